This design comes from an exercise in tuning for small area, a short achievable clock period and few clock cycles on the open sky130 flow, not from production work. At most, simulation tests tie the RTL to the original design; equivalence was not proved. The runs stand in the order in which they began. Some may have run side by side, so a run need not build on the results above it, and the first need not be the original design. Some runs may be left out. An edit can pass the tests and still lose a function that they never use. Only the layout flow was run in runs 2 and 3; the RTL was not checked for function there. Power figures rest on the tool's default switching activity, not on a simulated workload.

===== design/flow/design.v =====
module chipmunk
	#(parameter addrSize = 12)
	(input clk,
	 input reset,
	 input [addrSize-1:0] startPC,
	 input [7:0] dataBus,
	 output [7:0] dataBusWrite,
	 output reg [addrSize-1:0] addrBus,
	 output weMem,
	 output done);
	reg [7:0] aReg;               
	reg [7:0] xReg;               
	reg [7:0] yReg;               
	reg [5:0] spReg;              
	reg [addrSize-1:0] pcReg;     
	reg [addrSize-1:0] pcRegAlt;  
	reg [addrSize-1:0] eaReg;     
	reg [7:0] dataReg;            
	wire [7:0] dataRegPlus = dataReg+1;  
	reg cFlagReg, zFlagReg, nFlagReg;
	reg [5:0] opcode;             
	reg [1:0] parameter_size;     
	reg [3:0] state;              
	reg finished;                 
	reg [7:0] dataBusOutput;        
	reg [3:0] nextState;            
	wire [7:0] addSubResult;        
	wire addSubCarryOut;
	wire [7:0] shifterResult;       
	wire shifterCarry;
	wire [7:0] bitOperationResult;  
	wire OpLoadA         = opcode[5:1] == 5'b00000;
	wire OpLoadX         = opcode[5:1] == 5'b00001;
	wire OpLoadY         = opcode[5:1] == 5'b00010;
	wire OpIncDecMem     = opcode[5:2] == 4'b0111 && opcode[0];
	wire OpRolRorMem     = (opcode == 6'b011001 || opcode == 6'b011011);
	wire OpIncDec        = opcode[5:1] == 5'b10101;
	wire OpInxDex        = opcode[5:1] == 5'b10110;
	wire OpInyDey        = opcode[5:1] == 5'b10111;
	wire OpSta           = opcode == 6'b100001;
	wire OpStx           = opcode == 6'b100011;
	wire OpSty           = opcode == 6'b100101;
	wire OpLdaY          = opcode == 6'b101000;
	wire OpStaY          = opcode == 6'b101001;
	wire OpIndexY        = opcode[5:1] == 5'b10100;  
	wire OpSetCarryFlag  = opcode[5:1] == 5'b00011;
	wire OpUseAdder      = opcode[5:3] == 3'b001;
	wire OpUseBitOp      = opcode[5:2] == 4'b0100;
	wire OpUseShifter    = opcode[5:2] == 4'b0110;
	wire OpAdderUseCarry = opcode[5:2] == 4'b0011;
	wire OpCpx           = opcode[5:1] == 5'b01011;
	wire OpCpy           = opcode == 6'b011100;
	wire OpDoCompare     = opcode[5:2] == 4'b0101 || OpCpy;
	wire OpSubtractInstead = OpDoCompare ||                           
	                         (opcode[5:3] == 3'b001 && opcode[1]) ||  
	                         (opcode[5:3] == 3'b101 && opcode[0]);    
	wire aluUseX         = OpCpx || OpInxDex;
	wire aluUseY         = OpCpy || OpInyDey;
	reg OpReadMemory;  
	wire OpReadMemory2   = dataBus[2] && !dataBus[7] && dataBus[7:2] != 6'b000111;  
	wire OpBranch        = opcode[5:3] == 3'b111;  
	wire flagsMatch      = (!opcode[2] && (!opcode[1] || (opcode[0] == nFlagReg)))     
                        || (opcode[2]  && ((!opcode[1] && (opcode[0] == zFlagReg))     
                                         || (opcode[1] && (opcode[0] == cFlagReg))));  
	wire BranchTaken     = OpBranch && flagsMatch;
	always @(posedge clk) begin
		if (!reset)
			finished <= 0;
		else if(state == 4'b0000 && dataBus == 8'h83)  
			finished <= 1;
	end
	always @(posedge clk) begin
		if (!reset)
			state <= 4'b0000;
		else 
			state <= nextState; 
	end
	always @(posedge clk) begin
		if (state == 4'b0000) begin
			opcode <= dataBus[7:2];
			parameter_size <= dataBus[1:0];
			eaReg <= 0;    
			OpReadMemory <= OpReadMemory2;
			dataReg <= (dataBus[7:3] == 5'b10101 || dataBus[7:3] == 5'b10110 || dataBus[7:3] == 5'b10111);
		end else if(state == 4'b0001) begin  
			dataReg <= dataBus;
			eaReg[7:0] <= dataBus;
		end else if(state == 4'b0010 || state == 4'b1111)  
			eaReg[addrSize-1:8] <= dataBus;
		else if(state == 4'b0101)  
			dataReg <= dataBus + (OpIncDecMem ? (opcode[1] ? 8'hff : 8'h01): 0);
		else if (state == 4'b0011 || state == 4'b0100)  
			eaReg <= eaReg + ((state == 4'b0100) ? yReg : xReg);
		else if (state == 4'b0111)  
			eaReg <= {{8{dataReg[7]}}, dataReg[7:0]} + pcReg;
		else if (state == 4'b1110)  
			eaReg[7:0] <= dataBus;
	end
	always @(posedge clk) begin
		if (!reset)
			spReg <= 6'b111111;
		else if (state == 4'b1100 ||
		        (state == 4'b0000 &&
					((dataBus[7:5] == 3'b110 && dataBus[2])  
					|| (dataBus[7:2] == 6'b100111))  
				))
			spReg <= spReg + 1'b1;  
		else if (state == 4'b1000 || state == 4'b1010 || state == 4'b1011)
			spReg <= spReg - 1'b1;  
	end
	wire [7:0] aluLeft = aluUseX ? xReg : (aluUseY ? yReg : aReg);
	assign { addSubCarryOut, addSubResult } = 
		OpAdderUseCarry ? (OpSubtractInstead ?  
			aluLeft + {1'b0, ~dataReg[7:0]} + cFlagReg
			: aluLeft + dataReg + cFlagReg)
		: (OpSubtractInstead ?  
			aluLeft + {1'b0, ~dataReg[7:0]} + 1'b1  
			: aluLeft + dataReg);
	assign bitOperationResult = opcode[1] ? (aReg ^ dataReg) : ~(aReg | dataReg);
	wire [7:0] shifterLeft = opcode[0] ? dataReg : aReg;
	assign shifterResult = opcode[1] ?  
			(shifterLeft >> 1) | ((opcode[0] && cFlagReg) ? 8'b10000000 : 8'b00000000)  
			:(shifterLeft << 1) | ((opcode[0] && cFlagReg) ? 8'b00000001 : 8'b00000000);
	assign shifterCarry = opcode[1] ? shifterLeft[0] : shifterLeft[7];
	always @(posedge clk) begin
		if (state == 4'b0110) begin
			if (OpLoadA || OpLdaY)  
				aReg <= dataReg;
			else if (OpUseAdder || OpIncDec)  
				aReg <= addSubResult;
			else if (OpUseBitOp)  
				aReg <= bitOperationResult;
			else if (OpUseShifter && !opcode[0])  
				aReg <= shifterResult;
			else if (opcode == 6'b100100 || opcode == 6'b100110)  
				aReg <= xReg;
		end else if(state == 4'b1001 && opcode[2:1] == 2'b01)  
			aReg <= dataBus;
	end
	always @(posedge clk) begin
		if (state == 4'b0110) begin
			if (OpLoadX)  
				xReg <= dataReg;
			else if(OpInxDex)  
				xReg <= addSubResult;
			else if (opcode == 6'b100010 || opcode == 6'b100110)  
				xReg <= aReg;
		end else if(state == 4'b1001 && opcode[2:1] == 2'b10)  
			xReg <= dataBus;
	end
	always @(posedge clk) begin
		if (state == 4'b0110) begin
			if (OpLoadY)  
				yReg <= dataReg;
			else if(OpInyDey)  
				yReg <= addSubResult;
		end else if(state == 4'b1001 && opcode[2:1] == 2'b11)  
			yReg <= dataBus;
	end
	always @(posedge clk) begin
		if (state == 4'b0110) begin
			if (OpSetCarryFlag)  
				cFlagReg <= opcode[0];
			else if (OpUseAdder || OpDoCompare || OpIncDec || OpInxDex || OpInyDey) begin  
				nFlagReg <= addSubResult[7];
				zFlagReg <= (addSubResult == 8'b00000000) ? 1 : 0;
				if (OpUseAdder || OpDoCompare)  
					cFlagReg <= addSubCarryOut;
			end else if(OpUseBitOp) begin
				nFlagReg <= bitOperationResult[7];
				zFlagReg <= (bitOperationResult == 8'b00000000) ? 1 : 0;
			end else if(OpUseShifter) begin
				nFlagReg <= shifterResult[7];
				zFlagReg <= (shifterResult == 8'b00000000) ? 1 : 0;
				cFlagReg <= shifterCarry;
			end else if(OpLoadA || OpLoadX || OpLoadY || OpIncDecMem) begin
				nFlagReg <= dataReg[7];
				zFlagReg <= (dataReg == 8'b00000000) ? 1 : 0;
			end
		end else if(state == 4'b1001 && opcode[2:1] == 2'b00)
			{nFlagReg, zFlagReg, cFlagReg} <= dataBus[2:0];
	end
	always @(posedge clk) begin
		if (!reset)
			pcReg <= startPC; 
		else if(state == 4'b0000 || state == 4'b0001 || state == 4'b0010)
			pcReg <= pcReg + 1'b1;
		else if(state == 4'b0110 && BranchTaken) begin
			pcRegAlt <= pcReg;                  
			pcReg <= eaReg;
		end else if(state == 4'b1100) begin
			pcRegAlt[7:0] <= dataBus;           
		end else if(state == 4'b1101) begin
			pcReg <= {pcRegAlt[7:0], dataBus};  
		end
	end
	always @* begin
		case (state)
			4'b0101, 4'b0110:  
				addrBus <= eaReg;
			4'b1000, 4'b1001, 4'b1010, 4'b1011, 4'b1100, 4'b1101: 
				addrBus <= { {(addrSize-9){1'b0}}, 1'b1, 1'b1, 1'b1, spReg };  
			4'b0000, 4'b0001, 4'b0010:  
				addrBus <= pcReg;
			4'b1110:
				addrBus <= {{(addrSize-8){1'b0}}, dataReg};
			4'b1111:
				addrBus <= {{(addrSize-8){1'b0}}, dataRegPlus};
			default:
				addrBus <= {addrSize{1'b0}};
		endcase
	end
	always @* begin
		if (state == 4'b0110 && (OpSta || OpStaY))
			dataBusOutput <= aReg;
		else if (state == 4'b0110 && OpStx)
			dataBusOutput <= xReg;
		else if (state == 4'b0110 && OpSty)
			dataBusOutput <= yReg;
		else if (state == 4'b0110 && OpRolRorMem)  
			dataBusOutput <= shifterResult;
		else if (state == 4'b0110 && OpIncDecMem)  
			dataBusOutput <= dataReg;
		else if (state == 4'b1000)  
			dataBusOutput <= (opcode[2:1] == 2'b00) ? {1'b0, 1'b0, 1'b0, 1'b0, 1'b0, nFlagReg, zFlagReg, cFlagReg} :
			                 (opcode[2:1] == 2'b01) ? aReg :
			                 (opcode[2:1] == 2'b10) ? xReg :
			                 yReg;
		else if (state == 4'b1010)
			dataBusOutput <= pcRegAlt[7:0];
		else if (state == 4'b1011)
			dataBusOutput <= { {(16-addrSize){1'b0}}, pcRegAlt[addrSize-1:8] };
		else
			dataBusOutput <= 8'b00000000;
	end
	wire writeCycle =  ((state == 4'b0110 && (OpSta || OpStx || OpSty || OpStaY || OpIncDecMem || OpRolRorMem)) || state == 4'b1000 || state == 4'b1010 || state == 4'b1011);
	assign weMem = !writeCycle;  
	assign dataBusWrite = dataBusOutput;  
	assign done = finished;
	always @* begin		
		case (state)
			4'b0000:
				nextState = (dataBus[7:2] == 6'b100111) ? 4'b1100 :
					((dataBus[7:5] == 3'b110 && !dataBus[2]) ? 4'b1000 : 
					((dataBus[7:5] == 3'b110 && dataBus[2]) ? 4'b1001 :
					(dataBus[0] || dataBus[1]) ? 4'b0001 :
					(OpReadMemory2 ? 4'b0101 : 4'b0110)));
			4'b0001:
				nextState = parameter_size[1] ? 4'b0010 :   
				           (OpReadMemory ? 4'b0101 :     
				           (OpBranch ? 4'b0111 :          
				           (OpIndexY ? 4'b1110 :                 
				           4'b0110)));                         
			4'b0010:
				nextState = parameter_size[0] ? 4'b0011 :         
				(OpReadMemory ? 4'b0101 :                
				(OpIndexY ? 4'b0100 :                             
				4'b0110));
			4'b0011:
				nextState = OpReadMemory ? 4'b0101 : 4'b0110;
			4'b0101, 4'b0111:               
				nextState = 4'b0110;
			4'b0110:
				nextState = (BranchTaken && opcode[2:0] == 3'b001) ? 4'b1010 : 4'b0000;  
			4'b1011, 4'b1101, 4'b1001, 4'b1000:
				nextState = 4'b0000;
			4'b0100:
				nextState = OpLdaY ? 4'b0101 : 4'b0110;
			4'b1100:
				nextState = 4'b1101;
			4'b1010:
				nextState = 4'b1011;
			4'b1110:  
				nextState = 4'b1111;
			4'b1111:  
				nextState = 4'b0100;
		endcase
	end
endmodule

===== design/flow/config.mk =====
export PLATFORM = sky130hd
export DESIGN_NAME = chipmunk
export DESIGN_NICKNAME = chipmunk
export VERILOG_FILES = /design/flow/design.v
export SDC_FILE = /design/flow/constraint.sdc
export NUM_CORES = 4
export LEC_CHECK = 0
export CAP_MARGIN = 20
export CORE_MARGIN = 2
export CORE_UTILIZATION = 40
export SLEW_MARGIN = 20

===== design/flow/run.sh =====
#!/bin/bash
# synth_recipe.tcl (not shown) runs the flow's synth.tcl, then flattens the netlist and writes it again
# the make line also repeats each setting of config.mk as NAME=value (left out here)
make -C /OpenROAD-flow-scripts/flow DESIGN_CONFIG=/design/flow/config.mk WORK_HOME=/design/flow/orfs CLKGATE_MAP_FILE= SYNTH_SCRIPT=/design/flow/synth_recipe.tcl finish

===== design/flow/constraint.sdc =====
create_clock -name core_clock -period 5.0 [get_ports {clk}]
set_input_delay 1.0000 -clock core_clock [delete_from_list [all_inputs] [get_ports {clk}]]
set_output_delay 1.0000 -clock core_clock [all_outputs]
set_load 0.01 [all_outputs]

==> results.json, run 1 <==
{
  "final_hold_viol_count": 0,
  "num-fill-cells": 2522,
  "drt-total-wl_mm": 39.5,
  "setup_violations": 0,
  "path_class": "flip-flop to flip-flop",
  "grt_use_met3": 0.0457,
  "arrival_ns": 4.87,
  "ys_seq_area_frac": 0.244,
  "first_global_vias": 10216,
  "cts_sinks": 91,
  "port_buffers": 43,
  "fmaxAchievable_mhz": 211,
  "synthCells": 1295,
  "finalPower_w": 0.00857,
  "skew_ns": 0.00828,
  "use_met2": 0.488,
  "end_kind": "flip-flop",
  "vias": 10707,
  "die_w_um": 164,
  "synth_edf_count": 68,
  "async_flop_share": 0,
  "drtPass1Iterations": 6,
  "r2r_end": "nFlagReg",
  "r2r_slack_ns": 0.25,
  "final_cell_mix": "160 x nand2_1, 118 x a21oi_1, 105 x o21ai_0",
  "yosysWarnings": 1,
  "post-route-period-util": 0.950,
  "pwr_density_cell_mw_per_mm2": 732,
  "layout_commonest_cell": "nand2_1",
  "synth_ff_type": "edfxtp_1",
  "r2r_start": "opcode[5]",
  "status": "no timing/DRC/antenna violations",
  "tightest_slew_ns": 1.12,
  "drv_slew": 0,
  "antenna_cells": 0,
  "startpoint_type": "flip-flop",
  "grt_usage": 0.297,
  "cts-root-buf": "clkbuf_16",
  "multi_input_area_mm2": 0.00728,
  "place_congestion": 1.00,
  "tritoncts": "yes",
  "rows": 58,
  "hold_class": "flip-flop to flip-flop",
  "antenna_found_initial": 0,
  "die_area_mm2": 0.0269,
  "routedWlPerCell_um": 23.6,
  "avgViaCountPerCell": 6.38,
  "hold_end": "spReg[5]",
  "syn_avg_cell_area_um2": 7.92,
  "drc": 0,
  "start_util": 0.407,
  "numCtsBuffers": 9,
  "clk_pin_slew_ns": 0.07,
  "ioPinCount": 44,
  "r2r_cells": 18,
  "drive_above_1_share": 0.126,
  "busiest_layer": "met2",
  "synth_cell_types": 84,
  "critical_path_required_ns": 5.12,
  "critPathMaxFanout": 12,
  "drt-initial-drc-count": 1307,
  "syn2layout_area_growth_pct": 14.1,
  "grt_util_met1": 0.370,
  "dieHeight_um": 164,
  "min_from": "spReg[5]",
  "seq_area_mm2": 0.00250,
  "ys_ff_latch": 91,
  "min_path_cells": 2,
  "max-vdd-ir-drop_uv": 428,
  "setup_ws_ns": 0.251,
  "grt_pass1_wl_mm": 60.4,
  "cts.htree.levels": 3,
  "clock_latency_ns": 0.37,
  "leakage_nw": 4.59,
  "ctsHoldBuffers": 0,
  "grt_max_degree": 41,
  "ant_nets": 0,
  "maxSlewHeadroom": 0.251,
  "synth_area_mm2": 0.0103,
  "dp_slack_ns": 0.204,
  "core_area_mm2": 0.0252,
  "nets": 1433,
  "hpwl_mm": 29.9,
  "cts_max_path_buffers": 2,
  "grt_overflow_total": 0,
  "post-route-min-period_ns": 4.75,
  "max_cap_viol_count": 0,
  "synth.net_count": 1384
}
==> worst max-delay path, cell delays in order (launching register included) <==
cell      delay [ns]
edfxtp_1        0.46
nand2_1         0.18
nor2_2          0.07
inv_1           0.08
o22ai_1         0.07
and2_2          0.24
buf_4           0.18
o21ai_0         0.26
ha_1            0.33
buf_4           0.19
a211oi_1        0.39
o21ai_0         0.20
a22o_1          0.25
nand2_1         0.20
nor2_1          0.13
a311o_1         0.32
or4_4           0.53
and2_4          0.19
o31a_1          0.23
==> area by class of cell <==
class / instances / area share
tap: 330 / 0.0353
timing repair buffer: 119 / 0.0856
clock buffer: 12 / 0.0211
sequential: 91 / 0.214
multi-input combinational: 1061 / 0.622
clock inverter: 4 / 0.00225
inverter: 62 / 0.0199
==> per-layer routing <==
metal,vias to the layer above,part of all wire
met5,-,0
met4,0,0.064
met3,143,0.088
met2,613,0.46
met1,5011,0.39
li1,4940,-
==> sequential cells by signal, summed over array words and instances, names as in the netlist, 2 cells and up <==
name            cells
pcRegAlt           12
opcode              6
state               4
spReg               6
aReg                8
eaReg              12
dataReg             8
xReg                8
yReg                8
parameter_size      2
pcReg              12
==> synth_stat cells, drive strengths merged (9+ instances only) <==
library cell  instances  area (um^2)
inv                  58          218
mux2i                48          480
edfxtp               68         2040
o21ai               107          536
and3                 10         62.6
o211ai               18          135
nand2               161          607
o22ai                 9         56.3
a21o                 11         82.6
a22oi                 9         67.6
a21oi               119          596
or3                  10         62.6
mux4                 10          225
a222oi                9         90.1
dfxtp                23          460
a211oi               18          135
a31oi                14         87.6
xor2                 16          140
ha                   61          763
xnor2                45          394
buf                  13         58.8
nand3                22          110
nor2b                12         75.1
a221oi               12          123
o21bai               12         90.1
clkbuf               68          255
nor2                101          379
and2                  9         58.8
mux2                 32          360
nor4                 14         87.6
nor3                 34          170
==> through the flow <==
step	instance area (um^2)	utilization	setup TNS, ns	hold WS (ns)	cells
2_1_floorplan	10300	-	-0.0818	0.460	1295
3_3_place_gp	11400	0.452	0	0.506	1662
3_5_place_dp	11400	0.453	0	0.511	1662
4_1_cts	11700	0.463	0	0.533	1678
5_1_grt	11700	0.465	-0.0322	0.553	1679
6_report	11700	0.465	0	0.534	1679
==> kinds of logic (layout without fill, tap and decap cells) <==
family / Yosys count / in the layout / synth area share
AO/OA/AOI/OAI: 428 / 428 / 0.273
AND/OR/NAND/NOR: 415 / 415 / 0.188
buffers and inverters: 143 / 197 / 0.0533
flip-flops: 91 / 91 / 0.244
multiplexers: 90 / 90 / 0.104
adder cells (fa/ha/maj): 67 / 67 / 0.0862
XOR/XNOR: 61 / 61 / 0.0521
==> worst max path at each step <==
stage          startpoint        to  slack (ns)  depth (start not counted)
4_1_cts         opcode[5]  nFlagReg        0.17                         17
2_1_floorplan   opcode[1]  nFlagReg       -0.05                         19
6_report        opcode[5]  nFlagReg        0.25                         18
5_1_grt         opcode[5]  nFlagReg       -0.02                         17
3_3_place_gp    opcode[4]  nFlagReg        0.23                         16
3_5_place_dp    opcode[5]  nFlagReg        0.20                         17
==> report_power, final <==
group / switching, W / internal (W) / leakage [nW]
clock: 0.000334 / 0.000353 / 0.137
sequential: 0.000342 / 0.00112 / 0.833
combinational: 0.00386 / 0.00255 / 3.62
total: 0.00453 / 0.00403 / 4.59
==> repair_timing <==
action,4_1_cts,5_1_grt
setup buffers,0,1
gates resized for setup,0,9
endpoints found under the setup margin,0,6
Testbench counts, summed over its fixed seeds: cycles 449,900.
==> run 2, diff against run 1 <==
==> design/flow/design.v (replaced) <==
module chipmunk
	#(parameter addrSize = 12)
	(input clk,
	 input reset,
	 input [addrSize-1:0] startPC,
	 input [7:0] dataBus,
	 output [7:0] dataBusWrite,
	 output [addrSize-1:0] addrBus,
	 output weMem,
	 output done);
	localparam [3:0] F  = 4'd0,  O1 = 4'd1,  O2 = 4'd2,  IX = 4'd3,
	                 P1 = 4'd4,  P2 = 4'd5,  M  = 4'd6,  W  = 4'd7,
	                 PL = 4'd8,  R1 = 4'd9,  R2 = 4'd10, BD = 4'd11,
	                 C1 = 4'd12, C2 = 4'd13, T  = 4'd14;
	reg [7:0] aReg, xReg, yReg;
	reg [5:0] spReg;
	reg nFlag, cFlag;
	reg [7:0] zVal;               
	wire zFlag = (zVal == 8'd0);
	reg [3:0] st;
	reg [11:0] ar;                
	reg [11:0] pc;                
	reg [7:0] ir;                 
	reg irValid;
	reg [7:0] dr;                 
	reg [3:0] hr;                 
	reg wr;                       
	reg finished;
	assign addrBus = ar;
	assign weMem = !wr;
	assign done = finished;
	wire [5:0] f = ir[7:2];
	wire [1:0] ss = ir[1:0];
	wire iStack = f[5:3] == 3'b110;
	wire iPush  = iStack && !f[0];
	wire iBr    = f[5:3] == 3'b111;
	wire iBsr   = f == 6'h39;
	wire iRmw   = f[5:3] == 3'b011 && f[0];
	wire iMem   = !f[5] && f[0] && f != 6'h07;       
	wire iSt    = f == 6'h21 || f == 6'h23 || f == 6'h25;
	wire iLdy   = f == 6'h28;
	wire iSty   = f == 6'h29;
	wire useY   = (iLdy || iSty) && ss != 2'b11;
	wire taken = !f[2] ? (!f[1] || (f[0] == nFlag)) :
	             (!f[1] ? (f[0] == zFlag) : (f[0] == cFlag));
	wire [5:0] bf = dataBus[7:2];
	wire [1:0] bs = dataBus[1:0];
	wire bStack = bf[5:3] == 3'b110;
	wire bRts   = bf == 6'h27;
	wire bMem   = !bf[5] && bf[0] && bf != 6'h07;
	wire bSt    = bf == 6'h21 || bf == 6'h23 || bf == 6'h25 || bf == 6'h29;
	wire bBr    = bf[5:3] == 3'b111;
	wire [11:0] arInc = ar + 1'b1;
	wire [11:0] spA   = {6'b000111, spReg};
	wire [5:0]  spInc = spReg + 1'b1;
	wire [5:0]  spDec = spReg - 1'b1;
	wire [11:0] spAInc = {6'b000111, spInc};
	wire [11:0] spADec = {6'b000111, spDec};
	wire [7:0] idx = useY ? yReg : xReg;
	wire [11:0] ixSum = {hr, dr} + {4'b0, idx};
	wire [11:0] relT = pc + {{4{dr[7]}}, dr};
	wire [7:0] drInc = dr + 1'b1;
	reg [3:0] stN;
	reg [11:0] arN;
	always @* begin
		stN = F;
		arN = arInc;
		case (st)
			F: begin
				if (bRts) begin stN = R1; arN = spAInc; end
				else if (bStack && !bf[0]) begin stN = W; arN = spA; end
				else if (bStack) begin stN = PL; arN = spAInc; end
				else if (bs != 2'b00) stN = O1;
				else if (bMem) begin stN = M; arN = 12'd0; end
				else if (bSt) begin stN = W; arN = 12'd0; end
				else if (bBr) stN = BD;
			end
			O1: begin
				if (ss[1]) stN = O2;
				else if (iMem) begin stN = M; arN = {4'b0, dataBus}; end
				else if (iSt) begin stN = W; arN = {4'b0, dataBus}; end
				else if (iLdy || iSty) begin stN = P1; arN = {4'b0, dataBus}; end
				else if (iBr && taken) begin
					if (iBsr) begin stN = C1; arN = spA; end
					else stN = T;
				end
			end
			O2: begin
				if (ss[0]) begin
					if (iMem || iSt || iSty || (iBr && taken)) stN = IX;
				end else begin
					if (iMem) begin stN = M; arN = {dataBus[3:0], dr}; end
					else if (iSt) begin stN = W; arN = {dataBus[3:0], dr}; end
					else if (iLdy || iSty) stN = IX;
					else if (iBr && taken) begin
						if (iBsr) begin stN = C1; arN = spA; end
						else arN = {dataBus[3:0], dr};
					end
				end
			end
			IX: begin
				arN = ixSum;
				if (iMem || iLdy) stN = M;
				else if (iSt || iSty) stN = W;
				else if (iBsr) begin stN = C1; arN = spA; end
			end
			P1: begin stN = P2; arN = {4'b0, drInc}; end
			P2: stN = IX;
			M: begin
				if (iRmw) begin stN = W; arN = ar; end
				else arN = pc;
			end
			W, PL: arN = pc;
			R1: begin stN = R2; arN = spAInc; end
			R2: arN = {hr, dataBus};
			BD: begin
				if (!taken) arN = pc;
				else if (iBsr) begin stN = C1; arN = spA; end
				else arN = {hr, dr};
			end
			C1: begin stN = C2; arN = spADec; end
			C2: begin
				if (ss == 2'b01) stN = T;
				else arN = {hr, dr};
			end
			T: arN = relT;
			default: ;
		endcase
	end
	always @(posedge clk) begin
		if (!reset) begin
			st <= F;
			ar <= startPC;
			wr <= 1'b0;
		end else begin
			st <= stN;
			ar <= arN;
			wr <= stN == W || stN == C1 || stN == C2;
		end
	end
	always @(posedge clk) begin
		if (!reset)
			finished <= 1'b0;
		else if (st == F && dataBus == 8'h83)
			finished <= 1'b1;
	end
	always @(posedge clk) begin
		if (!reset)
			irValid <= 1'b0;
		else if (st == F)
			irValid <= 1'b1;
	end
	always @(posedge clk)
		if (st == F || st == O1 || st == O2)
			pc <= arInc;
	always @(posedge clk) begin
		if (!reset)
			spReg <= 6'd63;
		else if ((st == F && (bRts || (bStack && bf[0]))) || st == R1)
			spReg <= spInc;
		else if ((st == W && iPush) || st == C1 || st == C2)
			spReg <= spDec;
	end
	always @(posedge clk) begin
		case (st)
			F: begin
				ir <= dataBus;
				dr <= {7'b0, bf[5:3] == 3'b101 && bf[2:1] != 2'b00};
				hr <= 4'b0;
			end
			O1: dr <= dataBus;
			O2: hr <= dataBus[3:0];
			IX: {hr, dr} <= ixSum;
			P1: dr <= dataBus;
			P2: hr <= dataBus[3:0];
			M:  dr <= dataBus + ((f == 6'h1D) ? 8'h01 : (f == 6'h1F) ? 8'hff : 8'h00);
			PL: dr <= dataBus;
			R1: hr <= dataBus[3:0];
			default: ;
		endcase
	end
	wire aluUseX = f == 6'h16 || f == 6'h17 || f == 6'h2C || f == 6'h2D;
	wire aluUseY = f == 6'h1C || f == 6'h2E || f == 6'h2F;
	wire doCmp   = f[5:2] == 4'b0101 || f == 6'h1C;
	wire useAdd  = f[5:3] == 3'b001;
	wire useInc  = f[5:3] == 3'b101 && f[2:1] != 2'b00;
	wire sub     = doCmp || (useAdd && f[1]) || (f[5:3] == 3'b101 && f[0]);
	wire useC    = f[5:2] == 4'b0011;
	wire [7:0] aluL = aluUseX ? xReg : (aluUseY ? yReg : aReg);
	wire [7:0] aluR = sub ? ~dr : dr;
	wire aluCin = useC ? cFlag : sub;
	wire [8:0] sum = {1'b0, aluL} + {1'b0, aluR} + {8'b0, aluCin};
	wire [7:0] bitRes = f[1] ? (aReg ^ dr) : ~(aReg | dr);
	wire [7:0] shL = f[0] ? dr : aReg;
	wire shIn = f[0] && cFlag;
	wire [7:0] shRes = f[1] ? {shIn, shL[7:1]} : {shL[6:0], shIn};
	wire shC = f[1] ? shL[0] : shL[7];
	wire ex = st == F && irValid;
	always @(posedge clk) begin
		if (ex) begin
			if (f[5:1] == 5'b00000 || f == 6'h28 || f == 6'h33)
				aReg <= dr;
			else if (useAdd || f[5:1] == 5'b10101)
				aReg <= sum[7:0];
			else if (f[5:2] == 4'b0100)
				aReg <= bitRes;
			else if (f == 6'h18 || f == 6'h1A)
				aReg <= shRes;
			else if (f == 6'h24 || f == 6'h26)
				aReg <= xReg;
		end
	end
	always @(posedge clk) begin
		if (ex) begin
			if (f[5:1] == 5'b00001 || f == 6'h35)
				xReg <= dr;
			else if (f[5:1] == 5'b10110)
				xReg <= sum[7:0];
			else if (f == 6'h22 || f == 6'h26)
				xReg <= aReg;
		end
	end
	always @(posedge clk) begin
		if (ex) begin
			if (f[5:1] == 5'b00010 || f == 6'h37)
				yReg <= dr;
			else if (f[5:1] == 5'b10111)
				yReg <= sum[7:0];
		end
	end
	always @(posedge clk) begin
		if (ex) begin
			if (f[5:1] == 5'b00011)
				cFlag <= f[0];
			else if (useAdd || doCmp || useInc) begin
				nFlag <= sum[7];
				zVal <= sum[7:0];
				if (useAdd || doCmp)
					cFlag <= sum[8];
			end else if (f[5:2] == 4'b0100) begin
				nFlag <= bitRes[7];
				zVal <= bitRes;
			end else if (f[5:2] == 4'b0110) begin
				nFlag <= shRes[7];
				zVal <= shRes;
				cFlag <= shC;
			end else if (f[5:1] == 5'b00000 || f[5:1] == 5'b00001 || f[5:1] == 5'b00010 ||
			             f == 6'h1D || f == 6'h1F) begin
				nFlag <= dr[7];
				zVal <= dr;
			end else if (f == 6'h31) begin
				nFlag <= dr[2];
				zVal <= {7'b0, !dr[1]};
				cFlag <= dr[0];
			end
		end
	end
	reg [7:0] wd;
	always @* begin
		if (st == C1)
			wd = pc[7:0];
		else if (st == C2)
			wd = {4'b0, pc[11:8]};
		else if (iStack)
			case (f[2:1])
				2'b00: wd = {5'b0, nFlag, zFlag, cFlag};
				2'b01: wd = aReg;
				2'b10: wd = xReg;
				default: wd = yReg;
			endcase
		else if (f == 6'h19 || f == 6'h1B)
			wd = shRes;
		else if (f == 6'h1D || f == 6'h1F)
			wd = dr;
		else if (f == 6'h23)
			wd = xReg;
		else if (f == 6'h25)
			wd = yReg;
		else
			wd = aReg;
	end
	assign dataBusWrite = wd;
endmodule
--- a/design/flow/config.mk
+++ b/design/flow/config.mk
@@ -7,2 +7,3 @@
 export LEC_CHECK = 0
+export ABC_CLOCK_PERIOD_IN_PS = 2000
 export CAP_MARGIN = 20
@@ -10,2 +11,3 @@
 export CORE_UTILIZATION = 40
+export SETUP_SLACK_MARGIN = 2.7
 export SLEW_MARGIN = 20
==> results.json, run 2 <==
{
  "status": "no timing/DRC/antenna violations",
  "grt_usage": 0.336,
  "yosysMostFrequentCell": "nor2_1",
  "hold_class": "flip-flop to flip-flop",
  "post-route-min-period_ns": 3.55,
  "max_cap_viol_count": 0,
  "routedWlPerCell_um": 26.4,
  "power.switching_w": 0.00588,
  "async_flop_share": 0,
  "syn2layout_area_growth_pct": 39.6,
  "startpoint_type": "flip-flop",
  "start_util": 0.409,
  "r2r_slack_ns": 1.45,
  "post-route-period-util": 0.710,
  "largestRegisters": "ar x12, pc x12",
  "r2r_cells": 15,
  "drc": 0,
  "pwr_density_cell_mw_per_mm2": 807,
  "worstSetupEndpoint": "ar[3]",
  "grt_overflow_total": 0,
  "port_buffers": 43,
  "critical_path_required_ns": 5.11,
  "crit_chain": "buf_6 > buf_12 > buf_12 > nor4_4 > nand2_2 > buf_6 > mux2_4 > ha_4 > a21o_1 > a21oi_2 > xnor2_2 > a31oi_2 > nand4_1 > a2111oi_4 > a21oi_1",
  "place_congestion": 1.02,
  "syn_avg_cell_area_um2": 7.81,
  "fmaxAchievable_mhz": 282,
  "synth_ff_type": "edfxtp_1",
  "path_depth": 15,
  "arrival_ns": 3.66,
  "core_area_mm2": 0.0253,
  "leakage_nw": 5.42,
  "cts_sinks": 91,
  "die_area_mm2": 0.0271,
  "fin_tns_setup_ns": 0,
  "drt-initial-drc-count": 2036,
  "synth.top_cell.area_share": 0.227,
  "drtPass1Iterations": 7,
  "fin_util": 0.571,
  "synth_common_cells": "136 x nor2_1, 125 x nand2_1, 119 x a21oi_1, 92 x o21ai_0, 78 x edfxtp_1",
  "setup_violations": 0,
  "path_class": "flip-flop to flip-flop",
  "yosysWarnings": 1,
  "final_hold_viol_count": 0,
  "layout_commonest_cell": "buf_4",
  "ioPinCount": 44,
  "max-vdd-ir-drop_uv": 351,
  "antenna_cells": 0,
  "synth_area_mm2": 0.0103,
  "cts_max_path_buffers": 2,
  "dieHeight_um": 165,
  "end_kind": "flip-flop",
  "r2r_start": "ir[6]",
  "final_cell_mix": "134 x buf_4, 117 x nand2_1, 115 x nor2_1",
  "yosys.area.top_type": "edfxtp_1",
  "synth.net_count": 1395,
  "ant_nets": 0,
  "crit_path_top_delay_cell": "edfxtp_1",
  "sw_frac_of_total": 0.505,
  "drt-total-wl_mm": 48.0,
  "vias": 12524,
  "p_clk_frac": 0.060,
  "grt_pass1_wl_mm": 69.3,
  "skew_ns": 0.0123,
  "max_stage_delay_ns": 0.47,
  "path_buf_inv": 4,
  "rows": 58,
  "synthCells": 1323,
  "cts.htree.levels": 3,
  "crit_family": "compound AO/OA/AOI/OAI gates",
  "p_comb_frac": 0.780,
  "numCtsBuffers": 9,
  "cts-root-buf": "clkbuf_16",
  "maxSlewHeadroom": 0.277,
  "synthTopCellsByArea": "edfxtp_1 23%, a21oi_1 5.8%, ha_1 5.4%",
  "drive_above_1_share": 0.321,
  "clock_latency_ns": 0.37,
  "crit_start": "ir[6]",
  "drv_slew": 0,
  "p_int_w": 0.00576,
  "ys_ff_latch": 91,
  "tightest_slew_ns": 1.08,
  "seq_power_share": 0.160,
  "antenna_found_initial": 0,
  "rsz0062_at_grt": "yes",
  "die_w_um": 165,
  "synth_edf_count": 78,
  "hpwl_mm": 31.8,
  "critPathMaxFanout": 5,
  "synth_cell_types": 85,
  "grt_max_degree": 38,
  "first_global_vias": 11407,
  "tritoncts": "yes",
  "ys_seq_area_frac": 0.252,
  "nets": 1553,
  "r2r_end": "ar[3]",
  "avgViaCountPerCell": 6.90,
  "clk_pin_slew_ns": 0.08
}
run 2: changes by cell type after synthesis, moves of 11 or more:
| cell | change |
|---|---|
| nor2_1 | +35 |
| buf_2 | +21 |
| nand3_1 | +16 |
| o21ai_0 | -15 |
| nand2_1 | -35 |
| o221ai_1 | +11 |
| xnor2_1 | -11 |
| ha_1 | -16 |
| mux2_2 | -20 |
| a31oi_1 | +12 |
run 2: logic make-up after synthesis:
family	synth area share
adders and majority gates	0.0651
and+or+nand+nor	0.218
DFF	0.252
xor gates and xnor gates	0.0441
muxes	0.0637
buffers and inverters	0.0591
AOI/OAI and AO/OA	0.299
run 2: worst reg2reg max path: cells and delay by family, from the launching register on:
| family | cells | cell delay, ns |
|---|---|---|
| AO/OA/AOI/OAI | 5 | 1.07 |
| XOR/XNOR | 1 | 0.12 |
| adder cells (fa/ha/maj) | 1 | 0.28 |
| buffers and inverters | 4 | 0.56 |
| flip-flops | 1 | 0.47 |
| multiplexers | 1 | 0.33 |
| AND/OR/NAND/NOR | 3 | 0.47 |
run 2: layout make-up:
cell class / count / area [um^2]
repair buffers: 244 / 2400
fillers: 2149 / 10800
multi-input cells: 1079 / 8510
clock inverters: 5 / 38.8
well taps: 330 / 413
inverters: 56 / 223
clock buffers: 11 / 233
flip-flops and latches: 91 / 2610
run 2: what timing repair did:
item / 4_1_cts / 5_1_grt
gates cloned: 3 / 2
pin swaps: 102 / 84
hold buffers: 0 / 0
setup buffers: 107 / 42
endpoints found under the setup margin: 133 / 123
resized for setup: 281 / 119
run 2: per-stage QoR:
step / std cells / cell area (um^2) / worst slack, ns / hold WS (ns) / total power [W]
5_1_grt: 1816 / 14400 / 1.34 / 0.550 / 0.0121
2_1_floorplan: 1323 / 10600 / 1.65 / 0.440 / 0.00598
6_report: 1816 / 14400 / 1.45 / 0.488 / 0.0116
3_5_place_dp: 1646 / 11300 / 0.845 / 0.460 / 0.00787
4_1_cts: 1772 / 13500 / 1.52 / 0.494 / 0.0104
3_3_place_gp: 1646 / 11300 / 0.978 / 0.457 / 0.00783
run 2: metal layers:
| metal | vias up | global-route usage | part of all wire |
|---|---|---|---|
| li1 | 5355 | - | - |
| met1 | 5905 | 0.467 | 0.39 |
| met2 | 1043 | 0.506 | 0.42 |
| met3 | 221 | 0.0781 | 0.13 |
| met4 | 0 | 0.133 | 0.051 |
| met5 | - | 0 | 0 |
run 2: how the worst min path moves through the flow:
stage / start / to / slack, ns / depth (start not counted)
floorplan: irValid / irValid / 0.44 / 2
global placement: irValid / irValid / 0.46 / 2
detailed placement: finished / finished / 0.46 / 2
CTS: finished / finished / 0.49 / 2
global route: finished / finished / 0.55 / 2
finish: finished / finished / 0.49 / 2
run 2: power by group through the flow:
stage                     Clock (W)  Combinational (W)  Sequential, W
after floorplan                   0            0.00437        0.00161
after global placement            0            0.00590        0.00193
after detailed placement          0            0.00594        0.00192
after CTS                  0.000691            0.00787        0.00182
after global routing       0.000717            0.00950        0.00187
final                      0.000701            0.00909        0.00186
==> run 3, diff against run 2 <==
--- a/design/flow/config.mk
+++ b/design/flow/config.mk
@@ -7,3 +7,2 @@
 export LEC_CHECK = 0
-export ABC_CLOCK_PERIOD_IN_PS = 2000
 export CAP_MARGIN = 20
@@ -11,3 +10,2 @@
 export CORE_UTILIZATION = 40
-export SETUP_SLACK_MARGIN = 2.7
 export SLEW_MARGIN = 20
==> results.json, run 3 <==
{
  "status": "no timing/DRC/antenna violations",
  "placed_area_mm2": 0.0112,
  "hold_class": "flip-flop to flip-flop",
  "synthCells": 1323,
  "cts-root-buf": "clkbuf_16",
  "final_hold_viol_count": 0,
  "synth_cell_types": 85,
  "path_class": "flip-flop to output pin",
  "ctsHoldBuffers": 0,
  "drc": 0,
  "finalPower_w": 0.00865,
  "routedWlPerCell_um": 25.4,
  "die_w_um": 165,
  "final_cell_mix": "136 x nor2_1, 125 x nand2_1, 118 x a21oi_1",
  "drtPass1Iterations": 6,
  "post_cts_buffers": 0,
  "synth_ff_type": "edfxtp_1",
  "ys_seq_area_frac": 0.252,
  "ant_nets": 0,
  "critPathMaxFanout": 29,
  "critical_path_required_ns": 4.00,
  "syn_avg_cell_area_um2": 7.81,
  "tritoncts": "yes",
  "avgViaCountPerCell": 6.71,
  "synth.top_cell.area_share": 0.227,
  "end_kind": "output pin",
  "clock_latency_ns": 0.37,
  "largestRegisters": "ar x12, pc x12",
  "synth_common_cells": "136 x nor2_1, 125 x nand2_1, 119 x a21oi_1, 92 x o21ai_0, 78 x edfxtp_1",
  "leakage_nw": 4.22,
  "setup_violations": 0,
  "nets": 1401,
  "start_util": 0.409,
  "yosysMostFrequentCell": "nor2_1",
  "hpwl_mm": 31.8,
  "post-route-period-util": 0.953,
  "tightest_slew_ns": 1.14,
  "ys_ff_latch": 91,
  "rows": 58,
  "max_cap_viol_count": 0,
  "post-route-min-period_ns": 4.76,
  "cts.htree.levels": 3,
  "syn2layout_area_growth_pct": 10.9,
  "drt-total-wl_mm": 42.2,
  "final_area_mm2": 0.0115,
  "grt_pass1_wl_mm": 63.8,
  "synth_area_mm2": 0.0103,
  "cts_max_path_buffers": 2,
  "die_area_mm2": 0.0271,
  "pwr_density_cell_mw_per_mm2": 755,
  "grt_overflow_total": 0,
  "fmaxAchievable_mhz": 210,
  "antenna_found_initial": 1,
  "grt_max_degree": 37,
  "yosys.area.top_type": "edfxtp_1",
  "async_flop_share": 0,
  "drive_above_1_share": 0.0855,
  "crit_chain": "buf_4 > nand3_1 > a211o_1 > nand4_1 > a22oi_1 > o21ai_0 > clkdlybuf4s50_1",
  "synth.net_count": 1395,
  "place_congestion": 0.979,
  "cts_sinks": 91,
  "startpoint_type": "flip-flop",
  "core_area_mm2": 0.0253,
  "synthTopCellsByArea": "edfxtp_1 23%, a21oi_1 5.8%, ha_1 5.4%",
  "skew_ns": 0.0132,
  "layout_commonest_cell": "nor2_1",
  "cts_resized": 0,
  "yosysWarnings": 1,
  "crit_path_top_delay_cell": "edfxtp_1",
  "first_global_vias": 10220,
  "dieHeight_um": 165,
  "max-vdd-ir-drop_uv": 300,
  "num-fill-cells": 2539,
  "ioPinCount": 44,
  "rsz0062_at_grt": "no",
  "numCtsBuffers": 9,
  "clk_pin_slew_ns": 0.07,
  "vias": 11162,
  "drv_slew": 0,
  "arrival_ns": 3.76,
  "fin_tns_setup_ns": 0,
  "port_buffers": 43,
  "maxSlewHeadroom": 0.235,
  "drt-initial-drc-count": 1707,
  "grt_usage": 0.312,
  "antenna_cells": 0,
  "synth_edf_count": 78,
  "max_stage_delay_ns": 0.82
}
run 3: cell counts after synthesis:
Identical to the previous run, type by type.
run 3: cell type report:
type	count	area [um^2]	area share
inverters	56	210	0.0183
clock inverters	7	52.6	0.00459
clock buffers	9	225	0.0197
multi-input cells	1079	7160	0.625
flip-flops and latches	91	2600	0.227
repair buffers	92	798	0.0697
well taps	330	413	0.0360
run 3: path summary, 6_finish.rpt:
path | cells after the start | slack (ns) | endpoint | start
hold / removal | 2 | 0.48 | irValid | irValid
setup reg to reg | 15 | 0.45 | hr[2] | ir[7]
setup / recovery | 7 | 0.24 | dataBusWrite[1] | ir[3]
hold reg to reg | 2 | 0.48 | irValid | irValid
run 3: power breakdown:
group	switching (W)	total [W]	internal [W]
combinational	0.00372	0.00600	0.00227
sequential	0.000584	0.00195	0.00137
clock	0.000357	0.000699	0.000342
run 3: cell families after synthesis:
kind of cell             after synthesis  share of synthesized area
AO/OA/AOI/OAI                        461                      0.299
XOR/XNOR                              52                     0.0441
adder cells (fa/ha/maj)               51                     0.0651
buffers and inverters                153                     0.0591
flip-flops                            91                      0.252
multiplexers                          58                     0.0637
AND/OR/NAND/NOR                      457                      0.218
run 3: per-stage QoR:
stage,hold WS [ns],cells,worst slack (ns),util
3_3_place_gp,0.464,1648,0.623,0.443
3_5_place_dp,0.466,1648,0.544,0.443
6_report,0.475,1664,0.236,0.454
4_1_cts,0.482,1664,0.291,0.454
5_1_grt,0.542,1664,0.0924,0.454
2_1_floorplan,0.440,1323,0.962,-
run 3: worst max-delay path, delay by kind of cell (launching register included):
kind / cells / cell delay, ns
buf+inv: 2 / 1.09
compound gates: 3 / 0.86
flops: 1 / 0.82
simple gates: 2 / 0.63
run 3: per-layer routing:
layer | GRT usage | vias up | routed length [um]
li1 | - | 5037 | -
met1 | 0.457 | 5305 | 18600
met2 | 0.456 | 708 | 17600
met3 | 0.0618 | 112 | 4480
met4 | 0.102 | 0 | 1520
met5 | 0 | - | 0
==> run 4, diff against run 3 <==
==> design/flow/design.v (replaced) <==
module chipmunk
	#(parameter addrSize = 12)
	(input clk,
	 input reset,
	 input [addrSize-1:0] startPC,
	 input [7:0] dataBus,
	 output [7:0] dataBusWrite,
	 output [addrSize-1:0] addrBus,
	 output weMem,
	 output done);
	function [8:0] add8(input [7:0] a, input [7:0] b, input ci);
		reg [7:0] g, p, gg, pp, g2, p2;
		reg [8:0] c;
		integer i, d;
		begin
			g = a & b;
			p = a ^ b;
			gg = g;
			pp = p;
			for (d = 1; d < 8; d = d * 2) begin
				g2 = gg; p2 = pp;
				for (i = d; i < 8; i = i + 1) begin
					g2[i] = gg[i] | (pp[i] & gg[i-d]);
					p2[i] = pp[i] & pp[i-d];
				end
				gg = g2; pp = p2;
			end
			c[0] = ci;
			c[8:1] = gg | (pp & {8{ci}});
			add8 = {c[8], p ^ c[7:0]};
		end
	endfunction
	function [3:0] inc4(input [3:0] a);
		inc4 = {a[3] ^ (&a[2:0]), a[2] ^ (&a[1:0]), a[1] ^ a[0], !a[0]};
	endfunction
	function [3:0] dec4(input [3:0] a);
		dec4 = {a[3] ^ !(|a[2:0]), a[2] ^ !(|a[1:0]), a[1] ^ !a[0], !a[0]};
	endfunction
	function [11:0] inc12(input [11:0] a);
		integer i;
		begin
			for (i = 0; i < 12; i = i + 1)
				inc12[i] = a[i] ^ (&(a | ~((12'd1 << i) - 12'd1)));
		end
	endfunction
	function [7:0] inc8(input [7:0] a);
		integer i;
		begin
			for (i = 0; i < 8; i = i + 1)
				inc8[i] = a[i] ^ (&(a | ~((8'd1 << i) - 8'd1)) | (i == 0));
		end
	endfunction
	function [7:0] dec8(input [7:0] a);
		integer i;
		begin
			for (i = 0; i < 8; i = i + 1)
				dec8[i] = a[i] ^ (!(|(a & ((8'd1 << i) - 8'd1))));
		end
	endfunction
	reg [7:0] aReg, xReg, yReg;
	reg [5:0] spReg;
	reg nFlag, cFlag;
	reg [7:0] zVal;               
	wire zFlag = (zVal == 8'd0);
	reg sF, sO1, sO2, sIX, sP1, sP2, sM, sW, sPL, sR1, sR2, sBD, sC1, sC2, sT, sPW;
	reg [11:0] ar;                
	reg [11:0] pc;                
	reg [7:0] ir;                 
	reg irValid;
	reg [7:0] dr;                 
	reg [3:0] hr;                 
	reg rc;                       
	reg wr;                       
	reg finished;
	reg xSelD, xSelS, xSelB, xSelH, xSelX;    
	reg xWA, xWX, xWY, xXA, xNZ, xPLP;        
	reg xCF, xCS, xCH, xCR;                   
	reg xAluX, xAluY, xSub, xUseC;
	reg wsA, wsX, wsY, wsD;
	reg pX, pY;
	assign addrBus = ar;
	assign weMem = !wr;
	assign done = finished;
	wire [5:0] f = ir[7:2];
	wire [1:0] ss = ir[1:0];
	wire iBr    = f[5:3] == 3'b111;
	wire iBsr   = f == 6'h39;
	wire iRmw   = f[5:3] == 3'b011 && f[0];
	wire iMem   = !f[5] && f[0] && f != 6'h07;       
	wire iSt    = f == 6'h21 || f == 6'h23 || f == 6'h25;
	wire iLdy   = f == 6'h28;
	wire iSty   = f == 6'h29;
	wire taken = !f[2] ? (!f[1] || (f[0] == nFlag)) :
	             (!f[1] ? (f[0] == zFlag) : (f[0] == cFlag));
	wire [5:0] bf = dataBus[7:2];
	wire [1:0] bs = dataBus[1:0];
	wire bStack = bf[5:3] == 3'b110;
	wire bRts   = bf == 6'h27;
	wire bMem   = !bf[5] && bf[0] && bf != 6'h07;
	wire bSt    = bf == 6'h21 || bf == 6'h23 || bf == 6'h25 || bf == 6'h29;
	wire bBr    = bf[5:3] == 3'b111;
	wire bPhp   = bf == 6'h30;
	wire [11:0] arInc = inc12(ar);
	wire [7:0]  spInc8 = inc8({2'b0, spReg});
	wire [7:0]  spDec8 = dec8({2'b0, spReg});
	wire [5:0]  spInc = spInc8[5:0];
	wire [5:0]  spDec = spDec8[5:0];
	wire [7:0] idx = ({8{pX}} & xReg) | ({8{pY}} & yReg);
	wire [8:0] idxLo = add8(dr, idx, 1'b0);
	wire [3:0] busHi = dataBus[3:0];
	wire [3:0] busHiInc = inc4(busHi);
	wire [11:0] idxA = {idxLo[8] ? busHiInc : busHi, idxLo[7:0]};    
	wire [8:0] ixLo = add8(dr, xReg, 1'b0);
	wire [11:0] ixSum = {ixLo[8] ? inc4(hr) : hr, ixLo[7:0]};
	wire [8:0] relLo = add8(pc[7:0], dr, 1'b0);
	wire [3:0] pcHiInc = inc4(pc[11:8]);
	wire [3:0] pcHiDec = dec4(pc[11:8]);
	wire [11:0] relT = {(relLo[8] == dr[7]) ? pc[11:8] : (relLo[8] ? pcHiInc : pcHiDec), relLo[7:0]};
	reg nF, nO1, nO2, nIX, nP1, nP2, nM, nW, nPL, nR1, nR2, nBD, nC1, nC2, nT, nPW;
	reg aInc, aPC, aSP, aSPI, aSPD, aHB, aIdx, aPtr, aHD, aRel, aHold;
	always @* begin
		{nF, nO1, nO2, nIX, nP1, nP2, nM, nW, nPL, nR1, nR2, nBD, nC1, nC2, nT, nPW} = 16'b0;
		{aInc, aPC, aSP, aSPI, aSPD, aHB, aIdx, aPtr, aHD, aRel, aHold} = 11'b0;
		if (sF) begin
			if (bRts) begin nR1 = 1'b1; aSPI = 1'b1; end
			else if (bPhp) begin nPW = 1'b1; aSP = 1'b1; end
			else if (bStack && !bf[0]) begin nW = 1'b1; aSP = 1'b1; end
			else if (bStack) begin nPL = 1'b1; aSPI = 1'b1; end
			else if (bs != 2'b00) begin nO1 = 1'b1; aInc = 1'b1; end
			else if (bMem) nM = 1'b1;                  
			else if (bSt) nW = 1'b1;                   
			else if (bBr) begin nBD = 1'b1; aInc = 1'b1; end
			else begin nF = 1'b1; aInc = 1'b1; end
		end
		if (sO1) begin
			if (ss[1]) begin nO2 = 1'b1; aInc = 1'b1; end
			else if (iMem) begin nM = 1'b1; aHB = 1'b1; end
			else if (iSt) begin nW = 1'b1; aHB = 1'b1; end
			else if (iLdy || iSty) begin nP1 = 1'b1; aHB = 1'b1; end
			else if (iBr && taken) begin
				if (iBsr) begin nC1 = 1'b1; aSP = 1'b1; end
				else begin nT = 1'b1; aHold = 1'b1; end
			end
			else begin nF = 1'b1; aInc = 1'b1; end
		end
		if (sO2) begin
			if (iMem || iSt || (iSty && ss[0])) begin
				if (iMem) nM = 1'b1; else nW = 1'b1;
				aIdx = 1'b1;
			end
			else if (!ss[0] && (iLdy || iSty)) begin
				if (iLdy) nM = 1'b1; else nW = 1'b1;
				aIdx = 1'b1;
			end
			else if (iBr && taken) begin
				if (iBsr && ss[0]) begin nIX = 1'b1; aHold = 1'b1; end
				else if (iBsr) begin nC1 = 1'b1; aSP = 1'b1; end
				else begin nF = 1'b1; aIdx = 1'b1; end
			end
			else begin nF = 1'b1; aInc = 1'b1; end
		end
		if (sIX) begin nC1 = 1'b1; aSP = 1'b1; end
		if (sP1) begin nP2 = 1'b1; aPtr = 1'b1; end
		if (sP2) begin
			if (iLdy) nM = 1'b1; else nW = 1'b1;
			aIdx = 1'b1;
		end
		if (sM) begin
			if (iRmw) begin nW = 1'b1; aHold = 1'b1; end
			else begin nF = 1'b1; aPC = 1'b1; end
		end
		if (sW || sPL) begin nF = 1'b1; aPC = 1'b1; end
		if (sPW) begin nW = 1'b1; aHold = 1'b1; end
		if (sR1) begin nR2 = 1'b1; aSPI = 1'b1; end
		if (sR2) begin nF = 1'b1; aHB = 1'b1; end
		if (sBD) begin
			if (!taken) begin nF = 1'b1; aPC = 1'b1; end
			else if (iBsr) begin nC1 = 1'b1; aSP = 1'b1; end
			else nF = 1'b1;                            
		end
		if (sC1) begin nC2 = 1'b1; aSPD = 1'b1; end
		if (sC2) begin
			if (ss == 2'b01) begin nT = 1'b1; aHold = 1'b1; end
			else begin nF = 1'b1; aHD = 1'b1; end
		end
		if (sT) begin nF = 1'b1; aRel = 1'b1; end
	end
	wire [11:0] arN = ({12{aInc}} & arInc) |
	                  ({12{aPC}}  & pc) |
	                  ({12{aSP}}  & {6'b000111, spReg}) |
	                  ({12{aSPI}} & {6'b000111, spInc}) |
	                  ({12{aSPD}} & {6'b000111, spDec}) |
	                  ({12{aHB}}  & {hr, dataBus}) |
	                  ({12{aIdx}} & idxA) |
	                  ({12{aPtr}} & {4'b0, inc8(dr)}) |
	                  ({12{aHD}}  & {hr, dr}) |
	                  ({12{aRel}} & relT);
	always @(posedge clk) begin
		if (!reset) begin
			{sF, sO1, sO2, sIX, sP1, sP2, sM, sW, sPL, sR1, sR2, sBD, sC1, sC2, sT, sPW} <= 16'h8000;
			ar <= startPC;
			wr <= 1'b0;
		end else begin
			{sF, sO1, sO2, sIX, sP1, sP2, sM, sW, sPL, sR1, sR2, sBD, sC1, sC2, sT, sPW} <=
				{nF, nO1, nO2, nIX, nP1, nP2, nM, nW, nPL, nR1, nR2, nBD, nC1, nC2, nT, nPW};
			if (!aHold)
				ar <= arN;
			wr <= nW || nC1 || nC2;
		end
	end
	always @(posedge clk) begin
		if (!reset)
			finished <= 1'b0;
		else if (sF && dataBus == 8'h83)
			finished <= 1'b1;
	end
	always @(posedge clk) begin
		if (!reset)
			irValid <= 1'b0;
		else if (sF)
			irValid <= 1'b1;
	end
	always @(posedge clk)
		if (sF || sO1 || sO2)
			pc <= arInc;
	always @(posedge clk) begin
		if (!reset)
			spReg <= 6'd63;
		else if ((sF && (bRts || (bStack && bf[0]))) || sR1)
			spReg <= spInc;
		else if (sW && (f[5:3] == 3'b110) || sC1 || sC2)
			spReg <= spDec;
	end
	always @(posedge clk) begin
		if (sF) begin
			ir <= dataBus;
			dr <= {7'b0, bf[5:3] == 3'b101 && bf[2:1] != 2'b00};
			hr <= 4'b0;
		end
		if (sO1 || sP1 || sPL)
			dr <= dataBus;
		if (sO2 || sR1)
			hr <= dataBus[3:0];
		if (sIX)
			{hr, dr} <= ixSum;
		if (sM) begin
			case (f[2:1])
				2'b00: dr <= {dataBus[6:0], cFlag};         
				2'b01: dr <= {cFlag, dataBus[7:1]};         
				2'b10: dr <= inc8(dataBus);                 
				default: dr <= dec8(dataBus);               
			endcase
			if (!iRmw)
				dr <= dataBus;
			rc <= f[1] ? dataBus[0] : dataBus[7];
		end
		if (sPW)
			dr <= {5'b0, nFlag, zFlag, cFlag};
	end
	always @(posedge clk) begin
		if (sF) begin
			xSelD <= bf[5:1] == 5'b00000 || bf[5:1] == 5'b00001 || bf[5:1] == 5'b00010 ||
			         bf == 6'h19 || bf == 6'h1B || bf == 6'h1D || bf == 6'h1F ||
			         bf == 6'h28 || bf == 6'h33 || bf == 6'h35 || bf == 6'h37;
			xSelS <= bf[5:3] == 3'b001 || bf[5:2] == 4'b0101 || bf == 6'h1C ||
			         (bf[5:3] == 3'b101 && bf[2:1] != 2'b00);
			xSelB <= bf[5:2] == 4'b0100;
			xSelH <= bf == 6'h18 || bf == 6'h1A;
			xSelX <= bf == 6'h24 || bf == 6'h26;
			xWA   <= bf[5:1] == 5'b00000 || bf[5:3] == 3'b001 || bf[5:2] == 4'b0100 ||
			         bf == 6'h18 || bf == 6'h1A || bf == 6'h24 || bf == 6'h26 ||
			         bf == 6'h28 || bf[5:1] == 5'b10101 || bf == 6'h33;
			xWX   <= bf[5:1] == 5'b00001 || bf[5:1] == 5'b10110 || bf == 6'h35;
			xWY   <= bf[5:1] == 5'b00010 || bf[5:1] == 5'b10111 || bf == 6'h37;
			xXA   <= bf == 6'h22 || bf == 6'h26;
			xNZ   <= bf[5:3] == 3'b000 && bf[2:1] != 2'b11 ||
			         bf[5:3] == 3'b001 || bf[5:2] == 4'b0100 || bf[5:2] == 4'b0101 ||
			         bf[5:2] == 4'b0110 || bf == 6'h1C || bf == 6'h1D || bf == 6'h1F ||
			         (bf[5:3] == 3'b101 && bf[2:1] != 2'b00);
			xPLP  <= bf == 6'h31;
			xCF   <= bf[5:1] == 5'b00011;
			xCS   <= bf[5:3] == 3'b001 || bf[5:2] == 4'b0101 || bf == 6'h1C;
			xCH   <= bf == 6'h18 || bf == 6'h1A;
			xCR   <= bf == 6'h19 || bf == 6'h1B;
			xAluX <= bf == 6'h16 || bf == 6'h17 || bf == 6'h2C || bf == 6'h2D;
			xAluY <= bf == 6'h1C || bf == 6'h2E || bf == 6'h2F;
			xSub  <= bf[5:2] == 4'b0101 || bf == 6'h1C || (bf[5:3] == 3'b001 && bf[1]) ||
			         (bf[5:3] == 3'b101 && bf[0]);
			xUseC <= bf[5:2] == 4'b0011;
			wsA   <= bf == 6'h21 || bf == 6'h29 || bf == 6'h32;
			wsX   <= bf == 6'h23 || bf == 6'h34;
			wsY   <= bf == 6'h25 || bf == 6'h36;
			wsD   <= bf[5:3] == 3'b011 && bf[0] || bf == 6'h30;
			pX    <= bs == 2'b11;
			pY    <= (bf == 6'h28 || bf == 6'h29) && bs != 2'b11;
		end
	end
	wire [7:0] aluL = xAluX ? xReg : (xAluY ? yReg : aReg);
	wire [8:0] sum = add8(aluL, xSub ? ~dr : dr, xUseC ? cFlag : xSub);
	wire [7:0] bitRes = ir[3] ? (aReg ^ dr) : ~(aReg | dr);
	wire [7:0] shRes = ir[3] ? {1'b0, aReg[7:1]} : {aReg[6:0], 1'b0};
	wire shC = ir[3] ? aReg[0] : aReg[7];
	wire [7:0] res = ({8{xSelD}} & dr) | ({8{xSelS}} & sum[7:0]) | ({8{xSelB}} & bitRes) |
	                 ({8{xSelH}} & shRes) | ({8{xSelX}} & xReg);
	wire ex = sF && irValid;
	always @(posedge clk) begin
		if (ex && xWA)
			aReg <= res;
		if (ex && (xWX || xXA))
			xReg <= xXA ? aReg : res;
		if (ex && xWY)
			yReg <= res;
		if (ex && xNZ) begin
			nFlag <= res[7];
			zVal <= res;
		end
		if (ex && xPLP) begin
			nFlag <= dr[2];
			zVal <= {7'b0, !dr[1]};
		end
		if (ex && (xCF || xCS || xCH || xCR || xPLP))
			cFlag <= (xCF & ir[2]) | (xCS & sum[8]) | (xCH & shC) | (xCR & rc) | (xPLP & dr[0]);
	end
	assign dataBusWrite = ({8{wsA}} & aReg) | ({8{wsX}} & xReg) | ({8{wsY}} & yReg) |
	                      ({8{wsD}} & dr) | ({8{sC1}} & pc[7:0]) | ({8{sC2}} & {4'b0, pc[11:8]});
endmodule
--- a/design/flow/config.mk
+++ b/design/flow/config.mk
@@ -9,3 +9,3 @@
 export CORE_MARGIN = 2
-export CORE_UTILIZATION = 40
+export CORE_UTILIZATION = 55
 export SLEW_MARGIN = 20
==> results.json, run 4 <==
{
  "synthAdderAreaFrac": 0.0878,
  "multi_input_area_mm2": 0.00543,
  "port_buffers": 43,
  "synth-simple-area-share": 0.173,
  "cts-root-buf": "clkbuf_16",
  "synth.net_count": 1134,
  "hold_end": "zVal[6]",
  "rows": 47,
  "start_util": 0.565,
  "ys_ff_latch": 128,
  "cts_resized": 0,
  "path_class": "flip-flop to flip-flop",
  "p_comb_frac": 0.312,
  "vias": 8696,
  "synth_compound_area_frac": 0.225,
  "synthTopCellsByArea": "edfxtp_1 29%, dfxtp_1 7.9%, ha_1 7.8%",
  "crit_path_top_delay_cell": "edfxtp_1",
  "num-fill-cells": 1486,
  "r2r_end": "xReg[7]",
  "antenna_found_initial": 0,
  "nets": 1136,
  "startpoint_type": "flip-flop",
  "tightest_slew_ns": 1.13,
  "setup_violations": 0,
  "tritoncts": "yes",
  "clk_pin_slew_ns": 0.06,
  "synthCells": 1049,
  "synth_cell_types": 73,
  "grt_pass1_wl_mm": 47.8,
  "leakage_nw": 4.12,
  "cts_sinks": 128,
  "min_path_cells": 1,
  "grt_usage": 0.347,
  "synth.top_cell.area_share": 0.290,
  "synth_top_family_by_area": "compound AO/OA/AOI/OAI gates",
  "yosysMostFrequentCell": "nand2_1",
  "drc": 0,
  "grt_overflow_total": 0,
  "cp_common_cell": "o21ai_0",
  "critPathMaxFanout": 8,
  "yosys.area_share.xor_xnor": 0.0483,
  "synth_ff_type": "edfxtp_1",
  "largestRegisters": "ar x12, pc x12",
  "p_int_w": 0.00258,
  "seq_area_mm2": 0.00347,
  "synth_common_cells": "104 x nand2_1, 91 x edfxtp_1, 79 x nor2_1, 69 x o21ai_0, 59 x ha_1",
  "cts_max_path_buffers": 2,
  "hold_ws_ns": 0.484,
  "place_congestion": 0.925,
  "routedWlPerCell_um": 24.1,
  "layout_commonest_cell": "nand2_1",
  "pwr_density_cell_mw_per_mm2": 387,
  "drtPass1Iterations": 8,
  "drt-total-wl_mm": 31.0,
  "r2r_start": "xAluY",
  "ys_seq_area_frac": 0.368,
  "rsz0062_at_grt": "no",
  "min_from": "zVal[6]",
  "synth_edf_count": 91,
  "core_area_mm2": 0.0167,
  "status": "no timing/DRC/antenna violations",
  "grt_max_degree": 41,
  "numCtsBuffers": 17,
  "drv_slew": 0,
  "skew_ns": 0.00908,
  "max-vdd-ir-drop_uv": 237,
  "end_kind": "flip-flop",
  "ioPinCount": 44,
  "synthMuxAreaShare": 0.0405,
  "critical_path_required_ns": 5.29,
  "synth_area_mm2": 0.00943,
  "p_clk_frac": 0.297,
  "arrival_ns": 3.77,
  "syn2layout_area_growth_pct": 11.2,
  "ant_nets": 0,
  "drt-initial-drc-count": 1160,
  "antenna_cells": 0,
  "seq_power_share": 0.392,
  "post_cts_buffers": 0,
  "dieHeight_um": 135,
  "final_hold_viol_count": 0,
  "syn_avg_cell_area_um2": 8.99,
  "die_area_mm2": 0.0182,
  "crit_chain": "mux2i_1 > o21ai_0 > ha_1 > nand3_1 > o2111ai_1 > a31oi_1 > o21bai_1 > xnor2_1 > o21ai_0 > mux2_2",
  "post-route-min-period_ns": 3.48,
  "max_cap_viol_count": 0,
  "r2r_cells": 10,
  "post-route-period-util": 0.696,
  "avgViaCountPerCell": 6.77,
  "cts.htree.levels": 4,
  "power.switching_w": 0.00148,
  "max_stage_delay_ns": 0.68,
  "maxSlewHeadroom": 0.239,
  "clock_latency_ns": 0.42,
  "yosys.area.top_type": "edfxtp_1",
  "dp_slack_ns": 1.16,
  "drive_above_1_share": 0.0733,
  "yosysWarnings": 1,
  "final_cell_mix": "104 x nand2_1, 91 x edfxtp_1, 79 x nor2_1",
  "hpwl_mm": 22.6,
  "fin_tns_setup_ns": 0,
  "first_global_vias": 8026,
  "sw_frac_of_total": 0.365,
  "setup_ws_ns": 1.52,
  "async_flop_share": 0,
  "fmaxAchievable_mhz": 287,
  "die_w_um": 135,
  "ctsHoldBuffers": 0,
  "hold_class": "flip-flop to flip-flop",
  "r2r_slack_ns": 1.52
}
-- run 4: changes by cell type in the layout (fill, tap and decap cells not counted), sizes merged, moves of 13 or more --
cell / before / now
a21oi: 119 / 52
o21ai: 95 / 70
nand2: 125 / 104
edfxtp: 78 / 91
ha: 45 / 59
nor2: 137 / 79
o221ai: 16 / 2
buf: 49 / 13
mux2i: 41 / 19
dfxtp: 13 / 37
a211oi: 29 / 12
a22o: 4 / 17
a222oi: 0 / 14
-- run 4: per-stage QoR --
step           cells  instance area (um^2)   util  total power [W]
6_report        1284                 10500  0.628          0.00406
4_1_cts         1284                 10500  0.628          0.00403
3_3_place_gp    1252                  9930  0.595          0.00282
5_1_grt         1284                 10500  0.628          0.00424
3_5_place_dp    1252                  9930  0.595          0.00283
2_1_floorplan   1049                  9430      -          0.00239
-- run 4: layout make-up --
class | instances | share of cell area
repair buffers | 56 | 0.0503
multi-input cells | 789 | 0.518
flip-flops and latches | 128 | 0.331
well taps | 220 | 0.0262
inverters | 59 | 0.0211
clock buffers | 18 | 0.0409
clock inverters | 14 | 0.0125
-- run 4: metal layers --
metal | GRT usage | vias up | wire length (um)
li1 | - | 3952 | -
met1 | 0.504 | 4129 | 13500
met2 | 0.524 | 538 | 13600
met3 | 0.0559 | 77 | 2920
met4 | 0.126 | 0 | 967
met5 | 0 | - | 0
-- run 4: critical path: cells and delay by family (launching register included) --
family	cells	cell delay (ns)
xor+xnor	1	0.09
compound gates	5	1.56
fa+ha+maj	1	0.38
simple gates	1	0.11
flops	1	0.68
mux	2	0.51
-- run 4: worst max path at each step --
| stage | from | to | slack [ns] |
|---|---|---|---|
| finish | xAluY | xReg[7] | 1.52 |
| global route | xAluY | nFlag | 1.22 |
| CTS | xAluY | nFlag | 1.57 |
| detailed placement | dataBus[0] | dr[2] | 1.16 |
| global placement | dataBus[0] | dr[2] | 1.24 |
| floorplan | dataBus[0] | ar[8] | 1.98 |
-- run 4: logic make-up after synthesis --
kind of cell,count (synthesis)
xor gates and xnor gates,52
adders and majority gates,64
muxes,35
and+or+nand+nor,335
AOI/OAI and AO/OA,303
DFF,128
buffers and inverters,132
-- run 4: power groups by stage --
stage	Sequential, W	Clock [W]	Combinational [W]
floorplan	0.00146	0	0.000931
global placement	0.00160	0	0.00122
detailed placement	0.00160	0	0.00123
CTS	0.00158	0.00121	0.00124
global route	0.00160	0.00125	0.00139
finish	0.00159	0.00120	0.00126
Testbench counts for the RTL of run 4, summed over its fixed seeds: cycles 330,214.
==> run 5, diff against run 4 <==
--- a/design/flow/config.mk
+++ b/design/flow/config.mk
@@ -10,2 +10,3 @@
 export CORE_UTILIZATION = 55
+export SETUP_SLACK_MARGIN = 2.4
 export SLEW_MARGIN = 20
==> results.json, run 5 <==
{
  "finish.cell_count_without_fillers": 1386,
  "arrival_ns": 3.07,
  "post-route-period-util": 0.578,
  "avgViaCountPerCell": 6.82,
  "grt_pass1_wl_mm": 50.5,
  "final_hold_viol_count": 0,
  "ioPinCount": 44,
  "antenna_cells": 0,
  "fin_util": 0.728,
  "fin_tns_setup_ns": 0,
  "min_path_cells": 2,
  "grt_usage": 0.369,
  "hold_ws_ns": 0.545,
  "start_util": 0.565,
  "synth_cell_types": 73,
  "cts-root-buf": "clkbuf_16",
  "yosysWarnings": 1,
  "syn2layout_area_growth_pct": 28.8,
  "r2r_slack_ns": 2.11,
  "grt_max_degree": 39,
  "ctsHoldBuffers": 0,
  "die_w_um": 135,
  "first_global_vias": 8453,
  "drive_above_1_share": 0.251,
  "routedWlPerCell_um": 25.4,
  "synth_ff_type": "edfxtp_1",
  "max-vdd-ir-drop_uv": 287,
  "drc": 0,
  "die_area_mm2": 0.0182,
  "layout_commonest_cell": "nand2_1",
  "pwr_density_cell_mw_per_mm2": 379,
  "clk_pin_slew_ns": 0.07,
  "startpoint_type": "flip-flop",
  "async_flop_share": 0,
  "drv_slew": 0,
  "path_class": "flip-flop to flip-flop",
  "syn_avg_cell_area_um2": 8.99,
  "grt_overflow_total": 0,
  "ys_seq_area_frac": 0.368,
  "clock_latency_ns": 0.44,
  "cts.htree.levels": 4,
  "vias": 9450,
  "drt-initial-drc-count": 1254,
  "core_area_mm2": 0.0167,
  "final_cell_mix": "101 x nand2_1, 91 x edfxtp_1, 86 x buf_4",
  "fmaxAchievable_mhz": 346,
  "tightest_slew_ns": 0.993,
  "synthTopCellsByArea": "edfxtp_1 29%, dfxtp_1 7.9%, ha_1 7.8%",
  "numCtsBuffers": 17,
  "synth_area_mm2": 0.00943,
  "max_cap_viol_count": 0,
  "antenna_found_initial": 0,
  "placed_area_mm2": 0.00997,
  "leakage_nw": 4.93,
  "yosys.area.top_type": "edfxtp_1",
  "setup_violations": 0,
  "synthCells": 1049,
  "rsz0062_at_grt": "yes",
  "critical_path_required_ns": 5.18,
  "r2r_cells": 11,
  "hpwl_mm": 22.6,
  "cts_max_path_buffers": 2,
  "critPathMaxFanout": 4,
  "place_congestion": 0.959,
  "synth.top_cell.area_share": 0.290,
  "status": "no timing/DRC/antenna violations",
  "final_area_mm2": 0.0122,
  "synth_common_cells": "104 x nand2_1, 91 x edfxtp_1, 79 x nor2_1, 69 x o21ai_0, 59 x ha_1",
  "maxSlewHeadroom": 0.336,
  "post-route-min-period_ns": 2.89,
  "place_inst": 1251,
  "synth.net_count": 1134,
  "ys_ff_latch": 128,
  "ant_nets": 0,
  "skew_ns": 0.00916,
  "port_buffers": 43,
  "nets": 1238,
  "yosysMostFrequentCell": "nand2_1",
  "hold_class": "flip-flop to flip-flop",
  "dieHeight_um": 135,
  "rows": 47,
  "largestRegisters": "ar x12, pc x12",
  "tritoncts": "yes",
  "drtPass1Iterations": 6,
  "cts_sinks": 128,
  "drt-total-wl_mm": 35.2,
  "synth_edf_count": 91,
  "end_kind": "flip-flop"
}
-- run 5: cell counts after synthesis --
No cell type changed its count.
-- run 5: final timing paths --
path / endpoint / from
hold reg to reg: irValid / irValid
setup / recovery: ar[9] / pX
setup reg to reg: ar[9] / pX
hold / removal: irValid / irValid
-- run 5: metal layers --
layer | GRT usage | part of all wire | up-vias
li1 | - | - | 4168
met1 | 0.518 | 0.39 | 4478
met2 | 0.552 | 0.44 | 674
met3 | 0.0856 | 0.12 | 130
met4 | 0.149 | 0.046 | 0
met5 | 0 | 0 | -
-- run 5: cell families (layout without fill, tap and decap cells) --
| logic type | count (synthesis) | after routing | synth area share |
|---|---|---|---|
| AOI/OAI and AO/OA | 303 | 304 | 0.225 |
| xor gates and xnor gates | 52 | 52 | 0.0483 |
| adders and majority gates | 64 | 64 | 0.0878 |
| buffers and inverters | 132 | 248 | 0.0568 |
| DFF | 128 | 128 | 0.368 |
| muxes | 35 | 35 | 0.0405 |
| and+or+nand+nor | 335 | 335 | 0.173 |
-- run 5: layout make-up --
| cell class | count | area, um^2 |
|---|---|---|
| Clock buffer | 17 | 425 |
| Clock inverter | 15 | 166 |
| Fill cell | 1268 | 4550 |
| Inverter | 59 | 234 |
| Multi-Input combinational cell | 790 | 6050 |
| Sequential cell | 128 | 3480 |
| Tap cell | 220 | 275 |
| Timing Repair Buffer | 157 | 1520 |
-- run 5: power breakdown --
group	switching, W	leakage, nW	internal, W
Combinational	0.000943	3.42	0.000849
Clock	0.000572	0.292	0.000672
Sequential	0.000238	1.22	0.00133
Total	0.00175	4.93	0.00285
-- run 5: worst max-delay path, cell delays in order, from the launching register on --
cell and delay, ns:
edfxtp_1 0.50, a22o_1 0.29, ha_2 0.18, inv_2 0.05, fa_2 0.21, nor2b_2 0.06
o2111ai_2 0.17, nand3_2 0.14, o21ai_4 0.29, mux2_4 0.37, a221oi_2 0.29, a21oi_1 0.09
-- run 5: per-stage QoR --
stage	worst slack (ns)	total power (W)
final	2.11	0.00461
after global routing	2.04	0.00478
after CTS	2.16	0.00428
after detailed placement	1.19	0.00283
after global placement	1.27	0.00282
after floorplan	2.16	0.00240
-- run 5: timing repair --
action                                  in CTS  in global routing
endpoints found under the setup margin      85                 56
pin swaps                                   37                 49
cloned                                       4                  3
buffers inserted                            64                 32
gates resized for setup                    144                 92
==> run 6, diff against run 5 <==
--- a/design/flow/design.v
+++ b/design/flow/design.v
@@ -80,2 +80,3 @@
 	reg pX, pY;
+	reg cx;                       
 	assign addrBus = ar;
@@ -108,6 +109,6 @@
 	wire [7:0] idx = ({8{pX}} & xReg) | ({8{pY}} & yReg);
-	wire [8:0] idxLo = add8(dr, idx, 1'b0);
+	wire [8:0] idxIn = add8(dataBus, idx, 1'b0);
 	wire [3:0] busHi = dataBus[3:0];
 	wire [3:0] busHiInc = inc4(busHi);
-	wire [11:0] idxA = {idxLo[8] ? busHiInc : busHi, idxLo[7:0]};    
+	wire [11:0] idxA = {cx ? busHiInc : busHi, dr};
 	wire [8:0] ixLo = add8(dr, xReg, 1'b0);
@@ -239,4 +240,8 @@
 		end
-		if (sO1 || sP1 || sPL)
+		if (sO1 || sPL)
 			dr <= dataBus;
+		if ((sO1 && ss[1]) || sP1) begin
+			dr <= idxIn[7:0];
+			cx <= idxIn[8];
+		end
 		if (sO2 || sR1)
@@ -293,3 +298,3 @@
 			wsD   <= bf[5:3] == 3'b011 && bf[0] || bf == 6'h30;
-			pX    <= bs == 2'b11;
+			pX    <= bs == 2'b11 && (bMem || bSt || (bBr && bf != 6'h39));
 			pY    <= (bf == 6'h28 || bf == 6'h29) && bs != 2'b11;
==> results.json, run 6 <==
{
  "rsz0062_at_grt": "yes",
  "p_clk_frac": 0.261,
  "drv_slew": 0,
  "synth_common_cells": "102 x nand2_1, 92 x edfxtp_1, 78 x nor2_1, 71 x a21oi_1, 59 x ha_1",
  "port_buffers": 43,
  "synth_area_mm2": 0.00968,
  "end_kind": "flip-flop",
  "layout_commonest_cell": "buf_4",
  "core_area_mm2": 0.0172,
  "final_cell_mix": "111 x buf_4, 99 x nand2_1, 92 x edfxtp_1",
  "clk_pin_slew_ns": 0.07,
  "die_w_um": 137,
  "place_congestion": 0.920,
  "maxSlewHeadroom": 0.305,
  "hold_ws_ns": 0.510,
  "ant_nets": 0,
  "syn_avg_cell_area_um2": 9.10,
  "antenna_found_initial": 0,
  "routedWlPerCell_um": 24.4,
  "drive_above_1_share": 0.275,
  "largestRegisters": "ar x12, pc x12",
  "sw_frac_of_total": 0.388,
  "ctsHoldBuffers": 0,
  "grt_max_degree": 37,
  "startpoint_type": "flip-flop",
  "ioPinCount": 44,
  "synthTopCellsByArea": "edfxtp_1 29%, dfxtp_1 7.7%, ha_1 7.6%",
  "skew_ns": 0.0123,
  "leakage_nw": 5.04,
  "finalPower_w": 0.00485,
  "grt_usage": 0.363,
  "avgViaCountPerCell": 6.76,
  "synthCells": 1064,
  "clock_latency_ns": 0.43,
  "ys_seq_area_frac": 0.362,
  "status": "no timing/DRC/antenna violations",
  "cts_sinks": 129,
  "yosys.area.top_type": "edfxtp_1",
  "critPathMaxFanout": 3,
  "synth_edf_count": 92,
  "tightest_slew_ns": 1.03,
  "synth_ff_type": "edfxtp_1",
  "hold_class": "flip-flop to flip-flop",
  "path_class": "flip-flop to flip-flop",
  "fin_util": 0.724,
  "setup_violations": 0,
  "max-vdd-ir-drop_uv": 243,
  "pwr_density_cell_mw_per_mm2": 389,
  "die_area_mm2": 0.0187,
  "first_global_vias": 8548,
  "grt_overflow_total": 0,
  "drtPass1Iterations": 6,
  "vias": 9608,
  "start_util": 0.562,
  "max_cap_viol_count": 0,
  "numCtsBuffers": 17,
  "syn2layout_area_growth_pct": 29.0,
  "fin_tns_setup_ns": 0,
  "post-route-min-period_ns": 2.78,
  "ys_ff_latch": 129,
  "setup_ws_ns": 2.22,
  "p_int_w": 0.00297,
  "hpwl_mm": 22.8,
  "p_comb_frac": 0.404,
  "final_hold_viol_count": 0,
  "dieHeight_um": 137,
  "power.switching_w": 0.00188,
  "arrival_ns": 2.97,
  "yosysMostFrequentCell": "nand2_1",
  "tritoncts": "yes",
  "num-fill-cells": 1293,
  "async_flop_share": 0,
  "cts.htree.levels": 4,
  "cts-root-buf": "clkbuf_16",
  "cts_max_path_buffers": 2,
  "drt-initial-drc-count": 1273,
  "drt-total-wl_mm": 34.7,
  "nets": 1268,
  "synth.top_cell.area_share": 0.285,
  "drc": 0,
  "seq_power_share": 0.335,
  "rows": 48,
  "grt_pass1_wl_mm": 50.6,
  "yosysWarnings": 1,
  "post-route-period-util": 0.557,
  "fmaxAchievable_mhz": 359,
  "dp_slack_ns": 1.09,
  "antenna_cells": 0,
  "synth_cell_types": 81,
  "critical_path_required_ns": 5.18,
  "synth.net_count": 1149
}
[run 6: cell count changes after synthesis, sizes merged, moves of 6 or more]
cell    before  now
a21oi       52   71
buf         28   35
inv         57   47
mux2i       19   26
nand2b       6   20
nand3       35   24
nor3        26   19
nor4        16    5
o221ai       2    8
[run 6: final cells by class]
class | instances | area, um^2 | share of cell area
inverter | 50 | 214 | 0.0171
multi-input combinational | 810 | 6330 | 0.507
timing repair buffer | 175 | 1540 | 0.123
clock inverter | 15 | 174 | 0.0139
sequential | 129 | 3510 | 0.282
clock buffer | 17 | 425 | 0.0341
tap | 225 | 282 | 0.0225
[run 6: logic make-up (layout without fill, tap and decap cells)]
logic type / Yosys count / in the layout / synth area share
simple gates: 328 / 328 / 0.171
compound gates: 327 / 328 / 0.237
flops: 129 / 129 / 0.362
buf+inv: 126 / 257 / 0.0548
fa+ha+maj: 63 / 63 / 0.0845
xor+xnor: 53 / 53 / 0.0480
mux: 38 / 38 / 0.0420
[run 6: power groups by stage]
stage / registers [W] / logic [W] / clock network, W
after floorplan: 0.00150 / 0.00106 / 0
after global placement: 0.00166 / 0.00136 / 0
after detailed placement: 0.00166 / 0.00138 / 0
after CTS: 0.00160 / 0.00168 / 0.00127
after global routing: 0.00163 / 0.00209 / 0.00132
final: 0.00163 / 0.00196 / 0.00126
[run 6: per-layer routing]
metal  share of wire  GRT usage
met5               0          0
met3            0.12     0.0781
met4           0.030      0.124
met1            0.40      0.512
met2            0.45      0.553
[run 6: critical path, cell delays in order, from the launching register on]
cell and delay, ns:
edfxtp_1 0.44, buf_4 0.18, mux2i_1 0.11, o21ai_0 0.23, ha_1 0.31, a21o_1 0.18
nand2_1 0.09, nand3b_1 0.15, a21oi_2 0.18, xor2_1 0.21, o221ai_2 0.14, mux2_2 0.30
[run 6: worst paths after layout]
| kind | slack [ns] | end | from | cells after the start |
|---|---|---|---|---|
| worst min-delay path | 0.51 | sR2 | sR1 | 1 |
| worst max register to register | 2.22 | xReg[4] | xAluY | 11 |
| worst max-delay path | 2.22 | xReg[4] | xAluY | 11 |
| worst min register to register | 0.51 | sR2 | sR1 | 1 |
[run 6: stage by stage]
stage	area (um^2)	cells
2_1_floorplan	9830	1064
3_5_place_dp	10300	1272
5_1_grt	12500	1421
4_1_cts	11700	1375
6_report	12500	1421
3_3_place_gp	10300	1272
[run 6: repair_timing]
action	in CTS	in global routing
gates cloned	3	0
setup buffers	68	46
gates resized for setup	146	93
setup endpoints to repair	93	66
pin swaps	39	71
hold endpoints to repair	0	0
Testbench counts for the RTL of run 6, summed over its fixed seeds: cycles 330,214.
==> run 7, diff against run 6 <==
--- a/design/flow/config.mk
+++ b/design/flow/config.mk
@@ -10,3 +10,3 @@
 export CORE_UTILIZATION = 55
-export SETUP_SLACK_MARGIN = 2.4
+export SETUP_SLACK_MARGIN = 2.8
 export SLEW_MARGIN = 20
==> results.json, run 7 <==
{
  "status": "no timing/DRC/antenna violations",
  "syn2layout_area_growth_pct": 31.5,
  "clock_latency_ns": 0.44,
  "crit_start": "wsD",
  "post-route-period-util": 0.548,
  "drt-total-wl_mm": 33.9,
  "rows": 48,
  "grt_overflow_total": 0,
  "finish.cell_count_without_fillers": 1423,
  "hold_class": "flip-flop to flip-flop",
  "yosysMostFrequentCell": "nand2_1",
  "worstSetupEndpoint": "dataBusWrite[4]",
  "end_kind": "output pin",
  "tightest_slew_ns": 0.908,
  "tritoncts": "yes",
  "layout_commonest_cell": "buf_4",
  "die_area_mm2": 0.0187,
  "r2r_end": "xReg[6]",
  "first_global_vias": 8797,
  "hpwl_mm": 22.8,
  "drc": 0,
  "synthTopCellsByArea": "edfxtp_1 29%, dfxtp_1 7.7%, ha_1 7.6%",
  "arrival_ns": 1.74,
  "drv_slew": 0,
  "ys_ff_latch": 129,
  "antenna_cells": 0,
  "placed_area_mm2": 0.0105,
  "antenna_found_initial": 0,
  "drtPass1Iterations": 8,
  "maxSlewHeadroom": 0.394,
  "grt_pass1_wl_mm": 50.8,
  "max_stage_delay_ns": 0.51,
  "fmaxAchievable_mhz": 365,
  "place_congestion": 0.919,
  "cts-root-buf": "clkbuf_16",
  "max_cap_viol_count": 0,
  "crit_path_top_delay_cell": "edfxtp_1",
  "ys_seq_area_frac": 0.362,
  "yosys.area.top_type": "edfxtp_1",
  "finalPower_w": 0.00492,
  "drive_above_1_share": 0.292,
  "synth_cell_types": 81,
  "fin_tns_setup_ns": 0,
  "yosysWarnings": 1,
  "leakage_nw": 5.11,
  "syn_avg_cell_area_um2": 9.10,
  "routedWlPerCell_um": 23.9,
  "core_area_mm2": 0.0172,
  "critPathMaxFanout": 4,
  "synth.top_cell.area_share": 0.285,
  "pwr_density_cell_mw_per_mm2": 387,
  "largestRegisters": "ar x12, pc x12",
  "max-vdd-ir-drop_uv": 272,
  "nets": 1270,
  "port_buffers": 43,
  "synth_common_cells": "102 x nand2_1, 92 x edfxtp_1, 78 x nor2_1, 71 x a21oi_1, 59 x ha_1",
  "dieHeight_um": 137,
  "post-route-min-period_ns": 2.74,
  "final_cell_mix": "103 x buf_4, 95 x nand2_1, 92 x edfxtp_1",
  "cts_max_path_buffers": 2,
  "die_w_um": 137,
  "rsz0062_at_grt": "yes",
  "skew_ns": 0.0120,
  "synth.net_count": 1149,
  "ioPinCount": 44,
  "multi_input_area_mm2": 0.00650,
  "critical_path_required_ns": 4.00,
  "cts_sinks": 129,
  "r2r_start": "xAluY",
  "avgViaCountPerCell": 6.61,
  "path_class": "flip-flop to output pin",
  "drt-initial-drc-count": 1184,
  "setup_violations": 0,
  "place_inst": 1275,
  "synth_ff_type": "edfxtp_1",
  "seq_area_mm2": 0.00351,
  "synth_area_mm2": 0.00968,
  "final_hold_viol_count": 0,
  "num-fill-cells": 1278,
  "crit_chain": "buf_6 > a222oi_1 > nand2_1 > buf_2",
  "grt_usage": 0.364,
  "numCtsBuffers": 17,
  "startpoint_type": "flip-flop",
  "clk_pin_slew_ns": 0.07,
  "synthCells": 1064,
  "start_util": 0.562,
  "min_path_cells": 1,
  "synth_edf_count": 92,
  "r2r_slack_ns": 2.30,
  "hold_ws_ns": 0.516,
  "final_area_mm2": 0.0127,
  "r2r_cells": 12,
  "vias": 9402,
  "async_flop_share": 0,
  "cts.htree.levels": 4,
  "grt_max_degree": 38,
  "ant_nets": 0
}
-- run 7: report_power, final --
part | switching [W] | internal (W)
Clock | 0.000604 | 0.000679
Combinational | 0.00105 | 0.000974
Sequential | 0.000253 | 0.00136
-- run 7: cells by family (layout without fill, tap and decap cells) --
kind of cell / Yosys count / after routing / share of synthesized area
adders and majority gates: 63 / 63 / 0.0845
xor gates and xnor gates: 53 / 53 / 0.0480
muxes: 38 / 38 / 0.0420
DFF: 129 / 129 / 0.362
buffers and inverters: 126 / 259 / 0.0548
AOI/OAI and AO/OA: 327 / 327 / 0.237
and+or+nand+nor: 328 / 329 / 0.171
-- run 7: worst min path at each step --
stage	startpoint	endpoint	slack [ns]
after detailed placement	sR1	sR2	0.48
after global routing	sR1	sR2	0.53
after floorplan	sR1	sR2	0.44
final	sR1	sR2	0.52
after CTS	sR1	sR2	0.50
after global placement	sR1	sR2	0.47
-- run 7: cell type report --
cell class	count	share of cell area
Timing Repair Buffer	177	0.126
Sequential cell	129	0.276
Inverter	50	0.0171
Clock inverter	15	0.0147
Multi-Input combinational cell	810	0.511
Tap cell	225	0.0221
Clock buffer	17	0.0334
-- run 7: worst max-delay path: cells and delay by family (launching register included) --
family | cells | cell delay [ns]
DFF | 1 | 0.51
and+or+nand+nor | 1 | 0.12
AOI/OAI and AO/OA | 1 | 0.34
buffers and inverters | 2 | 0.33
-- run 7: through the flow --
stage               utilization  setup slack [ns]
finish                    0.738              2.26
global route              0.738              2.16
CTS                       0.707              2.31
detailed placement        0.607              1.23
global placement          0.607              1.25
floorplan                     -              2.25
-- run 7: timing repair --
action / CTS / global route
endpoints found under the setup margin: 138 / 95
hold buffers: 0 / 0
resized for setup: 189 / 75
setup buffers: 87 / 27
hold endpoints to repair: 0 / 0
pin swaps: 66 / 52
cloned: 2 / 0
-- run 7: layer usage --
layer	vias to the layer above	track usage	wire (um)	share of wire
met4	0	0.127	1090	0.032
met5	-	0	0	0
met3	91	0.0763	3420	0.10
li1	4264	-	-	-
met1	4458	0.511	14300	0.42
met2	589	0.555	15100	0.45
==> run 8, diff against run 7 <==
--- a/design/flow/design.v
+++ b/design/flow/design.v
@@ -74,5 +74,2 @@
 	reg finished;
-	reg xSelD, xSelS, xSelB, xSelH, xSelX;    
-	reg xWA, xWX, xWY, xXA, xNZ, xPLP;        
-	reg xCF, xCS, xCH, xCR;                   
 	reg xAluX, xAluY, xSub, xUseC;
@@ -266,25 +263,2 @@
 		if (sF) begin
-			xSelD <= bf[5:1] == 5'b00000 || bf[5:1] == 5'b00001 || bf[5:1] == 5'b00010 ||
-			         bf == 6'h19 || bf == 6'h1B || bf == 6'h1D || bf == 6'h1F ||
-			         bf == 6'h28 || bf == 6'h33 || bf == 6'h35 || bf == 6'h37;
-			xSelS <= bf[5:3] == 3'b001 || bf[5:2] == 4'b0101 || bf == 6'h1C ||
-			         (bf[5:3] == 3'b101 && bf[2:1] != 2'b00);
-			xSelB <= bf[5:2] == 4'b0100;
-			xSelH <= bf == 6'h18 || bf == 6'h1A;
-			xSelX <= bf == 6'h24 || bf == 6'h26;
-			xWA   <= bf[5:1] == 5'b00000 || bf[5:3] == 3'b001 || bf[5:2] == 4'b0100 ||
-			         bf == 6'h18 || bf == 6'h1A || bf == 6'h24 || bf == 6'h26 ||
-			         bf == 6'h28 || bf[5:1] == 5'b10101 || bf == 6'h33;
-			xWX   <= bf[5:1] == 5'b00001 || bf[5:1] == 5'b10110 || bf == 6'h35;
-			xWY   <= bf[5:1] == 5'b00010 || bf[5:1] == 5'b10111 || bf == 6'h37;
-			xXA   <= bf == 6'h22 || bf == 6'h26;
-			xNZ   <= bf[5:3] == 3'b000 && bf[2:1] != 2'b11 ||
-			         bf[5:3] == 3'b001 || bf[5:2] == 4'b0100 || bf[5:2] == 4'b0101 ||
-			         bf[5:2] == 4'b0110 || bf == 6'h1C || bf == 6'h1D || bf == 6'h1F ||
-			         (bf[5:3] == 3'b101 && bf[2:1] != 2'b00);
-			xPLP  <= bf == 6'h31;
-			xCF   <= bf[5:1] == 5'b00011;
-			xCS   <= bf[5:3] == 3'b001 || bf[5:2] == 4'b0101 || bf == 6'h1C;
-			xCH   <= bf == 6'h18 || bf == 6'h1A;
-			xCR   <= bf == 6'h19 || bf == 6'h1B;
 			xAluX <= bf == 6'h16 || bf == 6'h17 || bf == 6'h2C || bf == 6'h2D;
@@ -302,2 +276,25 @@
 	end
+	wire xSelD = f[5:1] == 5'b00000 || f[5:1] == 5'b00001 || f[5:1] == 5'b00010 ||
+	           f == 6'h19 || f == 6'h1B || f == 6'h1D || f == 6'h1F ||
+	           f == 6'h28 || f == 6'h33 || f == 6'h35 || f == 6'h37;
+	wire xSelS = f[5:3] == 3'b001 || f[5:2] == 4'b0101 || f == 6'h1C ||
+	           (f[5:3] == 3'b101 && f[2:1] != 2'b00);
+	wire xSelB = f[5:2] == 4'b0100;
+	wire xSelH = f == 6'h18 || f == 6'h1A;
+	wire xSelX = f == 6'h24 || f == 6'h26;
+	wire xWA = f[5:1] == 5'b00000 || f[5:3] == 3'b001 || f[5:2] == 4'b0100 ||
+	           f == 6'h18 || f == 6'h1A || f == 6'h24 || f == 6'h26 ||
+	           f == 6'h28 || f[5:1] == 5'b10101 || f == 6'h33;
+	wire xWX = f[5:1] == 5'b00001 || f[5:1] == 5'b10110 || f == 6'h35;
+	wire xWY = f[5:1] == 5'b00010 || f[5:1] == 5'b10111 || f == 6'h37;
+	wire xXA = f == 6'h22 || f == 6'h26;
+	wire xNZ = f[5:3] == 3'b000 && f[2:1] != 2'b11 ||
+	           f[5:3] == 3'b001 || f[5:2] == 4'b0100 || f[5:2] == 4'b0101 ||
+	           f[5:2] == 4'b0110 || f == 6'h1C || f == 6'h1D || f == 6'h1F ||
+	           (f[5:3] == 3'b101 && f[2:1] != 2'b00);
+	wire xPLP = f == 6'h31;
+	wire xCF = f[5:1] == 5'b00011;
+	wire xCS = f[5:3] == 3'b001 || f[5:2] == 4'b0101 || f == 6'h1C;
+	wire xCH = f == 6'h18 || f == 6'h1A;
+	wire xCR = f == 6'h19 || f == 6'h1B;
 	wire [7:0] aluL = xAluX ? xReg : (xAluY ? yReg : aReg);
--- a/design/flow/config.mk
+++ b/design/flow/config.mk
@@ -10,3 +10,3 @@
 export CORE_UTILIZATION = 55
-export SETUP_SLACK_MARGIN = 2.8
+export SETUP_SLACK_MARGIN = 2.2
 export SLEW_MARGIN = 20
==> results.json, run 8 <==
{
  "status": "no timing/DRC/antenna violations",
  "final_cell_mix": "115 x nand2_1, 86 x buf_4, 78 x edfxtp_1",
  "final_hold_viol_count": 0,
  "path_class": "flip-flop to flip-flop",
  "die_area_mm2": 0.0185,
  "yosys.area.top_type": "edfxtp_1",
  "cts_max_path_buffers": 2,
  "p_comb_frac": 0.374,
  "grt_max_degree": 32,
  "die_w_um": 136,
  "synth.top_cell.area_share": 0.244,
  "synth-simple-area-share": 0.190,
  "numCtsBuffers": 17,
  "seq_area_mm2": 0.00309,
  "layout_commonest_cell": "nand2_1",
  "antenna_found_initial": 0,
  "ioPinCount": 44,
  "syn_avg_cell_area_um2": 8.60,
  "multi_input_area_mm2": 0.00628,
  "crit_path_top_delay_cell": "a311o_2",
  "drt-total-wl_mm": 36.4,
  "arrival_ns": 2.99,
  "startpoint_type": "flip-flop",
  "setup_ws_ns": 2.16,
  "ctsHoldBuffers": 0,
  "post-route-period-util": 0.568,
  "min_from": "finished",
  "path_buf_inv": 2,
  "max_cap_viol_count": 0,
  "max-vdd-ir-drop_uv": 389,
  "grt_pass1_wl_mm": 54.1,
  "synth_edf_count": 78,
  "synth.net_count": 1201,
  "hold_class": "flip-flop to flip-flop",
  "hpwl_mm": 24.7,
  "yosysMostFrequentCell": "nand2_1",
  "drive_above_1_share": 0.196,
  "routedWlPerCell_um": 25.3,
  "rsz0062_at_grt": "yes",
  "grt_overflow_total": 0,
  "maxSlewHeadroom": 0.248,
  "avgViaCountPerCell": 6.77,
  "end_kind": "flip-flop",
  "crit_chain": "buf_12 > or3b_4 > a32oi_2 > nor4_4 > or2_1 > a311o_2 > buf_12 > a22oi_2 > a31oi_1",
  "p_clk_frac": 0.311,
  "synthAdderAreaFrac": 0.0852,
  "num-fill-cells": 1426,
  "tritoncts": "yes",
  "ant_nets": 0,
  "cts.htree.levels": 4,
  "drt-initial-drc-count": 1237,
  "p_int_w": 0.00284,
  "cts_sinks": 115,
  "post-route-min-period_ns": 2.84,
  "dp_slack_ns": 0.831,
  "place_congestion": 0.983,
  "sw_frac_of_total": 0.363,
  "synthTopCellsByArea": "edfxtp_1 24%, dfxtp_1 7.7%, ha_1 7.7%",
  "crit_start": "ir[4]",
  "vias": 9768,
  "critPathMaxFanout": 7,
  "port_buffers": 43,
  "setup_violations": 0,
  "yosysWarnings": 1,
  "synthMuxAreaShare": 0.0497,
  "rows": 48,
  "synth_common_cells": "121 x nand2_1, 78 x edfxtp_1, 73 x nor2_1, 72 x o21ai_0, 61 x a21oi_1",
  "crit_family": "compound AO/OA/AOI/OAI gates",
  "power.switching_w": 0.00162,
  "fin_tns_setup_ns": 0,
  "synthCells": 1116,
  "synth_compound_area_frac": 0.254,
  "synth_ff_type": "edfxtp_1",
  "synth_cell_types": 87,
  "clock_latency_ns": 0.43,
  "seq_power_share": 0.315,
  "leakage_nw": 4.76,
  "async_flop_share": 0,
  "skew_ns": 0.0117,
  "yosys.area_share.xor_xnor": 0.0429,
  "start_util": 0.559,
  "r2r_start": "ir[4]",
  "clk_pin_slew_ns": 0.06,
  "core_area_mm2": 0.0172,
  "drtPass1Iterations": 7,
  "pwr_density_cell_mw_per_mm2": 375,
  "drv_slew": 0,
  "antenna_cells": 0,
  "max_stage_delay_ns": 0.49,
  "grt_usage": 0.395,
  "critical_path_required_ns": 5.15,
  "fmaxAchievable_mhz": 352,
  "nets": 1289,
  "ys_ff_latch": 115,
  "largestRegisters": "ar x12, pc x12",
  "tightest_slew_ns": 1.12,
  "cp_common_cell": "buf_12",
  "synth_area_mm2": 0.00960,
  "syn2layout_area_growth_pct": 23.9,
  "cts-root-buf": "clkbuf_16",
  "first_global_vias": 9093,
  "dieHeight_um": 136,
  "synth_top_family_by_area": "compound AO/OA/AOI/OAI gates",
  "drc": 0,
  "ys_seq_area_frac": 0.321
}
-- run 8: logic make-up after synthesis --
logic type,count (synthesis)
AO/OA/AOI/OAI,347
XOR/XNOR,47
adder cells (fa/ha/maj),63
buffers and inverters,133
flip-flops,115
multiplexers,43
AND/OR/NAND/NOR,368
-- run 8: worst paths after layout --
kind	endpoint	slack (ns)	cells past startpoint
max	ar[10]	2.16	9
min	finished	0.47	2
max reg2reg	ar[10]	2.16	9
min reg2reg	finished	0.47	2
-- run 8: per-layer routing --
| metal | global-route usage | part of all wire | vias to the layer above |
|---|---|---|---|
| met5 | 0 | 0 | - |
| met4 | 0.201 | 0.057 | 0 |
| met3 | 0.0910 | 0.10 | 142 |
| met2 | 0.619 | 0.45 | 700 |
| met1 | 0.511 | 0.39 | 4543 |
| li1 | - | - | 4383 |
-- run 8: worst register-to-register path, delay by kind of cell, from the launching register on --
| kind | cells | cell delay (ns) |
|---|---|---|
| AOI/OAI and AO/OA | 4 | 1.01 |
| buffers and inverters | 2 | 0.37 |
| DFF | 1 | 0.48 |
| and+or+nand+nor | 3 | 0.72 |
-- run 8: stage by stage --
step	total power (W)	instances	hold slack [ns]	utilization	cell area, um^2
2_1_floorplan	0.00235	1116	0.451	-	9620
4_1_cts	0.00433	1422	0.480	0.677	11600
3_5_place_dp	0.00280	1327	0.466	0.592	10200
5_1_grt	0.00465	1442	0.491	0.692	11900
3_3_place_gp	0.00279	1327	0.457	0.592	10200
6_report	0.00446	1442	0.473	0.692	11900
-- run 8: area by class of cell --
cell class,count,area share
clock buffers,19,0.0372
clock inverters,13,0.0174
repair buffers,149,0.116
multi-input cells,868,0.529
flip-flops and latches,115,0.260
well taps,225,0.0237
inverters,53,0.0170
-- run 8: power groups by stage --
stage                     combinational, W  clock (W)  sequential [W]
after global placement             0.00133          0         0.00146
after detailed placement           0.00135          0         0.00146
after CTS                          0.00155    0.00139         0.00140
after global routing               0.00181    0.00143         0.00141
final                              0.00167    0.00139         0.00140
after floorplan                    0.00104          0         0.00131
-- run 8: repair_timing --
action,4_1_cts,5_1_grt
endpoints found under the setup margin,87,52
cloned,4,1
resized for setup,82,52
pin swaps,25,20
buffers inserted,59,19
Testbench counts for the RTL of run 8, summed over its fixed seeds: cycles 330,214.
==> run 9, diff against run 8 <==
--- a/design/flow/design.v
+++ b/design/flow/design.v
@@ -64,3 +64,3 @@
 	wire zFlag = (zVal == 8'd0);
-	reg sF, sO1, sO2, sIX, sP1, sP2, sM, sW, sPL, sR1, sR2, sBD, sC1, sC2, sT, sPW;
+	reg sF, sO1, sO2, sP1, sP2, sM, sW, sPL, sR1, sR2, sBD, sC1, sC2, sT, sPW;
 	reg [11:0] ar;                
@@ -110,4 +110,2 @@
 	wire [11:0] idxA = {cx ? busHiInc : busHi, dr};
-	wire [8:0] ixLo = add8(dr, xReg, 1'b0);
-	wire [11:0] ixSum = {ixLo[8] ? inc4(hr) : hr, ixLo[7:0]};
 	wire [8:0] relLo = add8(pc[7:0], dr, 1'b0);
@@ -116,6 +114,6 @@
 	wire [11:0] relT = {(relLo[8] == dr[7]) ? pc[11:8] : (relLo[8] ? pcHiInc : pcHiDec), relLo[7:0]};
-	reg nF, nO1, nO2, nIX, nP1, nP2, nM, nW, nPL, nR1, nR2, nBD, nC1, nC2, nT, nPW;
+	reg nF, nO1, nO2, nP1, nP2, nM, nW, nPL, nR1, nR2, nBD, nC1, nC2, nT, nPW;
 	reg aInc, aPC, aSP, aSPI, aSPD, aHB, aIdx, aPtr, aHD, aRel, aHold;
 	always @* begin
-		{nF, nO1, nO2, nIX, nP1, nP2, nM, nW, nPL, nR1, nR2, nBD, nC1, nC2, nT, nPW} = 16'b0;
+		{nF, nO1, nO2, nP1, nP2, nM, nW, nPL, nR1, nR2, nBD, nC1, nC2, nT, nPW} = 15'b0;
 		{aInc, aPC, aSP, aSPI, aSPD, aHB, aIdx, aPtr, aHD, aRel, aHold} = 11'b0;
@@ -153,4 +151,3 @@
 			else if (iBr && taken) begin
-				if (iBsr && ss[0]) begin nIX = 1'b1; aHold = 1'b1; end
-				else if (iBsr) begin nC1 = 1'b1; aSP = 1'b1; end
+				if (iBsr) begin nC1 = 1'b1; aSP = 1'b1; end
 				else begin nF = 1'b1; aIdx = 1'b1; end
@@ -159,3 +156,2 @@
 		end
-		if (sIX) begin nC1 = 1'b1; aSP = 1'b1; end
 		if (sP1) begin nP2 = 1'b1; aPtr = 1'b1; end
@@ -197,3 +193,3 @@
 		if (!reset) begin
-			{sF, sO1, sO2, sIX, sP1, sP2, sM, sW, sPL, sR1, sR2, sBD, sC1, sC2, sT, sPW} <= 16'h8000;
+			{sF, sO1, sO2, sP1, sP2, sM, sW, sPL, sR1, sR2, sBD, sC1, sC2, sT, sPW} <= 15'h4000;
 			ar <= startPC;
@@ -201,4 +197,4 @@
 		end else begin
-			{sF, sO1, sO2, sIX, sP1, sP2, sM, sW, sPL, sR1, sR2, sBD, sC1, sC2, sT, sPW} <=
-				{nF, nO1, nO2, nIX, nP1, nP2, nM, nW, nPL, nR1, nR2, nBD, nC1, nC2, nT, nPW};
+			{sF, sO1, sO2, sP1, sP2, sM, sW, sPL, sR1, sR2, sBD, sC1, sC2, sT, sPW} <=
+				{nF, nO1, nO2, nP1, nP2, nM, nW, nPL, nR1, nR2, nBD, nC1, nC2, nT, nPW};
 			if (!aHold)
@@ -243,6 +239,6 @@
 		end
-		if (sO2 || sR1)
+		if (sO2)
+			hr <= idxA[11:8];
+		if (sR1)
 			hr <= dataBus[3:0];
-		if (sIX)
-			{hr, dr} <= ixSum;
 		if (sM) begin
@@ -272,3 +268,3 @@
 			wsD   <= bf[5:3] == 3'b011 && bf[0] || bf == 6'h30;
-			pX    <= bs == 2'b11 && (bMem || bSt || (bBr && bf != 6'h39));
+			pX    <= bs == 2'b11 && (bMem || bSt || bBr);
 			pY    <= (bf == 6'h28 || bf == 6'h29) && bs != 2'b11;
--- a/design/flow/config.mk
+++ b/design/flow/config.mk
@@ -10,3 +10,3 @@
 export CORE_UTILIZATION = 55
-export SETUP_SLACK_MARGIN = 2.2
+export SETUP_SLACK_MARGIN = 2.8
 export SLEW_MARGIN = 20
==> results.json, run 9 <==
{
  "cts_sinks": 114,
  "port_buffers": 43,
  "hold_class": "flip-flop to flip-flop",
  "min_from": "zVal[1]",
  "routed.top_layer": "met4",
  "syn2layout_area_growth_pct": 46.4,
  "post-route-min-period_ns": 3.00,
  "yosys.area.top_type": "edfxtp_1",
  "cts-root-buf": "clkbuf_16",
  "largestRegisters": "ar x12, pc x12",
  "tritoncts": "yes",
  "place_congestion": 0.989,
  "ant_nets": 0,
  "status": "no timing/DRC/antenna violations",
  "first_global_vias": 9450,
  "rsz0062_at_grt": "yes",
  "setup_violations": 0,
  "dr_wl_met2_mm": 17.1,
  "p_comb_frac": 0.454,
  "ioPinCount": 44,
  "clk_pin_slew_ns": 0.06,
  "power.switching_w": 0.00179,
  "max_cap_viol_count": 0,
  "max-vdd-ir-drop_uv": 291,
  "routedWlPerCell_um": 27.8,
  "cts.htree.levels": 4,
  "synthAdderAreaFrac": 0.0756,
  "drv_slew": 0,
  "ys_ff_latch": 114,
  "grt_max_degree": 32,
  "synthTopCellsByArea": "edfxtp_1 26%, dfxtp_1 8.1%, ha_1 6.9%",
  "drc": 0,
  "fmaxAchievable_mhz": 333,
  "synth_edf_count": 78,
  "critical_path_required_ns": 5.16,
  "vias": 10317,
  "min_path_cells": 2,
  "drt-initial-drc-count": 1831,
  "tightest_slew_ns": 0.850,
  "syn_avg_cell_area_um2": 8.69,
  "synth_ff_type": "edfxtp_1",
  "layout_commonest_cell": "buf_4",
  "synthMuxAreaShare": 0.0482,
  "dieHeight_um": 131,
  "yosysMostFrequentCell": "nand2_1",
  "ys_seq_area_frac": 0.344,
  "numCtsBuffers": 17,
  "drt-total-wl_mm": 40.2,
  "r2r_slack_ns": 2.00,
  "final_hold_viol_count": 0,
  "p_clk_frac": 0.248,
  "fin_tns_setup_ns": 0,
  "core_area_mm2": 0.0158,
  "critPathMaxFanout": 5,
  "grt_usage": 0.435,
  "seq_power_share": 0.298,
  "grt_overflow_total": 0,
  "sw_frac_of_total": 0.384,
  "rows": 46,
  "r2r_start": "xAluY",
  "drive_above_1_share": 0.374,
  "die_w_um": 131,
  "synth_cell_types": 78,
  "drtPass1Iterations": 8,
  "skew_ns": 0.0144,
  "avgViaCountPerCell": 7.14,
  "arrival_ns": 3.17,
  "hpwl_mm": 23.5,
  "synth.net_count": 1098,
  "cts_max_path_buffers": 2,
  "grt_pass1_wl_mm": 57.0,
  "synth.top_cell.area_share": 0.263,
  "path_class": "flip-flop to flip-flop",
  "dr_wl_met3_mm": 5.68,
  "r2r_cells": 12,
  "synth_common_cells": "109 x nand2_1, 78 x edfxtp_1, 75 x nor2_1, 56 x o21ai_0, 55 x inv_1",
  "yosysWarnings": 1,
  "fin_util": 0.823,
  "antenna_found_initial": 0,
  "antenna_cells": 0,
  "pwr_density_cell_mw_per_mm2": 358,
  "maxSlewHeadroom": 0.432,
  "post-route-period-util": 0.600,
  "clock_latency_ns": 0.43,
  "synth_compound_area_frac": 0.245,
  "p_int_w": 0.00288,
  "m1WireLength_mm": 14.2,
  "startpoint_type": "flip-flop",
  "hold_end": "zVal[1]",
  "async_flop_share": 0,
  "synth_area_mm2": 0.00890,
  "final_cell_mix": "140 x buf_4, 95 x nand2_1, 78 x edfxtp_1",
  "num-fill-cells": 910,
  "r2r_end": "xReg[4]",
  "nets": 1289,
  "leakage_nw": 5.29,
  "synth_top_family_by_area": "compound AO/OA/AOI/OAI gates",
  "die_area_mm2": 0.0172,
  "synthCells": 1024,
  "start_util": 0.562,
  "end_kind": "flip-flop",
  "yosys.area_share.xor_xnor": 0.0433,
  "synth-simple-area-share": 0.183
}
run 9: changes by cell type after synthesis, sizes merged, moves of 10 or more:
cell	delta
nand2b	-19
ha	-10
o21ai	-21
a21oi	-14
nand2	-12
run 9: logic make-up after synthesis:
group,count (synthesis)
buffers and inverters,134
adder cells (fa/ha/maj),52
AO/OA/AOI/OAI,307
flip-flops,114
multiplexers,40
AND/OR/NAND/NOR,333
XOR/XNOR,44
run 9: power by group through the flow:
| stage | Sequential [W] | Combinational [W] | Clock (W) |
|---|---|---|---|
| CTS | 0.00137 | 0.00168 | 0.00115 |
| detailed placement | 0.00144 | 0.00124 | 0 |
| floorplan | 0.00129 | 0.000963 | 0 |
| global route | 0.00139 | 0.00221 | 0.00120 |
| finish | 0.00139 | 0.00212 | 0.00116 |
| global placement | 0.00144 | 0.00120 | 0 |
run 9: layout make-up:
class | count | area [um^2] | share of cell area
clock inverters | 9 | 85.1 | 0.00653
repair buffers | 247 | 2420 | 0.186
inverters | 56 | 228 | 0.0175
well taps | 216 | 270 | 0.0207
flip-flops and latches | 114 | 3070 | 0.236
multi-input cells | 779 | 6500 | 0.499
clock buffers | 23 | 458 | 0.0351
run 9: metrics by stage:
step | hold WS, ns | power (W) | area [um^2] | cells | worst slack (ns)
floorplan | 0.437 | 0.00225 | 9260 | 1024 | 2.27
global placement | 0.449 | 0.00263 | 9630 | 1220 | 1.18
detailed placement | 0.462 | 0.00268 | 9630 | 1220 | 1.09
CTS | 0.506 | 0.00420 | 11900 | 1387 | 2.03
global route | 0.522 | 0.00481 | 13000 | 1444 | 1.92
finish | 0.505 | 0.00467 | 13000 | 1444 | 2.00
run 9: critical path: stages (launching register included):
cell	delay (ns)
edfxtp_1	0.41
buf_12	0.16
mux2i_2	0.14
o21ai_2	0.19
ha_1	0.28
and3_4	0.20
buf_6	0.11
a2111oi_4	0.37
o21bai_1	0.16
xor2_1	0.20
a221o_1	0.37
inv_2	0.09
a21oi_2	0.05
run 9: repair_timing:
action,in CTS,in global routing
setup buffers,128,56
gates cloned,7,1
hold buffers,0,0
endpoints found under the hold margin,0,0
gates resized for setup,235,137
endpoints found under the setup margin,146,97
pin swaps,67,73
run 9: how the worst max path moves through the flow:
stage          startpoint       to  slack [ns]
4_1_cts             xAluY    nFlag        2.03
5_1_grt             xAluY  xReg[4]        1.92
3_3_place_gp   dataBus[3]    ar[7]        1.18
2_1_floorplan       xAluY    nFlag        2.27
6_report            xAluY  xReg[4]        2.00
3_5_place_dp   dataBus[3]    ar[7]        1.09
run 9: per-layer routing:
layer,global-route usage,vias to the layer above
met5,0,-
met4,0.257,0
met3,0.0945,246
met2,0.656,1019
met1,0.576,4798
li1,-,4254
Testbench counts for the RTL of run 9, summed over its fixed seeds: cycles 330,214.
==> run 10, diff against run 9 <==
--- a/design/flow/design.v
+++ b/design/flow/design.v
@@ -64,3 +64,3 @@
 	wire zFlag = (zVal == 8'd0);
-	reg sF, sO1, sO2, sP1, sP2, sM, sW, sPL, sR1, sR2, sBD, sC1, sC2, sT, sPW;
+	reg sF, sO1, sO2, sP1, sP2, sM, sW, sR1, sR2, sBD, sC1, sC2, sPW;
 	reg [11:0] ar;                
@@ -77,2 +77,4 @@
 	reg pX, pY;
+	reg pR;                       
+	reg rs;                       
 	reg cx;                       
@@ -105,4 +107,8 @@
 	wire [5:0]  spDec = spDec8[5:0];
-	wire [7:0] idx = ({8{pX}} & xReg) | ({8{pY}} & yReg);
-	wire [8:0] idxIn = add8(dataBus, idx, 1'b0);
+	wire spUp = (sF && (bRts || (bStack && bf[0]))) || sR1;
+	wire spDown = (sW && (f[5:3] == 3'b110)) || sC1 || sC2;
+	wire [5:0] spN = spUp ? spInc : (spDown ? spDec : spReg);
+	wire [7:0] idx = ({8{pX}} & xReg) | ({8{pY}} & yReg) | ({8{pR}} & ar[7:0]);
+	wire [8:0] idxIn = add8(dataBus, idx, pR);
+	wire [3:0] tgtHi = (!pR || cx == rs) ? hr : (cx ? inc4(hr) : dec4(hr));
 	wire [3:0] busHi = dataBus[3:0];
@@ -110,16 +116,12 @@
 	wire [11:0] idxA = {cx ? busHiInc : busHi, dr};
-	wire [8:0] relLo = add8(pc[7:0], dr, 1'b0);
-	wire [3:0] pcHiInc = inc4(pc[11:8]);
-	wire [3:0] pcHiDec = dec4(pc[11:8]);
-	wire [11:0] relT = {(relLo[8] == dr[7]) ? pc[11:8] : (relLo[8] ? pcHiInc : pcHiDec), relLo[7:0]};
-	reg nF, nO1, nO2, nP1, nP2, nM, nW, nPL, nR1, nR2, nBD, nC1, nC2, nT, nPW;
-	reg aInc, aPC, aSP, aSPI, aSPD, aHB, aIdx, aPtr, aHD, aRel, aHold;
+	reg nF, nO1, nO2, nP1, nP2, nM, nW, nR1, nR2, nBD, nC1, nC2, nPW;
+	reg aInc, aPC, aSP, aHB, aIdx, aPtr, aHD, aHold;
 	always @* begin
-		{nF, nO1, nO2, nP1, nP2, nM, nW, nPL, nR1, nR2, nBD, nC1, nC2, nT, nPW} = 15'b0;
-		{aInc, aPC, aSP, aSPI, aSPD, aHB, aIdx, aPtr, aHD, aRel, aHold} = 11'b0;
+		{nF, nO1, nO2, nP1, nP2, nM, nW, nR1, nR2, nBD, nC1, nC2, nPW} = 13'b0;
+		{aInc, aPC, aSP, aHB, aIdx, aPtr, aHD, aHold} = 8'b0;
 		if (sF) begin
-			if (bRts) begin nR1 = 1'b1; aSPI = 1'b1; end
+			if (bRts) begin nR1 = 1'b1; aSP = 1'b1; end
 			else if (bPhp) begin nPW = 1'b1; aSP = 1'b1; end
 			else if (bStack && !bf[0]) begin nW = 1'b1; aSP = 1'b1; end
-			else if (bStack) begin nPL = 1'b1; aSPI = 1'b1; end
+			else if (bStack) begin nM = 1'b1; aSP = 1'b1; end
 			else if (bs != 2'b00) begin nO1 = 1'b1; aInc = 1'b1; end
@@ -137,3 +139,3 @@
 				if (iBsr) begin nC1 = 1'b1; aSP = 1'b1; end
-				else begin nT = 1'b1; aHold = 1'b1; end
+				else begin nBD = 1'b1; aHold = 1'b1; end
 			end
@@ -165,5 +167,5 @@
 		end
-		if (sW || sPL) begin nF = 1'b1; aPC = 1'b1; end
+		if (sW) begin nF = 1'b1; aPC = 1'b1; end
 		if (sPW) begin nW = 1'b1; aHold = 1'b1; end
-		if (sR1) begin nR2 = 1'b1; aSPI = 1'b1; end
+		if (sR1) begin nR2 = 1'b1; aSP = 1'b1; end
 		if (sR2) begin nF = 1'b1; aHB = 1'b1; end
@@ -172,10 +174,8 @@
 			else if (iBsr) begin nC1 = 1'b1; aSP = 1'b1; end
-			else nF = 1'b1;                            
+			else begin nF = 1'b1; aHD = 1'b1; end
 		end
-		if (sC1) begin nC2 = 1'b1; aSPD = 1'b1; end
+		if (sC1) begin nC2 = 1'b1; aSP = 1'b1; end
 		if (sC2) begin
-			if (ss == 2'b01) begin nT = 1'b1; aHold = 1'b1; end
-			else begin nF = 1'b1; aHD = 1'b1; end
+			nF = 1'b1; aHD = 1'b1;
 		end
-		if (sT) begin nF = 1'b1; aRel = 1'b1; end
 	end
@@ -183,5 +183,3 @@
 	                  ({12{aPC}}  & pc) |
-	                  ({12{aSP}}  & {6'b000111, spReg}) |
-	                  ({12{aSPI}} & {6'b000111, spInc}) |
-	                  ({12{aSPD}} & {6'b000111, spDec}) |
+	                  ({12{aSP}}  & {6'b000111, spN}) |
 	                  ({12{aHB}}  & {hr, dataBus}) |
@@ -189,7 +187,6 @@
 	                  ({12{aPtr}} & {4'b0, inc8(dr)}) |
-	                  ({12{aHD}}  & {hr, dr}) |
-	                  ({12{aRel}} & relT);
+	                  ({12{aHD}}  & {tgtHi, dr});
 	always @(posedge clk) begin
 		if (!reset) begin
-			{sF, sO1, sO2, sP1, sP2, sM, sW, sPL, sR1, sR2, sBD, sC1, sC2, sT, sPW} <= 15'h4000;
+			{sF, sO1, sO2, sP1, sP2, sM, sW, sR1, sR2, sBD, sC1, sC2, sPW} <= 13'h1000;
 			ar <= startPC;
@@ -197,4 +194,4 @@
 		end else begin
-			{sF, sO1, sO2, sP1, sP2, sM, sW, sPL, sR1, sR2, sBD, sC1, sC2, sT, sPW} <=
-				{nF, nO1, nO2, nP1, nP2, nM, nW, nPL, nR1, nR2, nBD, nC1, nC2, nT, nPW};
+			{sF, sO1, sO2, sP1, sP2, sM, sW, sR1, sR2, sBD, sC1, sC2, sPW} <=
+				{nF, nO1, nO2, nP1, nP2, nM, nW, nR1, nR2, nBD, nC1, nC2, nPW};
 			if (!aHold)
@@ -222,6 +219,4 @@
 			spReg <= 6'd63;
-		else if ((sF && (bRts || (bStack && bf[0]))) || sR1)
-			spReg <= spInc;
-		else if (sW && (f[5:3] == 3'b110) || sC1 || sC2)
-			spReg <= spDec;
+		else
+			spReg <= spN;
 	end
@@ -233,5 +228,9 @@
 		end
-		if (sO1 || sPL)
+		if (sO1)
 			dr <= dataBus;
-		if ((sO1 && ss[1]) || sP1) begin
+		if (sO1 && pR) begin
+			hr <= ar[11:8];
+			rs <= dataBus[7];
+		end
+		if ((sO1 && (ss[1] || pR)) || sP1) begin
 			dr <= idxIn[7:0];
@@ -270,2 +269,3 @@
 			pY    <= (bf == 6'h28 || bf == 6'h29) && bs != 2'b11;
+			pR    <= bBr && bs == 2'b01;
 		end
--- a/design/flow/config.mk
+++ b/design/flow/config.mk
@@ -10,3 +10,3 @@
 export CORE_UTILIZATION = 55
-export SETUP_SLACK_MARGIN = 2.8
+export SETUP_SLACK_MARGIN = 2.5
 export SLEW_MARGIN = 20
==> results.json, run 10 <==
{
  "drc": 0,
  "startpoint_type": "flip-flop",
  "grt_max_degree": 34,
  "antenna_cells": 0,
  "hold_class": "flip-flop to flip-flop",
  "first_global_vias": 8829,
  "synth.top_cell.area_share": 0.281,
  "status": "no timing/DRC/antenna violations",
  "drive_above_1_share": 0.323,
  "multi_input_area_mm2": 0.00599,
  "largestRegisters": "ar x12, pc x12",
  "routedWlPerCell_um": 27.6,
  "seq_power_share": 0.317,
  "min_path_cells": 2,
  "antenna_found_initial": 0,
  "tritoncts": "yes",
  "max-vdd-ir-drop_uv": 287,
  "die_w_um": 129,
  "arrival_ns": 1.80,
  "use_met2": 0.631,
  "cts-root-buf": "clkbuf_16",
  "grt_pass1_wl_mm": 50.2,
  "ys_seq_area_frac": 0.360,
  "nets": 1162,
  "clk_pin_slew_ns": 0.06,
  "synth.net_count": 1030,
  "max_cap_viol_count": 0,
  "dieHeight_um": 129,
  "sw_frac_of_total": 0.372,
  "final_cell_mix": "106 x buf_4, 87 x nand2_1, 80 x edfxtp_1",
  "rsz0062_at_grt": "yes",
  "place_congestion": 0.974,
  "cts.htree.levels": 4,
  "vias": 9427,
  "place_inst": 1142,
  "post-route-min-period_ns": 2.80,
  "ctsHoldBuffers": 0,
  "crit_chain": "buf_6 > a222oi_1 > nand2_1 > buf_2",
  "synth_area_mm2": 0.00856,
  "path_class": "flip-flop to output pin",
  "cts_sinks": 114,
  "ioPinCount": 44,
  "end_kind": "output pin",
  "rows": 45,
  "maxSlewHeadroom": 0.443,
  "fin_util": 0.775,
  "setup_violations": 0,
  "dp_slack_ns": 1.08,
  "finish.cell_count_without_fillers": 1297,
  "ant_nets": 0,
  "p_int_w": 0.00276,
  "critical_path_required_ns": 4.00,
  "ys_ff_latch": 114,
  "pwr_density_cell_mw_per_mm2": 373,
  "synth_edf_count": 80,
  "fin_tns_setup_ns": 0,
  "synthTopCellsByArea": "edfxtp_1 28%, dfxtp_1 7.9%, ha_1 6.1%",
  "r2r_cells": 7,
  "crit_path_top_delay_cell": "edfxtp_1",
  "setup_ws_ns": 2.20,
  "yosysWarnings": 1,
  "syn_avg_cell_area_um2": 8.88,
  "synth_cell_types": 78,
  "die_area_mm2": 0.0166,
  "grt_util_met1": 0.525,
  "start_util": 0.563,
  "final_hold_viol_count": 0,
  "drt-total-wl_mm": 35.7,
  "hpwl_mm": 22.2,
  "synthCells": 964,
  "drtPass1Iterations": 9,
  "fmaxAchievable_mhz": 358,
  "drv_slew": 0,
  "power.switching_w": 0.00164,
  "seq_area_mm2": 0.00309,
  "numCtsBuffers": 17,
  "yosys.area.top_type": "edfxtp_1",
  "yosysMostFrequentCell": "nand2_1",
  "cts_max_path_buffers": 2,
  "syn2layout_area_growth_pct": 37.6,
  "layout_commonest_cell": "buf_4",
  "grt_usage": 0.406,
  "critPathMaxFanout": 5,
  "max_stage_delay_ns": 0.51,
  "synth_common_cells": "91 x nand2_1, 80 x edfxtp_1, 62 x nor2_1, 61 x inv_1, 54 x o21ai_0",
  "busiest_layer": "met2",
  "core_area_mm2": 0.0152,
  "p_comb_frac": 0.419,
  "leakage_nw": 4.63,
  "avgViaCountPerCell": 7.27,
  "p_clk_frac": 0.264,
  "num-fill-cells": 1004,
  "async_flop_share": 0,
  "skew_ns": 0.0155,
  "grt_overflow_total": 0,
  "synth_ff_type": "edfxtp_1",
  "grt_use_met3": 0.0965,
  "drt-initial-drc-count": 1481,
  "port_buffers": 43,
  "tightest_slew_ns": 0.833,
  "clock_latency_ns": 0.43,
  "post-route-period-util": 0.559
}
==> run 10: cell types whose count changed after synthesis, moves of 7 or more <==
cell / before / now
mux2_2: 9 / 17
ha_1: 49 / 42
a222oi_1: 5 / 12
nor2_1: 75 / 62
a221o_1: 10 / 2
a22o_1: 12 / 1
a22oi_1: 32 / 23
nand2_1: 109 / 91
==> run 10: kinds of logic after synthesis <==
kind of cell	Yosys count	share of synthesized area
flip-flops	114	0.360
AND/OR/NAND/NOR	309	0.181
AO/OA/AOI/OAI	285	0.237
adder cells (fa/ha/maj)	44	0.0660
XOR/XNOR	36	0.0368
multiplexers	46	0.0592
buffers and inverters	130	0.0595
==> run 10: cell type report <==
cell class                 count  area share
tap                          188      0.0200
clock buffer                  19      0.0376
inverter                      61      0.0205
clock inverter                13     0.00955
timing repair buffer         181       0.142
sequential                   114       0.262
multi-input combinational    721       0.508
==> run 10: path summary, 6_finish.rpt <==
path | from | end | slack [ns]
setup / recovery | wsD | dataBusWrite[4] | 2.20
hold / removal | zVal[7] | zVal[7] | 0.48
setup reg to reg | ir[4] | ar[6] | 2.28
hold reg to reg | zVal[7] | zVal[7] | 0.48
==> run 10: power by group through the flow <==
stage,logic (W),clock network (W),registers (W)
6_report,0.00184,0.00116,0.00139
3_5_place_dp,0.00110,0,0.00144
3_3_place_gp,0.00106,0,0.00144
2_1_floorplan,0.000828,0,0.00130
4_1_cts,0.00143,0.00116,0.00138
5_1_grt,0.00193,0.00120,0.00139
==> run 10: repair_timing <==
action / CTS / global route
setup buffers: 80 / 38
gates resized for setup: 163 / 117
gates cloned: 4 / 1
endpoints found under the setup margin: 115 / 79
pin swaps: 48 / 52
==> run 10: per-stage QoR <==
step	area, um^2	hold WS, ns	total power, W
floorplan	8710	0.444	0.00213
global placement	9190	0.461	0.00249
detailed placement	9190	0.464	0.00254
CTS	11000	0.486	0.00397
global route	11800	0.507	0.00452
finish	11800	0.476	0.00440
==> run 10: layer usage <==
layer	part of all wire	up-vias
met5	0	-
met1	0.36	4426
li1	-	3925
met4	0.069	0
met2	0.44	854
met3	0.13	222
==> run 10: worst max-delay path, delay by kind of cell (launching register included) <==
kind,cells,cell delay [ns]
buf+inv,2,0.33
flops,1,0.51
compound gates,1,0.43
simple gates,1,0.10
Testbench counts for the RTL of run 10, summed over its fixed seeds: cycles 328,514.
==> run 11, diff against run 10 <==
--- a/design/flow/config.mk
+++ b/design/flow/config.mk
@@ -7,2 +7,3 @@
 export LEC_CHECK = 0
+export ABC_AREA = 1
 export CAP_MARGIN = 20
==> results.json, run 11 <==
{
  "synthTopCellsByArea": "edfxtp_1 28%, nand2_1 15%, dfxtp_1 8.0%",
  "largestRegisters": "ar x12, pc x12",
  "core_area_mm2": 0.0151,
  "avgViaCountPerCell": 6.25,
  "dp_slack_ns": 1.16,
  "syn2layout_area_growth_pct": 30.4,
  "die_area_mm2": 0.0165,
  "path_class": "flip-flop to output pin",
  "ctsHoldBuffers": 0,
  "grt_max_degree": 32,
  "yosysMostFrequentCell": "nand2_1",
  "port_buffers": 43,
  "nets": 1346,
  "die_w_um": 128,
  "fin_tns_setup_ns": 0,
  "synth.top_cell.area_share": 0.282,
  "synthCells": 1162,
  "first_global_vias": 8169,
  "numCtsBuffers": 17,
  "clk_pin_slew_ns": 0.06,
  "syn_avg_cell_area_um2": 7.32,
  "post-route-period-util": 0.545,
  "async_flop_share": 0,
  "startpoint_type": "flip-flop",
  "tritoncts": "yes",
  "routedWlPerCell_um": 21.7,
  "critPathMaxFanout": 7,
  "max-vdd-ir-drop_uv": 274,
  "final_hold_viol_count": 0,
  "grt_pass1_wl_mm": 45.8,
  "ys_ff_latch": 114,
  "drc": 0,
  "cts_max_path_buffers": 2,
  "drtPass1Iterations": 6,
  "finalPower_w": 0.00434,
  "dieHeight_um": 128,
  "yosys.area.top_type": "edfxtp_1",
  "vias": 9249,
  "antenna_cells": 0,
  "synth_edf_count": 80,
  "leakage_nw": 4.91,
  "fin_util": 0.733,
  "setup_ws_ns": 2.27,
  "fmaxAchievable_mhz": 367,
  "clock_latency_ns": 0.44,
  "critical_path_required_ns": 4.00,
  "status": "no timing/DRC/antenna violations",
  "hold_class": "flip-flop to flip-flop",
  "skew_ns": 0.0137,
  "end_kind": "output pin",
  "drt-initial-drc-count": 1422,
  "ant_nets": 0,
  "rsz0062_at_grt": "yes",
  "synth_common_cells": "350 x nand2_1, 114 x inv_1, 110 x nor2_1, 80 x edfxtp_1, 70 x a21oi_1",
  "setup_violations": 0,
  "arrival_ns": 1.73,
  "hpwl_mm": 21.7,
  "synth_cell_types": 63,
  "ys_seq_area_frac": 0.362,
  "rows": 45,
  "final_cell_mix": "315 x nand2_1, 104 x inv_1, 97 x nor2_1",
  "layout_commonest_cell": "nand2_1",
  "place_congestion": 0.947,
  "pwr_density_cell_mw_per_mm2": 391,
  "grt_usage": 0.372,
  "cts-root-buf": "clkbuf_16",
  "max_cap_viol_count": 0,
  "cts_sinks": 114,
  "drv_slew": 0,
  "drive_above_1_share": 0.242,
  "ioPinCount": 44,
  "maxSlewHeadroom": 0.438,
  "antenna_found_initial": 0,
  "synth_area_mm2": 0.00851,
  "synth_ff_type": "edfxtp_1",
  "post-route-min-period_ns": 2.73,
  "drt-total-wl_mm": 32.2,
  "yosysWarnings": 1,
  "tightest_slew_ns": 0.841,
  "grt_overflow_total": 0,
  "start_util": 0.562,
  "cts.htree.levels": 4,
  "synth.net_count": 1228
}
run 11: cell types whose count changed in the layout (fill, tap and decap cells not counted), sizes merged, moves of 24 or more:
| cell | change |
|---|---|
| mux2i | -26 |
| nand2 | +275 |
| a21oi | +33 |
| buf | -41 |
| nand3 | +24 |
| inv | +65 |
| nor2 | +58 |
run 11: timing repair:
action,in CTS,in global routing
endpoints found under the setup margin,93,89
pin swaps,45,43
gates resized for setup,144,108
buffers inserted,57,24
cloned,3,2
run 11: cell families (layout without fill, tap and decap cells):
family,Yosys count,in the layout,synth area share
adders and majority gates,44,44,0.0665
muxes,2,2,0.00250
AOI/OAI and AO/OA,228,228,0.171
xor gates and xnor gates,31,31,0.0319
and+or+nand+nor,574,576,0.287
buffers and inverters,169,298,0.0782
DFF,114,114,0.362
run 11: critical path, cell delays in order, from the launching register on:
cell and delay (ns):
edfxtp_1 0.52, buf_6 0.18, nand2_2 0.07, nand2_2 0.08, a221oi_4 0.21, nand2_1 0.09, buf_2 0.14
run 11: final timing paths:
check                           slack, ns              end    start  cells after the start
worst max register to register       2.28          xReg[6]    xAluY                     15
worst max-delay path                 2.27  dataBusWrite[5]      wsX                      6
worst min-delay path                 0.45          zVal[4]  zVal[4]                      2
worst min register to register       0.45          zVal[4]  zVal[4]                      2
run 11: per-stage QoR:
step | hold WS (ns) | area (um^2) | std cells
floorplan | 0.423 | 8530 | 1162
global placement | 0.435 | 9080 | 1363
finish | 0.453 | 11100 | 1481
global route | 0.478 | 11100 | 1481
CTS | 0.456 | 10400 | 1455
detailed placement | 0.439 | 9080 | 1363
run 11: final cells by class:
cell class | count | area [um^2]
fillers | 1145 | 4050
repair buffers | 134 | 1220
flip-flops and latches | 114 | 3080
well taps | 188 | 235
clock inverters | 11 | 138
repair inverters | 1 | 7.51
multi-input cells | 881 | 5430
clock buffers | 21 | 450
inverters | 131 | 527
run 11: where the power goes:
part	leakage (nW)	internal [W]	switching, W
Combinational	3.55	0.000732	0.000976
Sequential	1.08	0.00120	0.000178
Clock	0.283	0.000791	0.000460
run 11: layer usage:
layer  track usage  vias to the layer above  share of wire
met5             0                        -              0
met3        0.0595                      135           0.11
met1         0.516                     4244           0.40
li1              -                     4170              -
met4         0.180                        0          0.047
met2         0.570                      700           0.45
==> run 12, diff against run 11 <==
--- a/design/flow/config.mk
+++ b/design/flow/config.mk
@@ -13 +13,2 @@
 export SLEW_MARGIN = 20
+export TNS_END_PERCENT = 10
==> results.json, run 12 <==
{
  "async_flop_share": 0,
  "cts.htree.levels": 4,
  "synth.top_cell.area_share": 0.282,
  "port_buffers": 43,
  "end_kind": "output pin",
  "cts_max_path_buffers": 2,
  "rows": 45,
  "hold_class": "flip-flop to flip-flop",
  "die_w_um": 128,
  "syn2layout_area_growth_pct": 22.8,
  "startpoint_type": "flip-flop",
  "hpwl_mm": 21.6,
  "min_from": "zVal[3]",
  "grt_max_degree": 32,
  "yosysWarnings": 1,
  "ant_nets": 0,
  "finish.cell_count_without_fillers": 1460,
  "drc": 0,
  "final_hold_viol_count": 0,
  "synthCells": 1162,
  "yosys.area.top_type": "edfxtp_1",
  "ioPinCount": 44,
  "synth_common_cells": "350 x nand2_1, 114 x inv_1, 110 x nor2_1, 80 x edfxtp_1, 70 x a21oi_1",
  "synth_area_mm2": 0.00851,
  "place_inst": 1362,
  "layout_commonest_cell": "nand2_1",
  "skew_ns": 0.0101,
  "drive_above_1_share": 0.189,
  "synth_cell_types": 63,
  "core_area_mm2": 0.0151,
  "routedWlPerCell_um": 20.5,
  "drtPass1Iterations": 6,
  "place_congestion": 0.950,
  "dp_slack_ns": 1.17,
  "max-vdd-ir-drop_uv": 254,
  "post-route-period-util": 0.551,
  "drv_slew": 0,
  "grt_usage": 0.362,
  "fin_tns_setup_ns": 0,
  "cts-root-buf": "clkbuf_16",
  "ctsHoldBuffers": 0,
  "crit_start": "wsX",
  "avgViaCountPerCell": 6.06,
  "max_cap_viol_count": 0,
  "critical_path_required_ns": 4.00,
  "ys_seq_area_frac": 0.362,
  "routed.top_layer": "met4",
  "largestRegisters": "ar x12, pc x12",
  "nets": 1325,
  "arrival_ns": 1.76,
  "clock_latency_ns": 0.42,
  "path_class": "flip-flop to output pin",
  "synthTopCellsByArea": "edfxtp_1 28%, nand2_1 15%, dfxtp_1 8.0%",
  "grt_pass1_wl_mm": 44.8,
  "critPathMaxFanout": 7,
  "grt_overflow_total": 0,
  "rsz0062_at_grt": "yes",
  "clk_pin_slew_ns": 0.06,
  "setup_violations": 0,
  "start_util": 0.562,
  "r2r_start": "xAluY",
  "antenna_cells": 0,
  "synth.net_count": 1228,
  "ys_ff_latch": 114,
  "final_cell_mix": "332 x nand2_1, 108 x inv_1, 106 x nor2_1",
  "dr_wl_met2_mm": 13.5,
  "yosysMostFrequentCell": "nand2_1",
  "fin_util": 0.690,
  "die_area_mm2": 0.0165,
  "cts_sinks": 114,
  "pwr_density_cell_mw_per_mm2": 383,
  "fmaxAchievable_mhz": 363,
  "drt-total-wl_mm": 29.9,
  "dieHeight_um": 128,
  "tightest_slew_ns": 0.878,
  "synth_ff_type": "edfxtp_1",
  "antenna_found_initial": 0,
  "tritoncts": "yes",
  "vias": 8852,
  "drt-initial-drc-count": 1276,
  "synth_edf_count": 80,
  "numCtsBuffers": 17,
  "post-route-min-period_ns": 2.76,
  "syn_avg_cell_area_um2": 7.32,
  "maxSlewHeadroom": 0.407,
  "m1WireLength_mm": 12.1,
  "first_global_vias": 8121,
  "setup_ws_ns": 2.24,
  "finalPower_w": 0.00400,
  "dr_wl_met3_mm": 2.96,
  "leakage_nw": 4.70,
  "status": "no timing/DRC/antenna violations"
}
## run 12: final timing paths
check	endpoint	slack, ns	cells past startpoint
setup / recovery	dataBusWrite[1]	2.24	6
hold / removal	zVal[3]	0.45	2
setup reg to reg	xReg[5]	2.27	16
hold reg to reg	zVal[3]	0.45	2
## run 12: cell type report
class / count / area [um^2]
Clock buffer: 20 / 447
Clock inverter: 12 / 116
Fill cell: 1281 / 4700
Inverter: 131 / 513
Multi-Input combinational cell: 879 / 5070
Sequential cell: 114 / 3080
Tap cell: 188 / 235
Timing Repair Buffer: 115 / 975
Timing Repair inverter: 1 / 7.51
## run 12: worst max-delay path, stage by stage, from the launching register on
cell,delay [ns]
edfxtp_1,0.54
buf_6,0.19
nand2_4,0.04
nand2_2,0.05
a221oi_2,0.24
nand3_1,0.12
buf_2,0.16
## run 12: what timing repair did
item,in CTS,in global routing
gates cloned,1,1
pin swaps,10,36
resized for setup,84,68
endpoints found under the setup margin,111,89
buffers inserted,42,22
## run 12: metal layers
metal | vias to the layer above | global-route usage
met5 | - | 0
met2 | 536 | 0.563
met4 | 0 | 0.158
met1 | 4121 | 0.504
li1 | 4109 | -
met3 | 86 | 0.0553
## run 12: cell families after synthesis
kind of cell             after synthesis  synth area share
AO/OA/AOI/OAI                        228             0.171
XOR/XNOR                              31            0.0319
adder cells (fa/ha/maj)               44            0.0665
buffers and inverters                169            0.0782
flip-flops                           114             0.362
multiplexers                           2           0.00250
AND/OR/NAND/NOR                      574             0.287
## run 12: through the flow
stage	hold WS, ns	area, um^2
2_1_floorplan	0.423	8530
3_3_place_gp	0.436	9070
3_5_place_dp	0.443	9070
4_1_cts	0.453	10100
5_1_grt	0.488	10400
6_report	0.453	10400
## run 12: power breakdown
part / leakage [nW] / internal [W] / switching, W
Combinational: 3.35 / 0.000595 / 0.000853
Sequential: 1.08 / 0.00120 / 0.000172
Clock: 0.273 / 0.000737 / 0.000445
Total: 4.70 / 0.00253 / 0.00147
==> run 13, diff against run 12 <==
--- a/design/flow/config.mk
+++ b/design/flow/config.mk
@@ -11,4 +11,4 @@
 export CORE_UTILIZATION = 55
+export CTS_BUF_LIST = sky130_fd_sc_hd__clkbuf_4 sky130_fd_sc_hd__clkbuf_8
 export SETUP_SLACK_MARGIN = 2.5
 export SLEW_MARGIN = 20
-export TNS_END_PERCENT = 10
==> results.json, run 13 <==
{
  "synth.net_count": 1228,
  "crit_start": "xAluX",
  "drt-total-wl_mm": 31.5,
  "rsz0062_at_grt": "yes",
  "die_w_um": 128,
  "r2r_slack_ns": 2.24,
  "die_area_mm2": 0.0165,
  "critical_path_required_ns": 5.22,
  "ys_ff_latch": 114,
  "antenna_found_initial": 0,
  "skew_ns": 0.0132,
  "drc": 0,
  "hpwl_mm": 21.7,
  "arrival_ns": 2.98,
  "drive_above_1_share": 0.249,
  "ys_seq_area_frac": 0.362,
  "maxSlewHeadroom": 0.439,
  "async_flop_share": 0,
  "core_area_mm2": 0.0151,
  "synth_ff_type": "edfxtp_1",
  "drt-initial-drc-count": 1235,
  "cts-root-buf": "clkbuf_8",
  "cts_max_path_buffers": 2,
  "drtPass1Iterations": 8,
  "tightest_slew_ns": 0.840,
  "synth_edf_count": 80,
  "grt_pass1_wl_mm": 45.0,
  "grt_usage": 0.365,
  "hold_class": "flip-flop to flip-flop",
  "crit_family": "simple AND/OR/NAND/NOR gates",
  "synthTopCellsByArea": "edfxtp_1 28%, nand2_1 15%, dfxtp_1 8.0%",
  "status": "no timing/DRC/antenna violations",
  "grt_overflow_total": 0,
  "cts.htree.levels": 4,
  "hold_ws_ns": 0.451,
  "drv_slew": 0,
  "r2r_cells": 14,
  "r2r_start": "xAluX",
  "yosysWarnings": 1,
  "yosysMostFrequentCell": "nand2_1",
  "ctsHoldBuffers": 0,
  "path_class": "flip-flop to flip-flop",
  "worstSetupEndpoint": "xReg[7]",
  "clk_pin_slew_ns": 0.08,
  "r2r_end": "xReg[7]",
  "min_from": "zVal[4]",
  "leakage_nw": 4.88,
  "num-fill-cells": 1181,
  "post-route-min-period_ns": 2.76,
  "dieHeight_um": 128,
  "start_util": 0.562,
  "ant_nets": 0,
  "cts_sinks": 114,
  "path_buf_inv": 3,
  "pwr_density_cell_mw_per_mm2": 371,
  "place_congestion": 0.947,
  "port_buffers": 43,
  "layout_commonest_cell": "nand2_1",
  "max_cap_viol_count": 0,
  "tritoncts": "yes",
  "critPathMaxFanout": 6,
  "syn_avg_cell_area_um2": 7.32,
  "final_cell_mix": "309 x nand2_1, 105 x inv_1, 95 x nor2_1",
  "crit_chain": "clkinvlp_4 > buf_12 > buf_6 > o21ai_4 > ha_4 > a21oi_2 > o2111ai_2 > nand2_2 > nand2_2 > or2_4 > nand3_4 > nand2_4 > nand2_2 > nand2_1",
  "synth_area_mm2": 0.00851,
  "fmaxAchievable_mhz": 362,
  "syn2layout_area_growth_pct": 28.5,
  "synth_common_cells": "350 x nand2_1, 114 x inv_1, 110 x nor2_1, 80 x edfxtp_1, 70 x a21oi_1",
  "max_stage_delay_ns": 0.47,
  "clock_latency_ns": 0.47,
  "synth.top_cell.area_share": 0.282,
  "crit_path_top_delay_cell": "edfxtp_1",
  "cp_common_cell": "nand2_2",
  "grt_max_degree": 32,
  "antenna_cells": 0,
  "avgViaCountPerCell": 6.10,
  "yosys.area.top_type": "edfxtp_1",
  "post-route-period-util": 0.552,
  "synthCells": 1162,
  "vias": 9023,
  "largestRegisters": "ar x12, pc x12",
  "first_global_vias": 7998,
  "nets": 1343,
  "end_kind": "flip-flop",
  "path_depth": 14,
  "fin_tns_setup_ns": 0,
  "ioPinCount": 44,
  "startpoint_type": "flip-flop",
  "rows": 45,
  "max-vdd-ir-drop_uv": 211,
  "synth_cell_types": 63,
  "numCtsBuffers": 17,
  "final_hold_viol_count": 0,
  "routedWlPerCell_um": 21.3,
  "setup_violations": 0
}
## run 13: changes by cell type in the layout (fill, tap and decap cells not counted), sizes merged
cell and delta:
inv +1, buf +15, clkdlybuf4s50 -1, clkbuf +3, dlygate4sd2 +1, dlymetal6s2s +1
clkinv -3, clkdlybuf4s15 -2, bufinv +1, nand2 +2
## run 13: metal layers
layer  up-vias  track usage  wire length (um)
li1       4157            -                 -
met1      4129        0.505             12500
met2       612        0.574             14200
met3       125       0.0661              3280
met4         0        0.135              1530
met5         -            0                 0
## run 13: final cells by class
cell class | instances | area, um^2 | area share
multi-input combinational | 881 | 5510 | 0.504
sequential | 114 | 3080 | 0.282
timing repair buffer | 131 | 1160 | 0.106
inverter | 131 | 528 | 0.0483
clock buffer | 21 | 270 | 0.0247
tap | 188 | 235 | 0.0215
clock inverter | 11 | 138 | 0.0126
timing repair inverter | 1 | 7.51 | 0.000686
## run 13: worst min path at each step
| stage | endpoint | slack (ns) | cells after the start |
|---|---|---|---|
| after floorplan | irValid | 0.42 | 2 |
| after global placement | irValid | 0.43 | 2 |
| after detailed placement | irValid | 0.44 | 2 |
| after CTS | irValid | 0.45 | 2 |
| after global routing | finished | 0.48 | 2 |
| final | zVal[4] | 0.45 | 2 |
## run 13: worst min-delay path, delay by kind of cell, from the launching register on
kind / cells / cell delay [ns]
and+or+nand+nor: 2 / 0.10
DFF: 1 / 0.32
## run 13: cells by family after synthesis
family | Yosys count | share of synthesized area
AO/OA/AOI/OAI | 228 | 0.171
XOR/XNOR | 31 | 0.0319
adder cells (fa/ha/maj) | 44 | 0.0665
buffers and inverters | 169 | 0.0782
flip-flops | 114 | 0.362
multiplexers | 2 | 0.00250
AND/OR/NAND/NOR | 574 | 0.287
## run 13: where the power goes
| part | internal, W | switching (W) |
|---|---|---|
| Combinational | 0.000756 | 0.00101 |
| Clock | 0.000517 | 0.000411 |
| Sequential | 0.00120 | 0.000163 |
| Total | 0.00247 | 0.00158 |
## run 13: repair_timing
action,CTS,global route
resized for setup,147,123
setup endpoints to repair,94,89
cloned,2,2
setup buffers,49,30
pin swaps,46,41
## run 13: metrics by stage
step | total power, W | area, um^2 | std cells | setup WS (ns) | util
after floorplan | 0.00211 | 8530 | 1162 | 2.51 | -
after global placement | 0.00248 | 9080 | 1363 | 1.17 | 0.599
after detailed placement | 0.00249 | 9080 | 1363 | 1.16 | 0.599
after CTS | 0.00369 | 10200 | 1446 | 2.27 | 0.675
after global routing | 0.00422 | 10900 | 1478 | 2.17 | 0.722
final | 0.00405 | 10900 | 1478 | 2.24 | 0.722
==> run 14, diff against run 13 <==
--- a/design/flow/design.v
+++ b/design/flow/design.v
@@ -74,3 +74,3 @@
 	reg finished;
-	reg xAluX, xAluY, xSub, xUseC;
+	reg xAluA, xAluX, xAluY, xSub, xUseC;    
 	reg wsA, wsX, wsY, wsD;
@@ -260,2 +260,4 @@
 			xAluY <= bf == 6'h1C || bf == 6'h2E || bf == 6'h2F;
+			xAluA <= !(bf == 6'h16 || bf == 6'h17 || bf == 6'h2C || bf == 6'h2D ||
+			           bf == 6'h1C || bf == 6'h2E || bf == 6'h2F);
 			xSub  <= bf[5:2] == 4'b0101 || bf == 6'h1C || (bf[5:3] == 3'b001 && bf[1]) ||
@@ -295,3 +297,3 @@
 	wire xCR = f == 6'h19 || f == 6'h1B;
-	wire [7:0] aluL = xAluX ? xReg : (xAluY ? yReg : aReg);
+	wire [7:0] aluL = ({8{xAluA}} & aReg) | ({8{xAluX}} & xReg) | ({8{xAluY}} & yReg);
 	wire [8:0] sum = add8(aluL, xSub ? ~dr : dr, xUseC ? cFlag : xSub);
@@ -307,5 +309,5 @@
 		if (ex && (xWX || xXA))
-			xReg <= xXA ? aReg : res;
+			xReg <= ({8{xXA}} & aReg) | ({8{xSelD}} & dr) | ({8{xSelS}} & sum[7:0]);
 		if (ex && xWY)
-			yReg <= res;
+			yReg <= ({8{xSelD}} & dr) | ({8{xSelS}} & sum[7:0]);
 		if (ex && xNZ) begin
--- a/design/flow/config.mk
+++ b/design/flow/config.mk
@@ -11,4 +11,4 @@
 export CORE_UTILIZATION = 55
-export CTS_BUF_LIST = sky130_fd_sc_hd__clkbuf_4 sky130_fd_sc_hd__clkbuf_8
 export SETUP_SLACK_MARGIN = 2.5
 export SLEW_MARGIN = 20
+export TNS_END_PERCENT = 5
==> results.json, run 14 <==
{
  "avgViaCountPerCell": 5.96,
  "grt_max_degree": 37,
  "post-route-min-period_ns": 2.68,
  "max-vdd-ir-drop_uv": 253,
  "ioPinCount": 44,
  "routedWlPerCell_um": 20.1,
  "drtPass1Iterations": 6,
  "fmaxAchievable_mhz": 373,
  "cts_sinks": 115,
  "tritoncts": "yes",
  "synth.top_cell.area_share": 0.279,
  "antenna_cells": 0,
  "cts_max_path_buffers": 2,
  "ys_ff_latch": 115,
  "grt_overflow_total": 0,
  "leakage_nw": 4.59,
  "die_w_um": 130,
  "synthCells": 1193,
  "placed_area_mm2": 0.00925,
  "drt-initial-drc-count": 1068,
  "min_from": "zVal[4]",
  "yosysMostFrequentCell": "nand2_1",
  "max_cap_viol_count": 0,
  "nets": 1319,
  "synth_edf_count": 81,
  "synth_cell_types": 60,
  "synth.net_count": 1259,
  "syn2layout_area_growth_pct": 17.6,
  "synth_ff_type": "edfxtp_1",
  "synthTopCellsByArea": "edfxtp_1 28%, nand2_1 15%, dfxtp_1 7.8%",
  "drive_above_1_share": 0.175,
  "final_cell_mix": "327 x nand2_1, 112 x inv_1, 102 x nor2_1",
  "rows": 46,
  "status": "no timing/DRC/antenna violations",
  "cts.htree.levels": 4,
  "drc": 0,
  "hold_end": "zVal[4]",
  "maxSlewHeadroom": 0.280,
  "place_congestion": 0.981,
  "r2r_slack_ns": 2.39,
  "startpoint_type": "flip-flop",
  "final_area_mm2": 0.0103,
  "yosysWarnings": 1,
  "async_flop_share": 0,
  "num-fill-cells": 1405,
  "dieHeight_um": 130,
  "min_path_cells": 2,
  "end_kind": "output pin",
  "grt_pass1_wl_mm": 45.0,
  "vias": 8828,
  "hold_ws_ns": 0.458,
  "start_util": 0.556,
  "r2r_end": "aReg[7]",
  "largestRegisters": "ar x12, pc x12",
  "path_class": "flip-flop to output pin",
  "hpwl_mm": 22.4,
  "drt-total-wl_mm": 29.8,
  "cts-root-buf": "clkbuf_16",
  "first_global_vias": 8120,
  "critPathMaxFanout": 6,
  "r2r_cells": 12,
  "post-route-period-util": 0.536,
  "drv_slew": 0,
  "arrival_ns": 1.68,
  "critical_path_required_ns": 4.00,
  "clock_latency_ns": 0.43,
  "fin_tns_setup_ns": 0,
  "final_hold_viol_count": 0,
  "hold_class": "flip-flop to flip-flop",
  "skew_ns": 0.00806,
  "rsz0062_at_grt": "yes",
  "antenna_found_initial": 0,
  "synth_common_cells": "345 x nand2_1, 118 x inv_1, 108 x nor2_1, 81 x edfxtp_1, 76 x nand3_1",
  "port_buffers": 43,
  "pwr_density_cell_mw_per_mm2": 372,
  "syn_avg_cell_area_um2": 7.32,
  "yosys.area.top_type": "edfxtp_1",
  "layout_commonest_cell": "nand2_1",
  "core_area_mm2": 0.0157,
  "ys_seq_area_frac": 0.356,
  "tightest_slew_ns": 1.08,
  "clk_pin_slew_ns": 0.06,
  "setup_violations": 0,
  "die_area_mm2": 0.0169,
  "numCtsBuffers": 17,
  "r2r_start": "xSub",
  "synth_area_mm2": 0.00873,
  "ant_nets": 0,
  "grt_usage": 0.359
}
run 14: changes by cell type in the layout (fill, tap and decap cells not counted), sizes merged, moves of 4 or more:
cell    delta
o21ai     +11
a211oi     -5
xor2       -4
o22ai      -6
buf       -49
o21a       -6
a221oi     +4
nand3     +31
a21oi      -9
nor3       +4
inv        +9
nor2       +7
run 14: worst max-delay path, stage by stage (launching register included):
cell      delay [ns]
edfxtp_1        0.50
buf_6           0.17
nand2_2         0.05
nand2_2         0.07
a221oi_2        0.19
nand2_1         0.12
buf_2           0.16
run 14: power by group:
group	internal, W	leakage [nW]	switching [W]
combinational	0.000502	3.25	0.000802
clock	0.000634	0.252	0.000488
sequential	0.00121	1.08	0.000187
run 14: worst max-delay path by stage:
stage	cells past startpoint	slack, ns	end	start
after global placement	16	1.30	ar[3]	dataBus[7]
after CTS	6	2.25	dataBusWrite[7]	wsX
final	6	2.32	dataBusWrite[7]	wsX
after floorplan	17	2.48	ar[3]	dataBus[5]
after detailed placement	16	1.21	ar[3]	dataBus[3]
after global routing	12	2.22	aReg[7]	xSub
run 14: final cells by class:
| cell class | instances | area [um^2] | share of cell area |
|---|---|---|---|
| clock inverters | 15 | 110 | 0.0107 |
| clock buffers | 17 | 425 | 0.0414 |
| flip-flops and latches | 115 | 3110 | 0.303 |
| well taps | 216 | 270 | 0.0263 |
| repair buffers | 84 | 694 | 0.0677 |
| multi-input cells | 901 | 5130 | 0.499 |
| inverters | 134 | 524 | 0.0511 |
run 14: cell families (layout without fill, tap and decap cells):
group                      Yosys count  after routing  synth area share
DFF                                115            115             0.356
buffers and inverters              177            250            0.0867
AOI/OAI and AO/OA                  211            211             0.153
adders and majority gates           44             44            0.0648
and+or+nand+nor                    616            616             0.309
xor gates and xnor gates            30             30            0.0301
run 14: per-stage QoR:
step	utilization	total power, W	cells	worst slack, ns
floorplan	-	0.00216	1193	2.48
global placement	0.588	0.00254	1416	1.30
detailed placement	0.588	0.00255	1416	1.21
CTS	0.640	0.00370	1472	2.25
global route	0.653	0.00402	1482	2.22
finish	0.653	0.00382	1482	2.32
run 14: timing repair:
| item | CTS | global route |
|---|---|---|
| hold buffers | 0 | 0 |
| gates cloned | 0 | 0 |
| pin swaps | 14 | 15 |
| buffers inserted | 24 | 10 |
| endpoints found under the setup margin | 91 | 94 |
| gates resized for setup | 82 | 56 |
run 14: routing by layer:
layer | track usage | part of all wire | wire length [um] | up-vias
li1 | - | - | - | 4129
met3 | 0.0771 | 0.094 | 2790 | 72
met4 | 0.153 | 0.036 | 1080 | 0
met1 | 0.485 | 0.41 | 12300 | 4110
met2 | 0.558 | 0.46 | 13600 | 517
met5 | 0 | 0 | 0 | -
Testbench counts for the RTL of run 14, summed over its fixed seeds: cycles 328,514.
==> run 15, diff against run 14 <==
--- a/design/flow/config.mk
+++ b/design/flow/config.mk
@@ -11,2 +11,3 @@
 export CORE_UTILIZATION = 55
+export PLACE_DENSITY = 0.75
 export SETUP_SLACK_MARGIN = 2.5
==> results.json, run 15 <==
{
  "synth_common_cells": "345 x nand2_1, 118 x inv_1, 108 x nor2_1, 81 x edfxtp_1, 76 x nand3_1",
  "drt-total-wl_mm": 30.1,
  "sw_frac_of_total": 0.366,
  "pwr_density_cell_mw_per_mm2": 394,
  "first_global_vias": 8149,
  "cts-root-buf": "clkbuf_16",
  "skew_ns": 0.0104,
  "port_buffers": 43,
  "seq_power_share": 0.337,
  "p_comb_frac": 0.341,
  "synth_ff_type": "edfxtp_1",
  "yosysMostFrequentCell": "nand2_1",
  "setup_violations": 0,
  "startpoint_type": "flip-flop",
  "dp_slack_ns": 1.22,
  "drt-initial-drc-count": 1268,
  "end_kind": "output pin",
  "clock_latency_ns": 0.43,
  "p_clk_frac": 0.322,
  "syn_avg_cell_area_um2": 7.32,
  "ioPinCount": 44,
  "rows": 46,
  "synth.top_cell.area_share": 0.279,
  "power.switching_w": 0.00151,
  "clk_pin_slew_ns": 0.06,
  "hold_class": "flip-flop to flip-flop",
  "critical_path_required_ns": 4.00,
  "path_class": "flip-flop to output pin",
  "tightest_slew_ns": 0.688,
  "leakage_nw": 4.66,
  "die_w_um": 130,
  "max-vdd-ir-drop_uv": 279,
  "setup_ws_ns": 2.31,
  "antenna_found_initial": 0,
  "antenna_cells": 0,
  "hpwl_mm": 21.8,
  "synthCells": 1193,
  "ys_seq_area_frac": 0.356,
  "tritoncts": "yes",
  "fin_tns_setup_ns": 0,
  "dieHeight_um": 130,
  "rsz0062_at_grt": "yes",
  "drv_slew": 0,
  "drtPass1Iterations": 9,
  "fin_util": 0.663,
  "synth_cell_types": 60,
  "syn2layout_area_growth_pct": 19.3,
  "fmaxAchievable_mhz": 371,
  "max_cap_viol_count": 0,
  "arrival_ns": 1.69,
  "place_congestion": 0.977,
  "post-route-period-util": 0.539,
  "cts_sinks": 115,
  "routedWlPerCell_um": 20.3,
  "drive_above_1_share": 0.178,
  "grt_overflow_total": 0,
  "yosysWarnings": 1,
  "grt_max_degree": 32,
  "ys_ff_latch": 115,
  "numCtsBuffers": 17,
  "async_flop_share": 0,
  "core_area_mm2": 0.0157,
  "cts.htree.levels": 4,
  "maxSlewHeadroom": 0.540,
  "synthTopCellsByArea": "edfxtp_1 28%, nand2_1 15%, dfxtp_1 7.8%",
  "start_util": 0.556,
  "nets": 1325,
  "avgViaCountPerCell": 6.07,
  "p_int_w": 0.00260,
  "final_cell_mix": "333 x nand2_1, 113 x inv_1, 106 x nor2_1",
  "largestRegisters": "ar x12, pc x12",
  "finalPower_w": 0.00411,
  "cts_max_path_buffers": 2,
  "layout_commonest_cell": "nand2_1",
  "status": "no timing/DRC/antenna violations",
  "ant_nets": 0,
  "critPathMaxFanout": 4,
  "grt_pass1_wl_mm": 45.2,
  "synth.net_count": 1259,
  "die_area_mm2": 0.0169,
  "drc": 0,
  "grt_usage": 0.355,
  "yosys.area.top_type": "edfxtp_1",
  "final_hold_viol_count": 0,
  "synth_area_mm2": 0.00873,
  "vias": 9025,
  "synth_edf_count": 81,
  "post-route-min-period_ns": 2.69
}
==> run 15: changes by cell type in the layout (fill, tap and decap cells not counted), moves of 3 or more <==
cell	previous run	this run
nand3_1	76	70
clkinv_2	5	2
nand2_4	7	3
nand2_1	327	333
nor2_1	102	106
clkbuf_2	5	1
buf_4	36	42
bufinv_16	0	4
nand3_2	4	10
==> run 15: power by group through the flow <==
| stage | Sequential (W) | Clock, W | Combinational (W) |
|---|---|---|---|
| after floorplan | 0.00131 | 0 | 0.000845 |
| after detailed placement | 0.00142 | 0 | 0.00112 |
| after global placement | 0.00141 | 0 | 0.00112 |
| final | 0.00139 | 0.00132 | 0.00140 |
| after global routing | 0.00140 | 0.00136 | 0.00153 |
| after CTS | 0.00138 | 0.00132 | 0.00120 |
==> run 15: metal layers <==
metal,GRT usage,part of all wire
met1,0.481,0.40
met2,0.553,0.45
met3,0.0627,0.098
met4,0.174,0.053
met5,0,0
==> run 15: area by class of cell <==
type	instances	area (um^2)
multi-input combinational	901	5130
inverter	134	523
clock inverter	15	204
clock buffer	17	425
timing repair buffer	90	749
tap	216	270
sequential	115	3120
fill	1355	5290
==> run 15: path summary, 6_finish.rpt <==
| kind | start | endpoint | slack (ns) | cells after the start |
|---|---|---|---|---|
| min reg2reg | zVal[4] | zVal[4] | 0.45 | 2 |
| max | wsX | dataBusWrite[0] | 2.31 | 6 |
| max reg2reg | ir[3] | ar[10] | 2.45 | 13 |
| min | zVal[4] | zVal[4] | 0.45 | 2 |
==> run 15: timing repair <==
action                     in CTS  in global routing
pin swaps                       8                 27
buffers inserted               28                 13
gates resized for setup        84                 62
hold endpoints to repair        0                  0
hold buffers                    0                  0
setup endpoints to repair      91                 81
cloned                          0                  0
==> run 15: cells by family (layout without fill, tap and decap cells) <==
| logic type | after synthesis | in the layout | synth area share |
|---|---|---|---|
| simple gates | 616 | 616 | 0.309 |
| fa+ha+maj | 44 | 44 | 0.0648 |
| compound gates | 211 | 211 | 0.153 |
| flops | 115 | 115 | 0.356 |
| xor+xnor | 30 | 30 | 0.0301 |
| buf+inv | 177 | 256 | 0.0867 |
==> run 15: stage by stage <==
stage / hold slack, ns / cells / instance area, um^2
2_1_floorplan: 0.423 / 1193 / 8730
3_3_place_gp: 0.437 / 1415 / 9240
3_5_place_dp: 0.443 / 1415 / 9240
4_1_cts: 0.456 / 1475 / 10100
5_1_grt: 0.471 / 1488 / 10400
6_report: 0.454 / 1488 / 10400
==> run 15: worst max-delay path, cell delays in order, from the launching register on <==
cell and delay [ns]:
edfxtp_1 0.47, buf_6 0.17, nand2_2 0.06, nand2_2 0.06
a221oi_4 0.24, nand3_2 0.11, buf_2 0.16
==> run 16, diff against run 15 <==
--- a/design/flow/config.mk
+++ b/design/flow/config.mk
@@ -11,5 +11,4 @@
 export CORE_UTILIZATION = 55
-export PLACE_DENSITY = 0.75
 export SETUP_SLACK_MARGIN = 2.5
 export SLEW_MARGIN = 20
-export TNS_END_PERCENT = 5
+export TNS_END_PERCENT = 1
==> results.json, run 16 <==
{
  "multi_input_area_mm2": 0.00508,
  "tritoncts": "yes",
  "r2r_end": "aReg[7]",
  "clock_latency_ns": 0.43,
  "r2r_slack_ns": 2.39,
  "max_cap_viol_count": 0,
  "post-route-min-period_ns": 2.71,
  "clk_pin_slew_ns": 0.06,
  "start_util": 0.556,
  "startpoint_type": "flip-flop",
  "ant_nets": 0,
  "place_inst": 1416,
  "async_flop_share": 0,
  "grt_usage": 0.356,
  "drc": 0,
  "final_area_mm2": 0.0103,
  "grt_overflow_total": 0,
  "path_class": "flip-flop to output pin",
  "antenna_found_initial": 0,
  "status": "no timing/DRC/antenna violations",
  "drive_above_1_share": 0.169,
  "layout_commonest_cell": "nand2_1",
  "first_global_vias": 8072,
  "leakage_nw": 4.62,
  "largestRegisters": "ar x12, pc x12",
  "cts_max_path_buffers": 2,
  "ctsHoldBuffers": 0,
  "routedWlPerCell_um": 20.0,
  "synthCells": 1193,
  "drt-initial-drc-count": 925,
  "ys_seq_area_frac": 0.356,
  "port_buffers": 43,
  "critPathMaxFanout": 6,
  "rows": 46,
  "rsz0062_at_grt": "yes",
  "critical_path_required_ns": 4.00,
  "dp_slack_ns": 1.21,
  "end_kind": "output pin",
  "hold_class": "flip-flop to flip-flop",
  "drv_slew": 0,
  "grt_max_degree": 37,
  "setup_ws_ns": 2.29,
  "numCtsBuffers": 17,
  "cts-root-buf": "clkbuf_16",
  "seq_area_mm2": 0.00311,
  "r2r_cells": 12,
  "syn2layout_area_growth_pct": 17.4,
  "yosysWarnings": 1,
  "dieHeight_um": 130,
  "hpwl_mm": 22.4,
  "ys_ff_latch": 115,
  "hold_ws_ns": 0.461,
  "crit_start": "wsX",
  "nets": 1322,
  "setup_violations": 0,
  "pwr_density_cell_mw_per_mm2": 369,
  "synth_edf_count": 81,
  "max-vdd-ir-drop_uv": 252,
  "synth_common_cells": "345 x nand2_1, 118 x inv_1, 108 x nor2_1, 81 x edfxtp_1, 76 x nand3_1",
  "avgViaCountPerCell": 5.94,
  "cts.htree.levels": 4,
  "synth_ff_type": "edfxtp_1",
  "antenna_cells": 0,
  "skew_ns": 0.00848,
  "synth_cell_types": 60,
  "synthTopCellsByArea": "edfxtp_1 28%, nand2_1 15%, dfxtp_1 7.8%",
  "r2r_start": "xSub",
  "final_cell_mix": "332 x nand2_1, 113 x inv_1, 103 x nor2_1",
  "post-route-period-util": 0.542,
  "yosysMostFrequentCell": "nand2_1",
  "cts_sinks": 115,
  "synth_area_mm2": 0.00873,
  "fmaxAchievable_mhz": 369,
  "vias": 8816,
  "die_w_um": 130,
  "maxSlewHeadroom": 0.303,
  "worstSetupEndpoint": "dataBusWrite[0]",
  "placed_area_mm2": 0.00925,
  "synth.top_cell.area_share": 0.279,
  "finish.cell_count_without_fillers": 1485,
  "min_path_cells": 2,
  "synth.net_count": 1259,
  "drtPass1Iterations": 6,
  "fin_tns_setup_ns": 0,
  "grt_pass1_wl_mm": 44.8,
  "arrival_ns": 1.71,
  "ioPinCount": 44,
  "syn_avg_cell_area_um2": 7.32,
  "yosys.area.top_type": "edfxtp_1",
  "place_congestion": 0.981,
  "final_hold_viol_count": 0,
  "drt-total-wl_mm": 29.7,
  "die_area_mm2": 0.0169,
  "num-fill-cells": 1399,
  "core_area_mm2": 0.0157,
  "tightest_slew_ns": 1.04
}
run 16: cell types whose count changed in the layout (fill, tap and decap cells not counted), sizes merged:
cell / delta
clkinv: +4
clkinvlp: +1
dlymetal6s2s: +1
inv: -1
clkbuf: +5
buf: -10
dlygate4sd2: +1
bufinv: -4
run 16: worst min-delay path by stage:
stage | start | end | slack [ns]
global placement | zVal[7] | zVal[7] | 0.44
global route | finished | finished | 0.50
floorplan | irValid | irValid | 0.42
CTS | zVal[4] | zVal[4] | 0.46
finish | finished | finished | 0.46
detailed placement | zVal[4] | zVal[4] | 0.45
run 16: area by class of cell:
type | instances | share of cell area
clock buffer | 17 | 0.0415
multi-input combinational | 901 | 0.496
tap | 216 | 0.0264
clock inverter | 15 | 0.0107
sequential | 115 | 0.304
inverter | 134 | 0.0516
timing repair buffer | 87 | 0.0703
run 16: routing by layer:
layer / routed length [um] / up-vias / GRT usage
met1: 12300 / 4091 / 0.483
li1: - / 4123 / -
met3: 2690 / 87 / 0.0697
met4: 1120 / 0 / 0.146
met5: 0 / - / 0
met2: 13600 / 515 / 0.561
run 16: through the flow:
stage          power (W)  utilization
6_report         0.00379        0.652
5_1_grt          0.00398        0.652
4_1_cts          0.00369        0.635
3_5_place_dp     0.00255        0.588
3_3_place_gp     0.00254        0.588
2_1_floorplan    0.00216            -
run 16: kinds of logic (layout without fill, tap and decap cells):
| family | Yosys count | after routing | synth area share |
|---|---|---|---|
| and+or+nand+nor | 616 | 616 | 0.309 |
| AOI/OAI and AO/OA | 211 | 211 | 0.153 |
| buffers and inverters | 177 | 253 | 0.0867 |
| DFF | 115 | 115 | 0.356 |
| adders and majority gates | 44 | 44 | 0.0648 |
| xor gates and xnor gates | 30 | 30 | 0.0301 |
run 16: repair_timing:
item                       CTS  global route
gates resized for setup     53            73
pin swaps                    7            25
buffers inserted            19            18
setup endpoints to repair   91            99
run 16: critical path: stages, from the launching register on:
cell and delay, ns:
edfxtp_1 0.50, buf_6 0.17, nand2_2 0.06, nand2_2 0.05
a221oi_2 0.17, nand3_1 0.16, buf_2 0.17
run 16: report_power, final:
group          total (W)  switching [W]  leakage [nW]  internal (W)
clock network    0.00112       0.000491         0.252      0.000634
registers        0.00140       0.000186          1.08       0.00121
logic            0.00127       0.000782          3.28      0.000484
total            0.00379        0.00146          4.62       0.00233
==> run 17, diff against run 16 <==
--- a/design/flow/design.v
+++ b/design/flow/design.v
@@ -256,19 +256,24 @@
 	end
+	wire [7:0] cb = sF ? dataBus : ir;
+	wire [5:0] cf = cb[7:2];
+	wire [1:0] cs = cb[1:0];
+	wire cMem = !cf[5] && cf[0] && cf != 6'h07;
+	wire cSt  = cf == 6'h21 || cf == 6'h23 || cf == 6'h25 || cf == 6'h29;
+	wire cBr  = cf[5:3] == 3'b111;
+	wire cAluX = cf == 6'h16 || cf == 6'h17 || cf == 6'h2C || cf == 6'h2D;
+	wire cAluY = cf == 6'h1C || cf == 6'h2E || cf == 6'h2F;
 	always @(posedge clk) begin
-		if (sF) begin
-			xAluX <= bf == 6'h16 || bf == 6'h17 || bf == 6'h2C || bf == 6'h2D;
-			xAluY <= bf == 6'h1C || bf == 6'h2E || bf == 6'h2F;
-			xAluA <= !(bf == 6'h16 || bf == 6'h17 || bf == 6'h2C || bf == 6'h2D ||
-			           bf == 6'h1C || bf == 6'h2E || bf == 6'h2F);
-			xSub  <= bf[5:2] == 4'b0101 || bf == 6'h1C || (bf[5:3] == 3'b001 && bf[1]) ||
-			         (bf[5:3] == 3'b101 && bf[0]);
-			xUseC <= bf[5:2] == 4'b0011;
-			wsA   <= bf == 6'h21 || bf == 6'h29 || bf == 6'h32;
-			wsX   <= bf == 6'h23 || bf == 6'h34;
-			wsY   <= bf == 6'h25 || bf == 6'h36;
-			wsD   <= bf[5:3] == 3'b011 && bf[0] || bf == 6'h30;
-			pX    <= bs == 2'b11 && (bMem || bSt || bBr);
-			pY    <= (bf == 6'h28 || bf == 6'h29) && bs != 2'b11;
-			pR    <= bBr && bs == 2'b01;
-		end
+		xAluX <= cAluX;
+		xAluY <= cAluY;
+		xAluA <= !(cAluX || cAluY);
+		xSub  <= cf[5:2] == 4'b0101 || cf == 6'h1C || (cf[5:3] == 3'b001 && cf[1]) ||
+		         (cf[5:3] == 3'b101 && cf[0]);
+		xUseC <= cf[5:2] == 4'b0011;
+		wsA   <= cf == 6'h21 || cf == 6'h29 || cf == 6'h32;
+		wsX   <= cf == 6'h23 || cf == 6'h34;
+		wsY   <= cf == 6'h25 || cf == 6'h36;
+		wsD   <= cf[5:3] == 3'b011 && cf[0] || cf == 6'h30;
+		pX    <= cs == 2'b11 && (cMem || cSt || cBr);
+		pY    <= (cf == 6'h28 || cf == 6'h29) && cs != 2'b11;
+		pR    <= cBr && cs == 2'b01;
 	end
--- a/design/flow/config.mk
+++ b/design/flow/config.mk
@@ -13,2 +13,2 @@
 export SLEW_MARGIN = 20
-export TNS_END_PERCENT = 1
+export TNS_END_PERCENT = 5
==> results.json, run 17 <==
{
  "cts_sinks": 115,
  "setup_violations": 0,
  "p_comb_frac": 0.376,
  "ant_nets": 0,
  "p_clk_frac": 0.290,
  "status": "no timing/DRC/antenna violations",
  "syn2layout_area_growth_pct": 19.9,
  "synth_edf_count": 61,
  "rsz0062_at_grt": "yes",
  "hpwl_mm": 22.0,
  "ioPinCount": 44,
  "synth_area_mm2": 0.00852,
  "drc": 0,
  "yosysWarnings": 1,
  "tritoncts": "yes",
  "finish.cell_count_without_fillers": 1512,
  "core_area_mm2": 0.0151,
  "synth_cell_types": 55,
  "die_w_um": 128,
  "skew_ns": 0.00922,
  "critPathMaxFanout": 2,
  "max_cap_viol_count": 0,
  "cts.htree.levels": 4,
  "fmaxAchievable_mhz": 389,
  "grt_overflow_total": 0,
  "avgViaCountPerCell": 6.09,
  "numCtsBuffers": 17,
  "routedWlPerCell_um": 20.0,
  "final_hold_viol_count": 0,
  "num-fill-cells": 1382,
  "drt-total-wl_mm": 30.3,
  "grt_usage": 0.366,
  "critical_path_required_ns": 4.00,
  "synth_ff_type": "edfxtp_1",
  "synthTopCellsByArea": "edfxtp_1 21%, nand2_1 16%, dfxtp_1 13%",
  "drtPass1Iterations": 5,
  "die_area_mm2": 0.0165,
  "final_area_mm2": 0.0102,
  "r2r_start": "dr[1]",
  "arrival_ns": 1.57,
  "yosysMostFrequentCell": "nand2_1",
  "leakage_nw": 4.68,
  "tightest_slew_ns": 0.751,
  "rows": 45,
  "grt_max_degree": 35,
  "largestRegisters": "ar x12, pc x12",
  "sw_frac_of_total": 0.403,
  "final_cell_mix": "346 x nand2_1, 133 x nor2_1, 129 x inv_1",
  "post-route-period-util": 0.515,
  "hold_class": "flip-flop to flip-flop",
  "p_int_w": 0.00262,
  "seq_power_share": 0.335,
  "port_buffers": 43,
  "async_flop_share": 0,
  "drt-initial-drc-count": 1066,
  "layout_commonest_cell": "nand2_1",
  "drive_above_1_share": 0.150,
  "cts-root-buf": "clkbuf_16",
  "crit_start": "pc[10]",
  "yosys.area.top_type": "edfxtp_1",
  "place_inst": 1434,
  "start_util": 0.563,
  "clk_pin_slew_ns": 0.06,
  "post-route-min-period_ns": 2.57,
  "drv_slew": 0,
  "antenna_cells": 0,
  "placed_area_mm2": 0.00900,
  "synth_common_cells": "353 x nand2_1, 138 x inv_1, 138 x nor2_1, 86 x o21ai_0, 71 x a21oi_1",
  "dieHeight_um": 128,
  "grt_pass1_wl_mm": 45.9,
  "first_global_vias": 8558,
  "place_congestion": 1.02,
  "finalPower_w": 0.00438,
  "cts_max_path_buffers": 2,
  "vias": 9215,
  "startpoint_type": "flip-flop",
  "power.switching_w": 0.00176,
  "maxSlewHeadroom": 0.498,
  "end_kind": "output pin",
  "synthCells": 1241,
  "clock_latency_ns": 0.43,
  "antenna_found_initial": 0,
  "syn_avg_cell_area_um2": 6.87,
  "path_class": "flip-flop to output pin",
  "min_from": "zVal[3]",
  "pwr_density_cell_mw_per_mm2": 429,
  "fin_tns_setup_ns": 0,
  "max-vdd-ir-drop_uv": 344,
  "ys_ff_latch": 115,
  "synth.top_cell.area_share": 0.215,
  "synth.net_count": 1306,
  "nets": 1376,
  "ys_seq_area_frac": 0.342
}
run 17: cell count changes after synthesis, sizes merged, moves of 6 or more:
cell,before,now
nand2,367,359
edfxtp,81,61
nor4,0,6
dfxtp,34,54
a21oi,66,74
nor2,127,149
o21ai,70,95
a221oi,15,9
nand3,80,72
inv,132,146
run 17: final timing paths:
check	endpoint	slack, ns	cells after the start
min	zVal[3]	0.45	2
max reg2reg	xReg[4]	2.49	13
min reg2reg	zVal[3]	0.45	2
max	dataBusWrite[2]	2.43	5
run 17: area by class of cell:
class	count	area [um^2]	share of cell area
Clock buffer	17	425	0.0416
Clock inverter	15	180	0.0176
Inverter	149	594	0.0582
Multi-Input combinational cell	937	5080	0.497
Sequential cell	115	2950	0.289
Tap cell	188	235	0.0230
Timing Repair Buffer	91	752	0.0736
run 17: worst max-delay path, cell delays in order, from the launching register on:
cell and delay [ns]:
edfxtp_1 0.44, nand2_2 0.15, o21ai_4 0.08, a21oi_1 0.14, nand4_1 0.11, clkdlybuf4s15_2 0.24
run 17: stage by stage:
| step | util | hold WS (ns) | setup slack [ns] |
|---|---|---|---|
| 2_1_floorplan | - | 0.423 | 2.49 |
| 3_3_place_gp | 0.594 | 0.440 | 1.43 |
| 3_5_place_dp | 0.594 | 0.442 | 1.37 |
| 4_1_cts | 0.660 | 0.453 | 2.44 |
| 5_1_grt | 0.675 | 0.479 | 2.40 |
| 6_report | 0.675 | 0.450 | 2.43 |
run 17: power groups by stage:
stage | combinational [W] | clock (W) | sequential, W
3_5_place_dp | 0.00146 | 0 | 0.00147
5_1_grt | 0.00180 | 0.00131 | 0.00148
2_1_floorplan | 0.00110 | 0 | 0.00133
3_3_place_gp | 0.00144 | 0 | 0.00147
6_report | 0.00165 | 0.00127 | 0.00147
4_1_cts | 0.00156 | 0.00127 | 0.00144
run 17: repair_timing:
item | CTS | global route
setup buffers | 29 | 15
resized for setup | 111 | 55
gates cloned | 1 | 1
pin swaps | 7 | 10
setup endpoints to repair | 92 | 76
hold buffers | 0 | 0
run 17: kinds of logic (layout without fill, tap and decap cells):
group / Yosys count / in the layout / synth area share
simple gates: 630 / 631 / 0.311
fa+ha+maj: 43 / 43 / 0.0649
buf+inv: 191 / 272 / 0.0923
flops: 115 / 115 / 0.342
compound gates: 232 / 233 / 0.160
xor+xnor: 30 / 30 / 0.0308
run 17: per-layer routing:
| metal | vias to the layer above | track usage | routed length, um |
|---|---|---|---|
| met2 | 560 | 0.595 | 13900 |
| met3 | 103 | 0.0665 | 2910 |
| met4 | 0 | 0.169 | 1300 |
| met1 | 4267 | 0.476 | 12200 |
| li1 | 4285 | - | - |
| met5 | - | 0 | 0 |
Testbench counts for the RTL of run 17, summed over its fixed seeds: cycles 328,514.
==> run 18, diff against run 17 <==
--- a/design/flow/config.mk
+++ b/design/flow/config.mk
@@ -11,3 +11,3 @@
 export CORE_UTILIZATION = 55
-export SETUP_SLACK_MARGIN = 2.5
+export SETUP_SLACK_MARGIN = 2.8
 export SLEW_MARGIN = 20
==> results.json, run 18 <==
{
  "cts-root-buf": "clkbuf_16",
  "final_hold_viol_count": 0,
  "fin_tns_setup_ns": 0,
  "pwr_density_cell_mw_per_mm2": 443,
  "tritoncts": "yes",
  "yosysWarnings": 1,
  "place_inst": 1435,
  "end_kind": "output pin",
  "ys_seq_area_frac": 0.342,
  "ctsHoldBuffers": 0,
  "largestRegisters": "ar x12, pc x12",
  "post-route-period-util": 0.520,
  "drt-initial-drc-count": 1208,
  "maxSlewHeadroom": 0.515,
  "yosysMostFrequentCell": "nand2_1",
  "drive_above_1_share": 0.200,
  "synth.top_cell.area_share": 0.215,
  "hold_class": "flip-flop to flip-flop",
  "numCtsBuffers": 17,
  "vias": 9266,
  "avgViaCountPerCell": 6.04,
  "synth_cell_types": 55,
  "yosys.area.top_type": "edfxtp_1",
  "cts_sinks": 115,
  "r2r_end": "xReg[4]",
  "ant_nets": 0,
  "hold_end": "zVal[6]",
  "clock_latency_ns": 0.43,
  "critical_path_required_ns": 4.00,
  "async_flop_share": 0,
  "leakage_nw": 4.94,
  "grt_pass1_wl_mm": 47.1,
  "hpwl_mm": 21.6,
  "syn2layout_area_growth_pct": 26.8,
  "arrival_ns": 1.60,
  "cts.htree.levels": 4,
  "synth_edf_count": 61,
  "nets": 1397,
  "synthTopCellsByArea": "edfxtp_1 21%, nand2_1 16%, dfxtp_1 13%",
  "fmaxAchievable_mhz": 385,
  "synthCells": 1241,
  "max_cap_viol_count": 0,
  "dieHeight_um": 128,
  "post-route-min-period_ns": 2.60,
  "first_global_vias": 8737,
  "synth_common_cells": "353 x nand2_1, 138 x inv_1, 138 x nor2_1, 86 x o21ai_0, 71 x a21oi_1",
  "die_area_mm2": 0.0165,
  "antenna_found_initial": 0,
  "startpoint_type": "flip-flop",
  "grt_max_degree": 25,
  "min_from": "zVal[6]",
  "tightest_slew_ns": 0.725,
  "synth.net_count": 1306,
  "drv_slew": 0,
  "r2r_slack_ns": 2.45,
  "syn_avg_cell_area_um2": 6.87,
  "drc": 0,
  "final_cell_mix": "322 x nand2_1, 129 x nor2_1, 124 x inv_1",
  "critPathMaxFanout": 2,
  "fin_util": 0.714,
  "clk_pin_slew_ns": 0.06,
  "antenna_cells": 0,
  "finalPower_w": 0.00479,
  "drt-total-wl_mm": 31.4,
  "cts_max_path_buffers": 2,
  "routedWlPerCell_um": 20.5,
  "r2r_start": "dr[1]",
  "setup_violations": 0,
  "max-vdd-ir-drop_uv": 327,
  "skew_ns": 0.0105,
  "r2r_cells": 13,
  "port_buffers": 43,
  "min_path_cells": 2,
  "ys_ff_latch": 115,
  "layout_commonest_cell": "nand2_1",
  "drtPass1Iterations": 8,
  "path_class": "flip-flop to output pin",
  "ioPinCount": 44,
  "die_w_um": 128,
  "start_util": 0.563,
  "grt_overflow_total": 0,
  "synth_area_mm2": 0.00852,
  "grt_usage": 0.378,
  "rows": 45,
  "finish.cell_count_without_fillers": 1533,
  "status": "no timing/DRC/antenna violations",
  "rsz0062_at_grt": "yes",
  "core_area_mm2": 0.0151,
  "synth_ff_type": "edfxtp_1",
  "place_congestion": 0.959
}
[run 18: cell counts after synthesis]
No cell type changed its count.
[run 18: layout make-up]
class,instances,area (um^2)
fill,1241,4340
clock buffer,22,464
tap,188,235
timing repair buffer,112,1040
clock inverter,10,204
inverter,149,598
sequential,115,2960
multi-input combinational,937,5310
[run 18: cells by family after synthesis]
logic type                 count (synthesis)  synth area share
adders and majority gates                 43            0.0649
AOI/OAI and AO/OA                        232             0.160
and+or+nand+nor                          630             0.311
DFF                                      115             0.342
buffers and inverters                    191            0.0923
xor gates and xnor gates                  30            0.0308
[run 18: power by group]
group / switching [W] / internal, W / leakage (nW) / total [W]
Sequential: 0.000238 / 0.00123 / 1.05 / 0.00146
Combinational: 0.00115 / 0.000764 / 3.56 / 0.00191
Clock: 0.000451 / 0.000959 / 0.328 / 0.00141
Total: 0.00184 / 0.00295 / 4.94 / 0.00479
[run 18: timing repair]
item	in CTS	in global routing
pin swaps	28	21
endpoints found under the setup margin	145	126
setup buffers	41	21
hold endpoints to repair	0	0
gates resized for setup	185	59
cloned	4	0
[run 18: metrics by stage]
stage | cell area (um^2) | setup slack, ns | hold slack, ns
2_1_floorplan | 8520 | 2.49 | 0.423
3_3_place_gp | 9000 | 1.41 | 0.441
3_5_place_dp | 9000 | 1.31 | 0.445
4_1_cts | 10400 | 2.46 | 0.456
5_1_grt | 10800 | 2.38 | 0.470
6_report | 10800 | 2.40 | 0.453
[run 18: worst max path at each step]
stage,slack (ns),endpoint,startpoint
finish,2.40,dataBusWrite[7],aReg[7]
global route,2.38,dataBusWrite[7],aReg[7]
CTS,2.46,dataBusWrite[7],aReg[7]
detailed placement,1.31,ar[4],dataBus[5]
global placement,1.41,ar[0],dataBus[5]
floorplan,2.49,ar[7],dataBus[4]
[run 18: worst max-delay path: stages (launching register included)]
cell,delay [ns]
edfxtp_1,0.42
nand2_1,0.10
nand2_2,0.07
a221oi_4,0.28
o21ai_1,0.14
buf_2,0.17
[run 18: metal layers]
layer  GRT usage  wire length, um  part of all wire  vias to the layer above
li1            -                -                 -                     4313
met1       0.475            11800              0.38                     4199
met2       0.611            14500              0.46                      609
met3      0.0861             3390              0.11                      145
met4       0.196             1650             0.052                        0
met5           0                0                 0                        -
==> run 19, diff against run 18 <==
--- a/design/flow/design.v
+++ b/design/flow/design.v
@@ -77,2 +77,3 @@
 	reg pX, pY;
+	reg eA, eX, eY, eNZ, eC;      
 	reg pR;                       
@@ -278,2 +279,13 @@
 		pR    <= cBr && cs == 2'b01;
+		eA    <= cf[5:1] == 5'b00000 || cf[5:3] == 3'b001 || cf[5:2] == 4'b0100 ||
+		         cf == 6'h18 || cf == 6'h1A || cf == 6'h24 || cf == 6'h26 ||
+		         cf == 6'h28 || cf[5:1] == 5'b10101 || cf == 6'h33;
+		eX    <= cf[5:1] == 5'b00001 || cf[5:1] == 5'b10110 || cf == 6'h35 || cf == 6'h22 || cf == 6'h26;
+		eY    <= cf[5:1] == 5'b00010 || cf[5:1] == 5'b10111 || cf == 6'h37;
+		eNZ   <= cf[5:3] == 3'b000 && cf[2:1] != 2'b11 ||
+		         cf[5:3] == 3'b001 || cf[5:2] == 4'b0100 || cf[5:2] == 4'b0101 ||
+		         cf[5:2] == 4'b0110 || cf == 6'h1C || cf == 6'h1D || cf == 6'h1F ||
+		         (cf[5:3] == 3'b101 && cf[2:1] != 2'b00) || cf == 6'h31;
+		eC    <= cf[5:2] == 4'b0110 || cf[5:1] == 5'b00011 || cf[5:3] == 3'b001 ||
+		         cf[5:2] == 4'b0101 || cf == 6'h1C || cf == 6'h31;
 	end
@@ -287,12 +299,3 @@
 	wire xSelX = f == 6'h24 || f == 6'h26;
-	wire xWA = f[5:1] == 5'b00000 || f[5:3] == 3'b001 || f[5:2] == 4'b0100 ||
-	           f == 6'h18 || f == 6'h1A || f == 6'h24 || f == 6'h26 ||
-	           f == 6'h28 || f[5:1] == 5'b10101 || f == 6'h33;
-	wire xWX = f[5:1] == 5'b00001 || f[5:1] == 5'b10110 || f == 6'h35;
-	wire xWY = f[5:1] == 5'b00010 || f[5:1] == 5'b10111 || f == 6'h37;
 	wire xXA = f == 6'h22 || f == 6'h26;
-	wire xNZ = f[5:3] == 3'b000 && f[2:1] != 2'b11 ||
-	           f[5:3] == 3'b001 || f[5:2] == 4'b0100 || f[5:2] == 4'b0101 ||
-	           f[5:2] == 4'b0110 || f == 6'h1C || f == 6'h1D || f == 6'h1F ||
-	           (f[5:3] == 3'b101 && f[2:1] != 2'b00);
 	wire xPLP = f == 6'h31;
@@ -311,17 +314,13 @@
 	always @(posedge clk) begin
-		if (ex && xWA)
+		if (ex && eA)
 			aReg <= res;
-		if (ex && (xWX || xXA))
+		if (ex && eX)
 			xReg <= ({8{xXA}} & aReg) | ({8{xSelD}} & dr) | ({8{xSelS}} & sum[7:0]);
-		if (ex && xWY)
+		if (ex && eY)
 			yReg <= ({8{xSelD}} & dr) | ({8{xSelS}} & sum[7:0]);
-		if (ex && xNZ) begin
-			nFlag <= res[7];
-			zVal <= res;
-		end
-		if (ex && xPLP) begin
-			nFlag <= dr[2];
-			zVal <= {7'b0, !dr[1]};
+		if (ex && eNZ) begin
+			nFlag <= xPLP ? dr[2] : res[7];
+			zVal <= xPLP ? {7'b0, !dr[1]} : res;
 		end
-		if (ex && (xCF || xCS || xCH || xCR || xPLP))
+		if (ex && eC)
 			cFlag <= (xCF & ir[2]) | (xCS & sum[8]) | (xCH & shC) | (xCR & rc) | (xPLP & dr[0]);
--- a/design/flow/config.mk
+++ b/design/flow/config.mk
@@ -11,3 +11,3 @@
 export CORE_UTILIZATION = 55
-export SETUP_SLACK_MARGIN = 2.8
+export SETUP_SLACK_MARGIN = 2.5
 export SLEW_MARGIN = 20
==> results.json, run 19 <==
{
  "yosysMostFrequentCell": "nand2_1",
  "end_kind": "output pin",
  "synth.top_cell.area_share": 0.235,
  "yosys.area.top_type": "edfxtp_1",
  "final_cell_mix": "321 x nand2_1, 130 x nor2_1, 128 x inv_1",
  "ioPinCount": 44,
  "synth_common_cells": "324 x nand2_1, 133 x inv_1, 133 x nor2_1, 84 x nand3_1, 68 x edfxtp_1",
  "pwr_density_cell_mw_per_mm2": 439,
  "hold_class": "flip-flop to flip-flop",
  "num-fill-cells": 1344,
  "dp_slack_ns": 1.37,
  "grt_max_degree": 34,
  "maxSlewHeadroom": 0.328,
  "min_from": "irValid",
  "clock_latency_ns": 0.43,
  "synth_ff_type": "edfxtp_1",
  "post-route-min-period_ns": 2.64,
  "cts_max_path_buffers": 2,
  "final_hold_viol_count": 0,
  "numCtsBuffers": 17,
  "clk_pin_slew_ns": 0.06,
  "r2r_start": "aReg[0]",
  "status": "no timing/DRC/antenna violations",
  "drtPass1Iterations": 8,
  "r2r_slack_ns": 2.49,
  "max-vdd-ir-drop_uv": 240,
  "die_area_mm2": 0.0168,
  "syn2layout_area_growth_pct": 17.5,
  "critPathMaxFanout": 2,
  "fin_tns_setup_ns": 0,
  "skew_ns": 0.0125,
  "die_w_um": 130,
  "ys_seq_area_frac": 0.354,
  "largestRegisters": "ar x12, pc x12",
  "tightest_slew_ns": 1.00,
  "layout_commonest_cell": "nand2_1",
  "async_flop_share": 0,
  "rows": 45,
  "synth.net_count": 1277,
  "leakage_nw": 4.65,
  "hold_ws_ns": 0.466,
  "synth_edf_count": 68,
  "post-route-period-util": 0.528,
  "grt_usage": 0.355,
  "core_area_mm2": 0.0153,
  "rsz0062_at_grt": "yes",
  "arrival_ns": 1.64,
  "antenna_cells": 0,
  "synthCells": 1212,
  "fmaxAchievable_mhz": 379,
  "tritoncts": "yes",
  "seq_area_mm2": 0.00311,
  "vias": 9117,
  "drt-total-wl_mm": 29.7,
  "ys_ff_latch": 120,
  "first_global_vias": 8368,
  "crit_start": "xReg[1]",
  "start_util": 0.568,
  "path_class": "flip-flop to output pin",
  "startpoint_type": "flip-flop",
  "yosysWarnings": 1,
  "synth_area_mm2": 0.00870,
  "drv_slew": 0,
  "drive_above_1_share": 0.150,
  "cts.htree.levels": 4,
  "place_congestion": 0.968,
  "synthTopCellsByArea": "edfxtp_1 23%, nand2_1 14%, dfxtp_1 12%",
  "synth_cell_types": 59,
  "syn_avg_cell_area_um2": 7.18,
  "setup_ws_ns": 2.36,
  "setup_violations": 0,
  "grt_pass1_wl_mm": 45.3,
  "drc": 0,
  "antenna_found_initial": 0,
  "avgViaCountPerCell": 6.10,
  "grt_overflow_total": 0,
  "hpwl_mm": 21.7,
  "cts_sinks": 120,
  "ant_nets": 0,
  "port_buffers": 43,
  "routedWlPerCell_um": 19.9,
  "multi_input_area_mm2": 0.00507,
  "dieHeight_um": 130,
  "drt-initial-drc-count": 1139,
  "critical_path_required_ns": 4.00,
  "cts-root-buf": "clkbuf_16",
  "max_cap_viol_count": 0,
  "nets": 1335
}
[run 19: changes by cell type after synthesis, moves of 6 or more]
cell	previous run	this run
o21ai_0	86	56
inv_2	7	17
a21oi_1	71	55
nand2_1	353	324
nand4_1	13	22
nor3_1	21	15
nand3_1	68	84
o211ai_1	8	15
o21ai_2	3	9
edfxtp_1	61	68
[run 19: critical path, stage by stage, from the launching register on]
cell and delay, ns:
edfxtp_1 0.40, buf_4 0.17, nand2_2 0.06, nand2_2 0.07, a221oi_4 0.25, nand3_1 0.11
buf_2 0.15
[run 19: worst paths after layout]
kind | to | cells past startpoint
max | dataBusWrite[1] | 6
min | irValid | 2
max reg2reg | zVal[6] | 17
min reg2reg | irValid | 2
[run 19: final cells by class]
cell class              instances  area share
clock buffers                  21      0.0473
clock inverters                11     0.00686
inverters                     154      0.0573
multi-input cells             899       0.496
flip-flops and latches        120       0.304
well taps                     211      0.0258
repair buffers                 78      0.0624
[run 19: cell families after synthesis]
| family | Yosys count | share of synthesized area |
|---|---|---|
| adder cells (fa/ha/maj) | 43 | 0.0636 |
| buffers and inverters | 193 | 0.0897 |
| AO/OA/AOI/OAI | 207 | 0.152 |
| AND/OR/NAND/NOR | 616 | 0.307 |
| XOR/XNOR | 33 | 0.0332 |
| flip-flops | 120 | 0.354 |
[run 19: power breakdown]
group / leakage [nW] / internal, W / total (W) / switching, W
Sequential: 1.10 / 0.00132 / 0.00154 / 0.000224
Clock: 0.267 / 0.000687 / 0.00115 / 0.000460
Combinational: 3.29 / 0.000664 / 0.00179 / 0.00113
[run 19: through the flow]
step                instances  area (um^2)  utilization  total power, W
floorplan                1212         8700            -         0.00261
global placement         1430         9220        0.602         0.00308
detailed placement       1430         9220        0.602         0.00309
CTS                      1487        10000        0.656         0.00431
global route             1494        10200        0.667         0.00472
finish                   1494        10200        0.667         0.00448
[run 19: what timing repair did]
item,in CTS,in global routing
setup buffers,25,7
resized for setup,63,55
setup endpoints to repair,96,74
pin swaps,4,11
hold buffers,0,0
[run 19: layer usage]
| layer | track usage | wire (um) | up-vias |
|---|---|---|---|
| met3 | 0.0689 | 3040 | 109 |
| met1 | 0.481 | 12000 | 4233 |
| li1 | - | - | 4192 |
| met5 | 0 | 0 | - |
| met4 | 0.177 | 1420 | 0 |
| met2 | 0.547 | 13200 | 583 |
Testbench counts for the RTL of run 19, summed over its fixed seeds: cycles 328,514.
==> run 20, diff against run 19 <==
--- a/design/flow/design.v
+++ b/design/flow/design.v
@@ -77,3 +77,2 @@
 	reg pX, pY;
-	reg eA, eX, eY, eNZ, eC;      
 	reg pR;                       
@@ -279,13 +278,2 @@
 		pR    <= cBr && cs == 2'b01;
-		eA    <= cf[5:1] == 5'b00000 || cf[5:3] == 3'b001 || cf[5:2] == 4'b0100 ||
-		         cf == 6'h18 || cf == 6'h1A || cf == 6'h24 || cf == 6'h26 ||
-		         cf == 6'h28 || cf[5:1] == 5'b10101 || cf == 6'h33;
-		eX    <= cf[5:1] == 5'b00001 || cf[5:1] == 5'b10110 || cf == 6'h35 || cf == 6'h22 || cf == 6'h26;
-		eY    <= cf[5:1] == 5'b00010 || cf[5:1] == 5'b10111 || cf == 6'h37;
-		eNZ   <= cf[5:3] == 3'b000 && cf[2:1] != 2'b11 ||
-		         cf[5:3] == 3'b001 || cf[5:2] == 4'b0100 || cf[5:2] == 4'b0101 ||
-		         cf[5:2] == 4'b0110 || cf == 6'h1C || cf == 6'h1D || cf == 6'h1F ||
-		         (cf[5:3] == 3'b101 && cf[2:1] != 2'b00) || cf == 6'h31;
-		eC    <= cf[5:2] == 4'b0110 || cf[5:1] == 5'b00011 || cf[5:3] == 3'b001 ||
-		         cf[5:2] == 4'b0101 || cf == 6'h1C || cf == 6'h31;
 	end
@@ -299,3 +287,12 @@
 	wire xSelX = f == 6'h24 || f == 6'h26;
+	wire xWA = f[5:1] == 5'b00000 || f[5:3] == 3'b001 || f[5:2] == 4'b0100 ||
+	           f == 6'h18 || f == 6'h1A || f == 6'h24 || f == 6'h26 ||
+	           f == 6'h28 || f[5:1] == 5'b10101 || f == 6'h33;
+	wire xWX = f[5:1] == 5'b00001 || f[5:1] == 5'b10110 || f == 6'h35;
+	wire xWY = f[5:1] == 5'b00010 || f[5:1] == 5'b10111 || f == 6'h37;
 	wire xXA = f == 6'h22 || f == 6'h26;
+	wire xNZ = f[5:3] == 3'b000 && f[2:1] != 2'b11 ||
+	           f[5:3] == 3'b001 || f[5:2] == 4'b0100 || f[5:2] == 4'b0101 ||
+	           f[5:2] == 4'b0110 || f == 6'h1C || f == 6'h1D || f == 6'h1F ||
+	           (f[5:3] == 3'b101 && f[2:1] != 2'b00);
 	wire xPLP = f == 6'h31;
@@ -314,13 +311,17 @@
 	always @(posedge clk) begin
-		if (ex && eA)
+		if (ex && xWA)
 			aReg <= res;
-		if (ex && eX)
+		if (ex && (xWX || xXA))
 			xReg <= ({8{xXA}} & aReg) | ({8{xSelD}} & dr) | ({8{xSelS}} & sum[7:0]);
-		if (ex && eY)
+		if (ex && xWY)
 			yReg <= ({8{xSelD}} & dr) | ({8{xSelS}} & sum[7:0]);
-		if (ex && eNZ) begin
-			nFlag <= xPLP ? dr[2] : res[7];
-			zVal <= xPLP ? {7'b0, !dr[1]} : res;
+		if (ex && xNZ) begin
+			nFlag <= res[7];
+			zVal <= res;
+		end
+		if (ex && xPLP) begin
+			nFlag <= dr[2];
+			zVal <= {7'b0, !dr[1]};
 		end
-		if (ex && eC)
+		if (ex && (xCF || xCS || xCH || xCR || xPLP))
 			cFlag <= (xCF & ir[2]) | (xCS & sum[8]) | (xCH & shC) | (xCR & rc) | (xPLP & dr[0]);
--- a/design/flow/config.mk
+++ b/design/flow/config.mk
@@ -11,3 +11,3 @@
 export CORE_UTILIZATION = 55
-export SETUP_SLACK_MARGIN = 2.5
+export SETUP_SLACK_MARGIN = 2.2
 export SLEW_MARGIN = 20
==> results.json, run 20 <==
{
  "layout_commonest_cell": "nand2_1",
  "r2r_start": "sF",
  "finalPower_w": 0.00424,
  "rows": 45,
  "post-route-period-util": 0.607,
  "yosys.area.top_type": "edfxtp_1",
  "status": "no timing/DRC/antenna violations",
  "hold_class": "flip-flop to flip-flop",
  "ys_ff_latch": 115,
  "hpwl_mm": 22.0,
  "port_buffers": 43,
  "drt-total-wl_mm": 28.9,
  "synth_area_mm2": 0.00852,
  "end_kind": "output pin",
  "largestRegisters": "ar x12, pc x12",
  "grt_overflow_total": 0,
  "grt_usage": 0.356,
  "startpoint_type": "flip-flop",
  "die_w_um": 128,
  "skew_ns": 0.00904,
  "synth_ff_type": "edfxtp_1",
  "clock_latency_ns": 0.43,
  "die_area_mm2": 0.0165,
  "drc": 0,
  "start_util": 0.563,
  "core_area_mm2": 0.0151,
  "r2r_end": "xAluA",
  "r2r_cells": 9,
  "ioPinCount": 44,
  "async_flop_share": 0,
  "antenna_found_initial": 0,
  "fmaxAchievable_mhz": 329,
  "synthCells": 1241,
  "tritoncts": "yes",
  "clk_pin_slew_ns": 0.06,
  "cts-root-buf": "clkbuf_16",
  "place_congestion": 1.02,
  "drt-initial-drc-count": 912,
  "synth_edf_count": 61,
  "cts_max_path_buffers": 2,
  "crit_start": "sC1",
  "max_cap_viol_count": 0,
  "antenna_cells": 0,
  "drtPass1Iterations": 5,
  "yosysMostFrequentCell": "nand2_1",
  "dieHeight_um": 128,
  "tightest_slew_ns": 0.980,
  "fin_tns_setup_ns": 0,
  "max-vdd-ir-drop_uv": 335,
  "synthTopCellsByArea": "edfxtp_1 21%, nand2_1 16%, dfxtp_1 13%",
  "worstSetupEndpoint": "dataBusWrite[0]",
  "r2r_slack_ns": 2.18,
  "rsz0062_at_grt": "yes",
  "synth.top_cell.area_share": 0.215,
  "synth.net_count": 1306,
  "setup_violations": 0,
  "cts.htree.levels": 4,
  "drive_above_1_share": 0.0826,
  "post-route-min-period_ns": 3.04,
  "syn2layout_area_growth_pct": 14.4,
  "final_hold_viol_count": 0,
  "grt_pass1_wl_mm": 44.6,
  "ctsHoldBuffers": 0,
  "ant_nets": 0,
  "vias": 8863,
  "routed.top_layer": "met4",
  "dr_wl_met2_mm": 13.3,
  "nets": 1336,
  "pwr_density_cell_mw_per_mm2": 435,
  "leakage_nw": 4.50,
  "first_global_vias": 8345,
  "path_class": "flip-flop to output pin",
  "m1WireLength_mm": 11.7,
  "critical_path_required_ns": 4.00,
  "critPathMaxFanout": 6,
  "avgViaCountPerCell": 6.02,
  "routedWlPerCell_um": 19.6,
  "cts_sinks": 115,
  "drv_slew": 0,
  "final_cell_mix": "353 x nand2_1, 137 x nor2_1, 134 x inv_1",
  "arrival_ns": 2.04,
  "yosysWarnings": 1,
  "synth_cell_types": 55,
  "ys_seq_area_frac": 0.342,
  "syn_avg_cell_area_um2": 6.87,
  "grt_max_degree": 35,
  "dr_wl_met3_mm": 2.93,
  "synth_common_cells": "353 x nand2_1, 138 x inv_1, 138 x nor2_1, 86 x o21ai_0, 71 x a21oi_1",
  "maxSlewHeadroom": 0.346,
  "numCtsBuffers": 17
}
run 20: worst min-delay path by stage:
stage / startpoint / slack (ns) / endpoint / depth (start not counted)
detailed placement: zVal[7] / 0.44 / zVal[7] / 2
finish: zVal[7] / 0.45 / zVal[7] / 2
global route: zVal[5] / 0.48 / zVal[5] / 2
CTS: zVal[7] / 0.45 / zVal[7] / 2
floorplan: irValid / 0.42 / irValid / 2
global placement: zVal[7] / 0.44 / zVal[7] / 2
run 20: cells by family after synthesis:
| group | synth area share |
|---|---|
| adder cells (fa/ha/maj) | 0.0649 |
| XOR/XNOR | 0.0308 |
| AND/OR/NAND/NOR | 0.311 |
| flip-flops | 0.342 |
| buffers and inverters | 0.0923 |
| AO/OA/AOI/OAI | 0.160 |
run 20: timing repair:
item                       in CTS  in global routing
gates resized for setup        24                 17
setup endpoints to repair      48                 60
pin swaps                       1                  1
setup buffers                   4                  2
run 20: report_power, final:
| part | leakage, nW | switching (W) | internal (W) |
|---|---|---|---|
| registers | 1.05 | 0.000251 | 0.00122 |
| clock network | 0.290 | 0.000483 | 0.000787 |
| logic | 3.17 | 0.000965 | 0.000539 |
run 20: cell type report:
| type | count | area, um^2 |
|---|---|---|
| fill | 1445 | 5390 |
| multi-input combinational | 935 | 4910 |
| sequential | 115 | 2920 |
| inverter | 149 | 576 |
| timing repair buffer | 53 | 502 |
| clock buffer | 17 | 425 |
| tap | 188 | 235 |
| clock inverter | 15 | 180 |
run 20: layer usage:
layer  vias up  global-route usage
met1      4090               0.458
met2       500               0.581
met3        80              0.0723
met4         0               0.159
li1       4193                   -
met5         -                   0
run 20: worst max-delay path, cell delays in order, from the launching register on:
cell	delay (ns)
dfxtp_2	0.40
clkinvlp_4	0.20
o21ai_2	0.30
a21oi_1	0.08
nand4_1	0.09
clkdlybuf4s50_1	0.55
run 20: metrics by stage:
stage | hold WS, ns | instance area, um^2 | util | std cells | setup WS, ns
after global placement | 0.440 | 9000 | 0.594 | 1434 | 1.43
final | 0.449 | 9750 | 0.644 | 1472 | 1.96
after CTS | 0.453 | 9670 | 0.638 | 1470 | 2.02
after detailed placement | 0.442 | 9000 | 0.594 | 1434 | 1.37
after global routing | 0.479 | 9750 | 0.644 | 1472 | 1.96
after floorplan | 0.423 | 8520 | - | 1241 | 2.49
Testbench counts for the RTL of run 20, summed over its fixed seeds: cycles 328,514.
==> run 21, diff against run 20 <==
--- a/design/flow/config.mk
+++ b/design/flow/config.mk
@@ -10,4 +10,4 @@
 export CORE_MARGIN = 2
-export CORE_UTILIZATION = 55
-export SETUP_SLACK_MARGIN = 2.2
+export CORE_UTILIZATION = 65
+export SETUP_SLACK_MARGIN = 2.5
 export SLEW_MARGIN = 20
==> results.json, run 21 <==
{
  "status": "no timing/DRC/antenna violations",
  "synth-simple-area-share": 0.311,
  "drtPass1Iterations": 6,
  "grt_usage": 0.433,
  "synth_common_cells": "353 x nand2_1, 138 x inv_1, 138 x nor2_1, 86 x o21ai_0, 71 x a21oi_1",
  "ys_ff_latch": 115,
  "post-route-period-util": 0.522,
  "die_w_um": 119,
  "nets": 1378,
  "hpwl_mm": 21.1,
  "synthAdderAreaFrac": 0.0649,
  "synth_area_mm2": 0.00852,
  "grt_max_degree": 35,
  "core_area_mm2": 0.0127,
  "ant_nets": 0,
  "vias": 9588,
  "critPathMaxFanout": 5,
  "drt-total-wl_mm": 31.5,
  "yosys.area_share.xor_xnor": 0.0308,
  "yosys.area.top_type": "edfxtp_1",
  "hold_class": "flip-flop to flip-flop",
  "max-vdd-ir-drop_uv": 339,
  "async_flop_share": 0,
  "cts-root-buf": "clkbuf_16",
  "routedWlPerCell_um": 21.0,
  "drt-initial-drc-count": 1739,
  "first_global_vias": 8990,
  "cts_max_path_buffers": 2,
  "antenna_cells": 0,
  "end_kind": "output pin",
  "cts.htree.levels": 4,
  "post-route-min-period_ns": 2.61,
  "finish.cell_count_without_fillers": 1497,
  "arrival_ns": 1.61,
  "ctsHoldBuffers": 0,
  "setup_violations": 0,
  "tritoncts": "yes",
  "dieHeight_um": 119,
  "port_buffers": 43,
  "pwr_density_cell_mw_per_mm2": 432,
  "synth.net_count": 1306,
  "fmaxAchievable_mhz": 383,
  "synth_cell_types": 55,
  "rsz0062_at_grt": "yes",
  "finalPower_w": 0.00446,
  "die_area_mm2": 0.0140,
  "synth_edf_count": 61,
  "num-fill-cells": 882,
  "syn_avg_cell_area_um2": 6.87,
  "place_congestion": 1.04,
  "drc": 0,
  "leakage_nw": 4.72,
  "antenna_found_initial": 0,
  "cts_sinks": 115,
  "r2r_slack_ns": 2.40,
  "synthTopCellsByArea": "edfxtp_1 21%, nand2_1 16%, dfxtp_1 13%",
  "grt_pass1_wl_mm": 47.1,
  "yosysMostFrequentCell": "nand2_1",
  "rows": 41,
  "final_cell_mix": "340 x nand2_1, 131 x nor2_1, 125 x inv_1",
  "yosysWarnings": 1,
  "synthCells": 1241,
  "synth.top_cell.area_share": 0.215,
  "ioPinCount": 44,
  "fin_util": 0.811,
  "fin_tns_setup_ns": 0,
  "numCtsBuffers": 17,
  "start_util": 0.670,
  "critical_path_required_ns": 4.00,
  "synthMuxAreaShare": 0,
  "path_class": "flip-flop to output pin",
  "clock_latency_ns": 0.43,
  "synth_compound_area_frac": 0.160,
  "syn2layout_area_growth_pct": 21.0,
  "startpoint_type": "flip-flop",
  "ys_seq_area_frac": 0.342,
  "final_hold_viol_count": 0,
  "multi_input_area_mm2": 0.00514,
  "largestRegisters": "ar x12, pc x12",
  "maxSlewHeadroom": 0.522,
  "place_inst": 1420,
  "avgViaCountPerCell": 6.40,
  "seq_area_mm2": 0.00294,
  "layout_commonest_cell": "nand2_1",
  "grt_overflow_total": 0,
  "skew_ns": 0.00955,
  "clk_pin_slew_ns": 0.06,
  "max_cap_viol_count": 0,
  "synth_ff_type": "edfxtp_1",
  "drive_above_1_share": 0.154,
  "tightest_slew_ns": 0.714,
  "synth_top_family_by_area": "simple AND/OR/NAND/NOR gates",
  "drv_slew": 0
}
## run 21: changes by cell type in the layout (fill, tap and decap cells not counted), moves of 6 or more
cell             previous run  this run
buf_4                      10        44
clkdlybuf4s50_1            34        27
dfxtp_1                    46        39
inv_1                     134       125
nand2_1                   353       340
nand2_2                     5        17
nor2_1                    137       131
o21ai_0                    80        69
o21ai_1                     9        18
## run 21: worst paths after layout
check / startpoint / endpoint / depth (start not counted)
setup / recovery: dr[1] / dataBusWrite[1] / 4
hold / removal: zVal[3] / zVal[3] / 2
setup reg to reg: dr[1] / aReg[3] / 11
hold reg to reg: zVal[3] / zVal[3] / 2
## run 21: through the flow
step / area (um^2) / setup WS [ns] / hold WS [ns]
finish: 10300 / 2.39 / 0.449
global route: 10300 / 2.32 / 0.462
CTS: 10000 / 2.40 / 0.454
detailed placement: 8990 / 1.35 / 0.446
global placement: 8990 / 1.45 / 0.441
floorplan: 8520 / 2.49 / 0.423
## run 21: critical path, cell delays in order (launching register included)
cell and delay (ns):
edfxtp_1 0.53, buf_4 0.21, nand2_1 0.07, nand4_1 0.08, dlygate4sd2_1 0.29
## run 21: area by class of cell
type | instances | share of cell area
clock buffer | 21 | 0.0437
multi-input combinational | 937 | 0.498
timing repair buffer | 93 | 0.0810
tap | 172 | 0.0209
sequential | 115 | 0.285
clock inverter | 10 | 0.0130
inverter | 149 | 0.0581
## run 21: cell families after synthesis
| family | after synthesis |
|---|---|
| flip-flops | 115 |
| buffers and inverters | 191 |
| XOR/XNOR | 30 |
| AO/OA/AOI/OAI | 232 |
| adder cells (fa/ha/maj) | 43 |
| AND/OR/NAND/NOR | 630 |
## run 21: timing repair
action	in CTS	in global routing
hold endpoints to repair	0	0
buffers inserted	29	14
endpoints found under the setup margin	90	75
gates cloned	2	1
pin swaps	19	12
gates resized for setup	108	52
## run 21: routing by layer
metal	GRT usage	vias up	share of wire
met3	0.107	202	0.14
li1	-	4274	-
met5	0	-	0
met1	0.535	4251	0.35
met2	0.676	861	0.45
met4	0.277	0	0.067
## run 21: where the power goes
group | total, W | switching [W] | internal [W] | leakage, nW
Combinational | 0.00178 | 0.00111 | 0.000662 | 3.39
Sequential | 0.00146 | 0.000232 | 0.00122 | 1.05
Clock | 0.00123 | 0.000439 | 0.000789 | 0.283
Total | 0.00446 | 0.00179 | 0.00268 | 4.72
==> run 22, diff against run 21 <==
--- a/design/flow/config.mk
+++ b/design/flow/config.mk
@@ -10,4 +10,4 @@
 export CORE_MARGIN = 2
-export CORE_UTILIZATION = 65
-export SETUP_SLACK_MARGIN = 2.5
+export CORE_UTILIZATION = 55
+export SETUP_SLACK_MARGIN = 2.6
 export SLEW_MARGIN = 20
==> results.json, run 22 <==
{
  "status": "no timing/DRC/antenna violations",
  "synth_cell_types": 55,
  "yosysMostFrequentCell": "nand2_1",
  "final_cell_mix": "340 x nand2_1, 131 x nor2_1, 128 x inv_1",
  "num-fill-cells": 1303,
  "grt_max_degree": 32,
  "antenna_cells": 0,
  "r2r_start": "dr[1]",
  "clock_latency_ns": 0.43,
  "worstSetupEndpoint": "dataBusWrite[7]",
  "grt_use_met3": 0.0773,
  "die_area_mm2": 0.0165,
  "cts.htree.levels": 4,
  "arrival_ns": 1.58,
  "seq_area_mm2": 0.00295,
  "setup_ws_ns": 2.42,
  "synth.net_count": 1306,
  "antenna_found_initial": 0,
  "startpoint_type": "flip-flop",
  "final_hold_viol_count": 0,
  "p_int_w": 0.00281,
  "drc": 0,
  "drt-initial-drc-count": 1004,
  "hold_class": "flip-flop to flip-flop",
  "grt_pass1_wl_mm": 46.6,
  "synth_edf_count": 61,
  "final_area_mm2": 0.0104,
  "async_flop_share": 0,
  "leakage_nw": 4.77,
  "rsz0062_at_grt": "yes",
  "post-route-period-util": 0.517,
  "critPathMaxFanout": 2,
  "port_buffers": 43,
  "end_kind": "output pin",
  "syn2layout_area_growth_pct": 21.6,
  "ctsHoldBuffers": 0,
  "skew_ns": 0.00833,
  "core_area_mm2": 0.0151,
  "largestRegisters": "ar x12, pc x12",
  "synth.top_cell.area_share": 0.215,
  "dp_slack_ns": 1.31,
  "yosysWarnings": 1,
  "drv_slew": 0,
  "cts-root-buf": "clkbuf_16",
  "use_met2": 0.605,
  "critical_path_required_ns": 4.00,
  "rows": 45,
  "first_global_vias": 8612,
  "r2r_cells": 11,
  "start_util": 0.563,
  "sw_frac_of_total": 0.381,
  "pwr_density_cell_mw_per_mm2": 438,
  "power.switching_w": 0.00173,
  "p_clk_frac": 0.311,
  "r2r_slack_ns": 2.46,
  "multi_input_area_mm2": 0.00513,
  "p_comb_frac": 0.366,
  "nets": 1374,
  "fmaxAchievable_mhz": 387,
  "fin_tns_setup_ns": 0,
  "maxSlewHeadroom": 0.538,
  "finalPower_w": 0.00454,
  "routedWlPerCell_um": 20.1,
  "synthTopCellsByArea": "edfxtp_1 21%, nand2_1 16%, dfxtp_1 13%",
  "synthCells": 1241,
  "tritoncts": "yes",
  "seq_power_share": 0.323,
  "avgViaCountPerCell": 6.04,
  "synth_common_cells": "353 x nand2_1, 138 x inv_1, 138 x nor2_1, 86 x o21ai_0, 71 x a21oi_1",
  "ant_nets": 0,
  "die_w_um": 128,
  "yosys.area.top_type": "edfxtp_1",
  "hold_ws_ns": 0.454,
  "r2r_end": "aReg[3]",
  "ioPinCount": 44,
  "setup_violations": 0,
  "layout_commonest_cell": "nand2_1",
  "syn_avg_cell_area_um2": 6.87,
  "vias": 9119,
  "cts_sinks": 115,
  "dieHeight_um": 128,
  "post-route-min-period_ns": 2.58,
  "tightest_slew_ns": 0.691,
  "placed_area_mm2": 0.00900,
  "path_class": "flip-flop to output pin",
  "max_cap_viol_count": 0,
  "crit_start": "aReg[7]",
  "grt_usage": 0.373,
  "drt-total-wl_mm": 30.3,
  "clk_pin_slew_ns": 0.06,
  "numCtsBuffers": 17,
  "ys_ff_latch": 115,
  "grt_overflow_total": 0,
  "drtPass1Iterations": 7,
  "cts_max_path_buffers": 2,
  "ys_seq_area_frac": 0.342,
  "busiest_layer": "met2",
  "hpwl_mm": 21.6,
  "grt_util_met1": 0.477,
  "drive_above_1_share": 0.153,
  "synth_area_mm2": 0.00852,
  "max-vdd-ir-drop_uv": 317,
  "place_congestion": 0.959,
  "synth_ff_type": "edfxtp_1"
}
[run 22: cell counts after synthesis]
No cell type changed its count.
[run 22: metrics by stage]
step            util  instances
2_1_floorplan      -       1241
3_3_place_gp   0.594       1435
3_5_place_dp   0.594       1435
4_1_cts        0.671       1495
5_1_grt        0.684       1510
6_report       0.684       1510
[run 22: what timing repair did]
| action | CTS | global route |
|---|---|---|
| setup endpoints to repair | 132 | 86 |
| pin swaps | 18 | 5 |
| resized for setup | 135 | 37 |
| setup buffers | 25 | 15 |
| gates cloned | 3 | 0 |
[run 22: area by class of cell]
class	count	share of cell area
Timing Repair Buffer	89	0.0767
Multi-Input combinational cell	937	0.495
Sequential cell	115	0.284
Clock buffer	22	0.0448
Tap cell	188	0.0227
Clock inverter	10	0.0197
Inverter	149	0.0570
[run 22: critical path, stage by stage, from the launching register on]
cell      delay (ns)
edfxtp_1        0.42
nand2_1         0.10
nand2_2         0.06
a221oi_4        0.28
o21ai_1         0.14
buf_2           0.17
[run 22: worst min path at each step]
| stage | cells after the start | slack [ns] | endpoint | startpoint |
|---|---|---|---|---|
| floorplan | 2 | 0.42 | irValid | irValid |
| global placement | 2 | 0.44 | zVal[6] | zVal[6] |
| detailed placement | 2 | 0.45 | zVal[3] | zVal[3] |
| CTS | 2 | 0.46 | zVal[3] | zVal[3] |
| global route | 2 | 0.47 | zVal[3] | zVal[3] |
| finish | 2 | 0.45 | zVal[6] | zVal[6] |
[run 22: power by group through the flow]
stage | Clock [W] | Combinational, W | Sequential [W]
final | 0.00141 | 0.00166 | 0.00146
after global placement | 0 | 0.00144 | 0.00147
after floorplan | 0 | 0.00111 | 0.00133
after detailed placement | 0 | 0.00145 | 0.00147
after CTS | 0.00140 | 0.00157 | 0.00145
after global routing | 0.00145 | 0.00183 | 0.00148
[run 22: metal layers]
metal | up-vias | share of wire
met5 | - | 0
met4 | 0 | 0.046
met3 | 117 | 0.11
met2 | 565 | 0.46
met1 | 4179 | 0.39
li1 | 4258 | -
[run 22: logic make-up (layout without fill, tap and decap cells)]
logic type                 after synthesis  in the layout  synth area share
buffers and inverters                  191            270            0.0923
xor gates and xnor gates                30             30            0.0308
DFF                                    115            115             0.342
AOI/OAI and AO/OA                      232            233             0.160
and+or+nand+nor                        630            631             0.311
adders and majority gates               43             43            0.0649
==> run 23, diff against run 22 <==
--- a/design/flow/design.v
+++ b/design/flow/design.v
@@ -72,3 +72,2 @@
 	reg rc;                       
-	reg wr;                       
 	reg finished;
@@ -81,3 +80,3 @@
 	assign addrBus = ar;
-	assign weMem = !wr;
+	assign weMem = !(sW || sC1 || sC2);
 	assign done = finished;
@@ -192,3 +191,2 @@
 			ar <= startPC;
-			wr <= 1'b0;
 		end else begin
@@ -198,3 +196,2 @@
 				ar <= arN;
-			wr <= nW || nC1 || nC2;
 		end
--- a/design/flow/config.mk
+++ b/design/flow/config.mk
@@ -11,3 +11,3 @@
 export CORE_UTILIZATION = 55
-export SETUP_SLACK_MARGIN = 2.6
+export SETUP_SLACK_MARGIN = 2.5
 export SLEW_MARGIN = 20
==> results.json, run 23 <==
{
  "clk_pin_slew_ns": 0.06,
  "drt-initial-drc-count": 989,
  "min_from": "zVal[5]",
  "synth_edf_count": 61,
  "start_util": 0.560,
  "synthAdderAreaFrac": 0.0652,
  "layout_commonest_cell": "nand2_1",
  "nets": 1350,
  "syn2layout_area_growth_pct": 17.8,
  "max_cap_viol_count": 0,
  "drtPass1Iterations": 6,
  "synth_area_mm2": 0.00848,
  "dieHeight_um": 128,
  "vias": 8957,
  "min_path_cells": 2,
  "ys_seq_area_frac": 0.341,
  "yosysMostFrequentCell": "nand2_1",
  "cts.htree.levels": 4,
  "path_class": "flip-flop to output pin",
  "finish.cell_count_without_fillers": 1486,
  "drt-total-wl_mm": 29.8,
  "drv_slew": 0,
  "status": "no timing/DRC/antenna violations",
  "antenna_found_initial": 0,
  "critPathMaxFanout": 3,
  "cts_max_path_buffers": 2,
  "antenna_cells": 0,
  "synth_ff_type": "edfxtp_1",
  "synth.net_count": 1293,
  "synthTopCellsByArea": "edfxtp_1 22%, nand2_1 16%, dfxtp_1 13%",
  "final_hold_viol_count": 0,
  "post-route-period-util": 0.536,
  "final_cell_mix": "361 x nand2_1, 121 x nor2_1, 119 x inv_1",
  "end_kind": "output pin",
  "max_stage_delay_ns": 0.45,
  "synth-simple-area-share": 0.318,
  "hold_end": "zVal[5]",
  "grt_max_degree": 31,
  "async_flop_share": 0,
  "synthCells": 1228,
  "setup_violations": 0,
  "yosys.area_share.xor_xnor": 0.0300,
  "tritoncts": "yes",
  "yosys.area.top_type": "edfxtp_1",
  "maxSlewHeadroom": 0.262,
  "place_inst": 1421,
  "place_congestion": 1.02,
  "ys_ff_latch": 114,
  "core_area_mm2": 0.0151,
  "synth.top_cell.area_share": 0.216,
  "synth_cell_types": 55,
  "die_area_mm2": 0.0164,
  "clock_latency_ns": 0.43,
  "synth_top_family_by_area": "simple AND/OR/NAND/NOR gates",
  "post-route-min-period_ns": 2.68,
  "hpwl_mm": 22.1,
  "r2r_cells": 6,
  "path_buf_inv": 1,
  "startpoint_type": "flip-flop",
  "synth_compound_area_frac": 0.158,
  "die_w_um": 128,
  "fin_tns_setup_ns": 0,
  "arrival_ns": 1.68,
  "synth_common_cells": "367 x nand2_1, 124 x inv_1, 123 x nor2_1, 77 x nand3_1, 74 x a21oi_1",
  "drive_above_1_share": 0.129,
  "drc": 0,
  "grt_pass1_wl_mm": 45.9,
  "first_global_vias": 8372,
  "grt_overflow_total": 0,
  "ioPinCount": 44,
  "port_buffers": 43,
  "num-fill-cells": 1358,
  "crit_chain": "a221oi_2 > nand3_1 > dlygate4sd2_1",
  "grt_usage": 0.368,
  "crit_family": "flip-flops",
  "crit_path_top_delay_cell": "edfxtp_1",
  "r2r_end": "xReg[6]",
  "largestRegisters": "ar x12, pc x12",
  "synthMuxAreaShare": 0,
  "cts-root-buf": "clkbuf_16",
  "tightest_slew_ns": 1.10,
  "skew_ns": 0.00557,
  "yosysWarnings": 1,
  "routedWlPerCell_um": 20.1,
  "seq_area_mm2": 0.00292,
  "r2r_start": "ir[7]",
  "hold_ws_ns": 0.453,
  "cts_sinks": 114,
  "pwr_density_cell_mw_per_mm2": 425,
  "rows": 45,
  "max-vdd-ir-drop_uv": 249,
  "rsz0062_at_grt": "yes",
  "hold_class": "flip-flop to flip-flop",
  "syn_avg_cell_area_um2": 6.90,
  "critical_path_required_ns": 4.00,
  "multi_input_area_mm2": 0.00501,
  "r2r_slack_ns": 2.37,
  "numCtsBuffers": 17,
  "avgViaCountPerCell": 6.03,
  "fmaxAchievable_mhz": 373,
  "ant_nets": 0,
  "leakage_nw": 4.53
}
==> run 23: how the worst max path moves through the flow <==
stage | from | endpoint | slack, ns | depth (start not counted)
after global routing | pX | dr[6] | 2.25 | 16
final | yReg[1] | dataBusWrite[1] | 2.32 | 3
after CTS | dr[7] | dataBusWrite[7] | 2.25 | 3
after global placement | dataBus[5] | ar[1] | 1.40 | 13
after floorplan | dataBus[6] | ar[1] | 2.51 | 13
after detailed placement | dataBus[3] | ar[1] | 1.36 | 12
==> run 23: cells by family (layout without fill, tap and decap cells) <==
kind of cell	count (synthesis)	in the layout
adder cells (fa/ha/maj)	43	43
AO/OA/AOI/OAI	222	222
XOR/XNOR	29	29
AND/OR/NAND/NOR	638	638
flip-flops	114	114
buffers and inverters	182	252
==> run 23: routing by layer <==
layer  routed length, um  GRT usage
met5                   0          0
met3                2690     0.0668
met1               12500      0.498
met2               13400      0.581
met4                1230      0.152
==> run 23: layout make-up <==
type,instances,area share
multi-input combinational,932,0.502
sequential,114,0.292
timing repair buffer,78,0.0677
inverter,141,0.0545
clock buffer,18,0.0430
tap,188,0.0236
clock inverter,14,0.0164
timing repair inverter,1,0.000501
==> run 23: timing repair <==
item                                   in CTS  in global routing
buffers inserted                           23                  9
pin swaps                                   5                  6
cloned                                      0                  1
gates resized for setup                    70                 31
endpoints found under the hold margin       0                  0
setup endpoints to repair                  87                 89
hold buffers                                0                  0
==> run 23: worst min-delay path: stages (launching register included) <==
cell,delay [ns]
dfxtp_1,0.31
nand2_1,0.06
nand2_1,0.04
==> run 23: power breakdown <==
part	switching [W]	internal [W]
clock	0.000470	0.000779
sequential	0.000222	0.00121
combinational	0.000968	0.000591
total	0.00166	0.00258
==> run 23: stage by stage <==
| step | power (W) | setup WS [ns] | instance area [um^2] | util |
|---|---|---|---|---|
| after floorplan | 0.00235 | 2.51 | 8480 | - |
| after global placement | 0.00278 | 1.40 | 8960 | 0.592 |
| after detailed placement | 0.00280 | 1.36 | 8960 | 0.592 |
| after CTS | 0.00409 | 2.25 | 9830 | 0.649 |
| after global routing | 0.00446 | 2.25 | 9980 | 0.659 |
| final | 0.00424 | 2.32 | 9980 | 0.659 |
Testbench counts for the RTL of run 23, summed over its fixed seeds: cycles 328,514.
==> run 24, diff against run 23 <==
--- a/design/flow/design.v
+++ b/design/flow/design.v
@@ -72,2 +72,3 @@
 	reg rc;                       
+	reg wr;                       
 	reg finished;
@@ -80,3 +81,3 @@
 	assign addrBus = ar;
-	assign weMem = !(sW || sC1 || sC2);
+	assign weMem = !wr;
 	assign done = finished;
@@ -191,2 +192,3 @@
 			ar <= startPC;
+			wr <= 1'b0;
 		end else begin
@@ -196,2 +198,3 @@
 				ar <= arN;
+			wr <= nW || nC1 || nC2;
 		end
--- a/design/flow/config.mk
+++ b/design/flow/config.mk
@@ -11,3 +11,3 @@
 export CORE_UTILIZATION = 55
-export SETUP_SLACK_MARGIN = 2.5
+export SETUP_SLACK_MARGIN = 2.4
 export SLEW_MARGIN = 20
==> results.json, run 24 <==
{
  "cts_max_path_buffers": 2,
  "syn2layout_area_growth_pct": 15.9,
  "first_global_vias": 8420,
  "ys_seq_area_frac": 0.342,
  "clock_latency_ns": 0.43,
  "cp_common_cell": "nand2_1",
  "syn_avg_cell_area_um2": 6.87,
  "arrival_ns": 1.80,
  "skew_ns": 0.00803,
  "port_buffers": 43,
  "finalPower_w": 0.00428,
  "critical_path_required_ns": 4.00,
  "numCtsBuffers": 17,
  "antenna_cells": 0,
  "grt_overflow_total": 0,
  "p_int_w": 0.00256,
  "start_util": 0.563,
  "placed_area_mm2": 0.00900,
  "leakage_nw": 4.58,
  "setup_violations": 0,
  "cts-root-buf": "clkbuf_16",
  "ctsHoldBuffers": 0,
  "synth.net_count": 1306,
  "place_congestion": 1.02,
  "post-route-period-util": 0.560,
  "max_cap_viol_count": 0,
  "drt-initial-drc-count": 959,
  "fmaxAchievable_mhz": 357,
  "final_area_mm2": 0.00988,
  "nets": 1346,
  "clk_pin_slew_ns": 0.06,
  "crit_path_top_delay_cell": "edfxtp_1",
  "drt-total-wl_mm": 29.6,
  "max-vdd-ir-drop_uv": 334,
  "yosysWarnings": 1,
  "hold_class": "flip-flop to flip-flop",
  "synth_ff_type": "edfxtp_1",
  "fin_util": 0.652,
  "tritoncts": "yes",
  "power.switching_w": 0.00172,
  "ys_ff_latch": 115,
  "grt_pass1_wl_mm": 45.1,
  "final_cell_mix": "353 x nand2_1, 137 x nor2_1, 132 x inv_1",
  "vias": 8979,
  "synth_common_cells": "353 x nand2_1, 138 x inv_1, 138 x nor2_1, 86 x o21ai_0, 71 x a21oi_1",
  "rsz0062_at_grt": "yes",
  "core_area_mm2": 0.0151,
  "dieHeight_um": 128,
  "drive_above_1_share": 0.102,
  "die_area_mm2": 0.0165,
  "yosysMostFrequentCell": "nand2_1",
  "grt_usage": 0.360,
  "status": "no timing/DRC/antenna violations",
  "drv_slew": 0,
  "ant_nets": 0,
  "fin_tns_setup_ns": 0,
  "largestRegisters": "ar x12, pc x12",
  "synth.top_cell.area_share": 0.215,
  "synthCells": 1241,
  "startpoint_type": "flip-flop",
  "seq_power_share": 0.342,
  "pwr_density_cell_mw_per_mm2": 433,
  "synth_area_mm2": 0.00852,
  "die_w_um": 128,
  "yosys.area.top_type": "edfxtp_1",
  "max_stage_delay_ns": 0.45,
  "cts_sinks": 115,
  "grt_max_degree": 35,
  "synth_edf_count": 61,
  "antenna_found_initial": 0,
  "drtPass1Iterations": 6,
  "cts.htree.levels": 4,
  "async_flop_share": 0,
  "r2r_slack_ns": 2.33,
  "critPathMaxFanout": 4,
  "ioPinCount": 44,
  "path_class": "flip-flop to output pin",
  "end_kind": "output pin",
  "layout_commonest_cell": "nand2_1",
  "post-route-min-period_ns": 2.80,
  "final_hold_viol_count": 0,
  "p_clk_frac": 0.297,
  "drc": 0,
  "sw_frac_of_total": 0.402,
  "synth_cell_types": 55,
  "avgViaCountPerCell": 6.06,
  "rows": 45,
  "tightest_slew_ns": 0.745,
  "hpwl_mm": 22.0,
  "maxSlewHeadroom": 0.502,
  "synthTopCellsByArea": "edfxtp_1 21%, nand2_1 16%, dfxtp_1 13%",
  "routedWlPerCell_um": 20.0,
  "crit_chain": "nand2_1 > nand2_1 > a221oi_2 > o21ai_0 > dlygate4sd2_1",
  "p_comb_frac": 0.361
}
==> run 24: metal layers <==
| layer | routed length, um | global-route usage | up-vias |
|---|---|---|---|
| met5 | 0 | 0 | - |
| met4 | 1270 | 0.171 | 0 |
| met3 | 3180 | 0.0694 | 103 |
| met2 | 13500 | 0.586 | 534 |
| met1 | 11700 | 0.464 | 4126 |
| li1 | - | - | 4216 |
==> run 24: area by class of cell <==
cell class,instances,area (um^2)
fillers,1430,5270
multi-input cells,936,4940
flip-flops and latches,115,2930
inverters,149,583
repair buffers,62,577
clock buffers,17,425
well taps,188,235
clock inverters,15,180
==> run 24: what timing repair did <==
item                                    4_1_cts  5_1_grt
gates cloned                                  0        1
resized for setup                            61       18
pin swaps                                     5        3
hold endpoints to repair                      0        0
setup buffers                                14        1
endpoints found under the setup margin       76       75
==> run 24: path summary, 6_finish.rpt <==
kind,startpoint,endpoint,depth (start not counted)
setup / recovery,aReg[6],dataBusWrite[6],5
hold / removal,zVal[7],zVal[7],2
setup reg to reg,ir[4],zVal[0],11
hold reg to reg,zVal[7],zVal[7],2
==> run 24: worst max-delay path: cells and delay by family, from the launching register on <==
family	cells	cell delay (ns)
flip-flops	1	0.45
AO/OA/AOI/OAI	2	0.44
buffers and inverters	1	0.31
AND/OR/NAND/NOR	2	0.16
==> run 24: metrics by stage <==
step | std cells | hold WS, ns | setup slack, ns
global route | 1482 | 0.479 | 2.14
CTS | 1480 | 0.453 | 2.17
detailed placement | 1434 | 0.442 | 1.37
global placement | 1434 | 0.440 | 1.43
finish | 1482 | 0.449 | 2.20
floorplan | 1241 | 0.423 | 2.49
==> run 24: cells by family (layout without fill, tap and decap cells) <==
kind of cell               Yosys count  count (layout)  synth area share
AOI/OAI and AO/OA                  232             232             0.160
xor gates and xnor gates            30              30            0.0308
adders and majority gates           43              43            0.0649
buffers and inverters              191             243            0.0923
DFF                                115             115             0.342
and+or+nand+nor                    630             631             0.311
==> run 24: power groups by stage <==
stage               clock (W)  combinational [W]  sequential [W]
global placement            0            0.00144         0.00147
CTS                   0.00127            0.00149         0.00144
detailed placement          0            0.00146         0.00147
global route          0.00131            0.00170         0.00147
floorplan                   0            0.00110         0.00133
finish                0.00127            0.00154         0.00146
Testbench counts for the RTL of run 24, summed over its fixed seeds: cycles 328,514.
==> run 25, diff against run 24 <==
--- a/design/flow/design.v
+++ b/design/flow/design.v
@@ -72,3 +72,2 @@
 	reg rc;                       
-	reg wr;                       
 	reg finished;
@@ -81,3 +80,3 @@
 	assign addrBus = ar;
-	assign weMem = !wr;
+	assign weMem = !(sW || sC1 || sC2);
 	assign done = finished;
@@ -192,3 +191,2 @@
 			ar <= startPC;
-			wr <= 1'b0;
 		end else begin
@@ -198,3 +196,2 @@
 				ar <= arN;
-			wr <= nW || nC1 || nC2;
 		end
==> results.json, run 25 <==
{
  "fin_util": 0.645,
  "post-route-min-period_ns": 2.73,
  "cts.htree.levels": 4,
  "skew_ns": 0.00797,
  "synth_ff_type": "edfxtp_1",
  "max-vdd-ir-drop_uv": 243,
  "grt_max_degree": 31,
  "nets": 1335,
  "seq_area_mm2": 0.00292,
  "core_area_mm2": 0.0151,
  "synth_edf_count": 61,
  "async_flop_share": 0,
  "final_cell_mix": "363 x nand2_1, 120 x nor2_1, 118 x inv_1",
  "crit_path_top_delay_cell": "edfxtp_1",
  "syn2layout_area_growth_pct": 15.3,
  "yosysMostFrequentCell": "nand2_1",
  "drt-total-wl_mm": 29.7,
  "num-fill-cells": 1416,
  "yosys.area.top_type": "edfxtp_1",
  "numCtsBuffers": 17,
  "synth_cell_types": 55,
  "grt_overflow_total": 0,
  "clk_pin_slew_ns": 0.06,
  "maxSlewHeadroom": 0.214,
  "antenna_cells": 0,
  "largestRegisters": "ar x12, pc x12",
  "drtPass1Iterations": 8,
  "post-route-period-util": 0.545,
  "crit_chain": "nand2_1 > nand2_1 > a221oi_4 > nand3_1 > dlygate4sd2_1",
  "place_congestion": 0.985,
  "start_util": 0.560,
  "end_kind": "output pin",
  "cts-root-buf": "clkbuf_16",
  "cp_common_cell": "nand2_1",
  "avgViaCountPerCell": 6.16,
  "antenna_found_initial": 0,
  "leakage_nw": 4.45,
  "hold_class": "flip-flop to flip-flop",
  "cts_max_path_buffers": 2,
  "ioPinCount": 44,
  "synth.net_count": 1293,
  "synth.top_cell.area_share": 0.216,
  "vias": 9056,
  "drc": 0,
  "pwr_density_cell_mw_per_mm2": 419,
  "clock_latency_ns": 0.43,
  "drive_above_1_share": 0.115,
  "drt-initial-drc-count": 1032,
  "synth_area_mm2": 0.00848,
  "status": "no timing/DRC/antenna violations",
  "hpwl_mm": 22.0,
  "dieHeight_um": 128,
  "port_buffers": 43,
  "ys_ff_latch": 114,
  "final_hold_viol_count": 0,
  "max_stage_delay_ns": 0.44,
  "syn_avg_cell_area_um2": 6.90,
  "critical_path_required_ns": 4.00,
  "startpoint_type": "flip-flop",
  "arrival_ns": 1.73,
  "tritoncts": "yes",
  "max_cap_viol_count": 0,
  "ctsHoldBuffers": 0,
  "layout_commonest_cell": "nand2_1",
  "synthTopCellsByArea": "edfxtp_1 22%, nand2_1 16%, dfxtp_1 13%",
  "ys_seq_area_frac": 0.341,
  "yosysWarnings": 1,
  "rsz0062_at_grt": "yes",
  "drv_slew": 0,
  "die_area_mm2": 0.0164,
  "critPathMaxFanout": 4,
  "grt_pass1_wl_mm": 45.8,
  "multi_input_area_mm2": 0.00497,
  "grt_usage": 0.367,
  "fin_tns_setup_ns": 0,
  "first_global_vias": 8425,
  "setup_violations": 0,
  "synth_common_cells": "367 x nand2_1, 124 x inv_1, 123 x nor2_1, 77 x nand3_1, 74 x a21oi_1",
  "rows": 45,
  "routedWlPerCell_um": 20.2,
  "tightest_slew_ns": 1.17,
  "cts_sinks": 114,
  "path_class": "flip-flop to output pin",
  "synthCells": 1228,
  "die_w_um": 128,
  "fmaxAchievable_mhz": 367,
  "ant_nets": 0
}
run 25: path summary, 6_finish.rpt:
path / slack [ns] / from / depth (start not counted) / to
max reg2reg: 2.28 / ir[7] / 6 / xReg[3]
min reg2reg: 0.45 / zVal[5] / 2 / zVal[5]
max: 2.27 / aReg[0] / 5 / dataBusWrite[0]
min: 0.45 / zVal[5] / 2 / zVal[5]
run 25: repair_timing:
action                     4_1_cts  5_1_grt
resized for setup               49       38
pin swaps                        4        3
setup endpoints to repair       93       99
buffers inserted                14        4
run 25: cells by family (layout without fill, tap and decap cells):
kind of cell | Yosys count | in the layout | synth area share
AO/OA/AOI/OAI | 222 | 222 | 0.158
XOR/XNOR | 29 | 29 | 0.0300
adder cells (fa/ha/maj) | 43 | 43 | 0.0652
buffers and inverters | 182 | 237 | 0.0874
flip-flops | 114 | 114 | 0.341
AND/OR/NAND/NOR | 638 | 638 | 0.318
run 25: critical path: cells and delay by family (launching register included):
kind | cells | cell delay (ns)
AND/OR/NAND/NOR | 3 | 0.30
flip-flops | 1 | 0.44
buffers and inverters | 1 | 0.31
AO/OA/AOI/OAI | 1 | 0.25
run 25: metrics by stage:
step                total power [W]  worst slack, ns  hold slack, ns  cells  cell area [um^2]
floorplan                   0.00235             2.45           0.427   1228              8480
global placement            0.00280             1.48           0.438   1421              8960
detailed placement          0.00281             1.45           0.440   1421              8960
CTS                         0.00403             2.20           0.453   1467              9710
global route                0.00432             2.19           0.486   1471              9770
finish                      0.00410             2.27           0.452   1471              9770
run 25: layer usage:
metal | part of all wire | track usage | vias to the layer above
met5 | 0 | 0 | -
met4 | 0.037 | 0.144 | 0
met3 | 0.11 | 0.0810 | 90
met2 | 0.44 | 0.568 | 574
met1 | 0.42 | 0.503 | 4200
li1 | - | - | 4192
run 25: layout make-up:
cell class | count | area share
sequential | 114 | 0.298
timing repair buffer | 64 | 0.0550
tap | 188 | 0.0241
multi-input combinational | 932 | 0.508
inverter | 141 | 0.0552
clock inverter | 10 | 0.00704
clock buffer | 22 | 0.0518
run 25: power by group:
part | switching [W] | leakage [nW] | internal (W) | total, W
Clock | 0.000476 | 0.284 | 0.000720 | 0.00120
Combinational | 0.000944 | 3.13 | 0.000528 | 0.00147
Sequential | 0.000224 | 1.04 | 0.00121 | 0.00143
Total | 0.00164 | 4.45 | 0.00246 | 0.00410
Testbench counts for the RTL of run 25, summed over its fixed seeds: cycles 328,514.

==> port drivers added, routing unchanged <==
No port has a modelled driver above. Below, the same layouts with a new extraction and two added sets of constraints.
Step 1 sets driving cells, clkbuf_16 on the clock port and buf_2 on the other inputs (assumed; they add their load-dependent delay and slew).
Step 2 adds t to the input delays and takes it off the output delays; t is the mean of the earliest and latest rising clock arrival at the registers after step 1. Input paths then give back, and output paths get back, about the clock's delay inside the block.
Three values: ideal, step 1, step 2; two values: the first two.
| run | t, ns | setup slack, ns | hold WS [ns] | latest minus earliest clock arrival (ns) | cell pins on the clock port's net |
|---|---|---|---|---|---|
| run 1 | 0.404 | 0.251 / 0.224 / 0.251 | 0.534 / 0.534 / 0.534 | 0.008 / 0.008 | 1 |
| run 2 | 0.407 | 1.448 / 1.410 / 1.448 | 0.488 / 0.488 / 0.488 | 0.014 / 0.014 | 1 |
| run 3 | 0.410 | 0.236 / 0.192 / 0.455 | 0.475 / 0.475 / 0.475 | 0.014 / 0.013 | 1 |
| run 4 | 0.468 | 1.519 / 1.519 / 1.123 | 0.484 / 0.484 / 0.484 | 0.009 / 0.009 | 1 |
| run 5 | 0.479 | 2.109 / 2.109 / 1.887 | 0.545 / 0.545 / 0.545 | 0.009 / 0.009 | 1 |
| run 6 | 0.475 | 2.217 / 2.204 / 1.835 | 0.510 / 0.510 / 0.510 | 0.013 / 0.013 | 1 |
| run 7 | 0.481 | 2.261 / 2.213 / 1.924 | 0.516 / 0.516 / 0.516 | 0.013 / 0.013 | 1 |
| run 8 | 0.469 | 2.159 / 2.155 / 1.726 | 0.473 / 0.473 / 0.473 | 0.012 / 0.011 | 1 |
| run 9 | 0.472 | 1.998 / 1.998 / 1.909 | 0.505 / 0.505 / 0.505 | 0.015 / 0.015 | 1 |
| run 10 | 0.469 | 2.205 / 2.159 / 1.891 | 0.476 / 0.476 / 0.476 | 0.015 / 0.015 | 1 |
| run 11 | 0.472 | 2.275 / 2.232 / 2.089 | 0.453 / 0.453 / 0.453 | 0.014 / 0.014 | 1 |
| run 12 | 0.465 | 2.244 / 2.197 / 2.010 | 0.453 / 0.453 / 0.453 | 0.010 / 0.010 | 1 |
| run 13 | 0.498 | 2.240 / 2.240 / 2.031 | 0.451 / 0.451 / 0.451 | 0.013 / 0.013 | 1 |
| run 14 | 0.468 | 2.323 / 2.277 / 1.971 | 0.458 / 0.458 / 0.458 | 0.008 / 0.009 | 1 |
| run 15 | 0.473 | 2.306 / 2.259 / 1.987 | 0.454 / 0.454 / 0.454 | 0.010 / 0.010 | 1 |
| run 16 | 0.463 | 2.292 / 2.251 / 1.953 | 0.461 / 0.461 / 0.461 | 0.009 / 0.008 | 1 |
| run 17 | 0.469 | 2.427 / 2.381 / 2.051 | 0.450 / 0.450 / 0.450 | 0.009 / 0.009 | 1 |
| run 18 | 0.475 | 2.400 / 2.353 / 2.156 | 0.453 / 0.453 / 0.453 | 0.011 / 0.012 | 1 |
| run 19 | 0.468 | 2.361 / 2.315 / 2.006 | 0.466 / 0.466 / 0.466 | 0.013 / 0.013 | 1 |
| run 20 | 0.470 | 1.963 / 1.919 / 1.720 | 0.449 / 0.449 / 0.449 | 0.009 / 0.009 | 1 |
| run 21 | 0.464 | 2.392 / 2.350 / 1.968 | 0.449 / 0.449 / 0.449 | 0.010 / 0.010 | 1 |
| run 22 | 0.470 | 2.415 / 2.367 / 2.079 | 0.454 / 0.454 / 0.454 | 0.009 / 0.009 | 1 |
| run 23 | 0.467 | 2.322 / 2.278 / 1.965 | 0.453 / 0.453 / 0.453 | 0.006 / 0.006 | 1 |
| run 24 | 0.473 | 2.198 / 2.153 / 1.848 | 0.449 / 0.449 / 0.449 | 0.008 / 0.009 | 1 |
| run 25 | 0.467 | 2.273 / 2.230 / 2.075 | 0.452 / 0.452 / 0.452 | 0.008 / 0.008 | 1 |
After both steps every run listed still meets setup and hold. The setup slack of run 8, which loses most, moves by -0.004 ns with the drivers and by -0.433 ns with both steps.
